Context: an optimization exercise on an open-source flow, tuned for small area. The choices shown serve that exercise and are no tape-out recipe. Where RTL was checked, it was by simulation tests only, not by an equivalence proof against the original. Order is by start time. A run may have started before the one above it ended, and the first run may already hold edits. Not every run is shown, and edits may drop behaviour that the tests do not exercise. No functional check of the RTL was part of runs 1 and 3 to 7. No activity file was given, so power comes from the tool's default toggle rates.

[flow/run.sh]
#!/bin/bash
# synth_recipe.tcl (not shown) runs the flow's synth.tcl, then flattens the netlist and writes it again
# the make line also repeats each setting of config.mk as NAME=value (left out here)
make -C /OpenROAD-flow-scripts/flow DESIGN_CONFIG=/design/flow/config.mk WORK_HOME=/design/flow/orfs CLKGATE_MAP_FILE= SYNTH_SCRIPT=/design/flow/synth_recipe.tcl finish
[flow/config.mk]
export PLATFORM = sky130hd
export DESIGN_NAME = SuperBallPickupMasterRotaryChampionDeluxe5
export DESIGN_NICKNAME = SuperBallPickupMasterRotaryChampionDeluxe5
export VERILOG_FILES = /design/flow/design.v
export SDC_FILE = /design/flow/constraint.sdc
export NUM_CORES = 4
export LEC_CHECK = 0
export CAP_MARGIN = 20
export CORE_MARGIN = 2
export CORE_UTILIZATION = 40
export SLEW_MARGIN = 20
[flow/constraint.sdc]
create_clock -name core_clock -period 20.0 [get_ports {clk}]
set_input_delay 4.0000 -clock core_clock [delete_from_list [all_inputs] [get_ports {clk}]]
set_output_delay 4.0000 -clock core_clock [all_outputs]
set_load 0.01 [all_outputs]
[flow/design.v]
`timescale 1ns / 1ps
module Contador_Comparador(
	input	clk, rst,
	input enable,
	output reg iguales	
	);
reg [25:0] CuentaCada20ns;
always @ (posedge rst or posedge clk) 
	begin
	  if (rst) CuentaCada20ns <= 0;  
	  else if (iguales) CuentaCada20ns <= 0;
			else if (enable) CuentaCada20ns <= CuentaCada20ns +1;
			else CuentaCada20ns <= CuentaCada20ns;
	end
always @(CuentaCada20ns)
	begin
		if (CuentaCada20ns == 5_000) 
			iguales = 'b1; 
		else iguales = 0;
end
endmodule
`timescale 1ns / 1ps
module Debouncer(
    input Clock,
    input Reset,
    input Switch,
    output reg One_Shot,
	 output reg Sw_Clean
    );
	 parameter [2:0] Ini  = 'b000;
	 parameter [2:0] Shot = 'b001;
	 parameter [2:0] Off1 = 'b011;
	 parameter [2:0] Sw_1 = 'b010;
	 parameter [2:0] Off2 = 'b110;
	 wire Delay_End;
	 reg [2:0] Status;
	 always @ (posedge Reset, posedge Clock)
		begin
			if (Reset)
				Status <= Ini;
			else
				case (Status)
					Ini: if (Switch)
						Status <= Shot;
					else
						Status <= Ini; 
					Shot: Status <= Off1;
					Off1: if (Delay_End)
						Status <= Sw_1;
					else
						Status <= Off1;
					Sw_1: if (~Switch)
						Status <= Off2;
					else
						Status <= Sw_1;
					Off2: if (Delay_End)
						Status <= Ini;
					else
						Status <= Off2;
					default: Status <= Ini;
				endcase
		end
	always @ (Status)
		begin
			case (Status)
				Ini:  begin One_Shot = 'b0; Sw_Clean = 'b0; end
				Shot: begin One_Shot = 'b1; Sw_Clean = 'b0; end
				Off1: begin One_Shot = 'b0; Sw_Clean = 'b1; end
				Sw_1: begin One_Shot = 'b0; Sw_Clean = 'b0; end
				Off2: begin One_Shot = 'b0; Sw_Clean = 'b1; end
				default: begin One_Shot = 'b0; Sw_Clean = 'b0; end
			endcase
		end
	Contador_Comparador CC(.clk(Clock), .rst(Reset), .enable(Switch), .iguales(Delay_End));
endmodule
`timescale 1ns / 1ps
module MaquinaEstados(
	input A,
	input B,
	input clk,
	input reset,
	output reg inc,
	output reg dec
);
parameter espera = 'b0000;
parameter a_0    = 'b0001; 
parameter a_1    = 'b0010; 
parameter b_0    = 'b0011; 
parameter b_1    = 'b0100; 
reg [2:0] estado;
always @ (posedge clk, posedge reset)
begin
	if(reset)
		estado <= 0;
	else
	begin
		case(estado)
		espera:
		begin
			if(A == 1 && B == 0) estado <= a_0;
			else if(B == 1 && A == 0) estado <= b_0;
		end
		a_0:
		begin
			if(B)	estado <= a_1;
		end
		b_0:
		begin
			if(A) estado <= b_1;
		end
		a_1:
		begin
			estado <= espera;
		end
		b_1:
		begin
			estado <= espera;
		end
		default:	estado <= espera;
		endcase
	end
end
always @ (estado)
begin
	case(estado)
	espera:
	begin
		inc = 0;
		dec = 0;
	end
	a_0:
	begin
		inc = 0;
		dec = 0;
	end
	b_0:
	begin
		inc = 0;
		dec = 0;
	end
	a_1:
	begin
		inc = 1;
		dec = 0;
	end
	b_1:
	begin
		inc = 0;
		dec = 1;
	end
	default:
	begin
		inc = 0;
		dec = 0;
	end
	endcase
end
endmodule
`timescale 1ns / 1ps
module SumadorRotary #(parameter [11:0] resetValue = 12'd0)(
	input clk,
	input reset,
	input inc,
	input dec,
	output reg [15:0] result
    );
parameter increase = 15;
	always @ (posedge reset or posedge clk)
		begin
		if(reset) result <= resetValue;
		else if(inc)
		begin
			result <= result+increase;
		end
		else if(dec)
		begin
				result <= result-increase;
		end
		end
endmodule
`timescale 1ns / 1ps
module RotaryEncoders #(parameter [11:0] resetValue = 12'd0)(
	input clk,
	input reset,
	input LeftA,
	input LeftB,
	input RightA,
	input RightB,
	output [15:0] result,
	output [15:0] result2,
	output moved		 
    );
	 wire LeftA_shot;
	 wire LeftB_shot;
	 wire RightA_shot;
	 wire RightB_shot;
	 wire increase;
	 wire decrease;
	 wire [15:0] res;
	 wire increase2;
	 wire decrease2;
	 wire [15:0] res2;
	 Debouncer deb1(.Clock(clk), .Reset(reset), .Switch(LeftA), .Sw_Clean(LeftA_shot));
	 Debouncer deb2(.Clock(clk), .Reset(reset), .Switch(LeftB), .Sw_Clean(LeftB_shot));
	 MaquinaEstados maquina1(.A(LeftA_shot), .B(LeftB_shot), .clk(clk), .reset(reset), .inc(increase), .dec(decrease));
	 SumadorRotary #(resetValue) sumador(.clk(clk), .reset(reset), .inc(increase), .dec(decrease), .result(res));
	 Debouncer deb4(.Clock(clk), .Reset(reset), .Switch(RightA), .Sw_Clean(RightA_shot));
	 Debouncer deb3(.Clock(clk), .Reset(reset), .Switch(RightB), .Sw_Clean(RightB_shot));
	 MaquinaEstados maquina2(.A(RightA_shot), .B(RightB_shot), .clk(clk), .reset(reset), .inc(increase2), .dec(decrease2));
	 SumadorRotary #(resetValue) sumador2(.clk(clk), .reset(reset), .inc(increase2), .dec(decrease2), .result(res2));
	 assign result = res;
	 assign result2 = res2;
	 assign moved = increase | decrease | increase2 | decrease2;
endmodule
`timescale 1ns / 1ps
module clockdiv(
	input wire clk,		 
	input wire clr,		 
	output wire dclk,		 
	output wire segclk	 
	);
reg [16:0] q;
always @(posedge clk or posedge clr)
begin
	if (clr == 1)
		q <= 0;
	else
		q <= q + 1;
end
assign segclk = q[16];
assign dclk = q[0];
endmodule
`timescale 1ns / 1ps
module vga640x480(
	input wire clk,			      
	input wire pix_en,		      
	input wire moved,		      
	input wire clr,	           
	input [15:0] posx,
	input [15:0] posy,
	input [15:0] posx2,
	input [15:0] posy2,
	output wire hsync,		  
	output wire vsync,		 
	output reg[2:0] red,	      
	output reg[2:0] green,    
	output reg[1:0] blue,	    
	output [3:0] score1,
	output [3:0] score2
	);
parameter cursor_width  = 20;
parameter cursor_height = 20;
parameter ball_size = 10;
reg [15:0] ball_x;
reg [15:0] ball_y;
localparam [6:0] cursor_size_player1 = 20;
localparam [6:0] cursor_size_player2 = 20;
reg [3:0] player1_score;
reg [3:0] player2_score;
reg [7:0] player1_color;
reg [7:0] player2_color;
parameter hpixels  = 800;        
parameter vlines   = 521;       
parameter hpulse   = 96; 	    
parameter vpulse   = 2; 	   
parameter hbp      = 144; 	  
parameter hfp      = 784; 	 
parameter vbp      = 31;   
parameter vfp      = 511; 
reg [9:0] hc;
reg [9:0] vc;
always @(posedge clk or posedge clr)
begin
	if (clr == 1)
	begin
		hc <= 0;
		vc <= 0;
	end
	else if (pix_en)
	begin
		if (hc < hpixels - 1)
			hc <= hc + 1;
		else
		begin
			hc <= 0;
			if (vc < vlines - 1)
				vc <= vc + 1;
			else
				vc <= 0;
		end
	end
end
assign hsync = (hc < hpulse) ? 0:1;
assign vsync = (vc < vpulse) ? 0:1;
reg printH_player1;
reg printV_player1;
reg printH_ball;
reg printV_ball;
reg printH_player2;
reg printV_player2;
always @*
begin
	printV_player1 = (vc > vbp + posy && vc < vbp + posy + cursor_size_player1);
	printV_player2 = (vc > vbp + posy2 && vc < vbp + posy2 + cursor_size_player2);
	printV_ball    = (vc > vbp + ball_y && vc < vbp + ball_y + ball_size);
end
always @*
begin
	printH_player1 = (hc > hbp + posx && hc < hbp + posx + cursor_size_player1);
	printH_player2 = (hc > hbp + posx2 && hc < hbp + posx2 + cursor_size_player2);
	printH_ball    = (hc > hbp + ball_x && hc < hbp + ball_x + ball_size);
end
always @ (printH_player1, printV_player1, printH_player2, printV_player2, printH_ball, printV_ball, player1_color, player2_color)
begin
	if(printH_player1 && printV_player1 && printH_ball && printV_ball && printH_player2 && printV_player2)
	begin
		red = 3'b101;
		green = 3'b110;
		blue = 2'b01;
	end
	else if(printH_player1 && printV_player1)
	begin
		red = player1_color[7:5];
		green = player1_color[4:2];
		blue = player1_color[1:0];
	end
	else if(printH_player2 && printV_player2)
	begin
		red = player2_color[7:5];
		green = player2_color[4:2];
		blue = player2_color[1:0];
	end
	else if(printH_ball && printV_ball)
	begin
		red = 3'b001;
		green = 3'b111;
		blue = 2'b01;
	end
	else
	begin
		red = 3'b000;
		green = 3'b000;
		blue = 2'b00;
	end
end
reg [8:0] random;
always @(posedge clk or posedge clr)
begin
	if (clr == 1)
		random <= 0;
	else if (pix_en)
	begin
		if (random == 400)
			random <= 0;
		else
			random <= random + 1'b1;
	end
end
reg moved_q;
always @(posedge clk or posedge clr)
begin
	if (clr == 1)
	begin
		moved_q <= 0;
		ball_x <= 300;
		ball_y <= 300;
		player1_score <= 0;
		player2_score <= 0;
		player1_color <= 8'b11100110;
		player2_color <= 8'b00101011;
	end
	else
	begin
		moved_q <= moved;
		if (moved_q)
		begin
			if((ball_x >= posx && ball_x <= posx + cursor_size_player1) && (ball_y >= posy && ball_y <= posy + cursor_size_player1))
			begin
				ball_x <= random[8:0] ;
				ball_y <= random[8:0] ;
				player1_score <= player1_score + 1;
				player1_color <= player1_color+1;
			end
			else if((ball_x >= posx2 && ball_x <= posx2 + cursor_size_player2) && (ball_y >= posy2 && ball_y <= posy2 + cursor_size_player2))
			begin
				ball_x <= random[8:0] ;
				ball_y <= random[8:0] ;
				player2_score <= player2_score + 1;
				player2_color <= player2_color+1;
			end
		end
	end
end
assign score1 = player1_score;
assign score2 = player2_score;
endmodule
`timescale 1ns / 1ps
module nCounter #(parameter integer limit=2, parameter busSize = 4)(
    input clk, enable, rst,
    output reg [busSize-1:0] count,
	 output reg overflow
    );
	 always @ (posedge rst, posedge clk)
	 begin
		if(rst)
		begin
			count<='b0;
			overflow <= 0;
		end
		else
		begin
		overflow <= 0;
		if(count == limit)  
			begin
				count<='b0;
				overflow <= 1;
			end
		else if(enable)
			count<=count+'b1;
		end
	 end
endmodule
`timescale 1ns / 1ps
module Timer #(parameter busSize = 26, parameter binTime = 50_000_000)(
    input clk, enable, rst,
    output reg toggle
    );
	 reg [busSize-1:0] localCount;
	 reg [busSize-1:0] limit;
	always @ (posedge rst, posedge clk) 
	begin
		if (rst) begin localCount <= 0; limit <= binTime; end
		else if (toggle) localCount <= 0;
		else if (enable) localCount <= localCount +1;
	end
	always @ (limit, localCount) 
	begin
		if (localCount == limit) toggle = 'b1; 
		else toggle = 'b0;
	end
endmodule
`timescale 1ns / 1ps
module Mux4_4(
    input [3:0] numA,
	 input [3:0] numB,
	 input [3:0] numC,
	 input [3:0] numD,
    input [1:0] sw,
    output [3:0] out
    );
	 assign out = (sw[0] == 1) ? (sw[1] == 1 ? numD : numB) : (sw[1] == 1 ? numC : numA);
endmodule
`timescale 1ns / 1ps
module bin_to_hex(
    input w,
    input x,
    input y,
    input z,
    output [6:0] num
    );
		assign num[6]= (~w&~x&~y&z)| (~w&x&~y&~z)| (w&x&~y&z)| (w&~x&y&z);
		assign num[5]= (w&x&y&z)| (w&x&y&~z)| (w&x&~y&~z)| (w&~x&y&z)|(~w&x&y&~z)|(~w&x&~y&z);
		assign num[4]= (~w&~x&y&~z)| (w&x&~y&~z)| (w&x&y);
		assign num[3]= (x&y&z)| (~x&~y&z)| (w&~x&y&~z)| (~w&x&~y&~z);
		assign num[2]= (~w&z)| (~x&~y&z)| (~w&x&~y);
		assign num[1] = (~w&~x&~y&z)| (~w&~x&y&z)| (~w&~x&y&~z)| (~w&x&y&z)| (w&x&~y&z);
		assign num[0]= (~w&~x&~y)| (~w&x&y&z)| (w&x&~y&~z);
endmodule
`timescale 1ns / 1ps
module Display(
	 input clk,
	 input rst,
	 input [3:0]A, 
	 input [3:0]B, 
	 input [3:0]C, 
	 input [3:0]D,
    output [6:0] numOut,
    output [3:0] transistor
    );
	 wire tggl;
	 wire [1:0] switcher;
	 wire [3:0] currentNumber;
	 Timer #(22, 250_000) dispTimer(.clk(clk), .enable(1'b1), .rst(rst), .toggle(tggl));  
	 nCounter #(4, 2) switch(.clk(clk),.count(switcher), .enable(tggl), .rst(rst), .overflow());  
	 Mux4_4 numbers(.sw(switcher), .numA(D), .numB(C), .numC(B), .numD(A), .out(currentNumber));
	 Mux4_4 oneCold(.sw(switcher), .numA(4'b0111), .numB(4'b1011), .numC(4'b1101), .numD(4'b1110), .out(transistor));
	 bin_to_hex converter(.w(currentNumber[3]),.x(currentNumber[2]),.y(currentNumber[1]),.z(currentNumber[0]), .num(numOut));	 
endmodule
`timescale 1ns / 1ps
module SuperBallPickupMasterRotaryChampionDeluxe5(
	input LeftA,
	input LeftB,
	input RightA,
	input RightB,
	input LeftA2,
	input LeftB2,
	input RightA2,
	input RightB2,
	input wire clk,			 
	input wire reset,			 
	output wire [6:0] seg,	 
	output wire [3:0] an,	 
	output wire dp,			 
	output wire [2:0] red,	 
	output wire [2:0] green, 
	output wire [1:0] blue,	 
	output wire hsync,		 
	output wire vsync,			 
	output resetOut
	);
wire segclk;
wire dclk;
assign dp = 1;
wire [15:0] posx;
wire [15:0] posy;
wire [15:0] posx2;
wire [15:0] posy2;
wire moved1;
wire moved2;
RotaryEncoders #(12'd100) rot(.clk(clk),.reset(reset), .LeftA(LeftA),.LeftB(LeftB),.RightA(RightA),.RightB(RightB),.result(posx),.result2(posy),.moved(moved1));
RotaryEncoders #(12'd400) rot2(.clk(clk),.reset(reset), .LeftA(LeftA2),.LeftB(LeftB2),.RightA(RightA2),.RightB(RightB2),.result(posx2),.result2(posy2),.moved(moved2));
clockdiv U1(.clk(clk),.clr(reset),.segclk(segclk),.dclk(dclk));
wire [3:0] score1;
wire [3:0] score2;
vga640x480 U3(.clk(clk),.pix_en(~dclk),.moved(moved1 | moved2),.clr(reset),.hsync(hsync),.vsync(vsync), .posx(posx), .posy(posy),  .posx2(posx2), .posy2(posy2), .red(red),.green(green),.blue(blue),.score1(score1),.score2(score2));
Display outputDisp(.clk(clk),.rst(reset),.A(4'b0001),.B(score1),.C(4'b0010),.D(score2),.numOut(seg),.transistor(an));
assign resetOut = reset;
endmodule
==> results.sh, run 1 <==
export IMPL_wirelength_um=60700
export IMPL_postcts_setup_bufs=0
export IMPL_grt_pass1_wl_um=104000
export IMPL_first_global_vias=20900
export IMPL_cts_htree_levels=2
export IMPL_share_of_flip_flops_with_an_asynchronous_set_or_reset=1.00
export IMPL_fp_row_count=97
export IMPL_cts_root_buf="clkbuf_16"
export IMPL_nNetsFinal=3413
export IMPL_critPathLaunch="U3.ball_x[2]"
export IMPL_grt_util_met1=0.242
export IMPL_intPower_mw=2.34
export IMPL_worst_pin_slew_ns=1.06
export IMPL_report_final_hold_viol_count=0
export IMPL_cp_max_fo=13
export IMPL_required_ns=16.00
export IMPL_fin_tns_setup_ns=0
export IMPL_drcViolationCount=0
export IMPL_ctsHoldBuffers=0
export IMPL_yosysSeqAreaShare=0.354
export IMPL_avgRoutedWirePerCell_um=14.9
export IMPL_yosys_cell_types_count=87
export IMPL_max_cap_violations=0
export IMPL_worst_skew_pair_late_latency_ns=0.62
export IMPL_area_delta_synth_final_pct=10.2
export IMPL_io_pins=33
export IMPL_power_share_sequential=0.308
export IMPL_fmax_mhz=107
export IMPL_via_per_inst=5.27
export IMPL_worst_hold_path_type="reg2reg"
export IMPL_ir_worst_vdd_mv=0.0677
export IMPL_timing_setup_critical_path_class="reg2out"
export IMPL_num_vias=21500
export IMPL_synth_cell_area_um2=28100
export IMPL_numCtsBuffers=47
export IMPL_initialDrtViolationCount=1026
export IMPL_final_core_utilization=0.444
export IMPL_power_frac_clock=0.211
export IMPL_ctsResizeCount=0
export IMPL_timing_final_setup_violations=0
export IMPL_timing_critical_path_slowest_cell_delay_ns=0.78
export IMPL_worst_hold_startpoint="U3.player2_score[3]"
export IMPL_number_of_enable_type_register_cells_in_the_synthesized_netlist=0
export IMPL_crit_reg2reg_launch="U3.ball_x[0]"
export IMPL_clkSlewWorstSetupHoldPaths_ns=0.06
export IMPL_gp_routability_congestion=0.875
export IMPL_groute_layer_met3_usage=0.0237
export IMPL_maxSlewHeadroom=0.283
export IMPL_highest_delay_cell_along_the_critical_path="dfstp_2"
export IMPL_rsz_0062_raised_after_global_routing="false"
export IMPL_timing_critical_path_from_type="register"
export IMPL_fill_cells=6747
export IMPL_status="complete, no violations"
export IMPL_place_detailed_hpwl_um=43700
export IMPL_grt_overflow=0
export IMPL_detailedRoute_firstPassIterationCount=5
export IMPL_power_switching_fraction=0.426
export IMPL_timing_final_crit_share=0.469
export IMPL_cellPowerDensity_nw_per_um2=131
export IMPL_finalClockSkew_ns=0.0385
export IMPL_yosys_warnings=9
export IMPL_design_core_area_um2=69800
export IMPL_share_of_post_route_cells_with_drive_strength_above_1=0.0525
export IMPL_grt_max_degree=85
export IMPL_cts_tree="done"
export IMPL_initial_antenna_violation_count=0
export IMPL_die_height_um=269
export IMPL_die_w_um=269
export IMPL_total_leakage_power_nw=14.2
export IMPL_path_cells="inv_1, ha_1, a21boi_0, nand3_1, and3_1, xnor2_1, nor2_1, a21boi_0, ha_1, a22oi_1, o211ai_1, a311oi_1, nand4_1, nand4b_1, nor3b_2, a221o_1, clkdlybuf4s50_1"
export IMPL_grt_util_all_layers=0.172
export IMPL_cts_sinks=396
export IMPL_clk_path_buf_depth=3
export IMPL_critPathCaptureType="primary output"
export IMPL_syn_nets=3394
export IMPL_synth_main_ff_cell="dfrtp_1"
export IMPL_met2_usage=0.280
export IMPL_floorplan_die_area_um2=72400
export IMPL_port_buf_inserts=31
export IMPL_netlist_instances=3088
export IMPL_final_report_max_slew_violation_count=0
export IMPL_floorplan_initialDensity=0.403
export IMPL_worst_endpoint_arrival_ns=5.39
export IMPL_period_minus_slack_ns=9.39
export IMPL_combPwrFrac=0.481
export IMPL_postSynthRegisterBits=396
export IMPL_power_switching_mw=1.73
export IMPL_top_usage_layer="met2"
export IMPL_post_synth_cell_area_avg_um2=9.10
export IMPL_number_of_routed_nets_with_antenna_violations=0
## worst max-delay path: cells and delay by family (launching register included)
kind	cells	cell delay (ns)
xor+xnor	1	0.33
fa+ha+maj	2	0.51
compound gates	6	1.20
flops	1	0.78
simple gates	6	1.27
buf+inv	2	0.70
## cell usage after synthesis, drive strengths merged (8+ instances only)
cell,number,area share
dfrtp,371,0.33
ha,292,0.13
nor2,290,0.039
xnor2,248,0.078
nand2,234,0.031
xor2,172,0.054
inv,167,0.022
o21ai,140,0.025
nand3,136,0.024
a21oi,123,0.022
nand4,90,0.021
nor3,87,0.017
clkbuf,61,0.0082
and3,57,0.013
a21o,45,0.012
nor4,44,0.010
nand2b,43,0.0096
nor2b,42,0.0093
o21a,31,0.0083
nor4b,28,0.0087
or3,28,0.0062
mux2i,27,0.0096
dfstp,25,0.023
a31oi,24,0.0053
a211oi,20,0.0059
a2111oi,19,0.0061
buf,19,0.0038
and2,17,0.0038
and4,16,0.0050
mux2,16,0.0064
o31ai,15,0.0040
or4,14,0.0037
o211ai,12,0.0032
a22oi,11,0.0029
a21boi,10,0.0027
o21bai,10,0.0027
or2,10,0.0022
nor3b,8,0.0023
## flip-flops by register name, indices dropped and copies added, names as in the netlist, 22 cells and up
| signal | flops |
|---|---|
| rot.deb1.CC.CuentaCada20ns | 26 |
| rot.deb2.CC.CuentaCada20ns | 26 |
| rot.deb3.CC.CuentaCada20ns | 26 |
| rot.deb4.CC.CuentaCada20ns | 26 |
| rot2.deb1.CC.CuentaCada20ns | 26 |
| rot2.deb2.CC.CuentaCada20ns | 26 |
| rot2.deb3.CC.CuentaCada20ns | 26 |
| rot2.deb4.CC.CuentaCada20ns | 26 |
| outputDisp.dispTimer.localCount | 22 |
## per-layer routing
layer | part of all wire | vias to the layer above | wire length [µm]
met5 | 0 | - | 0
met4 | 0.018 | 0 | 1110
met3 | 0.027 | 66 | 1620
met2 | 0.45 | 241 | 27400
met1 | 0.50 | 10200 | 30600
li1 | - | 11000 | -
## area by class of cell
type	instances	area, µm²	share of cell area
tap	940	1180	0.0380
antenna	1	2.50	0.0000808
clock buffer	67	1330	0.0430
timing repair buffer	50	453	0.0146
clock inverter	20	216	0.00699
sequential	396	9940	0.321
multi-input combinational	2444	17200	0.556
inverter	168	638	0.0206
## cell families (layout without fill, tap and decap cells)
group                    after synthesis  in the layout  synth area share
AO/OA/AOI/OAI                        522            522             0.120
buffers and inverters                248            305            0.0345
XOR/XNOR                             420            420             0.131
other                                  1              2          0.000133
multiplexers                          43             43            0.0160
adder cells (fa/ha/maj)              296            296             0.133
flip-flops                           396            396             0.354
AND/OR/NAND/NOR                     1162           1162             0.212
## metrics by stage
stage               instances  total power [mW]  instance area (µm²)  setup slack [ns]  hold WS, ns
CTS                      4085              4.10                31000             10.57        0.467
global placement         3998              3.19                29400             10.84        0.456
detailed placement       3998              3.22                29400             10.84        0.456
finish                   4086              4.07                31000             10.61        0.464
global route             4085              4.46                31000             10.19        0.491
floorplan                3088              2.79                28100              5.03        0.406
## power by group through the flow
| stage | Sequential, mW | Clock, mW | Combinational [mW] |
|---|---|---|---|
| floorplan | 1.13 | 0 | 1.66 |
| global placement | 1.27 | 0 | 1.93 |
| detailed placement | 1.27 | 0 | 1.95 |
| CTS | 1.25 | 0.885 | 1.96 |
| global route | 1.29 | 0.918 | 2.25 |
| finish | 1.25 | 0.857 | 1.96 |
## layout by cell type (no fill, tap or decap), types with 10 or more instances in the layout
master and instances:
xnor2_1 247, xor2_1 172, clkdlybuf4s50_1 31, and4_1 16, nor2b_1 42, a21boi_0 10, dfstp_2 25, nor2_1 289
nand3_1 136, nand2b_1 43, mux2_2 16, o31ai_1 15, nor4_1 43, a21oi_1 123, nor4b_1 28, and2_1 16
clkbuf_16 47, o211ai_1 12, clkbuf_1 12, nand4_1 88, buf_4 19, o21bai_1 10, mux2i_1 27, a21o_1 45
o21a_1 31, o21ai_0 137, a31oi_1 24, or3_1 28, or4_1 14, ha_1 292, dfrtp_1 371, nor3_1 82
a211oi_1 17, and3_1 57, a2111oi_0 18, a22oi_1 11, inv_1 165, nand2_1 234
## path summary, 6_finish.rpt
kind | endpoint | slack [ns] | cells past startpoint
worst min-delay path | U3.player2_score[3] | 0.46 | 1
min in group asynchronous | rot2.deb4.CC.CuentaCada20ns[2] | 3.89 | 2
worst max register to register | U3.ball_x[4] | 15.66 | 12
worst max-delay path | green[1] | 10.61 | 17
max in group asynchronous | rot.sumador2.result[11] | 14.07 | 4
worst min register to register | U3.player2_score[3] | 0.46 | 1
==> run 2: changes to the inputs <==
==> flow/design.v (replaced) <==
`timescale 1ns / 1ps
module Contador_Comparador(
	input clk, rst,
	input enable,
	output iguales
	);
reg [12:0] cnt;
wire [12:0] nxt;
assign iguales = cnt[12] & cnt[9] & cnt[8] & cnt[7] & cnt[3];
inc_chain #(13) inc(.q(cnt), .cin(enable & ~iguales), .s(nxt));
always @(posedge rst or posedge clk)
	if (rst) cnt <= 13'd0;
	else cnt <= nxt & ~({13{iguales}} & 13'b1_0011_1000_1000);
endmodule
`timescale 1ns / 1ps
module Debouncer(
	input Clock,
	input Reset,
	input Switch,
	output Sw_Clean
	);
wire Delay_End;
reg c, a, b;
always @(posedge Reset or posedge Clock)
	if (Reset) begin
		c <= 1'b0;
		a <= 1'b0;
		b <= 1'b0;
	end else begin
		c <= c ? ~Delay_End : (b | (a & ~Switch));
		a <= a ^ (c & Delay_End);
		b <= ~c & ~a & ~b & Switch;
	end
assign Sw_Clean = c;
Contador_Comparador CC(.clk(Clock), .rst(Reset), .enable(Switch), .iguales(Delay_End));
endmodule
`timescale 1ns / 1ps
module MaquinaEstados(
	input A,
	input B,
	input clk,
	input reset,
	output step,
	output down
);
reg p, q, r;
wire second = r ? A : B;
always @(posedge clk, posedge reset)
	if (reset) begin
		p <= 1'b0;
		q <= 1'b0;
		r <= 1'b0;
	end else begin
		p <= p ? ~second : (~q & (A ^ B));
		q <= p & second;
		r <= (p | q) ? r : B;
	end
assign step = q;
assign down = r;
endmodule
`timescale 1ns / 1ps
module SumadorRotary #(parameter [11:0] resetValue = 12'd0)(
	input clk,
	input reset,
	input step,
	input down,
	output reg [15:0] result
	);
wire up = step & ~down;
wire dn = step & down;
wire [15:0] b = {{12{dn}}, up, up, up, step};
wire [16:0] c;
wire [15:0] s;
assign c[0] = 1'b0;
genvar i;
generate for (i = 0; i < 16; i = i + 1) begin : g
	assign s[i] = result[i] ^ b[i] ^ c[i];
	assign c[i+1] = (result[i] & b[i]) | (result[i] & c[i]) | (b[i] & c[i]);
end endgenerate
always @(posedge reset or posedge clk)
	if (reset) result <= {4'd0, resetValue};
	else result <= s;
endmodule
`timescale 1ns / 1ps
module RotaryEncoders #(parameter [11:0] resetValue = 12'd0)(
	input clk,
	input reset,
	input LeftA,
	input LeftB,
	input RightA,
	input RightB,
	output [15:0] result,
	output [15:0] result2,
	output moved		 
	);
wire la, lb, ra, rb;
wire step1, down1, step2, down2;
Debouncer deb1(.Clock(clk), .Reset(reset), .Switch(LeftA), .Sw_Clean(la));
Debouncer deb2(.Clock(clk), .Reset(reset), .Switch(LeftB), .Sw_Clean(lb));
MaquinaEstados maquina1(.A(la), .B(lb), .clk(clk), .reset(reset), .step(step1), .down(down1));
SumadorRotary #(resetValue) sumador(.clk(clk), .reset(reset), .step(step1), .down(down1), .result(result));
Debouncer deb4(.Clock(clk), .Reset(reset), .Switch(RightA), .Sw_Clean(ra));
Debouncer deb3(.Clock(clk), .Reset(reset), .Switch(RightB), .Sw_Clean(rb));
MaquinaEstados maquina2(.A(ra), .B(rb), .clk(clk), .reset(reset), .step(step2), .down(down2));
SumadorRotary #(resetValue) sumador2(.clk(clk), .reset(reset), .step(step2), .down(down2), .result(result2));
assign moved = step1 | step2;
endmodule
`timescale 1ns / 1ps
module clockdiv(
	input wire clk,
	input wire clr,
	output reg dclk
	);
always @(posedge clk or posedge clr)
	if (clr) dclk <= 1'b0;
	else dclk <= ~dclk;
endmodule
`timescale 1ns / 1ps
module vga640x480(
	input wire clk,			 
	input wire pix_en,		 
	input wire moved,		 
	input wire clr,			 
	input [15:0] posx,
	input [15:0] posy,
	input [15:0] posx2,
	input [15:0] posy2,
	output wire hsync,
	output wire vsync,
	output wire [2:0] red,
	output wire [2:0] green,
	output wire [1:0] blue,
	output [3:0] score1,
	output [3:0] score2
	);
reg [9:0] hc;
reg [9:0] vc;
wire hend = hc[9] & hc[8] & hc[4] & hc[3] & hc[2] & hc[1] & hc[0];	 
wire vend = vc[9] & vc[3];						 
wire [9:0] hc_inc, vc_inc;
inc_chain #(10) hinc(.q(hc), .cin(pix_en & ~hend), .s(hc_inc));
inc_chain #(10) vinc(.q(vc), .cin(pix_en & hend & ~vend), .s(vc_inc));
always @(posedge clk or posedge clr)
	if (clr) begin
		hc <= 10'd0;
		vc <= 10'd0;
	end else begin
		hc <= hc_inc & ~({10{pix_en & hend}} & 10'b11_0001_1111);
		vc <= vc_inc & ~({10{pix_en & hend & vend}} & 10'b10_0000_1000);
	end
assign hsync = hc[9] | hc[8] | hc[7] | (hc[6] & hc[5]);	 
assign vsync = |vc[9:1];					 
reg [8:0] ball;
wire [10:0] hh = {1'b0, hc} - 11'd145;
wire [10:0] vv = {1'b0, vc} - 11'd32;
wire [10:0] dh1, dv1, dh2, dv2, dhb, dvb;
sub_chain #(11) sh1(.a(hh), .b({1'b0, posx[9:0]}), .d(dh1));
sub_chain #(11) sv1(.a(vv), .b({1'b0, posy[9:0]}), .d(dv1));
sub_chain #(11) sh2(.a(hh), .b({1'b0, posx2[9:0]}), .d(dh2));
sub_chain #(11) sv2(.a(vv), .b({1'b0, posy2[9:0]}), .d(dv2));
sub_chain #(11) shb(.a(hh), .b({2'b0, ball}), .d(dhb));
sub_chain #(11) svb(.a(vv), .b({2'b0, ball}), .d(dvb));
wire h1 = ~|posx[15:10]  & ~|dh1[10:5] & (dh1[4:0] <= 5'd18);
wire v1 = ~|posy[15:10]  & ~|dv1[10:5] & (dv1[4:0] <= 5'd18);
wire h2 = ~|posx2[15:10] & ~|dh2[10:5] & (dh2[4:0] <= 5'd18);
wire v2 = ~|posy2[15:10] & ~|dv2[10:5] & (dv2[4:0] <= 5'd18);
wire hb = ~|dhb[10:4] & (dhb[3:0] <= 4'd8);
wire vb = ~|dvb[10:4] & (dvb[3:0] <= 4'd8);
wire p1 = h1 & v1;
wire p2 = h2 & v2;
wire pb = hb & vb;
reg [7:0] player1_color;
reg [7:0] player2_color;
assign {red, green, blue} = (p1 & p2 & pb) ? 8'b101_110_01 :
                            p1 ? player1_color :
                            p2 ? player2_color :
                            pb ? 8'b001_111_01 : 8'b0;
reg [8:0] random;
wire rend = random[8] & random[7] & random[4];	 
wire [8:0] random_inc;
inc_chain #(9) rinc(.q(random), .cin(pix_en & ~rend), .s(random_inc));
always @(posedge clk or posedge clr)
	if (clr) random <= 9'd0;
	else random <= random_inc & ~({9{pix_en & rend}} & 9'b1_1001_0000);
wire [9:0] cx1, cy1, cx2, cy2;
sub_chain #(10) scx1(.a({1'b0, ball}), .b({1'b0, posx[8:0]}), .d(cx1));
sub_chain #(10) scy1(.a({1'b0, ball}), .b({1'b0, posy[8:0]}), .d(cy1));
sub_chain #(10) scx2(.a({1'b0, ball}), .b({1'b0, posx2[8:0]}), .d(cx2));
sub_chain #(10) scy2(.a({1'b0, ball}), .b({1'b0, posy2[8:0]}), .d(cy2));
wire catch1 = ~|posx[15:9]  & ~|posy[15:9]  & ~|cx1[9:5] & (cx1[4:0] <= 5'd20) & ~|cy1[9:5] & (cy1[4:0] <= 5'd20);
wire catch2 = ~|posx2[15:9] & ~|posy2[15:9] & ~|cx2[9:5] & (cx2[4:0] <= 5'd20) & ~|cy2[9:5] & (cy2[4:0] <= 5'd20);
reg moved_q;
wire [7:0] c1_inc, c2_inc;
inc_chain #(8) c1i(.q(player1_color), .cin(1'b1), .s(c1_inc));
inc_chain #(8) c2i(.q(player2_color), .cin(1'b1), .s(c2_inc));
always @(posedge clk or posedge clr)
	if (clr) begin
		moved_q <= 1'b0;
		ball <= 9'd300;
		player1_color <= 8'b11100110;
		player2_color <= 8'b00101011;
	end else begin
		moved_q <= moved;
		if (moved_q) begin
			if (catch1) begin
				ball <= random;
				player1_color <= c1_inc;
			end else if (catch2) begin
				ball <= random;
				player2_color <= c2_inc;
			end
		end
	end
assign score1 = player1_color[3:0] - 4'd6;
assign score2 = player2_color[3:0] - 4'd11;
endmodule
`timescale 1ns / 1ps
module inc_chain #(parameter N = 4)(
	input [N-1:0] q,
	input cin,
	output [N-1:0] s
	);
wire [N:0] c;
assign c[0] = cin;
genvar i;
generate for (i = 0; i < N; i = i + 1) begin : g
	assign s[i] = q[i] ^ c[i];
	assign c[i+1] = q[i] & c[i];
end endgenerate
endmodule
module sub_chain #(parameter N = 4)(
	input [N-1:0] a,
	input [N-1:0] b,
	output [N-1:0] d
	);
wire [N:0] c;
assign c[0] = 1'b1;
genvar i;
generate for (i = 0; i < N; i = i + 1) begin : g
	assign d[i] = a[i] ^ ~b[i] ^ c[i];
	assign c[i+1] = (a[i] & ~b[i]) | (a[i] & c[i]) | (~b[i] & c[i]);
end endgenerate
endmodule
`timescale 1ns / 1ps
module Timer(
	input clk, rst,
	output toggle
	);
reg [17:0] localCount;
wire [17:0] nxt;
assign toggle = localCount[17] & localCount[16] & localCount[15] & localCount[14]
              & localCount[12] & localCount[7] & localCount[4];
inc_chain #(18) inc(.q(localCount), .cin(~toggle), .s(nxt));
always @(posedge rst, posedge clk)
	if (rst) localCount <= 18'd0;
	else localCount <= nxt & ~({18{toggle}} & 18'b11_1101_0000_1001_0000);
endmodule
`timescale 1ns / 1ps
module bin_to_hex(
    input w,
    input x,
    input y,
    input z,
    output [6:0] num
    );
		assign num[6]= (~w&~x&~y&z)| (~w&x&~y&~z)| (w&x&~y&z)| (w&~x&y&z);
		assign num[5]= (w&x&y&z)| (w&x&y&~z)| (w&x&~y&~z)| (w&~x&y&z)|(~w&x&y&~z)|(~w&x&~y&z);
		assign num[4]= (~w&~x&y&~z)| (w&x&~y&~z)| (w&x&y);
		assign num[3]= (x&y&z)| (~x&~y&z)| (w&~x&y&~z)| (~w&x&~y&~z);
		assign num[2]= (~w&z)| (~x&~y&z)| (~w&x&~y);
		assign num[1] = (~w&~x&~y&z)| (~w&~x&y&z)| (~w&~x&y&~z)| (~w&x&y&z)| (w&x&~y&z);
		assign num[0]= (~w&~x&~y)| (~w&x&y&z)| (w&x&~y&~z);
endmodule
`timescale 1ns / 1ps
module Display(
	input clk,
	input rst,
	input [3:0] score1,
	input [3:0] score2,
	output [6:0] numOut,
	output [3:0] transistor
	);
wire tggl;
reg [1:0] sw;
Timer dispTimer(.clk(clk), .rst(rst), .toggle(tggl));
always @(posedge rst, posedge clk)
	if (rst) sw <= 2'd0;
	else if (tggl) sw <= sw + 2'd1;
wire [3:0] cur = sw[0] ? (sw[1] ? 4'd1 : 4'd2) : (sw[1] ? score1 : score2);
assign transistor = sw[0] ? (sw[1] ? 4'b1110 : 4'b1011) : (sw[1] ? 4'b1101 : 4'b0111);
bin_to_hex converter(.w(cur[3]), .x(cur[2]), .y(cur[1]), .z(cur[0]), .num(numOut));
endmodule
`timescale 1ns / 1ps
module SuperBallPickupMasterRotaryChampionDeluxe5(
	input LeftA,
	input LeftB,
	input RightA,
	input RightB,
	input LeftA2,
	input LeftB2,
	input RightA2,
	input RightB2,
	input wire clk,			 
	input wire reset,			 
	output wire [6:0] seg,	 
	output wire [3:0] an,	 
	output wire dp,			 
	output wire [2:0] red,	 
	output wire [2:0] green, 
	output wire [1:0] blue,	 
	output wire hsync,		 
	output wire vsync,			 
	output resetOut
	);
assign dp = 1;
wire [15:0] posx, posy, posx2, posy2;
wire moved1, moved2;
wire dclk;
wire [3:0] score1, score2;
RotaryEncoders #(12'd100) rot(.clk(clk), .reset(reset), .LeftA(LeftA), .LeftB(LeftB), .RightA(RightA), .RightB(RightB), .result(posx), .result2(posy), .moved(moved1));
RotaryEncoders #(12'd400) rot2(.clk(clk), .reset(reset), .LeftA(LeftA2), .LeftB(LeftB2), .RightA(RightA2), .RightB(RightB2), .result(posx2), .result2(posy2), .moved(moved2));
clockdiv U1(.clk(clk), .clr(reset), .dclk(dclk));
vga640x480 U3(.clk(clk), .pix_en(~dclk), .moved(moved1 | moved2), .clr(reset), .hsync(hsync), .vsync(vsync),
	.posx(posx), .posy(posy), .posx2(posx2), .posy2(posy2), .red(red), .green(green), .blue(blue),
	.score1(score1), .score2(score2));
Display outputDisp(.clk(clk), .rst(reset), .score1(score1), .score2(score2), .numOut(seg), .transistor(an));
assign resetOut = reset;
endmodule
==> results.sh, run 2 <==
export IMPL_post_route_worst_setup_slack_ns=8.40
export IMPL_netlist_instances=1159
export IMPL_via_per_inst=4.84
export IMPL_power_switching_mw=0.572
export IMPL_worst_hold_path_type="reg2reg"
export IMPL_cp_num_buf_inv=5
export IMPL_mostFrequentLayoutCells="dfrtp_1, ha_1, fa_1"
export IMPL_fin_tns_setup_ns=0
export IMPL_floorplan_die_area_um2=39600
export IMPL_cp_max_fo=12
export IMPL_required_ns=16.00
export IMPL_area_delta_synth_final_pct=13.9
export IMPL_number_of_enable_type_register_cells_in_the_synthesized_netlist=0
export IMPL_first_global_vias=8750
export IMPL_timing_critical_path_from_type="register"
export IMPL_die_w_um=199
export IMPL_cts_tree="done"
export IMPL_critical_path_top_delay_family="adder cells"
export IMPL_wirelength_um=25200
export IMPL_detailedRoute_firstPassIterationCount=4
export IMPL_largest_reg_flops=18
export IMPL_worst_endpoint_arrival_ns=7.60
export IMPL_design_core_area_um2=37600
export IMPL_finalClockSkew_ns=0.00896
export IMPL_status="complete, no violations"
export IMPL_port_buf_inserts=31
export IMPL_timing_final_crit_share=0.580
export IMPL_cellPowerDensity_nw_per_um2=109
export IMPL_die_height_um=199
export IMPL_postSynthRegisterBits=280
export IMPL_synthDominantAreaCellType="dfrtp_1"
export IMPL_synth_cell_area_um2=15200
export IMPL_synth_most_common_cell="dfrtp_1"
export IMPL_cts_sinks=280
export IMPL_registers_top_by_ff_count="outputDisp.dispTimer.localCount"
export IMPL_maxSlewHeadroom=0.369
export IMPL_share_of_flip_flops_with_an_asynchronous_set_or_reset=1.00
export IMPL_yosysSeqAreaShare=0.462
export IMPL_timing_final_setup_violations=0
export IMPL_fill_cells=3401
export IMPL_path_cells="inv_1, ha_1, inv_1, fa_1, inv_1, fa_1, inv_1, fa_1, fa_1, fa_1, fa_1, fa_1, fa_1, fa_1, or4_1, nor4_1, o211ai_1, nor4_4, mux2_2, o21ai_0, clkdlybuf4s50_1"
export IMPL_drcViolationCount=0
export IMPL_layout_area_seq_um2=7040
export IMPL_grt_overflow=0
export IMPL_ctsHoldBuffers=0
export IMPL_fmax_mhz=86.2
export IMPL_grt_util_all_layers=0.137
export IMPL_timing_setup_critical_path_class="reg2out"
export IMPL_power_switching_fraction=0.303
export IMPL_avgRoutedWirePerCell_um=14.4
export IMPL_yosys_warnings=9
export IMPL_postcts_setup_bufs=0
export IMPL_power_share_sequential=0.432
export IMPL_ctsResizeCount=0
export IMPL_ir_worst_vdd_mv=0.0580
export IMPL_worst_hold_startpoint="rot.deb3.b"
export IMPL_rsz_0062_raised_after_global_routing="false"
export IMPL_numCtsBuffers=34
export IMPL_initial_antenna_violation_count=0
export IMPL_yosys_cell_types_count=56
export IMPL_gp_routability_congestion=0.805
export IMPL_whs_path_depth=1
export IMPL_report_final_hold_viol_count=0
export IMPL_synth_main_ff_cell="dfrtp_1"
export IMPL_worst_hold_path_endpoint="rot.deb3.b"
export IMPL_post_synth_cell_area_avg_um2=13.1
export IMPL_worst_pin_slew_ns=0.946
export IMPL_combPwrFrac=0.235
export IMPL_power_frac_clock=0.333
export IMPL_floorplan_initialDensity=0.405
export IMPL_multi_input_area_um2=7750
export IMPL_reg2reg_slack_ns=13.66
export IMPL_cts_htree_levels=2
export IMPL_fp_row_count=71
export IMPL_synth_top_cells_by_count="dfrtp_1, ha_1, fa_1, inv_1, xnor2_1"
export IMPL_max_cap_violations=0
export IMPL_io_pins=33
export IMPL_initialDrtViolationCount=493
export IMPL_highest_delay_cell_along_the_critical_path="nor4_4"
export IMPL_number_of_routed_nets_with_antenna_violations=0
export IMPL_worst_skew_pair_late_latency_ns=0.51
export IMPL_synth_area_top_cells="dfrtp_1, fa_1, ha_1"
export IMPL_final_report_max_slew_violation_count=0
export IMPL_num_vias=8490
export IMPL_reg_to_reg_end="rot2.sumador2.result[15]"
export IMPL_intPower_mw=1.32
export IMPL_place_detailed_hpwl_um=18300
export IMPL_synthDominantCellAreaShare=0.419
export IMPL_syn_nets=1471
export IMPL_timing_critical_path_slowest_cell_delay_ns=0.70
export IMPL_grt_pass1_wl_um=43400
export IMPL_period_minus_slack_ns=11.60
export IMPL_crit_reg2reg_launch="rot2.maquina2.q"
export IMPL_share_of_post_route_cells_with_drive_strength_above_1=0.0901
export IMPL_clkSlewWorstSetupHoldPaths_ns=0.06
export IMPL_nNetsFinal=1530
export IMPL_preCtsSetupSlack_ns=8.59
export IMPL_grt_max_degree=133
export IMPL_critPathCaptureType="primary output"
export IMPL_crit_path_top_cell_by_count="fa_1"
export IMPL_cts_root_buf="clkbuf_16"
export IMPL_timing_reg2reg_worst_path_depth=18
export IMPL_total_leakage_power_nw=8.40
export IMPL_clk_path_buf_depth=3
export IMPL_layout_cells_most_common="dfrtp_1"
export IMPL_antennaDiodeCount=0
## run 2: cell types whose count changed after synthesis, sizes merged, moves of 116 or more
| cell | delta |
|---|---|
| xnor2 | -196 |
| nor2 | -242 |
| ha | -118 |
| o21ai | -117 |
| nand2 | -191 |
| fa | +124 |
| dfrtp | -116 |
| xor2 | -155 |
| nand3 | -116 |
## run 2: area by class of cell
type	count	area share
clock buffers	46	0.0564
clock inverters	15	0.0111
inverters	106	0.0234
multi-input cells	761	0.447
flip-flops and latches	280	0.406
well taps	511	0.0369
repair buffers	35	0.0196
## run 2: cell families (layout without fill, tap and decap cells)
| kind of cell | count (synthesis) | in the layout | share of synthesized area |
|---|---|---|---|
| AO/OA/AOI/OAI | 108 | 108 | 0.0464 |
| other | 1 | 1 | 0.000246 |
| multiplexers | 24 | 24 | 0.0175 |
| XOR/XNOR | 69 | 69 | 0.0397 |
| buffers and inverters | 118 | 202 | 0.0298 |
| adder cells (fa/ha/maj) | 302 | 302 | 0.311 |
| flip-flops | 280 | 280 | 0.462 |
| AND/OR/NAND/NOR | 257 | 257 | 0.0926 |
## run 2: power groups by stage
| stage | Clock, mW | Sequential [mW] | Combinational (mW) |
|---|---|---|---|
| 2_1_floorplan | 0 | 0.795 | 0.344 |
| 3_3_place_gp | 0 | 0.824 | 0.428 |
| 3_5_place_dp | 0 | 0.827 | 0.451 |
| 4_1_cts | 0.652 | 0.819 | 0.457 |
| 5_1_grt | 0.675 | 0.836 | 0.538 |
| 6_report | 0.630 | 0.816 | 0.445 |
## run 2: how the worst max path moves through the flow
stage / start / slack (ns) / to / cells after the start
2_1_floorplan: reset / 8.32 / U1.dclk / 1
4_1_cts: U3.vc[0] / 8.06 / red[2] / 21
3_5_place_dp: U3.vc[0] / 8.59 / red[2] / 21
6_report: U3.vc[0] / 8.40 / red[2] / 21
5_1_grt: U3.vc[0] / 8.04 / green[2] / 21
3_3_place_gp: U3.vc[0] / 8.76 / red[2] / 21
## run 2: per-layer routing
metal  up-vias  share of wire  track usage
met1      4291           0.49        0.204
met5         -              0            0
met4         0          0.024       0.0442
li1       4037              -            -
met3        36          0.041       0.0224
met2       126           0.45        0.205
## run 2: through the flow
step | hold WS [ns] | total power, mW | cell area [µm²] | utilization | instances
finish | 0.433 | 1.89 | 17300 | 0.461 | 1754
global route | 0.452 | 2.05 | 17300 | 0.461 | 1754
CTS | 0.436 | 1.93 | 17300 | 0.461 | 1754
detailed placement | 0.425 | 1.28 | 16200 | 0.430 | 1693
global placement | 0.420 | 1.25 | 16200 | 0.430 | 1693
floorplan | 0.410 | 1.14 | 15200 | - | 1159
==> run 3: changes to the inputs <==
--- a/flow/design.v
+++ b/flow/design.v
@@ -70,13 +70,6 @@
 wire dn = step & down;
-wire [15:0] b = {{12{dn}}, up, up, up, step};
-wire [16:0] c;
 wire [15:0] s;
-assign c[0] = 1'b0;
-genvar i;
-generate for (i = 0; i < 16; i = i + 1) begin : g
-	assign s[i] = result[i] ^ b[i] ^ c[i];
-	assign c[i+1] = (result[i] & b[i]) | (result[i] & c[i]) | (b[i] & c[i]);
-end endgenerate
+add_chain #(16) add(.a(result), .b({{12{up}}, dn, dn, dn, step}), .cin(1'b0), .s(s));
 always @(posedge reset or posedge clk)
-	if (reset) result <= {4'd0, resetValue};
+	if (reset) result <= ~{4'd0, resetValue};
 	else result <= s;
@@ -91,3 +84,3 @@
 	input RightB,
-	output [15:0] result,
+	output [15:0] result,	 
 	output [15:0] result2,
@@ -123,6 +116,6 @@
 	input wire clr,			 
-	input [15:0] posx,
-	input [15:0] posy,
-	input [15:0] posx2,
-	input [15:0] posy2,
+	input [15:0] nposx,		 
+	input [15:0] nposy,
+	input [15:0] nposx2,
+	input [15:0] nposy2,
 	output wire hsync,
@@ -135,35 +128,36 @@
 	);
-reg [9:0] hc;
-reg [9:0] vc;
-wire hend = hc[9] & hc[8] & hc[4] & hc[3] & hc[2] & hc[1] & hc[0];	 
-wire vend = vc[9] & vc[3];						 
-wire [9:0] hc_inc, vc_inc;
-inc_chain #(10) hinc(.q(hc), .cin(pix_en & ~hend), .s(hc_inc));
-inc_chain #(10) vinc(.q(vc), .cin(pix_en & hend & ~vend), .s(vc_inc));
+reg [10:0] ha;
+reg [10:0] va;
+wire hend = ~ha[10] & ha[9] & ha[7] & ha[3] & ha[2] & ha[1];		 
+wire vend = ~va[10] & va[8] & va[7] & va[6] & va[5] & va[3];		 
+wire [10:0] ha_inc, va_inc;
+inc_chain #(11) hinc(.q(ha), .cin(pix_en & ~hend), .s(ha_inc));
+inc_chain #(11) vinc(.q(va), .cin(pix_en & hend & ~vend), .s(va_inc));
+wire hload = pix_en & hend;		 
+wire vload = pix_en & hend & vend;	 
 always @(posedge clk or posedge clr)
 	if (clr) begin
-		hc <= 10'd0;
-		vc <= 10'd0;
+		ha <= -11'sd145;
+		va <= -11'sd32;
 	end else begin
-		hc <= hc_inc & ~({10{pix_en & hend}} & 10'b11_0001_1111);
-		vc <= vc_inc & ~({10{pix_en & hend & vend}} & 10'b10_0000_1000);
+		ha <= (ha_inc | ({11{hload}} & 11'b101_0110_0001)) & ~({11{hload}} & 11'b000_1000_0000);
+		va <= (va_inc | ({11{vload}} & 11'b110_0000_0000)) & ~({11{vload}} & 11'b000_0000_1000);
 	end
-assign hsync = hc[9] | hc[8] | hc[7] | (hc[6] & hc[5]);	 
-assign vsync = |vc[9:1];					 
+assign hsync = ~ha[10] | (ha[9] & ha[8] & ha[7] & ha[6] & (ha[5] | ha[4] | (ha[3] & ha[2] & ha[1] & ha[0])));
+assign vsync = ~va[10] | va[4] | va[3] | va[2] | va[1];
 reg [8:0] ball;
-wire [10:0] hh = {1'b0, hc} - 11'd145;
-wire [10:0] vv = {1'b0, vc} - 11'd32;
+wire [10:0] nball = {2'b11, ~ball};
 wire [10:0] dh1, dv1, dh2, dv2, dhb, dvb;
-sub_chain #(11) sh1(.a(hh), .b({1'b0, posx[9:0]}), .d(dh1));
-sub_chain #(11) sv1(.a(vv), .b({1'b0, posy[9:0]}), .d(dv1));
-sub_chain #(11) sh2(.a(hh), .b({1'b0, posx2[9:0]}), .d(dh2));
-sub_chain #(11) sv2(.a(vv), .b({1'b0, posy2[9:0]}), .d(dv2));
-sub_chain #(11) shb(.a(hh), .b({2'b0, ball}), .d(dhb));
-sub_chain #(11) svb(.a(vv), .b({2'b0, ball}), .d(dvb));
-wire h1 = ~|posx[15:10]  & ~|dh1[10:5] & (dh1[4:0] <= 5'd18);
-wire v1 = ~|posy[15:10]  & ~|dv1[10:5] & (dv1[4:0] <= 5'd18);
-wire h2 = ~|posx2[15:10] & ~|dh2[10:5] & (dh2[4:0] <= 5'd18);
-wire v2 = ~|posy2[15:10] & ~|dv2[10:5] & (dv2[4:0] <= 5'd18);
-wire hb = ~|dhb[10:4] & (dhb[3:0] <= 4'd8);
-wire vb = ~|dvb[10:4] & (dvb[3:0] <= 4'd8);
+add_chain #(11) sh1(.a(ha), .b({1'b1, nposx[9:0]}),  .cin(1'b1), .s(dh1));
+add_chain #(11) sv1(.a(va), .b({1'b1, nposy[9:0]}),  .cin(1'b1), .s(dv1));
+add_chain #(11) sh2(.a(ha), .b({1'b1, nposx2[9:0]}), .cin(1'b1), .s(dh2));
+add_chain #(11) sv2(.a(va), .b({1'b1, nposy2[9:0]}), .cin(1'b1), .s(dv2));
+add_chain #(11) shb(.a(ha), .b(nball), .cin(1'b1), .s(dhb));
+add_chain #(11) svb(.a(va), .b(nball), .cin(1'b1), .s(dvb));
+wire h1 = &nposx[15:10]  & ~|dh1[10:5] & ~(dh1[4] & (dh1[3] | dh1[2] | (dh1[1] & dh1[0])));
+wire v1 = &nposy[15:10]  & ~|dv1[10:5] & ~(dv1[4] & (dv1[3] | dv1[2] | (dv1[1] & dv1[0])));
+wire h2 = &nposx2[15:10] & ~|dh2[10:5] & ~(dh2[4] & (dh2[3] | dh2[2] | (dh2[1] & dh2[0])));
+wire v2 = &nposy2[15:10] & ~|dv2[10:5] & ~(dv2[4] & (dv2[3] | dv2[2] | (dv2[1] & dv2[0])));
+wire hb = ~|dhb[10:4] & ~(dhb[3] & (dhb[2] | dhb[1] | dhb[0]));
+wire vb = ~|dvb[10:4] & ~(dvb[3] & (dvb[2] | dvb[1] | dvb[0]));
 wire p1 = h1 & v1;
@@ -185,12 +179,16 @@
 wire [9:0] cx1, cy1, cx2, cy2;
-sub_chain #(10) scx1(.a({1'b0, ball}), .b({1'b0, posx[8:0]}), .d(cx1));
-sub_chain #(10) scy1(.a({1'b0, ball}), .b({1'b0, posy[8:0]}), .d(cy1));
-sub_chain #(10) scx2(.a({1'b0, ball}), .b({1'b0, posx2[8:0]}), .d(cx2));
-sub_chain #(10) scy2(.a({1'b0, ball}), .b({1'b0, posy2[8:0]}), .d(cy2));
-wire catch1 = ~|posx[15:9]  & ~|posy[15:9]  & ~|cx1[9:5] & (cx1[4:0] <= 5'd20) & ~|cy1[9:5] & (cy1[4:0] <= 5'd20);
-wire catch2 = ~|posx2[15:9] & ~|posy2[15:9] & ~|cx2[9:5] & (cx2[4:0] <= 5'd20) & ~|cy2[9:5] & (cy2[4:0] <= 5'd20);
+add_chain #(10) scx1(.a({1'b0, ball}), .b({1'b1, nposx[8:0]}),  .cin(1'b1), .s(cx1));
+add_chain #(10) scy1(.a({1'b0, ball}), .b({1'b1, nposy[8:0]}),  .cin(1'b1), .s(cy1));
+add_chain #(10) scx2(.a({1'b0, ball}), .b({1'b1, nposx2[8:0]}), .cin(1'b1), .s(cx2));
+add_chain #(10) scy2(.a({1'b0, ball}), .b({1'b1, nposy2[8:0]}), .cin(1'b1), .s(cy2));
+wire in1x = &nposx[15:9]  & ~|cx1[9:5] & ~(cx1[4] & (cx1[3] | (cx1[2] & (cx1[1] | cx1[0]))));
+wire in1y = &nposy[15:9]  & ~|cy1[9:5] & ~(cy1[4] & (cy1[3] | (cy1[2] & (cy1[1] | cy1[0]))));
+wire in2x = &nposx2[15:9] & ~|cx2[9:5] & ~(cx2[4] & (cx2[3] | (cx2[2] & (cx2[1] | cx2[0]))));
+wire in2y = &nposy2[15:9] & ~|cy2[9:5] & ~(cy2[4] & (cy2[3] | (cy2[2] & (cy2[1] | cy2[0]))));
 reg moved_q;
+wire catch1 = moved_q & in1x & in1y;
+wire catch2 = moved_q & ~(in1x & in1y) & in2x & in2y;
 wire [7:0] c1_inc, c2_inc;
-inc_chain #(8) c1i(.q(player1_color), .cin(1'b1), .s(c1_inc));
-inc_chain #(8) c2i(.q(player2_color), .cin(1'b1), .s(c2_inc));
+inc_chain #(8) c1i(.q(player1_color), .cin(catch1), .s(c1_inc));
+inc_chain #(8) c2i(.q(player2_color), .cin(catch2), .s(c2_inc));
 always @(posedge clk or posedge clr)
@@ -203,11 +201,5 @@
 		moved_q <= moved;
-		if (moved_q) begin
-			if (catch1) begin
-				ball <= random;
-				player1_color <= c1_inc;
-			end else if (catch2) begin
-				ball <= random;
-				player2_color <= c2_inc;
-			end
-		end
+		if (catch1 | catch2) ball <= random;
+		player1_color <= c1_inc;
+		player2_color <= c2_inc;
 	end
@@ -230,13 +222,14 @@
 endmodule
-module sub_chain #(parameter N = 4)(
+module add_chain #(parameter N = 4)(
 	input [N-1:0] a,
 	input [N-1:0] b,
-	output [N-1:0] d
+	input cin,
+	output [N-1:0] s
 	);
 wire [N:0] c;
-assign c[0] = 1'b1;
+assign c[0] = cin;
 genvar i;
 generate for (i = 0; i < N; i = i + 1) begin : g
-	assign d[i] = a[i] ^ ~b[i] ^ c[i];
-	assign c[i+1] = (a[i] & ~b[i]) | (a[i] & c[i]) | (~b[i] & c[i]);
+	assign s[i] = a[i] ^ b[i] ^ c[i];
+	assign c[i+1] = (a[i] & b[i]) | (a[i] & c[i]) | (b[i] & c[i]);
 end endgenerate
@@ -248,10 +241,9 @@
 	);
-reg [17:0] localCount;
-wire [17:0] nxt;
-assign toggle = localCount[17] & localCount[16] & localCount[15] & localCount[14]
-              & localCount[12] & localCount[7] & localCount[4];
-inc_chain #(18) inc(.q(localCount), .cin(~toggle), .s(nxt));
+localparam [17:0] FIRST = 18'h0db34;
+localparam [17:0] LAST  = 18'h26c9a;
+reg [17:0] lfsr;
+assign toggle = (lfsr == LAST);
 always @(posedge rst, posedge clk)
-	if (rst) localCount <= 18'd0;
-	else localCount <= nxt & ~({18{toggle}} & 18'b11_1101_0000_1001_0000);
+	if (rst) lfsr <= FIRST;
+	else lfsr <= {lfsr[16:0], lfsr[17] ^ lfsr[10]} ^ {8'd0, toggle, 9'd0};
 endmodule
@@ -323,3 +315,3 @@
 vga640x480 U3(.clk(clk), .pix_en(~dclk), .moved(moved1 | moved2), .clr(reset), .hsync(hsync), .vsync(vsync),
-	.posx(posx), .posy(posy), .posx2(posx2), .posy2(posy2), .red(red), .green(green), .blue(blue),
+	.nposx(posx), .nposy(posy), .nposx2(posx2), .nposy2(posy2), .red(red), .green(green), .blue(blue),
 	.score1(score1), .score2(score2));
==> results.sh, run 3 <==
export IMPL_timing_final_setup_violations=0
export IMPL_grt_pass1_wl_um=43500
export IMPL_crit_path_top_cell_by_count="fa_1"
export IMPL_postSynthRegisterBits=282
export IMPL_timing_critical_path_from_type="register"
export IMPL_via_per_inst=4.91
export IMPL_critPathCaptureType="primary output"
export IMPL_synthDominantCellAreaShare=0.326
export IMPL_fin_total_pwr_mw=1.79
export IMPL_cts_sinks=282
export IMPL_first_global_vias=8504
export IMPL_number_of_routed_nets_with_antenna_violations=0
export IMPL_yosys_cell_types_count=56
export IMPL_max_cap_violations=0
export IMPL_final_core_utilization=0.460
export IMPL_synth_area_top_cells="dfrtp_1, fa_1, dfstp_2"
export IMPL_synth_cell_area_um2=14800
export IMPL_cts_root_buf="clkbuf_16"
export IMPL_total_leakage_power_nw=8.27
export IMPL_synth_main_ff_cell="dfrtp_1"
export IMPL_wirelength_um=24900
export IMPL_period_minus_slack_ns=11.40
export IMPL_combPwrFrac=0.198
export IMPL_clkSlewWorstSetupHoldPaths_ns=0.06
export IMPL_highest_delay_cell_along_the_critical_path="a211oi_2"
export IMPL_grt_overflow=0
export IMPL_fmax_mhz=87.7
export IMPL_finalClockSkew_ns=0.00935
export IMPL_maxSlewHeadroom=0.362
export IMPL_worst_hold_path_type="reg2reg"
export IMPL_ir_worst_vdd_mv=0.0741
export IMPL_registers_top_by_ff_count="outputDisp.dispTimer.lfsr"
export IMPL_initial_antenna_violation_count=0
export IMPL_critical_path_top_delay_family="adder cells"
export IMPL_gp_routability_congestion=0.798
export IMPL_initialDrtViolationCount=379
export IMPL_postcts_setup_bufs=0
export IMPL_timing_final_crit_share=0.570
export IMPL_cts_tree="done"
export IMPL_whs_ns=0.360
export IMPL_power_share_sequential=0.477
export IMPL_floorplan_die_area_um2=38600
export IMPL_final_report_max_slew_violation_count=0
export IMPL_nNetsFinal=1432
export IMPL_report_final_hold_viol_count=0
export IMPL_timing_reg2reg_worst_path_depth=26
export IMPL_number_of_enable_type_register_cells_in_the_synthesized_netlist=0
export IMPL_mostFrequentLayoutCells="dfrtp_1, ha_1, fa_1"
export IMPL_io_pins=33
export IMPL_floorplan_initialDensity=0.405
export IMPL_required_ns=16.00
export IMPL_post_synth_cell_area_avg_um2=13.7
export IMPL_drcViolationCount=0
export IMPL_num_vias=7982
export IMPL_power_switching_mw=0.520
export IMPL_fp_row_count=70
export IMPL_intPower_mw=1.27
export IMPL_timing_setup_critical_path_class="reg2out"
export IMPL_synth_top_cells_by_count="dfrtp_1, ha_1, fa_1, dfstp_2, inv_1"
export IMPL_numCtsBuffers=30
export IMPL_share_of_post_route_cells_with_drive_strength_above_1=0.149
export IMPL_power_frac_clock=0.325
export IMPL_worst_skew_pair_late_latency_ns=0.56
export IMPL_synth_most_common_cell="dfrtp_1"
export IMPL_worst_pin_slew_ns=0.952
export IMPL_place_detailed_hpwl_um=18200
export IMPL_logic_depth_of_the_worst_setup_path_including_buffers=20
export IMPL_antennaDiodeCount=0
export IMPL_ctsResizeCount=0
export IMPL_post_route_cell_area_um2=16800
export IMPL_cp_num_buf_inv=5
export IMPL_worst_endpoint_arrival_ns=7.40
export IMPL_syn_nets=1375
export IMPL_whs_path_depth=0
export IMPL_synthDominantAreaCellType="dfrtp_1"
export IMPL_cellPowerDensity_nw_per_um2=107
export IMPL_port_buf_inserts=31
export IMPL_clk_path_buf_depth=3
export IMPL_rsz_0062_raised_after_global_routing="false"
export IMPL_grt_max_degree=137
export IMPL_layout_cells_most_common="dfrtp_1"
export IMPL_yosysSeqAreaShare=0.484
export IMPL_cts_htree_levels=1
export IMPL_yosys_warnings=9
export IMPL_share_of_flip_flops_with_an_asynchronous_set_or_reset=1.00
export IMPL_die_w_um=196
export IMPL_die_height_um=196
export IMPL_dpl_instance_area_um2=15700
export IMPL_design_core_area_um2=36500
export IMPL_cp_max_fo=10
export IMPL_area_delta_synth_final_pct=13.4
export IMPL_grt_util_all_layers=0.138
export IMPL_largest_reg_flops=18
export IMPL_netlist_instances=1077
export IMPL_detailedRoute_firstPassIterationCount=5
export IMPL_ctsHoldBuffers=0
export IMPL_fin_tns_setup_ns=0
export IMPL_path_cells="inv_1, ha_1, inv_1, fa_1, fa_1, inv_1, fa_1, inv_1, fa_1, fa_1, fa_1, fa_1, fa_1, fa_1, nor4_1, nand3_1, a211oi_2, nor3_1, a221o_1, clkdlybuf4s50_1"
export IMPL_timing_critical_path_slowest_cell_delay_ns=0.61
export IMPL_status="complete, no violations"
export IMPL_avgRoutedWirePerCell_um=15.3
export IMPL_power_switching_fraction=0.290
## run 3: changes by cell type after synthesis, sizes merged, moves of 10 or more
cell and change:
dfstp +64, dfrtp -62, inv -23, ha -14
nand2 -13, xnor2 -11, nor2b -10
## run 3: stage by stage
| stage | std cells | setup slack, ns |
|---|---|---|
| after floorplan | 1077 | 8.37 |
| after global placement | 1569 | 9.33 |
| after detailed placement | 1569 | 9.20 |
| after CTS | 1625 | 8.54 |
| after global routing | 1626 | 8.22 |
| final | 1626 | 8.60 |
## run 3: worst paths after layout
check                                              start                            end  slack, ns
setup / recovery                                U3.ha[0]                        blue[0]       8.60
hold / removal             outputDisp.dispTimer.lfsr[14]  outputDisp.dispTimer.lfsr[15]       0.36
setup reg to reg                              U3.ball[0]            U3.player2_color[7]      13.04
hold reg to reg            outputDisp.dispTimer.lfsr[14]  outputDisp.dispTimer.lfsr[15]       0.36
max in group asynchronous                          reset            rot.deb1.CC.cnt[11]      13.88
min in group asynchronous                          reset        rot2.sumador2.result[4]       4.09
## run 3: final cells by class
class                   instances  area, µm²
fillers                      3241      19700
multi-input cells             701       7290
flip-flops and latches        282       7170
clock buffers                  42        877
well taps                     468        586
repair buffers                 36        368
inverters                      83        319
clock inverters                14        178
## run 3: power by group through the flow
stage / logic (mW) / clock network, mW / registers, mW
after floorplan: 0.278 / 0 / 0.829
after global placement: 0.339 / 0 / 0.865
after detailed placement: 0.363 / 0 / 0.867
after CTS: 0.366 / 0.604 / 0.859
after global routing: 0.434 / 0.630 / 0.876
final: 0.356 / 0.582 / 0.855
## run 3: cells by family after synthesis
family / share of synthesized area
other: 0.000253
flip-flops: 0.484
AND/OR/NAND/NOR: 0.0923
multiplexers: 0.0155
adder cells (fa/ha/maj): 0.308
AO/OA/AOI/OAI: 0.0415
buffers and inverters: 0.0245
XOR/XNOR: 0.0331
## run 3: metal layers
layer,part of all wire,up-vias,GRT usage
met3,0.043,48,0.0212
met5,0,-,0
li1,-,3782,-
met1,0.48,4041,0.198
met2,0.45,111,0.220
met4,0.025,0,0.0390
==> run 4: changes to the inputs <==
--- a/flow/config.mk
+++ b/flow/config.mk
@@ -10,2 +10,3 @@
 export CORE_UTILIZATION = 40
+export CTS_BUF_LIST = sky130_fd_sc_hd__clkbuf_4
 export SLEW_MARGIN = 20
==> results.sh, run 4 <==
export IMPL_grt_overflow=0
export IMPL_crit_path_top_cell_by_count="fa_1"
export IMPL_die_height_um=196
export IMPL_area_delta_synth_final_pct=12.9
export IMPL_initial_antenna_violation_count=2
export IMPL_status="complete, no violations"
export IMPL_registers_top_by_ff_count="outputDisp.dispTimer.lfsr"
export IMPL_timing_critical_path_slowest_cell_delay_ns=0.60
export IMPL_grt_max_degree=137
export IMPL_maxSlewHeadroom=0.352
export IMPL_dpl_instance_area_um2=15700
export IMPL_grt_pass1_wl_um=44300
export IMPL_gp_routability_congestion=0.798
export IMPL_io_pins=33
export IMPL_place_detailed_hpwl_um=18200
export IMPL_netlist_instances=1077
export IMPL_number_of_enable_type_register_cells_in_the_synthesized_netlist=0
export IMPL_crit_reg2reg_launch="U3.ball[0]"
export IMPL_reg2reg_slack_ns=13.01
export IMPL_postSynthRegisterBits=282
export IMPL_rsz_0062_raised_after_global_routing="false"
export IMPL_numCtsBuffers=77
export IMPL_floorplan_die_area_um2=38600
export IMPL_postcts_setup_bufs=0
export IMPL_groute_layer_met3_usage=0.0363
export IMPL_fmax_mhz=86.2
export IMPL_max_cap_violations=0
export IMPL_design_core_area_um2=36500
export IMPL_path_cells="inv_1, ha_1, inv_1, fa_1, fa_1, inv_1, fa_1, inv_1, fa_1, fa_1, fa_1, fa_1, fa_1, fa_1, nor4_1, nand4_1, a211oi_2, nor3_1, a221o_1, clkdlybuf4s50_1"
export IMPL_highest_delay_cell_along_the_critical_path="a211oi_2"
export IMPL_via_per_inst=4.84
export IMPL_cellPowerDensity_nw_per_um2=103
export IMPL_report_final_hold_viol_count=0
export IMPL_period_minus_slack_ns=11.60
export IMPL_mostFrequentLayoutCells="dfrtp_1, ha_1, fa_1"
export IMPL_synth_main_ff_cell="dfrtp_1"
export IMPL_cts_root_buf="clkbuf_4"
export IMPL_worst_pin_slew_ns=0.972
export IMPL_num_vias=8269
export IMPL_finalClockSkew_ns=0.0546
export IMPL_die_w_um=196
export IMPL_worst_endpoint_arrival_ns=7.60
export IMPL_ctsHoldBuffers=0
export IMPL_total_leakage_power_nw=8.33
export IMPL_clkSlewWorstSetupHoldPaths_ns=0.06
export IMPL_critPathCaptureType="primary output"
export IMPL_met2_usage=0.223
export IMPL_required_ns=16.00
export IMPL_fin_tns_setup_ns=0
export IMPL_nNetsFinal=1478
export IMPL_yosys_warnings=9
export IMPL_worst_hold_path_type="reg2reg"
export IMPL_timing_reg2reg_worst_path_depth=26
export IMPL_cp_max_fo=10
export IMPL_synthDominantCellAreaShare=0.326
export IMPL_grt_util_all_layers=0.144
export IMPL_grt_util_met1=0.193
export IMPL_worst_skew_pair_late_latency_ns=0.74
export IMPL_layout_cells_most_common="dfrtp_1"
export IMPL_timing_final_crit_share=0.580
export IMPL_fill_cells=3324
export IMPL_wirelength_um=25200
export IMPL_clk_path_buf_depth=3
export IMPL_floorplan_initialDensity=0.405
export IMPL_critPathLaunch="U3.va[0]"
export IMPL_syn_nets=1375
export IMPL_drcViolationCount=0
export IMPL_critPathCapture="blue[0]"
export IMPL_largest_reg_flops=18
export IMPL_number_of_routed_nets_with_antenna_violations=0
export IMPL_final_report_max_slew_violation_count=0
export IMPL_post_route_cell_area_um2=16700
export IMPL_synthDominantAreaCellType="dfrtp_1"
export IMPL_first_global_vias=8931
export IMPL_post_synth_cell_area_avg_um2=13.7
export IMPL_detailedRoute_firstPassIterationCount=4
export IMPL_whs_ns=0.365
export IMPL_timing_final_setup_violations=0
export IMPL_fp_row_count=70
export IMPL_synth_cell_area_um2=14800
export IMPL_cts_sinks=282
export IMPL_preCtsSetupSlack_ns=9.20
export IMPL_top_usage_layer="met2"
export IMPL_timing_critical_path_from_type="register"
export IMPL_fin_total_pwr_mw=1.72
export IMPL_cts_htree_levels=3
export IMPL_synth_most_common_cell="dfrtp_1"
export IMPL_yosysSeqAreaShare=0.484
export IMPL_reg_to_reg_end="U3.player2_color[7]"
export IMPL_yosys_cell_types_count=56
export IMPL_synth_area_top_cells="dfrtp_1, fa_1, dfstp_2"
export IMPL_share_of_post_route_cells_with_drive_strength_above_1=0.198
export IMPL_avgRoutedWirePerCell_um=14.7
export IMPL_timing_setup_critical_path_class="reg2out"
export IMPL_synth_top_cells_by_count="dfrtp_1, ha_1, fa_1, dfstp_2, inv_1"
export IMPL_initialDrtViolationCount=363
export IMPL_share_of_flip_flops_with_an_asynchronous_set_or_reset=1.00
export IMPL_ctsResizeCount=0
export IMPL_port_buf_inserts=31
export IMPL_ir_worst_vdd_mv=0.0428
export IMPL_post_route_worst_setup_slack_ns=8.40
export IMPL_cts_tree="done"
[run 4: per-layer routing]
metal / vias to the layer above / part of all wire / wire length, µm
met4: 0 / 0.024 / 607
li1: 3926 / - / -
met2: 145 / 0.46 / 11700
met5: - / 0 / 0
met3: 51 / 0.047 / 1190
met1: 4147 / 0.46 / 11700
[run 4: cell families after synthesis]
group / count (synthesis) / synth area share
XOR/XNOR: 56 / 0.0331
other: 1 / 0.000253
buffers and inverters: 94 / 0.0245
AO/OA/AOI/OAI: 90 / 0.0415
multiplexers: 20 / 0.0155
AND/OR/NAND/NOR: 246 / 0.0923
flip-flops: 282 / 0.484
adder cells (fa/ha/maj): 288 / 0.308
[run 4: cell type report]
type | count | area [µm²] | share of cell area
inverters | 83 | 319 | 0.0191
diodes | 4 | 10.0 | 0.000599
clock inverters | 17 | 104 | 0.00622
well taps | 468 | 586 | 0.0351
multi-input cells | 701 | 7290 | 0.436
repair buffers | 35 | 340 | 0.0204
clock buffers | 118 | 886 | 0.0530
flip-flops and latches | 282 | 7170 | 0.429
[run 4: worst min path at each step]
stage                     cells past startpoint  slack (ns)                           from                            end
after global placement                        0        0.35  outputDisp.dispTimer.lfsr[14]  outputDisp.dispTimer.lfsr[15]
after global routing                          0        0.37  outputDisp.dispTimer.lfsr[14]  outputDisp.dispTimer.lfsr[15]
after floorplan                               0        0.35  outputDisp.dispTimer.lfsr[13]  outputDisp.dispTimer.lfsr[14]
after detailed placement                      0        0.36   outputDisp.dispTimer.lfsr[3]   outputDisp.dispTimer.lfsr[4]
after CTS                                     0        0.36  outputDisp.dispTimer.lfsr[14]  outputDisp.dispTimer.lfsr[15]
final                                         0        0.36  outputDisp.dispTimer.lfsr[14]  outputDisp.dispTimer.lfsr[15]
[run 4: report_power, final]
part,switching (mW),internal (mW),total [mW]
Sequential,0.113,0.742,0.855
Combinational,0.180,0.174,0.355
Clock,0.229,0.281,0.510
Total,0.523,1.20,1.72
[run 4: metrics by stage]
| stage | std cells | utilization |
|---|---|---|
| 2_1_floorplan | 1077 | - |
| 3_3_place_gp | 1569 | 0.430 |
| 3_5_place_dp | 1569 | 0.430 |
| 4_1_cts | 1704 | 0.457 |
| 5_1_grt | 1708 | 0.457 |
| 6_report | 1708 | 0.457 |
[run 4: worst max-delay path, delay by kind of cell (launching register included)]
family,cells,cell delay [ns]
AO/OA/AOI/OAI,2,0.92
adder cells (fa/ha/maj),10,4.07
buffers and inverters,5,0.81
flip-flops,1,0.38
AND/OR/NAND/NOR,3,0.71
==> run 5: changes to the inputs <==
==> flow/flow/run.sh (new file) <==
#!/bin/bash
# Layout flow: the standard synthesis and layout, with a lighter clock tree
# (small buffers, no dummy loads) and the smallest buffer on the ports.
set -euo pipefail
bash standard.sh synth > synth.log 2>&1
bash standard.sh \
  "CTS_ARGS=-sink_clustering_enable -repair_clock_nets -dont_use_dummy_load -buf_list sky130_fd_sc_hd__clkbuf_4" \
  "BUFFER_PORTS_ARGS=-buffer_cell sky130_fd_sc_hd__buf_1" \
  finish > layout.log 2>&1
==> flow/standard.sh (new file) <==
#!/bin/bash
# synth_recipe.tcl (not shown) runs the flow's synth.tcl, then flattens the netlist and writes it again
# the make line also repeats each setting of config.mk as NAME=value (left out here)
make -C /OpenROAD-flow-scripts/flow DESIGN_CONFIG=/design/flow/config.mk WORK_HOME=/design/flow/orfs CLKGATE_MAP_FILE= SYNTH_SCRIPT=/design/flow/synth_recipe.tcl "${@:-finish}"
--- a/flow/config.mk
+++ b/flow/config.mk
@@ -10,3 +10,2 @@
 export CORE_UTILIZATION = 40
-export CTS_BUF_LIST = sky130_fd_sc_hd__clkbuf_4
 export SLEW_MARGIN = 20
removed: flow/run.sh
==> results.sh, run 5 <==
export IMPL_clkSlewWorstSetupHoldPaths_ns=0.06
export IMPL_synthDominantCellAreaShare=0.326
export IMPL_required_ns=16.00
export IMPL_worst_hold_path_type="reg2reg"
export IMPL_dpl_instance_area_um2=15500
export IMPL_worst_hold_path_endpoint="outputDisp.dispTimer.lfsr[15]"
export IMPL_num_vias=8148
export IMPL_rsz_0062_raised_after_global_routing="false"
export IMPL_share_of_post_route_cells_with_drive_strength_above_1=0.169
export IMPL_layout_cells_non_filler=1648
export IMPL_placedCellCount=1568
export IMPL_timing_critical_path_from_type="register"
export IMPL_timing_setup_critical_path_class="reg2out"
export IMPL_synth_most_common_cell="dfrtp_1"
export IMPL_numCtsBuffers=79
export IMPL_timing_final_crit_share=0.555
export IMPL_maxSlewHeadroom=0.332
export IMPL_initial_antenna_violation_count=1
export IMPL_whs_path_depth=0
export IMPL_synth_area_top_cells="dfrtp_1, fa_1, dfstp_2"
export IMPL_wirelength_um=24800
export IMPL_first_global_vias=8884
export IMPL_drcViolationCount=0
export IMPL_cts_sinks=282
export IMPL_timing_final_setup_violations=0
export IMPL_post_route_cell_area_um2=16100
export IMPL_period_minus_slack_ns=11.10
export IMPL_reg_to_reg_end="U3.player2_color[7]"
export IMPL_worst_hold_startpoint="outputDisp.dispTimer.lfsr[14]"
export IMPL_registers_top_by_ff_count="outputDisp.dispTimer.lfsr"
export IMPL_reg2reg_slack_ns=12.95
export IMPL_number_of_routed_nets_with_antenna_violations=0
export IMPL_netlist_instances=1077
export IMPL_initialDrtViolationCount=413
export IMPL_post_synth_cell_area_avg_um2=13.7
export IMPL_detailedRoute_firstPassIterationCount=4
export IMPL_crit_path_top_cell_by_count="fa_1"
export IMPL_die_w_um=196
export IMPL_floorplan_initialDensity=0.405
export IMPL_fill_cells=3361
export IMPL_cp_max_fo=10
export IMPL_syn_nets=1375
export IMPL_crit_reg2reg_launch="U3.ball[0]"
export IMPL_worst_pin_slew_ns=0.997
export IMPL_synth_cell_area_um2=14800
export IMPL_final_report_max_slew_violation_count=0
export IMPL_nNetsFinal=1479
export IMPL_timing_critical_path_slowest_cell_delay_ns=0.63
export IMPL_finalClockSkew_ns=0.0746
export IMPL_grt_max_degree=133
export IMPL_ctsResizeCount=0
export IMPL_number_of_enable_type_register_cells_in_the_synthesized_netlist=0
export IMPL_yosys_cell_types_count=56
export IMPL_cts_tree="done"
export IMPL_place_detailed_hpwl_um=18000
export IMPL_io_pins=33
export IMPL_clk_path_buf_depth=3
export IMPL_yosysSeqAreaShare=0.484
export IMPL_ir_worst_vdd_mv=0.0323
export IMPL_worst_endpoint_arrival_ns=7.10
export IMPL_grt_util_all_layers=0.142
export IMPL_ctsHoldBuffers=0
export IMPL_cts_htree_levels=3
export IMPL_floorplan_die_area_um2=38600
export IMPL_die_height_um=196
export IMPL_postSynthRegisterBits=282
export IMPL_cellPowerDensity_nw_per_um2=98.8
export IMPL_port_buf_inserts=31
export IMPL_cts_root_buf="clkbuf_4"
export IMPL_synth_top_cells_by_count="dfrtp_1, ha_1, fa_1, dfstp_2, inv_1"
export IMPL_highest_delay_cell_along_the_critical_path="a211oi_2"
export IMPL_status="complete, no violations"
export IMPL_design_core_area_um2=36500
export IMPL_grt_overflow=0
export IMPL_postcts_setup_bufs=0
export IMPL_synthDominantAreaCellType="dfrtp_1"
export IMPL_report_final_hold_viol_count=0
export IMPL_total_leakage_power_nw=8.01
export IMPL_grt_pass1_wl_um=43700
export IMPL_mostFrequentLayoutCells="dfrtp_1, ha_1, fa_1"
export IMPL_timing_reg2reg_worst_path_depth=26
export IMPL_yosys_warnings=9
export IMPL_fin_total_pwr_mw=1.59
export IMPL_max_cap_violations=0
export IMPL_via_per_inst=4.94
export IMPL_layout_cells_most_common="dfrtp_1"
export IMPL_fmax_mhz=90.1
export IMPL_critPathCaptureType="primary output"
export IMPL_avgRoutedWirePerCell_um=15.1
export IMPL_worst_skew_pair_late_latency_ns=0.70
export IMPL_gp_routability_congestion=0.790
export IMPL_largest_reg_flops=18
export IMPL_fin_tns_setup_ns=0
export IMPL_path_cells="inv_1, ha_1, inv_1, fa_1, fa_1, inv_1, fa_1, inv_1, fa_1, fa_1, fa_1, fa_1, fa_1, fa_1, nor4_1, nand3_1, a211oi_2, nor3_1, a221o_1, buf_1"
export IMPL_share_of_flip_flops_with_an_asynchronous_set_or_reset=1.00
export IMPL_synth_main_ff_cell="dfrtp_1"
export IMPL_fp_row_count=70
export IMPL_area_delta_synth_final_pct=8.69
run 5: changes by cell type in the layout (fill, tap and decap cells not counted), moves of 2 or more:
cell             change
clkbuf_4            -39
buf_1               +31
clkdlybuf4s50_1     -31
clkinv_1            -11
diode_2              -3
clkinvlp_4           -2
nor2b_2              +2
nor2b_4              -2
run 5: worst max-delay path: cells and delay by family, from the launching register on:
| kind | cells | cell delay, ns |
|---|---|---|
| AOI/OAI and AO/OA | 2 | 0.94 |
| adders and majority gates | 10 | 4.04 |
| buffers and inverters | 5 | 0.46 |
| DFF | 1 | 0.37 |
| and+or+nand+nor | 3 | 0.61 |
run 5: routing by layer:
layer,wire length [µm],GRT usage,up-vias
met5,0,0,-
met4,567,0.0527,0
met3,1220,0.0383,55
met2,11100,0.215,145
met1,12000,0.196,4063
li1,-,-,3885
run 5: cells by family (layout without fill, tap and decap cells):
kind of cell,Yosys count,after routing,share of synthesized area
buffers and inverters,94,196,0.0245
adders and majority gates,288,288,0.308
AOI/OAI and AO/OA,90,90,0.0415
muxes,20,20,0.0155
DFF,282,282,0.484
other,1,2,0.000253
xor gates and xnor gates,56,56,0.0331
and+or+nand+nor,246,246,0.0923
run 5: power breakdown:
group	switching, mW	leakage (nW)	internal [mW]
clock	0.205	0.363	0.178
sequential	0.114	3.42	0.743
combinational	0.179	4.23	0.170
total	0.498	8.01	1.09
run 5: layout make-up:
cell class / count / area (µm²) / area share
Antenna cell: 1 / 2.50 / 0.000156
Multi-Input combinational cell: 701 / 7280 / 0.452
Timing Repair Buffer: 34 / 139 / 0.00863
Sequential cell: 282 / 7170 / 0.446
Clock buffer: 79 / 593 / 0.0369
Tap cell: 468 / 586 / 0.0364
Inverter: 83 / 319 / 0.0198
run 5: worst max-delay path by stage:
stage / slack, ns / cells past startpoint / to / from
2_1_floorplan: 8.37 / 1 / U1.dclk / reset
3_3_place_gp: 9.69 / 20 / green[1] / U3.ha[0]
3_5_place_dp: 9.59 / 20 / blue[0] / U3.va[0]
4_1_cts: 8.82 / 20 / blue[0] / U3.ha[0]
5_1_grt: 8.52 / 20 / blue[0] / U3.ha[0]
6_report: 8.90 / 20 / blue[0] / U3.ha[0]
run 5: stage by stage:
stage	setup slack, ns	util	hold slack [ns]
final	8.90	0.440	0.356
after global routing	8.52	0.440	0.364
after CTS	8.82	0.440	0.358
after detailed placement	9.59	0.424	0.354
after global placement	9.69	0.424	0.354
after floorplan	8.37	-	0.347
==> run 6: changes to the inputs <==
--- a/flow/flow/run.sh
+++ b/flow/flow/run.sh
@@ -6,3 +6,3 @@
 bash standard.sh \
-  "CTS_ARGS=-sink_clustering_enable -repair_clock_nets -dont_use_dummy_load -buf_list sky130_fd_sc_hd__clkbuf_4" \
+  "CTS_ARGS=-sink_clustering_enable -repair_clock_nets -dont_use_dummy_load -buf_list sky130_fd_sc_hd__clkbuf_8 -sink_clustering_size 12 -sink_clustering_max_diameter 40" \
   "BUFFER_PORTS_ARGS=-buffer_cell sky130_fd_sc_hd__buf_1" \
==> results.sh, run 6 <==
export IMPL_grt_util_all_layers=0.140
export IMPL_max_cap_violations=0
export IMPL_synth_main_ff_cell="dfrtp_1"
export IMPL_crit_path_top_cell_by_count="fa_1"
export IMPL_post_synth_cell_area_avg_um2=13.7
export IMPL_final_report_max_slew_violation_count=0
export IMPL_synth_cell_area_um2=14800
export IMPL_timing_final_crit_share=0.549
export IMPL_yosysSeqAreaShare=0.484
export IMPL_floorplan_initialDensity=0.405
export IMPL_avgRoutedWirePerCell_um=15.2
export IMPL_port_buf_inserts=31
export IMPL_worst_endpoint_arrival_ns=6.98
export IMPL_number_of_routed_nets_with_antenna_violations=0
export IMPL_wirelength_um=24600
export IMPL_nNetsFinal=1445
export IMPL_detailroute_wirelength_met3_um=986
export IMPL_detailedRoute_firstPassIterationCount=4
export IMPL_place_detailed_hpwl_um=18000
export IMPL_timing_setup_critical_path_class="reg2out"
export IMPL_io_pins=33
export IMPL_area_delta_synth_final_pct=8.85
export IMPL_timing_final_setup_violations=0
export IMPL_ir_worst_vdd_mv=0.0438
export IMPL_ctsHoldBuffers=0
export IMPL_placedCellCount=1568
export IMPL_met2WireLength_um=11000
export IMPL_worst_skew_pair_late_latency_ns=0.57
export IMPL_timing_critical_path_from_type="register"
export IMPL_cts_sinks=282
export IMPL_critPathLaunch="U3.va[0]"
export IMPL_registers_top_by_ff_count="outputDisp.dispTimer.lfsr"
export IMPL_gp_routability_congestion=0.790
export IMPL_power_frac_clock=0.248
export IMPL_final_core_utilization=0.441
export IMPL_timing_critical_path_slowest_cell_delay_ns=0.59
export IMPL_highest_layer="met4"
export IMPL_period_minus_slack_ns=10.98
export IMPL_report_final_hold_viol_count=0
export IMPL_clk_path_buf_depth=3
export IMPL_cts_tree="done"
export IMPL_crit_reg2reg_launch="U3.ball[0]"
export IMPL_intPower_mw=1.11
export IMPL_largest_reg_flops=18
export IMPL_synth_most_common_cell="dfrtp_1"
export IMPL_grt_overflow=0
export IMPL_fin_tns_setup_ns=0
export IMPL_antennaDiodeCount=0
export IMPL_highest_delay_cell_along_the_critical_path="a211oi_2"
export IMPL_fmax_mhz=91.1
export IMPL_first_global_vias=8596
export IMPL_clkSlewWorstSetupHoldPaths_ns=0.07
export IMPL_grt_pass1_wl_um=43400
export IMPL_synthDominantAreaCellType="dfrtp_1"
export IMPL_cellPowerDensity_nw_per_um2=99.4
export IMPL_synth_area_top_cells="dfrtp_1, fa_1, dfstp_2"
export IMPL_syn_nets=1375
export IMPL_required_ns=16.00
export IMPL_status="complete, no violations"
export IMPL_power_switching_fraction=0.307
export IMPL_yosys_cell_types_count=56
export IMPL_layout_cells_most_common="dfrtp_1"
export IMPL_die_w_um=196
export IMPL_floorplan_die_area_um2=38600
export IMPL_fp_row_count=70
export IMPL_design_core_area_um2=36500
export IMPL_share_of_flip_flops_with_an_asynchronous_set_or_reset=1.00
export IMPL_power_switching_mw=0.492
export IMPL_grt_max_degree=133
export IMPL_power_share_sequential=0.535
export IMPL_die_height_um=196
export IMPL_num_vias=7913
export IMPL_post_route_met1_wirelength_um=11900
export IMPL_postSynthRegisterBits=282
export IMPL_fin_total_pwr_mw=1.60
export IMPL_postcts_setup_bufs=0
export IMPL_cts_root_buf="clkbuf_8"
export IMPL_path_cells="inv_1, ha_1, inv_1, fa_1, fa_1, inv_1, fa_1, inv_1, fa_1, fa_1, fa_1, fa_1, fa_1, fa_1, nor4_1, nand4_1, a211oi_2, nor3_1, a221o_1, buf_1"
export IMPL_synthDominantCellAreaShare=0.326
export IMPL_initial_antenna_violation_count=0
export IMPL_worst_hold_startpoint="outputDisp.dispTimer.lfsr[13]"
export IMPL_numCtsBuffers=45
export IMPL_worst_pin_slew_ns=1.00
export IMPL_cts_htree_levels=2
export IMPL_number_of_enable_type_register_cells_in_the_synthesized_netlist=0
export IMPL_finalClockSkew_ns=0.0386
export IMPL_rsz_0062_raised_after_global_routing="false"
export IMPL_critPathCaptureType="primary output"
export IMPL_yosys_warnings=9
export IMPL_initialDrtViolationCount=425
export IMPL_share_of_post_route_cells_with_drive_strength_above_1=0.144
export IMPL_netlist_instances=1077
export IMPL_ctsResizeCount=0
export IMPL_drcViolationCount=0
export IMPL_cp_max_fo=10
export IMPL_via_per_inst=4.91
export IMPL_total_leakage_power_nw=7.97
export IMPL_mostFrequentLayoutCells="dfrtp_1, ha_1, fa_1"
export IMPL_combPwrFrac=0.217
export IMPL_synth_top_cells_by_count="dfrtp_1, ha_1, fa_1, dfstp_2, inv_1"
export IMPL_fill_cells=3321
export IMPL_layout_cells_non_filler=1613
export IMPL_worst_hold_path_type="reg2reg"
export IMPL_maxSlewHeadroom=0.329
run 6: layout make-up:
type                    count  area (µm²)  area share
well taps                 468         586      0.0363
multi-input cells         701        7280       0.452
repair buffers             34         139     0.00862
inverters                  83         319      0.0198
flip-flops and latches    282        7170       0.445
clock buffers              45         619      0.0384
run 6: logic make-up (layout without fill, tap and decap cells):
logic type	Yosys count	count (layout)	share of synthesized area
XOR/XNOR	56	56	0.0331
AND/OR/NAND/NOR	246	246	0.0923
adder cells (fa/ha/maj)	288	288	0.308
AO/OA/AOI/OAI	90	90	0.0415
other	1	1	0.000253
buffers and inverters	94	162	0.0245
multiplexers	20	20	0.0155
flip-flops	282	282	0.484
run 6: power by group through the flow:
stage	clock (mW)	combinational, mW	sequential, mW
floorplan	0	0.278	0.829
detailed placement	0	0.359	0.868
global placement	0	0.336	0.865
CTS	0.421	0.358	0.861
global route	0.443	0.428	0.877
finish	0.397	0.348	0.857
run 6: worst paths after layout:
path	depth (start not counted)	slack, ns	to
setup / recovery	20	9.02	blue[0]
hold / removal	0	0.35	outputDisp.dispTimer.lfsr[14]
setup reg to reg	26	12.99	U3.player2_color[7]
hold reg to reg	0	0.35	outputDisp.dispTimer.lfsr[14]
max in group asynchronous	3	14.76	rot.deb1.CC.cnt[5]
min in group asynchronous	2	3.67	U3.player2_color[6]
run 6: metal layers:
metal  GRT usage  vias up
li1            -     3782
met1       0.199     3968
met2       0.215      112
met3      0.0265       51
met4      0.0502        0
met5           0        -
run 6: per-stage QoR:
stage	worst slack, ns	area, µm²	hold slack (ns)
2_1_floorplan	8.37	14800	0.347
3_3_place_gp	9.69	15500	0.354
3_5_place_dp	9.59	15500	0.354
4_1_cts	8.97	16100	0.348
5_1_grt	8.67	16100	0.363
6_report	9.02	16100	0.349
run 6: critical path, delay by kind of cell (launching register included):
kind / cells / cell delay [ns]
AO/OA/AOI/OAI: 2 / 0.89
flip-flops: 1 / 0.37
adder cells (fa/ha/maj): 10 / 4.05
buffers and inverters: 5 / 0.45
AND/OR/NAND/NOR: 3 / 0.67
==> run 7: changes to the inputs <==
--- a/flow/flow/run.sh
+++ b/flow/flow/run.sh
@@ -6,3 +6,3 @@
 bash standard.sh \
-  "CTS_ARGS=-sink_clustering_enable -repair_clock_nets -dont_use_dummy_load -buf_list sky130_fd_sc_hd__clkbuf_8 -sink_clustering_size 12 -sink_clustering_max_diameter 40" \
+  "CTS_ARGS=-sink_clustering_enable -repair_clock_nets -dont_use_dummy_load -buf_list sky130_fd_sc_hd__clkbuf_16 -sink_clustering_size 25 -sink_clustering_max_diameter 50" \
   "BUFFER_PORTS_ARGS=-buffer_cell sky130_fd_sc_hd__buf_1" \
==> results.sh, run 7 <==
export IMPL_status="complete, no violations"
export IMPL_timing_reg2reg_worst_path_depth=26
export IMPL_max_cap_violations=0
export IMPL_final_report_max_slew_violation_count=0
export IMPL_fin_total_pwr_mw=1.71
export IMPL_grt_util_all_layers=0.139
export IMPL_synthDominantAreaCellType="dfrtp_1"
export IMPL_clk_path_buf_depth=3
export IMPL_synth_most_common_cell="dfrtp_1"
export IMPL_ctsResizeCount=0
export IMPL_post_synthesis_xor_xnor_area_fraction=0.0331
export IMPL_netlist_instances=1077
export IMPL_power_frac_clock=0.296
export IMPL_io_pins=33
export IMPL_share_of_post_route_cells_with_drive_strength_above_1=0.136
export IMPL_yosys_warnings=9
export IMPL_mostFrequentLayoutCells="dfrtp_1, ha_1, fa_1"
export IMPL_cts_htree_levels=2
export IMPL_initial_antenna_violation_count=0
export IMPL_reg2reg_slack_ns=12.99
export IMPL_worst_skew_pair_late_latency_ns=0.52
export IMPL_yosysSeqAreaShare=0.484
export IMPL_intPower_mw=1.21
export IMPL_synth_cell_area_um2=14800
export IMPL_cellPowerDensity_nw_per_um2=105
export IMPL_combPwrFrac=0.204
export IMPL_port_buf_inserts=31
export IMPL_timing_setup_critical_path_class="reg2out"
export IMPL_registers_top_by_ff_count="outputDisp.dispTimer.lfsr"
export IMPL_whs_path_depth=0
export IMPL_rsz_0062_raised_after_global_routing="false"
export IMPL_syn_nets=1375
export IMPL_place_detailed_hpwl_um=18000
export IMPL_die_w_um=196
export IMPL_drcViolationCount=0
export IMPL_timing_critical_path_from_type="register"
export IMPL_power_share_sequential=0.501
export IMPL_postcts_setup_bufs=0
export IMPL_combinational_family_with_the_most_area_after_synthesis="adder cells"
export IMPL_synth_area_top_cells="dfrtp_1, fa_1, dfstp_2"
export IMPL_grt_overflow=0
export IMPL_via_per_inst=4.91
export IMPL_report_final_hold_viol_count=0
export IMPL_clkSlewWorstSetupHoldPaths_ns=0.07
export IMPL_fp_row_count=70
export IMPL_largest_reg_flops=18
export IMPL_share_of_flip_flops_with_an_asynchronous_set_or_reset=1.00
export IMPL_post_synth_mux_area_share=0.0155
export IMPL_worst_hold_startpoint="outputDisp.dispTimer.lfsr[13]"
export IMPL_avgRoutedWirePerCell_um=15.3
export IMPL_finalClockSkew_ns=0.0531
export IMPL_post_synth_cell_area_avg_um2=13.7
export IMPL_fmax_mhz=91.6
export IMPL_postSynthRegisterBits=282
export IMPL_worst_pin_slew_ns=0.998
export IMPL_power_switching_mw=0.502
export IMPL_worst_hold_path_endpoint="outputDisp.dispTimer.lfsr[14]"
export IMPL_worst_endpoint_arrival_ns=6.92
export IMPL_area_delta_synth_final_pct=10.4
export IMPL_total_leakage_power_nw=8.07
export IMPL_required_ns=16.00
export IMPL_yosys_cell_types_count=56
export IMPL_synth_fa_ha_area_frac=0.308
export IMPL_first_global_vias=8507
export IMPL_critPathCaptureType="primary output"
export IMPL_multi_input_area_um2=7280
export IMPL_synth_main_ff_cell="dfrtp_1"
export IMPL_synth_compound_area_frac=0.0415
export IMPL_gp_routability_congestion=0.790
export IMPL_layout_cells_most_common="dfrtp_1"
export IMPL_cts_root_buf="clkbuf_16"
export IMPL_floorplan_die_area_um2=38600
export IMPL_period_minus_slack_ns=10.92
export IMPL_grt_max_degree=133
export IMPL_antennaDiodeCount=0
export IMPL_final_core_utilization=0.447
export IMPL_power_switching_fraction=0.293
export IMPL_num_vias=7869
export IMPL_initialDrtViolationCount=438
export IMPL_timing_final_setup_violations=0
export IMPL_synthDominantCellAreaShare=0.326
export IMPL_detailedRoute_firstPassIterationCount=4
export IMPL_design_core_area_um2=36500
export IMPL_ctsHoldBuffers=0
export IMPL_number_of_enable_type_register_cells_in_the_synthesized_netlist=0
export IMPL_layout_area_seq_um2=7170
export IMPL_fill_cells=3287
export IMPL_cp_max_fo=10
export IMPL_numCtsBuffers=34
export IMPL_number_of_routed_nets_with_antenna_violations=0
export IMPL_maxSlewHeadroom=0.332
export IMPL_cts_tree="done"
export IMPL_synth_top_cells_by_count="dfrtp_1, ha_1, fa_1, dfstp_2, inv_1"
export IMPL_synthSimpleGateAreaFrac=0.0923
export IMPL_wirelength_um=24500
export IMPL_crit_reg2reg_launch="U3.ball[0]"
export IMPL_cts_sinks=282
export IMPL_timing_final_crit_share=0.546
export IMPL_grt_pass1_wl_um=43200
export IMPL_worst_hold_path_type="reg2reg"
export IMPL_ir_worst_vdd_mv=0.0587
export IMPL_reg_to_reg_end="U3.player2_color[7]"
export IMPL_floorplan_initialDensity=0.405
export IMPL_nNetsFinal=1434
export IMPL_fin_tns_setup_ns=0
export IMPL_die_height_um=196
run 7: cell counts after synthesis:
Identical to the previous run, type by type.
run 7: worst max path at each step:
stage,start,end,slack [ns]
2_1_floorplan,reset,U1.dclk,8.37
3_3_place_gp,U3.ha[0],green[1],9.69
3_5_place_dp,U3.va[0],blue[0],9.59
4_1_cts,U3.ha[0],blue[0],9.04
5_1_grt,U3.ha[0],blue[0],8.74
6_report,U3.ha[0],blue[0],9.08
run 7: routing by layer:
metal	track usage	up-vias	routed length, µm
met5	0	-	0
met3	0.0217	44	944
li1	-	3766	-
met1	0.200	3947	11900
met4	0.0457	0	605
met2	0.216	112	11100
run 7: cell type report:
class	instances	share of cell area
clock buffer	34	0.0521
sequential	282	0.439
multi-input combinational	701	0.445
tap	468	0.0358
inverter	83	0.0195
timing repair buffer	34	0.00850
run 7: power groups by stage:
stage | clock network, mW | registers [mW] | logic, mW
2_1_floorplan | 0 | 0.829 | 0.278
5_1_grt | 0.551 | 0.878 | 0.428
4_1_cts | 0.528 | 0.861 | 0.359
3_5_place_dp | 0 | 0.868 | 0.359
6_report | 0.506 | 0.857 | 0.349
3_3_place_gp | 0 | 0.865 | 0.336
run 7: critical path, stage by stage (launching register included):
cell and delay [ns]:
dfstp_2 0.37, inv_1 0.13, ha_1 0.16, inv_1 0.05, fa_1 0.44, fa_1 0.43, inv_1 0.09, fa_1 0.18
inv_1 0.06, fa_1 0.48, fa_1 0.47, fa_1 0.47, fa_1 0.46, fa_1 0.47, fa_1 0.48, nor4_1 0.27
nand3_1 0.12, a211oi_2 0.63, nor3_1 0.22, a221o_1 0.30, buf_1 0.13
run 7: logic make-up after synthesis:
family | after synthesis
fa+ha+maj | 288
flops | 282
simple gates | 246
buf+inv | 94
compound gates | 90
xor+xnor | 56
mux | 20
other cells | 1
run 7: metrics by stage:
stage          std cells  area [µm²]  hold WS (ns)  setup slack, ns
6_report            1602       16300         0.349             9.08
5_1_grt             1602       16300         0.369             8.74
4_1_cts             1602       16300         0.354             9.04
3_5_place_dp        1568       15500         0.354             9.59
3_3_place_gp        1568       15500         0.354             9.69
2_1_floorplan       1077       14800         0.347             8.37
==> run 8: changes to the inputs <==
--- a/flow/design.v
+++ b/flow/design.v
@@ -71,3 +71,3 @@
 wire [15:0] s;
-add_chain #(16) add(.a(result), .b({{12{up}}, dn, dn, dn, step}), .cin(1'b0), .s(s));
+add_chain #(16) add(.a(result), .b({{12{up}}, dn, dn, dn, step}), .cin(1'b0), .s(s), .co());
 always @(posedge reset or posedge clk)
@@ -148,16 +148,17 @@
 reg [8:0] ball;
-wire [10:0] nball = {2'b11, ~ball};
-wire [10:0] dh1, dv1, dh2, dv2, dhb, dvb;
-add_chain #(11) sh1(.a(ha), .b({1'b1, nposx[9:0]}),  .cin(1'b1), .s(dh1));
-add_chain #(11) sv1(.a(va), .b({1'b1, nposy[9:0]}),  .cin(1'b1), .s(dv1));
-add_chain #(11) sh2(.a(ha), .b({1'b1, nposx2[9:0]}), .cin(1'b1), .s(dh2));
-add_chain #(11) sv2(.a(va), .b({1'b1, nposy2[9:0]}), .cin(1'b1), .s(dv2));
-add_chain #(11) shb(.a(ha), .b(nball), .cin(1'b1), .s(dhb));
-add_chain #(11) svb(.a(va), .b(nball), .cin(1'b1), .s(dvb));
-wire h1 = &nposx[15:10]  & ~|dh1[10:5] & ~(dh1[4] & (dh1[3] | dh1[2] | (dh1[1] & dh1[0])));
-wire v1 = &nposy[15:10]  & ~|dv1[10:5] & ~(dv1[4] & (dv1[3] | dv1[2] | (dv1[1] & dv1[0])));
-wire h2 = &nposx2[15:10] & ~|dh2[10:5] & ~(dh2[4] & (dh2[3] | dh2[2] | (dh2[1] & dh2[0])));
-wire v2 = &nposy2[15:10] & ~|dv2[10:5] & ~(dv2[4] & (dv2[3] | dv2[2] | (dv2[1] & dv2[0])));
-wire hb = ~|dhb[10:4] & ~(dhb[3] & (dhb[2] | dhb[1] | dhb[0]));
-wire vb = ~|dvb[10:4] & ~(dvb[3] & (dvb[2] | dvb[1] | dvb[0]));
+wire [9:0] dh1, dh2, dhb;
+wire [8:0] dv1, dv2, dvb;
+wire ch1, ch2, chb, cv1, cv2, cvb;
+add_chain #(10) sh1(.a(ha[9:0]), .b(nposx[9:0]),  .cin(1'b1), .s(dh1), .co(ch1));
+add_chain #(10) sh2(.a(ha[9:0]), .b(nposx2[9:0]), .cin(1'b1), .s(dh2), .co(ch2));
+add_chain #(10) shb(.a(ha[9:0]), .b({1'b1, ~ball}), .cin(1'b1), .s(dhb), .co(chb));
+add_chain #(9)  sv1(.a(va[8:0]), .b(nposy[8:0]),  .cin(1'b1), .s(dv1), .co(cv1));
+add_chain #(9)  sv2(.a(va[8:0]), .b(nposy2[8:0]), .cin(1'b1), .s(dv2), .co(cv2));
+add_chain #(9)  svb(.a(va[8:0]), .b(~ball), .cin(1'b1), .s(dvb), .co(cvb));
+wire h1 = ~ha[10] & &nposx[15:10]  & ch1 & ~|dh1[9:5] & ~(dh1[4] & (dh1[3] | dh1[2] | (dh1[1] & dh1[0])));
+wire h2 = ~ha[10] & &nposx2[15:10] & ch2 & ~|dh2[9:5] & ~(dh2[4] & (dh2[3] | dh2[2] | (dh2[1] & dh2[0])));
+wire v1 = ~va[10] & &nposy[15:9]   & cv1 & ~|dv1[8:5] & ~(dv1[4] & (dv1[3] | dv1[2] | (dv1[1] & dv1[0])));
+wire v2 = ~va[10] & &nposy2[15:9]  & cv2 & ~|dv2[8:5] & ~(dv2[4] & (dv2[3] | dv2[2] | (dv2[1] & dv2[0])));
+wire hb = ~ha[10] & chb & ~|dhb[9:4] & ~(dhb[3] & (dhb[2] | dhb[1] | dhb[0]));
+wire vb = ~va[10] & cvb & ~|dvb[8:4] & ~(dvb[3] & (dvb[2] | dvb[1] | dvb[0]));
 wire p1 = h1 & v1;
@@ -178,11 +179,12 @@
 	else random <= random_inc & ~({9{pix_en & rend}} & 9'b1_1001_0000);
-wire [9:0] cx1, cy1, cx2, cy2;
-add_chain #(10) scx1(.a({1'b0, ball}), .b({1'b1, nposx[8:0]}),  .cin(1'b1), .s(cx1));
-add_chain #(10) scy1(.a({1'b0, ball}), .b({1'b1, nposy[8:0]}),  .cin(1'b1), .s(cy1));
-add_chain #(10) scx2(.a({1'b0, ball}), .b({1'b1, nposx2[8:0]}), .cin(1'b1), .s(cx2));
-add_chain #(10) scy2(.a({1'b0, ball}), .b({1'b1, nposy2[8:0]}), .cin(1'b1), .s(cy2));
-wire in1x = &nposx[15:9]  & ~|cx1[9:5] & ~(cx1[4] & (cx1[3] | (cx1[2] & (cx1[1] | cx1[0]))));
-wire in1y = &nposy[15:9]  & ~|cy1[9:5] & ~(cy1[4] & (cy1[3] | (cy1[2] & (cy1[1] | cy1[0]))));
-wire in2x = &nposx2[15:9] & ~|cx2[9:5] & ~(cx2[4] & (cx2[3] | (cx2[2] & (cx2[1] | cx2[0]))));
-wire in2y = &nposy2[15:9] & ~|cy2[9:5] & ~(cy2[4] & (cy2[3] | (cy2[2] & (cy2[1] | cy2[0]))));
+wire [8:0] cx1, cy1, cx2, cy2;
+wire kx1, ky1, kx2, ky2;
+add_chain #(9) scx1(.a(ball), .b(nposx[8:0]),  .cin(1'b1), .s(cx1), .co(kx1));
+add_chain #(9) scy1(.a(ball), .b(nposy[8:0]),  .cin(1'b1), .s(cy1), .co(ky1));
+add_chain #(9) scx2(.a(ball), .b(nposx2[8:0]), .cin(1'b1), .s(cx2), .co(kx2));
+add_chain #(9) scy2(.a(ball), .b(nposy2[8:0]), .cin(1'b1), .s(cy2), .co(ky2));
+wire in1x = &nposx[15:9]  & kx1 & ~|cx1[8:5] & ~(cx1[4] & (cx1[3] | (cx1[2] & (cx1[1] | cx1[0]))));
+wire in1y = &nposy[15:9]  & ky1 & ~|cy1[8:5] & ~(cy1[4] & (cy1[3] | (cy1[2] & (cy1[1] | cy1[0]))));
+wire in2x = &nposx2[15:9] & kx2 & ~|cx2[8:5] & ~(cx2[4] & (cx2[3] | (cx2[2] & (cx2[1] | cx2[0]))));
+wire in2y = &nposy2[15:9] & ky2 & ~|cy2[8:5] & ~(cy2[4] & (cy2[3] | (cy2[2] & (cy2[1] | cy2[0]))));
 reg moved_q;
@@ -226,3 +228,4 @@
 	input cin,
-	output [N-1:0] s
+	output [N-1:0] s,
+	output co
 	);
@@ -235,2 +238,3 @@
 end endgenerate
+assign co = c[N];
 endmodule
--- a/flow/flow/run.sh
+++ b/flow/flow/run.sh
@@ -6,3 +6,3 @@
 bash standard.sh \
-  "CTS_ARGS=-sink_clustering_enable -repair_clock_nets -dont_use_dummy_load -buf_list sky130_fd_sc_hd__clkbuf_16 -sink_clustering_size 25 -sink_clustering_max_diameter 50" \
+  "CTS_ARGS=-sink_clustering_enable -repair_clock_nets -dont_use_dummy_load -buf_list sky130_fd_sc_hd__clkbuf_4" \
   "BUFFER_PORTS_ARGS=-buffer_cell sky130_fd_sc_hd__buf_1" \
==> results.sh, run 8 <==
export IMPL_post_route_worst_setup_slack_ns=8.77
export IMPL_design_core_area_um2=36500
export IMPL_number_of_enable_type_register_cells_in_the_synthesized_netlist=0
export IMPL_rsz_0062_raised_after_global_routing="false"
export IMPL_combPwrFrac=0.215
export IMPL_clk_path_buf_depth=3
export IMPL_io_pins=33
export IMPL_first_global_vias=8875
export IMPL_wirelength_um=24700
export IMPL_post_synth_cell_area_avg_um2=13.9
export IMPL_yosys_cell_types_count=57
export IMPL_share_of_post_route_cells_with_drive_strength_above_1=0.180
export IMPL_share_of_flip_flops_with_an_asynchronous_set_or_reset=1.00
export IMPL_cellPowerDensity_nw_per_um2=98.9
export IMPL_port_buf_inserts=31
export IMPL_yosys_warnings=9
export IMPL_grt_max_degree=159
export IMPL_power_switching_fraction=0.311
export IMPL_ctsHoldBuffers=0
export IMPL_synthDominantCellAreaShare=0.326
export IMPL_cts_sinks=282
export IMPL_fp_row_count=70
export IMPL_layout_cells_non_filler=1643
export IMPL_floorplan_die_area_um2=38600
export IMPL_grt_overflow=0
export IMPL_num_vias=8163
export IMPL_synthDominantAreaCellType="dfrtp_1"
export IMPL_detailedRoute_firstPassIterationCount=5
export IMPL_synth_top_cells_by_count="dfrtp_1, ha_1, fa_1, dfstp_2, inv_1"
export IMPL_cts_tree="done"
export IMPL_initialDrtViolationCount=346
export IMPL_power_frac_clock=0.249
export IMPL_number_of_routed_nets_with_antenna_violations=0
export IMPL_power_share_sequential=0.536
export IMPL_worst_hold_path_type="reg2reg"
export IMPL_initial_antenna_violation_count=2
export IMPL_fmax_mhz=89.1
export IMPL_via_per_inst=4.97
export IMPL_preCtsSetupSlack_ns=9.50
export IMPL_registers_top_by_ff_count="outputDisp.dispTimer.lfsr"
export IMPL_timing_critical_path_from_type="register"
export IMPL_synth_most_common_cell="dfrtp_1"
export IMPL_grt_pass1_wl_um=43600
export IMPL_mostFrequentLayoutCells="dfrtp_1, ha_1, fa_1"
export IMPL_intPower_mw=1.10
export IMPL_synth_area_top_cells="dfrtp_1, fa_1, dfstp_2"
export IMPL_grt_util_all_layers=0.141
export IMPL_die_w_um=196
export IMPL_worst_skew_pair_late_latency_ns=0.72
export IMPL_floorplan_initialDensity=0.405
export IMPL_ir_worst_vdd_mv=0.0409
export IMPL_postSynthRegisterBits=282
export IMPL_avgRoutedWirePerCell_um=15.0
export IMPL_cp_max_fo=13
export IMPL_total_leakage_power_nw=8.00
export IMPL_largest_reg_flops=18
export IMPL_power_switching_mw=0.497
export IMPL_yosysSeqAreaShare=0.484
export IMPL_fin_tns_setup_ns=0
export IMPL_worst_pin_slew_ns=1.03
export IMPL_finalClockSkew_ns=0.0698
export IMPL_place_detailed_hpwl_um=17500
export IMPL_status="complete, no violations"
export IMPL_postcts_setup_bufs=0
export IMPL_drcViolationCount=0
export IMPL_placedCellCount=1555
export IMPL_critPathCaptureType="primary output"
export IMPL_die_height_um=196
export IMPL_cts_root_buf="clkbuf_4"
export IMPL_max_cap_violations=0
export IMPL_maxSlewHeadroom=0.306
export IMPL_period_minus_slack_ns=11.23
export IMPL_netlist_instances=1067
export IMPL_final_report_max_slew_violation_count=0
export IMPL_layout_cells_most_common="dfrtp_1"
export IMPL_syn_nets=1362
export IMPL_cts_htree_levels=3
export IMPL_timing_final_crit_share=0.561
export IMPL_clkSlewWorstSetupHoldPaths_ns=0.05
export IMPL_gp_routability_congestion=0.794
export IMPL_ctsResizeCount=0
export IMPL_timing_final_setup_violations=0
export IMPL_nNetsFinal=1468
export IMPL_worst_endpoint_arrival_ns=7.23
export IMPL_report_final_hold_viol_count=0
export IMPL_numCtsBuffers=84
export IMPL_required_ns=16.00
export IMPL_synth_cell_area_um2=14800
export IMPL_synth_main_ff_cell="dfrtp_1"
export IMPL_area_delta_synth_final_pct=9.04
export IMPL_whs_ns=0.364
export IMPL_timing_setup_critical_path_class="reg2out"
[run 8: area by class of cell]
class / instances / area, µm²
diodes: 4 / 10.0
well taps: 468 / 586
repair buffers: 34 / 151
clock buffers: 84 / 631
flip-flops and latches: 282 / 7170
fillers: 3309 / 20400
inverters: 81 / 312
multi-input cells: 690 / 7290
[run 8: power groups by stage]
stage / clock network (mW) / registers, mW / logic (mW)
final: 0.397 / 0.857 / 0.344
after global routing: 0.458 / 0.877 / 0.416
after CTS: 0.425 / 0.861 / 0.355
after detailed placement: 0 / 0.868 / 0.351
after global placement: 0 / 0.864 / 0.327
after floorplan: 0 / 0.826 / 0.275
[run 8: layer usage]
| metal | routed length [µm] | track usage | part of all wire | vias up |
|---|---|---|---|---|
| met5 | 0 | 0 | 0 | - |
| met4 | 478 | 0.0525 | 0.019 | 0 |
| met3 | 1190 | 0.0395 | 0.048 | 49 |
| met2 | 11400 | 0.219 | 0.46 | 141 |
| met1 | 11700 | 0.189 | 0.47 | 4110 |
| li1 | - | - | - | 3863 |
[run 8: cell families (layout without fill, tap and decap cells)]
family                   after synthesis  in the layout  share of synthesized area
AO/OA/AOI/OAI                         84             84                     0.0372
XOR/XNOR                              50             50                     0.0296
adder cells (fa/ha/maj)              286            286                      0.305
buffers and inverters                 95            199                     0.0248
flip-flops                           282            282                      0.484
multiplexers                          27             27                     0.0226
other                                  1              5                   0.000253
AND/OR/NAND/NOR                      242            242                     0.0962
[run 8: critical path: stages (launching register included)]
cell	delay [ns]
dfstp_2	0.36
inv_1	0.15
ha_1	0.18
inv_1	0.05
fa_1	0.44
fa_1	0.42
inv_1	0.09
fa_1	0.18
inv_1	0.06
fa_1	0.45
fa_1	0.46
fa_1	0.47
fa_1	0.46
fa_1	0.47
fa_1	0.48
nor4_1	0.21
and4_1	0.21
and4_1	0.58
mux2_2	0.40
mux2_2	0.26
buf_1	0.13
[run 8: worst paths after layout]
kind,startpoint,endpoint,slack (ns),cells after the start
worst max-delay path,U3.ha[0],green[0],8.77,20
worst min-delay path,outputDisp.dispTimer.lfsr[3],outputDisp.dispTimer.lfsr[4],0.36,0
worst max register to register,U3.ball[0],U3.player2_color[7],12.86,25
worst min register to register,outputDisp.dispTimer.lfsr[3],outputDisp.dispTimer.lfsr[4],0.36,0
max in group asynchronous,reset,rot.deb3.CC.cnt[3],15.12,3
min in group asynchronous,reset,rot2.sumador2.result[8],3.44,2
[run 8: per-stage QoR]
| step | utilization | instance area, µm² | total power, mW |
|---|---|---|---|
| after floorplan | - | 14800 | 1.10 |
| after global placement | 0.425 | 15500 | 1.19 |
| after detailed placement | 0.425 | 15500 | 1.22 |
| after CTS | 0.442 | 16100 | 1.64 |
| after global routing | 0.442 | 16100 | 1.75 |
| final | 0.442 | 16100 | 1.60 |
==> run 9: changes to the inputs <==
--- a/flow/flow/run.sh
+++ b/flow/flow/run.sh
@@ -6,3 +6,3 @@
 bash standard.sh \
-  "CTS_ARGS=-sink_clustering_enable -repair_clock_nets -dont_use_dummy_load -buf_list sky130_fd_sc_hd__clkbuf_4" \
+  "CTS_ARGS=-sink_clustering_enable -repair_clock_nets -dont_use_dummy_load -buf_list sky130_fd_sc_hd__clkbuf_4 -sink_clustering_size 8 -sink_clustering_max_diameter 200" \
   "BUFFER_PORTS_ARGS=-buffer_cell sky130_fd_sc_hd__buf_1" \
==> results.sh, run 9 <==
export IMPL_cts_tree="done"
export IMPL_timing_final_setup_violations=0
export IMPL_avgRoutedWirePerCell_um=15.3
export IMPL_drcViolationCount=0
export IMPL_cts_sinks=282
export IMPL_timing_setup_critical_path_class="reg2out"
export IMPL_crit_reg2reg_launch="U3.ball[0]"
export IMPL_clkSlewWorstSetupHoldPaths_ns=0.09
export IMPL_cts_root_buf="clkbuf_4"
export IMPL_yosysSeqAreaShare=0.484
export IMPL_period_minus_slack_ns=11.17
export IMPL_maxSlewHeadroom=0.335
export IMPL_max_cap_violations=0
export IMPL_synth_main_ff_cell="dfrtp_1"
export IMPL_grt_util_all_layers=0.137
export IMPL_place_detailed_hpwl_um=17500
export IMPL_worst_hold_path_type="reg2reg"
export IMPL_yosys_warnings=9
export IMPL_postcts_setup_bufs=0
export IMPL_ctsResizeCount=0
export IMPL_fmax_mhz=89.5
export IMPL_timing_reg2reg_worst_path_depth=25
export IMPL_nNetsFinal=1425
export IMPL_area_delta_synth_final_pct=6.81
export IMPL_cp_max_fo=13
export IMPL_port_buf_inserts=31
export IMPL_synthDominantAreaCellType="dfrtp_1"
export IMPL_status="complete, no violations"
export IMPL_syn_nets=1362
export IMPL_fin_tns_setup_ns=0
export IMPL_numCtsBuffers=41
export IMPL_layout_area_seq_um2=7170
export IMPL_wirelength_um=24500
export IMPL_timing_critical_path_from_type="register"
export IMPL_grt_max_degree=159
export IMPL_share_of_post_route_cells_with_drive_strength_above_1=0.149
export IMPL_number_of_routed_nets_with_antenna_violations=0
export IMPL_critPathLaunch="U3.ha[0]"
export IMPL_reg_to_reg_end="U3.player2_color[7]"
export IMPL_registers_top_by_ff_count="outputDisp.dispTimer.lfsr"
export IMPL_clk_path_buf_depth=3
export IMPL_critPathCapture="green[0]"
export IMPL_synth_cell_area_um2=14800
export IMPL_critPathCaptureType="primary output"
export IMPL_fp_row_count=70
export IMPL_initialDrtViolationCount=336
export IMPL_die_height_um=196
export IMPL_rsz_0062_raised_after_global_routing="false"
export IMPL_floorplan_initialDensity=0.405
export IMPL_postSynthRegisterBits=282
export IMPL_layout_cells_most_common="dfrtp_1"
export IMPL_die_w_um=196
export IMPL_synth_top_cells_by_count="dfrtp_1, ha_1, fa_1, dfstp_2, inv_1"
export IMPL_timing_final_crit_share=0.559
export IMPL_multi_input_area_um2=7290
export IMPL_fill_cells=3311
export IMPL_netlist_instances=1067
export IMPL_grt_pass1_wl_um=42900
export IMPL_floorplan_die_area_um2=38600
export IMPL_grt_overflow=0
export IMPL_yosys_cell_types_count=57
export IMPL_fin_total_pwr_mw=1.48
export IMPL_whs_ns=0.362
export IMPL_worst_pin_slew_ns=0.989
export IMPL_design_core_area_um2=36500
export IMPL_final_report_max_slew_violation_count=0
export IMPL_io_pins=33
export IMPL_synthDominantCellAreaShare=0.326
export IMPL_worst_endpoint_arrival_ns=7.17
export IMPL_cts_htree_levels=2
export IMPL_required_ns=16.00
export IMPL_num_vias=7913
export IMPL_finalClockSkew_ns=0.0653
export IMPL_synth_area_top_cells="dfrtp_1, fa_1, dfstp_2"
export IMPL_report_final_hold_viol_count=0
export IMPL_reg2reg_slack_ns=12.86
export IMPL_largest_reg_flops=18
export IMPL_detailedRoute_firstPassIterationCount=7
export IMPL_total_leakage_power_nw=7.81
export IMPL_post_synth_cell_area_avg_um2=13.9
export IMPL_via_per_inst=4.95
export IMPL_first_global_vias=8511
export IMPL_cellPowerDensity_nw_per_um2=93.4
export IMPL_synth_most_common_cell="dfrtp_1"
export IMPL_ir_worst_vdd_mv=0.0420
export IMPL_gp_routability_congestion=0.794
export IMPL_initial_antenna_violation_count=1
export IMPL_share_of_flip_flops_with_an_asynchronous_set_or_reset=1.00
export IMPL_ctsHoldBuffers=0
export IMPL_mostFrequentLayoutCells="dfrtp_1, ha_1, fa_1"
export IMPL_number_of_enable_type_register_cells_in_the_synthesized_netlist=0
export IMPL_worst_skew_pair_late_latency_ns=0.68
-- run 9: critical path, cell delays in order, from the launching register on --
cell     delay, ns
dfstp_2       0.37
inv_1         0.14
ha_1          0.18
inv_1         0.05
fa_1          0.44
fa_1          0.42
inv_1         0.09
fa_1          0.18
inv_1         0.06
fa_1          0.45
fa_1          0.46
fa_1          0.47
fa_1          0.46
fa_1          0.47
fa_1          0.48
nor4_1        0.20
and4_1        0.21
and4_1        0.59
mux2_2        0.40
mux2_2        0.26
buf_1         0.13
-- run 9: layout make-up --
class,count,area share
Sequential cell,282,0.453
Antenna cell,1,0.000158
Timing Repair Buffer,34,0.00957
Clock buffer,41,0.0195
Multi-Input combinational cell,690,0.461
Inverter,81,0.0197
Tap cell,468,0.0370
-- run 9: cell families (layout without fill, tap and decap cells) --
| kind of cell | Yosys count | in the layout | share of synthesized area |
|---|---|---|---|
| flops | 282 | 282 | 0.484 |
| buf+inv | 95 | 156 | 0.0248 |
| other cells | 1 | 2 | 0.000253 |
| mux | 27 | 27 | 0.0226 |
| simple gates | 242 | 242 | 0.0962 |
| fa+ha+maj | 286 | 286 | 0.305 |
| xor+xnor | 50 | 50 | 0.0296 |
| compound gates | 84 | 84 | 0.0372 |
-- run 9: layer usage --
metal  routed length [µm]  track usage  part of all wire
met4                  492       0.0384             0.020
met3                 1180       0.0265             0.048
met2                11300        0.219              0.46
met5                    0            0                 0
met1                11500        0.193              0.47
-- run 9: metrics by stage --
stage | instance area [µm²] | instances | utilization | setup slack (ns)
floorplan | 14800 | 1067 | - | 8.37
finish | 15800 | 1597 | 0.433 | 8.83
detailed placement | 15500 | 1555 | 0.425 | 9.50
global route | 15800 | 1597 | 0.433 | 8.42
CTS | 15800 | 1596 | 0.433 | 8.70
global placement | 15500 | 1555 | 0.425 | 9.58
-- run 9: worst min path at each step --
| stage | startpoint | endpoint | slack [ns] | depth (start not counted) |
|---|---|---|---|---|
| 4_1_cts | outputDisp.dispTimer.lfsr[4] | outputDisp.dispTimer.lfsr[5] | 0.36 | 0 |
| 2_1_floorplan | outputDisp.dispTimer.lfsr[13] | outputDisp.dispTimer.lfsr[14] | 0.35 | 0 |
| 5_1_grt | outputDisp.dispTimer.lfsr[11] | outputDisp.dispTimer.lfsr[12] | 0.37 | 0 |
| 6_report | outputDisp.dispTimer.lfsr[11] | outputDisp.dispTimer.lfsr[12] | 0.36 | 0 |
| 3_5_place_dp | outputDisp.dispTimer.lfsr[11] | outputDisp.dispTimer.lfsr[12] | 0.36 | 0 |
| 3_3_place_gp | outputDisp.dispTimer.lfsr[7] | outputDisp.dispTimer.lfsr[8] | 0.35 | 0 |
-- run 9: power breakdown --
group / internal (mW) / switching (mW) / leakage (nW)
Sequential: 0.740 / 0.114 / 3.42
Combinational: 0.169 / 0.174 / 4.20
Clock: 0.0945 / 0.185 / 0.189
Total: 1.00 / 0.473 / 7.81
==> run 10: changes to the inputs <==
--- a/flow/design.v
+++ b/flow/design.v
@@ -6,9 +6,9 @@
 	);
-reg [12:0] cnt;
-wire [12:0] nxt;
-assign iguales = cnt[12] & cnt[9] & cnt[8] & cnt[7] & cnt[3];
-inc_chain #(13) inc(.q(cnt), .cin(enable & ~iguales), .s(nxt));
+localparam [12:0] FIRST = 13'h0310;
+localparam [10:0] LAST  = 11'h388;
+reg [12:0] lfsr;
+assign iguales = (lfsr[10:0] == LAST);
 always @(posedge rst or posedge clk)
-	if (rst) cnt <= 13'd0;
-	else cnt <= nxt & ~({13{iguales}} & 13'b1_0011_1000_1000);
+	if (rst) lfsr <= FIRST;
+	else if (enable | iguales) lfsr <= {lfsr[11:0], lfsr[12] ^ lfsr[2]} ^ {2'b0, iguales, 10'd0};
 endmodule
@@ -51,3 +51,2 @@
 		q <= 1'b0;
-		r <= 1'b0;
 	end else begin
@@ -55,4 +54,5 @@
 		q <= p & second;
-		r <= (p | q) ? r : B;
 	end
+always @(posedge clk)
+	r <= (p | q) ? r : B;
 assign step = q;
@@ -128,9 +128,11 @@
 	);
-reg [10:0] ha;
-reg [10:0] va;
-wire hend = ~ha[10] & ha[9] & ha[7] & ha[3] & ha[2] & ha[1];		 
-wire vend = ~va[10] & va[8] & va[7] & va[6] & va[5] & va[3];		 
-wire [10:0] ha_inc, va_inc;
-inc_chain #(11) hinc(.q(ha), .cin(pix_en & ~hend), .s(ha_inc));
-inc_chain #(11) vinc(.q(va), .cin(pix_en & hend & ~vend), .s(va_inc));
+reg [9:0] ha;
+reg [9:0] va;
+wire hneg = ha[9] & ha[8];
+wire vneg = va[9];
+wire hend = ha[9] & ~ha[8] & ha[7] & ha[3] & ha[2] & ha[1];		 
+wire vend = ~va[9] & va[8] & va[7] & va[6] & va[5] & va[3];		 
+wire [9:0] ha_inc, va_inc;
+inc_chain #(10) hinc(.q(ha), .cin(pix_en & ~hend), .s(ha_inc));
+inc_chain #(10) vinc(.q(va), .cin(pix_en & hend & ~vend), .s(va_inc));
 wire hload = pix_en & hend;		 
@@ -139,10 +141,10 @@
 	if (clr) begin
-		ha <= -11'sd145;
-		va <= -11'sd32;
+		ha <= 10'd879;
+		va <= 10'd992;
 	end else begin
-		ha <= (ha_inc | ({11{hload}} & 11'b101_0110_0001)) & ~({11{hload}} & 11'b000_1000_0000);
-		va <= (va_inc | ({11{vload}} & 11'b110_0000_0000)) & ~({11{vload}} & 11'b000_0000_1000);
+		ha <= (ha_inc | ({10{hload}} & 10'b01_0110_0001)) & ~({10{hload}} & 10'b00_1000_0000);
+		va <= (va_inc | ({10{vload}} & 10'b10_0000_0000)) & ~({10{vload}} & 10'b00_0000_1000);
 	end
-assign hsync = ~ha[10] | (ha[9] & ha[8] & ha[7] & ha[6] & (ha[5] | ha[4] | (ha[3] & ha[2] & ha[1] & ha[0])));
-assign vsync = ~va[10] | va[4] | va[3] | va[2] | va[1];
+assign hsync = ~hneg | (ha[7] & ha[6] & (ha[5] | ha[4] | (ha[3] & ha[2] & ha[1] & ha[0])));
+assign vsync = ~vneg | va[4] | va[3] | va[2] | va[1];
 reg [8:0] ball;
@@ -157,8 +159,8 @@
 add_chain #(9)  svb(.a(va[8:0]), .b(~ball), .cin(1'b1), .s(dvb), .co(cvb));
-wire h1 = ~ha[10] & &nposx[15:10]  & ch1 & ~|dh1[9:5] & ~(dh1[4] & (dh1[3] | dh1[2] | (dh1[1] & dh1[0])));
-wire h2 = ~ha[10] & &nposx2[15:10] & ch2 & ~|dh2[9:5] & ~(dh2[4] & (dh2[3] | dh2[2] | (dh2[1] & dh2[0])));
-wire v1 = ~va[10] & &nposy[15:9]   & cv1 & ~|dv1[8:5] & ~(dv1[4] & (dv1[3] | dv1[2] | (dv1[1] & dv1[0])));
-wire v2 = ~va[10] & &nposy2[15:9]  & cv2 & ~|dv2[8:5] & ~(dv2[4] & (dv2[3] | dv2[2] | (dv2[1] & dv2[0])));
-wire hb = ~ha[10] & chb & ~|dhb[9:4] & ~(dhb[3] & (dhb[2] | dhb[1] | dhb[0]));
-wire vb = ~va[10] & cvb & ~|dvb[8:4] & ~(dvb[3] & (dvb[2] | dvb[1] | dvb[0]));
+wire h1 = ~hneg & &nposx[15:10]  & ch1 & ~|dh1[9:5] & ~(dh1[4] & (dh1[3] | dh1[2] | (dh1[1] & dh1[0])));
+wire h2 = ~hneg & &nposx2[15:10] & ch2 & ~|dh2[9:5] & ~(dh2[4] & (dh2[3] | dh2[2] | (dh2[1] & dh2[0])));
+wire v1 = ~vneg & &nposy[15:9]   & cv1 & ~|dv1[8:5] & ~(dv1[4] & (dv1[3] | dv1[2] | (dv1[1] & dv1[0])));
+wire v2 = ~vneg & &nposy2[15:9]  & cv2 & ~|dv2[8:5] & ~(dv2[4] & (dv2[3] | dv2[2] | (dv2[1] & dv2[0])));
+wire hb = ~hneg & chb & ~|dhb[9:4] & ~(dhb[3] & (dhb[2] | dhb[1] | dhb[0]));
+wire vb = ~vneg & cvb & ~|dvb[8:4] & ~(dvb[3] & (dvb[2] | dvb[1] | dvb[0]));
 wire p1 = h1 & v1;
==> flow/flow/run.sh (replaced) <==
#!/bin/bash
# Layout flow: the standard synthesis and layout (standard.sh), with a
# lighter clock tree (clkbuf_4 leaf buffers driving about 7 flip-flops each,
# no dummy loads) and the smallest buffer (buf_1) on the input and output ports.
# Each step's full output goes to its own log here (synth.log, layout.log),
# besides ORFS's per-step logs under orfs/logs.
set -euo pipefail
bash standard.sh synth > synth.log 2>&1
bash standard.sh \
  "CTS_ARGS=-sink_clustering_enable -repair_clock_nets -dont_use_dummy_load -buf_list sky130_fd_sc_hd__clkbuf_4 -sink_clustering_size 7 -sink_clustering_max_diameter 60" \
  "BUFFER_PORTS_ARGS=-buffer_cell sky130_fd_sc_hd__buf_1" \
  finish > layout.log 2>&1
==> results.sh, run 10 <==
export IMPL_status="complete, no violations"
export IMPL_worst_skew_pair_late_latency_ns=0.75
export IMPL_numCtsBuffers=47
export IMPL_floorplan_die_area_um2=38200
export IMPL_dpl_instance_area_um2=15300
export IMPL_synthDominantCellAreaShare=0.282
export IMPL_first_global_vias=8915
export IMPL_fp_row_count=70
export IMPL_worst_hold_path_type="reg2reg"
export IMPL_wirelength_um=25400
export IMPL_highest_delay_cell_along_the_critical_path="and4_1"
export IMPL_clkSlewWorstSetupHoldPaths_ns=0.07
export IMPL_mostFrequentLayoutCells="dfrtp_1, fa_1, dfstp_2"
export IMPL_detailedRoute_firstPassIterationCount=4
export IMPL_area_delta_synth_final_pct=7.00
export IMPL_grt_overflow=0
export IMPL_clk_path_buf_depth=3
export IMPL_number_of_enable_type_register_cells_in_the_synthesized_netlist=4
export IMPL_cp_num_buf_inv=5
export IMPL_initial_antenna_violation_count=1
export IMPL_netlist_instances=1083
export IMPL_power_switching_fraction=0.325
export IMPL_timing_final_setup_violations=0
export IMPL_critPathLaunch="U3.ha[0]"
export IMPL_number_of_routed_nets_with_antenna_violations=0
export IMPL_cts_root_buf="clkbuf_4"
export IMPL_synthDominantAreaCellType="dfrtp_1"
export IMPL_io_pins=33
export IMPL_maxSlewHeadroom=0.347
export IMPL_reg_to_reg_end="U3.player2_color[7]"
export IMPL_design_core_area_um2=36300
export IMPL_crit_reg2reg_launch="U3.ball[0]"
export IMPL_power_frac_clock=0.196
export IMPL_cts_htree_levels=2
export IMPL_cellPowerDensity_nw_per_um2=97.4
export IMPL_grt_util_all_layers=0.143
export IMPL_num_vias=8157
export IMPL_finalClockSkew_ns=0.0799
export IMPL_path_cells="inv_1, ha_1, inv_1, fa_1, fa_1, inv_1, fa_1, inv_1, fa_1, fa_1, fa_1, fa_1, fa_1, fa_1, nor4_1, and4_1, and4_1, mux2i_1, o221a_2, buf_1"
export IMPL_crit_path_top_cell_by_count="fa_1"
export IMPL_multi_input_area_um2=7140
export IMPL_fin_tns_setup_ns=0
export IMPL_nNetsFinal=1346
export IMPL_grt_pass1_wl_um=44000
export IMPL_fill_cells=3338
export IMPL_registers_top_by_ff_count="outputDisp.dispTimer.lfsr"
export IMPL_reg2reg_slack_ns=13.12
export IMPL_timing_final_crit_share=0.554
export IMPL_ctsResizeCount=0
export IMPL_worst_pin_slew_ns=0.975
export IMPL_synth_main_ff_cell="dfrtp_1"
export IMPL_die_height_um=195
export IMPL_yosys_cell_types_count=64
export IMPL_cp_max_fo=15
export IMPL_postSynthRegisterBits=280
export IMPL_largest_reg_flops=18
export IMPL_floorplan_initialDensity=0.403
export IMPL_syn_nets=1279
export IMPL_critical_path_top_delay_family="adder cells"
export IMPL_postcts_setup_bufs=0
export IMPL_die_w_um=195
export IMPL_max_cap_violations=0
export IMPL_timing_critical_path_slowest_cell_delay_ns=0.61
export IMPL_worst_endpoint_arrival_ns=7.08
export IMPL_place_detailed_hpwl_um=17700
export IMPL_timing_reg2reg_worst_path_depth=25
export IMPL_final_report_max_slew_violation_count=0
export IMPL_yosysSeqAreaShare=0.489
export IMPL_port_buf_inserts=31
export IMPL_period_minus_slack_ns=11.08
export IMPL_timing_critical_path_from_type="register"
export IMPL_synth_most_common_cell="dfrtp_1"
export IMPL_placedCellCount=1569
export IMPL_share_of_flip_flops_with_an_asynchronous_set_or_reset=0.986
export IMPL_layout_cells_non_filler=1618
export IMPL_layout_cells_most_common="dfrtp_1"
export IMPL_synth_top_cells_by_count="dfrtp_1, fa_1, dfstp_2, nand2_1, mux2_2"
export IMPL_via_per_inst=5.04
export IMPL_rsz_0062_raised_after_global_routing="false"
export IMPL_synth_area_top_cells="dfrtp_1, dfstp_2, fa_1"
export IMPL_avgRoutedWirePerCell_um=15.7
export IMPL_grt_max_degree=147
export IMPL_cts_tree="done"
export IMPL_cts_sinks=280
export IMPL_logic_depth_of_the_worst_setup_path_including_buffers=20
export IMPL_layout_area_seq_um2=7170
export IMPL_post_synth_cell_area_avg_um2=13.5
export IMPL_ir_worst_vdd_mv=0.0559
export IMPL_drcViolationCount=0
export IMPL_fmax_mhz=90.3
export IMPL_power_share_sequential=0.566
export IMPL_combPwrFrac=0.238
export IMPL_post_route_cell_area_um2=15700
export IMPL_critPathCaptureType="primary output"
export IMPL_share_of_post_route_cells_with_drive_strength_above_1=0.242
export IMPL_timing_setup_critical_path_class="reg2out"
export IMPL_whs_ns=0.366
export IMPL_gp_routability_congestion=0.822
export IMPL_ctsHoldBuffers=0
export IMPL_power_switching_mw=0.497
export IMPL_critPathCapture="green[0]"
export IMPL_report_final_hold_viol_count=0
export IMPL_total_leakage_power_nw=7.21
export IMPL_intPower_mw=1.03
export IMPL_initialDrtViolationCount=333
export IMPL_yosys_warnings=9
export IMPL_required_ns=16.00
export IMPL_synth_cell_area_um2=14700
## run 10: changes by cell type in the layout (fill, tap and decap cells not counted), sizes merged, moves of 9 or more
cell	before	now
nand2	28	86
nor3	12	21
mux2i	12	22
mux2	15	85
nor2	26	35
dfrtp	193	165
dfstp	89	111
and3	26	9
and2	38	3
ha	159	60
## run 10: worst min path at each step
stage                                  start                       endpoint  cells after the start
4_1_cts        outputDisp.dispTimer.lfsr[11]  outputDisp.dispTimer.lfsr[12]                      0
2_1_floorplan  outputDisp.dispTimer.lfsr[13]  outputDisp.dispTimer.lfsr[14]                      0
3_5_place_dp   outputDisp.dispTimer.lfsr[11]  outputDisp.dispTimer.lfsr[12]                      0
3_3_place_gp   outputDisp.dispTimer.lfsr[14]  outputDisp.dispTimer.lfsr[15]                      0
5_1_grt        outputDisp.dispTimer.lfsr[14]  outputDisp.dispTimer.lfsr[15]                      0
6_report       outputDisp.dispTimer.lfsr[11]  outputDisp.dispTimer.lfsr[12]                      0
## run 10: layout make-up
class                      instances  area share
clock buffer                      47      0.0225
inverter                          76      0.0187
tap                              468      0.0373
sequential                       280       0.457
timing repair buffer              33     0.00917
multi-input combinational        712       0.455
antenna                            2    0.000319
## run 10: through the flow
| stage | util | power (mW) | worst slack, ns |
|---|---|---|---|
| finish | 0.432 | 1.53 | 8.92 |
| global route | 0.432 | 1.67 | 8.51 |
| CTS | 0.431 | 1.57 | 8.75 |
| detailed placement | 0.422 | 1.25 | 9.57 |
| global placement | 0.422 | 1.23 | 9.69 |
| floorplan | - | 1.13 | 8.57 |
## run 10: power by group through the flow
stage	Combinational, mW	Sequential (mW)	Clock (mW)
final	0.364	0.865	0.299
after global routing	0.434	0.888	0.346
after CTS	0.375	0.868	0.325
after detailed placement	0.373	0.876	0
after global placement	0.354	0.874	0
after floorplan	0.297	0.837	0
## run 10: per-layer routing
layer  routed length (µm)  part of all wire  vias to the layer above  track usage
met3                 1160             0.046                       45       0.0333
met2                11800              0.46                      131        0.233
li1                     -                 -                     3865            -
met5                    0                 0                        -            0
met1                11800              0.46                     4116        0.187
met4                  655             0.026                        0       0.0563
## run 10: kinds of logic (layout without fill, tap and decap cells)
logic type	count (synthesis)	after routing	synth area share
flops	280	280	0.489
xor+xnor	49	49	0.0293
mux	107	107	0.0817
simple gates	281	281	0.112
buf+inv	91	156	0.0252
fa+ha+maj	186	186	0.223
compound gates	88	88	0.0400
other cells	1	3	0.000256
==> run 11: changes to the inputs <==
--- a/flow/design.v
+++ b/flow/design.v
@@ -132,4 +132,4 @@
 wire vneg = va[9];
-wire hend = ha[9] & ~ha[8] & ha[7] & ha[3] & ha[2] & ha[1];		 
-wire vend = ~va[9] & va[8] & va[7] & va[6] & va[5] & va[3];		 
+wire hend = ha[9] & ~ha[8] & ha[7] & ha[3] & ha[2] & ha[1] & ha[0];	 
+wire vend = ~va[9] & va[8] & va[7] & va[6] & va[5] & va[3] & va[0];	 
 wire [9:0] ha_inc, va_inc;
@@ -141,10 +141,10 @@
 	if (clr) begin
-		ha <= 10'd879;
-		va <= 10'd992;
+		ha <= 10'd880;
+		va <= 10'd993;
 	end else begin
-		ha <= (ha_inc | ({10{hload}} & 10'b01_0110_0001)) & ~({10{hload}} & 10'b00_1000_0000);
+		ha <= (ha_inc | ({10{hload}} & 10'b01_0111_0000)) & ~({10{hload}} & 10'b00_1000_1111);
 		va <= (va_inc | ({10{vload}} & 10'b10_0000_0000)) & ~({10{vload}} & 10'b00_0000_1000);
 	end
-assign hsync = ~hneg | (ha[7] & ha[6] & (ha[5] | ha[4] | (ha[3] & ha[2] & ha[1] & ha[0])));
-assign vsync = ~vneg | va[4] | va[3] | va[2] | va[1];
+assign hsync = ~hneg | (ha[7] & ha[6] & (ha[5] | ha[4]));
+assign vsync = ~vneg | va[4] | va[3] | va[2] | ~(va[1] ^ va[0]);
 reg [8:0] ball;
@@ -153,8 +153,8 @@
 wire ch1, ch2, chb, cv1, cv2, cvb;
-add_chain #(10) sh1(.a(ha[9:0]), .b(nposx[9:0]),  .cin(1'b1), .s(dh1), .co(ch1));
-add_chain #(10) sh2(.a(ha[9:0]), .b(nposx2[9:0]), .cin(1'b1), .s(dh2), .co(ch2));
-add_chain #(10) shb(.a(ha[9:0]), .b({1'b1, ~ball}), .cin(1'b1), .s(dhb), .co(chb));
-add_chain #(9)  sv1(.a(va[8:0]), .b(nposy[8:0]),  .cin(1'b1), .s(dv1), .co(cv1));
-add_chain #(9)  sv2(.a(va[8:0]), .b(nposy2[8:0]), .cin(1'b1), .s(dv2), .co(cv2));
-add_chain #(9)  svb(.a(va[8:0]), .b(~ball), .cin(1'b1), .s(dvb), .co(cvb));
+add_chain #(10) sh1(.a(ha[9:0]), .b(nposx[9:0]),  .cin(1'b0), .s(dh1), .co(ch1));
+add_chain #(10) sh2(.a(ha[9:0]), .b(nposx2[9:0]), .cin(1'b0), .s(dh2), .co(ch2));
+add_chain #(10) shb(.a(ha[9:0]), .b({1'b1, ~ball}), .cin(1'b0), .s(dhb), .co(chb));
+add_chain #(9)  sv1(.a(va[8:0]), .b(nposy[8:0]),  .cin(1'b0), .s(dv1), .co(cv1));
+add_chain #(9)  sv2(.a(va[8:0]), .b(nposy2[8:0]), .cin(1'b0), .s(dv2), .co(cv2));
+add_chain #(9)  svb(.a(va[8:0]), .b(~ball), .cin(1'b0), .s(dvb), .co(cvb));
 wire h1 = ~hneg & &nposx[15:10]  & ch1 & ~|dh1[9:5] & ~(dh1[4] & (dh1[3] | dh1[2] | (dh1[1] & dh1[0])));
==> results.sh, run 11 <==
export IMPL_finalClockSkew_ns=0.0809
export IMPL_share_of_post_route_cells_with_drive_strength_above_1=0.232
export IMPL_worst_pin_slew_ns=1.03
export IMPL_grt_overflow=0
export IMPL_critPathCaptureType="primary output"
export IMPL_drcViolationCount=0
export IMPL_timing_final_setup_violations=0
export IMPL_io_pins=33
export IMPL_fin_total_pwr_mw=1.56
export IMPL_cellPowerDensity_nw_per_um2=100
export IMPL_share_of_flip_flops_with_an_asynchronous_set_or_reset=0.986
export IMPL_required_ns=16.00
export IMPL_period_minus_slack_ns=10.98
export IMPL_final_core_utilization=0.436
export IMPL_cts_root_buf="clkbuf_4"
export IMPL_max_cap_violations=0
export IMPL_combPwrFrac=0.234
export IMPL_gp_routability_congestion=0.810
export IMPL_synth_main_ff_cell="dfrtp_1"
export IMPL_number_of_enable_type_register_cells_in_the_synthesized_netlist=4
export IMPL_grt_max_degree=158
export IMPL_area_delta_synth_final_pct=7.13
export IMPL_clkSlewWorstSetupHoldPaths_ns=0.08
export IMPL_crit_path_top_cell_by_count="fa_1"
export IMPL_highest_delay_cell_along_the_critical_path="or4_1"
export IMPL_worst_skew_pair_late_latency_ns=0.76
export IMPL_die_height_um=195
export IMPL_postSynthRegisterBits=280
export IMPL_synth_most_common_cell="dfrtp_1"
export IMPL_yosysSeqAreaShare=0.492
export IMPL_dpl_instance_area_um2=15200
export IMPL_die_w_um=195
export IMPL_synth_area_top_cells="dfrtp_1, dfstp_2, fa_1"
export IMPL_initialDrtViolationCount=360
export IMPL_fin_tns_setup_ns=0
export IMPL_post_synth_cell_area_avg_um2=13.4
export IMPL_number_of_routed_nets_with_antenna_violations=0
export IMPL_port_buf_inserts=31
export IMPL_wirelength_um=25600
export IMPL_power_frac_clock=0.192
export IMPL_report_final_hold_viol_count=0
export IMPL_design_core_area_um2=35700
export IMPL_post_route_worst_setup_slack_ns=9.02
export IMPL_layout_cells_most_common="dfrtp_1"
export IMPL_num_vias=8299
export IMPL_grt_util_all_layers=0.145
export IMPL_detailedRoute_firstPassIterationCount=4
export IMPL_rsz_0062_raised_after_global_routing="false"
export IMPL_maxSlewHeadroom=0.312
export IMPL_total_leakage_power_nw=7.12
export IMPL_placedCellCount=1564
export IMPL_cp_max_fo=6
export IMPL_place_detailed_hpwl_um=18100
export IMPL_floorplan_die_area_um2=37900
export IMPL_status="complete, no violations"
export IMPL_layout_cells_non_filler=1614
export IMPL_largest_reg_flops=18
export IMPL_worst_hold_path_type="reg2reg"
export IMPL_syn_nets=1279
export IMPL_ctsHoldBuffers=0
export IMPL_floorplan_initialDensity=0.407
export IMPL_synthDominantAreaCellType="dfrtp_1"
export IMPL_numCtsBuffers=47
export IMPL_fp_row_count=69
export IMPL_power_switching_mw=0.509
export IMPL_ctsResizeCount=0
export IMPL_via_per_inst=5.14
export IMPL_nNetsFinal=1347
export IMPL_power_switching_fraction=0.326
export IMPL_registers_top_by_ff_count="outputDisp.dispTimer.lfsr"
export IMPL_initial_antenna_violation_count=2
export IMPL_preCtsSetupSlack_ns=9.74
export IMPL_intPower_mw=1.05
export IMPL_timing_critical_path_from_type="register"
export IMPL_avgRoutedWirePerCell_um=15.9
export IMPL_yosys_cell_types_count=58
export IMPL_cts_sinks=280
export IMPL_path_cells="ha_1, fa_1, fa_1, inv_1, fa_1, inv_1, fa_1, fa_1, fa_1, fa_1, fa_1, fa_1, nor4_1, nand4_1, or4_1, a21oi_1, a22o_1, buf_1"
export IMPL_cts_tree="done"
export IMPL_whs_ns=0.352
export IMPL_clk_path_buf_depth=3
export IMPL_power_share_sequential=0.574
export IMPL_timing_final_crit_share=0.549
export IMPL_netlist_instances=1084
export IMPL_yosys_warnings=9
export IMPL_final_report_max_slew_violation_count=0
export IMPL_synth_top_cells_by_count="dfrtp_1, fa_1, dfstp_2, nand2_1, mux2_2"
export IMPL_ir_worst_vdd_mv=0.0343
export IMPL_fmax_mhz=91.1
export IMPL_worst_endpoint_arrival_ns=6.98
export IMPL_post_route_cell_area_um2=15600
export IMPL_first_global_vias=8788
export IMPL_cts_htree_levels=2
export IMPL_grt_pass1_wl_um=44600
export IMPL_timing_setup_critical_path_class="reg2out"
export IMPL_synth_cell_area_um2=14600
export IMPL_mostFrequentLayoutCells="dfrtp_1, fa_1, dfstp_2"
export IMPL_postcts_setup_bufs=0
export IMPL_synthDominantCellAreaShare=0.287
export IMPL_timing_critical_path_slowest_cell_delay_ns=0.60
-- run 11: logic make-up after synthesis --
logic type               share of synthesized area
AO/OA/AOI/OAI                               0.0447
XOR/XNOR                                    0.0307
flip-flops                                   0.492
AND/OR/NAND/NOR                              0.104
multiplexers                                0.0810
adder cells (fa/ha/maj)                      0.224
buffers and inverters                       0.0235
other                                     0.000258
-- run 11: power groups by stage --
stage,clock (mW),combinational (mW),sequential (mW)
floorplan,0,0.299,0.857
global placement,0,0.358,0.902
detailed placement,0,0.374,0.906
CTS,0.324,0.375,0.897
global route,0.346,0.434,0.920
finish,0.300,0.366,0.896
-- run 11: critical path, delay by kind of cell (launching register included) --
family,cells,cell delay (ns)
fa+ha+maj,10,4.07
simple gates,3,1.11
flops,1,0.47
compound gates,2,0.35
buf+inv,3,0.28
-- run 11: routing by layer --
metal	up-vias	global-route usage	share of wire
met3	59	0.0324	0.044
met5	-	0	0
li1	3860	-	-
met1	4243	0.197	0.46
met2	137	0.227	0.46
met4	0	0.0529	0.029
-- run 11: path summary, 6_finish.rpt --
kind	from	end	slack, ns	depth (start not counted)
min in group asynchronous	reset	U3.random[3]	3.48	2
min	outputDisp.dispTimer.lfsr[11]	outputDisp.dispTimer.lfsr[12]	0.35	0
min reg2reg	outputDisp.dispTimer.lfsr[11]	outputDisp.dispTimer.lfsr[12]	0.35	0
max in group asynchronous	reset	rot2.deb3.CC.lfsr[7]	15.26	3
max	U3.ha[0]	blue[1]	9.02	18
max reg2reg	U3.ball[0]	U3.player2_color[7]	13.00	25
-- run 11: layout make-up --
class / count / area [µm²]
multi-input cells: 716 / 7060
flip-flops and latches: 280 / 7160
fillers: 3293 / 20100
repair buffers: 34 / 151
inverters: 73 / 282
well taps: 461 / 577
diodes: 3 / 7.51
clock buffers: 47 / 353
==> run 12: changes to the inputs <==
--- a/flow/design.v
+++ b/flow/design.v
@@ -56,3 +56,3 @@
 always @(posedge clk)
-	r <= (p | q) ? r : B;
+	r <= p ? r : B;
 assign step = q;
==> results.sh, run 12 <==
export IMPL_port_buf_inserts=31
export IMPL_worst_pin_slew_ns=0.954
export IMPL_floorplan_die_area_um2=37900
export IMPL_total_leakage_power_nw=7.13
export IMPL_intPower_mw=1.05
export IMPL_floorplan_initialDensity=0.408
export IMPL_cts_htree_levels=2
export IMPL_share_of_flip_flops_with_an_asynchronous_set_or_reset=0.986
export IMPL_timing_critical_path_from_type="register"
export IMPL_final_core_utilization=0.437
export IMPL_cts_sinks=280
export IMPL_io_pins=33
export IMPL_fmax_mhz=90.9
export IMPL_first_global_vias=8760
export IMPL_detailedRoute_firstPassIterationCount=4
export IMPL_yosys_cell_types_count=59
export IMPL_ctsHoldBuffers=0
export IMPL_via_per_inst=5.13
export IMPL_synth_most_common_cell="dfrtp_1"
export IMPL_timing_final_crit_share=0.550
export IMPL_gp_routability_congestion=0.810
export IMPL_fin_total_pwr_mw=1.55
export IMPL_cp_max_fo=6
export IMPL_worst_skew_pair_late_latency_ns=0.69
export IMPL_power_switching_mw=0.504
export IMPL_synth_area_top_cells="dfrtp_1, dfstp_2, fa_1"
export IMPL_mostFrequentLayoutCells="dfrtp_1, fa_1, dfstp_2"
export IMPL_finalClockSkew_ns=0.0947
export IMPL_initial_antenna_violation_count=1
export IMPL_dpl_instance_area_um2=15200
export IMPL_area_delta_synth_final_pct=7.05
export IMPL_design_core_area_um2=35700
export IMPL_power_share_sequential=0.573
export IMPL_critPathCaptureType="primary output"
export IMPL_met2WireLength_um=12300
export IMPL_wirelength_um=25600
export IMPL_numCtsBuffers=46
export IMPL_netlist_instances=1079
export IMPL_cts_tree="done"
export IMPL_clk_path_buf_depth=3
export IMPL_largest_reg_flops=18
export IMPL_maxSlewHeadroom=0.364
export IMPL_detailroute_wirelength_met3_um=1020
export IMPL_nNetsFinal=1342
export IMPL_synth_cell_area_um2=14500
export IMPL_ir_worst_vdd_mv=0.0375
export IMPL_synth_top_cells_by_count="dfrtp_1, fa_1, dfstp_2, nand2_1, mux2_2"
export IMPL_avgRoutedWirePerCell_um=15.9
export IMPL_cellPowerDensity_nw_per_um2=99.8
export IMPL_die_w_um=195
export IMPL_grt_max_degree=136
export IMPL_worst_endpoint_arrival_ns=7.00
export IMPL_number_of_routed_nets_with_antenna_violations=0
export IMPL_cts_root_buf="clkbuf_4"
export IMPL_initialDrtViolationCount=424
export IMPL_timing_final_setup_violations=0
export IMPL_place_detailed_hpwl_um=18400
export IMPL_postSynthRegisterBits=280
export IMPL_num_vias=8244
export IMPL_max_cap_violations=0
export IMPL_syn_nets=1274
export IMPL_highest_layer="met4"
export IMPL_clkSlewWorstSetupHoldPaths_ns=0.07
export IMPL_share_of_post_route_cells_with_drive_strength_above_1=0.235
export IMPL_die_height_um=195
export IMPL_required_ns=16.00
export IMPL_grt_util_all_layers=0.146
export IMPL_power_switching_fraction=0.324
export IMPL_post_route_met1_wirelength_um=11800
export IMPL_final_report_max_slew_violation_count=0
export IMPL_layout_cells_most_common="dfrtp_1"
export IMPL_post_synth_cell_area_avg_um2=13.5
export IMPL_synthDominantAreaCellType="dfrtp_1"
export IMPL_yosys_warnings=9
export IMPL_period_minus_slack_ns=11.00
export IMPL_drcViolationCount=0
export IMPL_combPwrFrac=0.238
export IMPL_whs_ns=0.364
export IMPL_power_frac_clock=0.189
export IMPL_registers_top_by_ff_count="outputDisp.dispTimer.lfsr"
export IMPL_rsz_0062_raised_after_global_routing="false"
export IMPL_yosysSeqAreaShare=0.493
export IMPL_timing_setup_critical_path_class="reg2out"
export IMPL_synth_main_ff_cell="dfrtp_1"
export IMPL_number_of_enable_type_register_cells_in_the_synthesized_netlist=4
export IMPL_postcts_setup_bufs=0
export IMPL_fp_row_count=69
export IMPL_status="complete, no violations"
export IMPL_worst_hold_path_type="reg2reg"
export IMPL_post_route_cell_area_um2=15600
export IMPL_grt_overflow=0
export IMPL_grt_pass1_wl_um=45100
export IMPL_report_final_hold_viol_count=0
export IMPL_fin_tns_setup_ns=0
export IMPL_ctsResizeCount=0
export IMPL_synthDominantCellAreaShare=0.287
-- run 12: changes by cell type in the layout (fill, tap and decap cells not counted), moves of 2 or more --
cell and delta:
nand2_1 -6, diode_2 -2, a21oi_1 -4, a2bb2oi_1 +4
buf_4 +2, nor4b_1 -2, mux2_2 +2, inv_1 +4
nor2b_1 -8, nor2_1 +5
-- run 12: final cells by class --
class,count,area (µm²)
Tap cell,461,577
Fill cell,3290,20100
Sequential cell,280,7160
Multi-Input combinational cell,707,7040
Timing Repair Buffer,35,146
Inverter,77,297
Antenna cell,1,2.50
Clock buffer,46,345
-- run 12: through the flow --
| step | std cells | worst slack [ns] |
|---|---|---|
| 2_1_floorplan | 1079 | 8.57 |
| 3_3_place_gp | 1560 | 9.70 |
| 3_5_place_dp | 1560 | 9.65 |
| 4_1_cts | 1606 | 8.99 |
| 5_1_grt | 1607 | 8.57 |
| 6_report | 1607 | 9.00 |
-- run 12: critical path, cell delays in order, from the launching register on --
cell and delay (ns):
dfrtp_1 0.46, ha_1 0.26, fa_1 0.45, fa_1 0.42
inv_1 0.08, fa_1 0.17, inv_1 0.05, fa_1 0.44
fa_1 0.46, fa_1 0.46, fa_1 0.47, fa_1 0.47
fa_1 0.49, nor4_1 0.34, nand4_1 0.25, or4_1 0.61
a21oi_1 0.22, a22o_1 0.16, buf_1 0.15
-- run 12: routing by layer --
metal  vias to the layer above  global-route usage
li1                       3848                   -
met1                      4216               0.201
met2                       132               0.238
met3                        48              0.0264
met4                         0              0.0393
met5                         -                   0
-- run 12: cells by family after synthesis --
group,after synthesis,share of synthesized area
AND/OR/NAND/NOR,270,0.0998
multiplexers,108,0.0826
AO/OA/AOI/OAI,92,0.0454
flip-flops,280,0.493
buffers and inverters,92,0.0245
XOR/XNOR,51,0.0307
other,1,0.000258
adder cells (fa/ha/maj),185,0.224
-- run 12: power by group through the flow --
stage	Combinational [mW]	Clock, mW	Sequential (mW)
after floorplan	0.299	0	0.856
after global placement	0.357	0	0.898
after detailed placement	0.375	0	0.902
after CTS	0.377	0.310	0.893
after global routing	0.439	0.338	0.916
final	0.370	0.294	0.890
-- run 12: final timing paths --
path                                          startpoint                       endpoint  slack (ns)  cells after the start
min                        outputDisp.dispTimer.lfsr[14]  outputDisp.dispTimer.lfsr[15]        0.36                      0
max reg2reg                                   U3.ball[0]            U3.player2_color[7]       13.08                     25
min in group asynchronous                          reset          rot.sumador.result[6]        3.56                      2
min reg2reg                outputDisp.dispTimer.lfsr[14]  outputDisp.dispTimer.lfsr[15]        0.36                      0
max in group asynchronous                          reset                     rot.deb4.a       14.90                      3
max                                             U3.ha[0]                         red[1]        9.00                     18
==> run 13: changes to the inputs <==
==> flow/flow/run.sh (replaced) <==
#!/bin/bash
# Layout flow: the standard synthesis and layout (standard.sh), with a
# lighter clock tree (clkbuf_4 leaf buffers driving about 8 flip-flops each,
# no dummy loads) and the smallest buffer (buf_1) on the input and output ports.
# Each step's full output goes to its own log here (synth.log, layout.log),
# besides ORFS's per-step logs under orfs/logs.
set -euo pipefail
bash standard.sh synth > synth.log 2>&1
bash standard.sh \
  "CTS_ARGS=-sink_clustering_enable -repair_clock_nets -dont_use_dummy_load -buf_list sky130_fd_sc_hd__clkbuf_4 -sink_clustering_size 8 -sink_clustering_max_diameter 80" \
  "BUFFER_PORTS_ARGS=-buffer_cell sky130_fd_sc_hd__buf_1" \
  finish > layout.log 2>&1
==> results.sh, run 13 <==
export IMPL_status="complete, no violations"
export IMPL_numCtsBuffers=41
export IMPL_synth_most_common_cell="dfrtp_1"
export IMPL_synthSimpleGateAreaFrac=0.0998
export IMPL_die_w_um=195
export IMPL_post_synth_mux_area_share=0.0826
export IMPL_num_vias=8209
export IMPL_design_core_area_um2=35700
export IMPL_timing_setup_critical_path_class="reg2out"
export IMPL_first_global_vias=8751
export IMPL_post_synthesis_xor_xnor_area_fraction=0.0307
export IMPL_number_of_routed_nets_with_antenna_violations=0
export IMPL_report_final_hold_viol_count=0
export IMPL_post_synth_cell_area_avg_um2=13.5
export IMPL_cts_htree_levels=2
export IMPL_avgRoutedWirePerCell_um=16.0
export IMPL_yosysSeqAreaShare=0.493
export IMPL_worst_skew_pair_late_latency_ns=0.67
export IMPL_timing_reg2reg_worst_path_depth=25
export IMPL_number_of_enable_type_register_cells_in_the_synthesized_netlist=4
export IMPL_critical_path_top_delay_family="adder cells"
export IMPL_grt_max_degree=136
export IMPL_required_ns=16.00
export IMPL_cts_tree="done"
export IMPL_synth_cell_area_um2=14500
export IMPL_syn_nets=1274
export IMPL_synth_fa_ha_area_frac=0.224
export IMPL_postSynthRegisterBits=280
export IMPL_wirelength_um=25600
export IMPL_via_per_inst=5.12
export IMPL_layout_cells_most_common="dfrtp_1"
export IMPL_cts_root_buf="clkbuf_4"
export IMPL_total_leakage_power_nw=7.10
export IMPL_timing_critical_path_from_type="register"
export IMPL_crit_path_top_cell_by_count="fa_1"
export IMPL_fmax_mhz=90.6
export IMPL_postcts_setup_bufs=0
export IMPL_ctsResizeCount=0
export IMPL_period_minus_slack_ns=11.04
export IMPL_whs_path_depth=0
export IMPL_worst_hold_path_type="reg2reg"
export IMPL_place_detailed_hpwl_um=18400
export IMPL_nNetsFinal=1337
export IMPL_die_height_um=195
export IMPL_final_report_max_slew_violation_count=0
export IMPL_grt_overflow=0
export IMPL_area_delta_synth_final_pct=6.80
export IMPL_fp_row_count=69
export IMPL_whs_ns=0.354
export IMPL_worst_endpoint_arrival_ns=7.04
export IMPL_synth_area_top_cells="dfrtp_1, dfstp_2, fa_1"
export IMPL_cp_max_fo=6
export IMPL_rsz_0062_raised_after_global_routing="false"
export IMPL_worst_pin_slew_ns=0.951
export IMPL_netlist_instances=1079
export IMPL_grt_util_all_layers=0.145
export IMPL_floorplan_die_area_um2=37900
export IMPL_max_cap_violations=0
export IMPL_timing_final_setup_violations=0
export IMPL_grt_pass1_wl_um=44900
export IMPL_path_cells="ha_1, fa_1, fa_1, inv_1, fa_1, inv_1, fa_1, fa_1, fa_1, fa_1, fa_1, fa_1, nor4_1, nand4_1, or4_1, a21oi_1, a22o_1, buf_1"
export IMPL_cellPowerDensity_nw_per_um2=99.1
export IMPL_io_pins=33
export IMPL_cts_sinks=280
export IMPL_registers_top_by_ff_count="outputDisp.dispTimer.lfsr"
export IMPL_ctsHoldBuffers=0
export IMPL_timing_final_crit_share=0.552
export IMPL_synthDominantCellAreaShare=0.287
export IMPL_fin_tns_setup_ns=0
export IMPL_critPathCaptureType="primary output"
export IMPL_maxSlewHeadroom=0.363
export IMPL_yosys_warnings=9
export IMPL_drcViolationCount=0
export IMPL_largest_reg_flops=18
export IMPL_cp_num_buf_inv=3
export IMPL_synth_top_cells_by_count="dfrtp_1, fa_1, dfstp_2, nand2_1, mux2_2"
export IMPL_share_of_flip_flops_with_an_asynchronous_set_or_reset=0.986
export IMPL_port_buf_inserts=31
export IMPL_synth_main_ff_cell="dfrtp_1"
export IMPL_share_of_post_route_cells_with_drive_strength_above_1=0.232
export IMPL_combinational_family_with_the_most_area_after_synthesis="adder cells"
export IMPL_timing_critical_path_slowest_cell_delay_ns=0.61
export IMPL_ir_worst_vdd_mv=0.0350
export IMPL_synthDominantAreaCellType="dfrtp_1"
export IMPL_clkSlewWorstSetupHoldPaths_ns=0.11
export IMPL_clk_path_buf_depth=3
export IMPL_detailedRoute_firstPassIterationCount=4
export IMPL_initial_antenna_violation_count=1
export IMPL_logic_depth_of_the_worst_setup_path_including_buffers=18
export IMPL_mostFrequentLayoutCells="dfrtp_1, fa_1, dfstp_2"
export IMPL_finalClockSkew_ns=0.0800
export IMPL_yosys_cell_types_count=59
export IMPL_synth_compound_area_frac=0.0454
export IMPL_gp_routability_congestion=0.810
export IMPL_floorplan_initialDensity=0.408
export IMPL_highest_delay_cell_along_the_critical_path="or4_1"
export IMPL_initialDrtViolationCount=427
## run 13: layout make-up
class,instances,area (µm²)
Tap cell,461,577
Timing Repair Buffer,35,146
Clock buffer,41,308
Inverter,77,297
Multi-Input combinational cell,707,7040
Sequential cell,280,7160
Antenna cell,1,2.50
Fill cell,3296,20100
## run 13: kinds of logic (layout without fill, tap and decap cells)
group | after synthesis | after routing
flops | 280 | 280
simple gates | 270 | 270
fa+ha+maj | 185 | 185
mux | 108 | 108
compound gates | 92 | 92
buf+inv | 92 | 153
xor+xnor | 51 | 51
other cells | 1 | 2
## run 13: worst reg2reg max path, delay by kind of cell, from the launching register on
family | cells | cell delay, ns
fa+ha+maj | 16 | 4.74
compound gates | 1 | 0.48
flops | 1 | 0.39
simple gates | 3 | 0.61
buf+inv | 4 | 0.45
xor+xnor | 1 | 0.14
## run 13: final timing paths
path                                                 to                    startpoint  slack, ns
max                                              red[1]                      U3.ha[0]       8.96
min                        outputDisp.dispTimer.lfsr[5]  outputDisp.dispTimer.lfsr[4]       0.35
max reg2reg                         U3.player2_color[7]                    U3.ball[0]      13.07
min reg2reg                outputDisp.dispTimer.lfsr[5]  outputDisp.dispTimer.lfsr[4]       0.35
max in group asynchronous                    rot.deb4.a                         reset      14.89
min in group asynchronous         rot.sumador.result[6]                         reset       3.57
## run 13: per-stage QoR
step | cell area [µm²] | instances | total power, mW | worst slack, ns | utilization
floorplan | 14500 | 1079 | 1.15 | 8.57 | -
global placement | 15200 | 1560 | 1.26 | 9.70 | 0.427
CTS | 15500 | 1601 | 1.57 | 8.95 | 0.435
global route | 15500 | 1602 | 1.67 | 8.54 | 0.436
detailed placement | 15200 | 1560 | 1.28 | 9.65 | 0.427
finish | 15500 | 1602 | 1.54 | 8.96 | 0.436
## run 13: power breakdown
group	switching, mW	internal, mW	total (mW)
clock	0.185	0.0944	0.279
sequential	0.137	0.753	0.890
combinational	0.178	0.192	0.369
## run 13: per-layer routing
| layer | part of all wire | track usage | vias to the layer above |
|---|---|---|---|
| met5 | 0 | 0 | - |
| met4 | 0.023 | 0.0405 | 0 |
| met3 | 0.041 | 0.0245 | 46 |
| met2 | 0.47 | 0.238 | 134 |
| met1 | 0.46 | 0.199 | 4189 |
| li1 | - | - | 3840 |
==> run 14: changes to the inputs <==
--- a/flow/design.v
+++ b/flow/design.v
@@ -248,5 +248,5 @@
 localparam [17:0] FIRST = 18'h0db34;
-localparam [17:0] LAST  = 18'h26c9a;
+localparam [16:0] LAST  = 17'h06c9a;	 
 reg [17:0] lfsr;
-assign toggle = (lfsr == LAST);
+assign toggle = (lfsr[16:0] == LAST);
 always @(posedge rst, posedge clk)
==> results.sh, run 14 <==
export IMPL_ctsResizeCount=0
export IMPL_gp_routability_congestion=0.838
export IMPL_fmax_mhz=91.5
export IMPL_grt_overflow=0
export IMPL_reg2reg_slack_ns=13.05
export IMPL_worst_endpoint_arrival_ns=6.93
export IMPL_yosysSeqAreaShare=0.493
export IMPL_worst_pin_slew_ns=0.948
export IMPL_synth_most_common_cell="dfrtp_1"
export IMPL_synth_main_ff_cell="dfrtp_1"
export IMPL_cp_max_fo=6
export IMPL_syn_nets=1277
export IMPL_number_of_enable_type_register_cells_in_the_synthesized_netlist=4
export IMPL_max_cap_violations=0
export IMPL_wirelength_um=25800
export IMPL_cellPowerDensity_nw_per_um2=99.3
export IMPL_die_w_um=195
export IMPL_reg_to_reg_end="U3.player2_color[7]"
export IMPL_ctsHoldBuffers=0
export IMPL_postcts_setup_bufs=0
export IMPL_registers_top_by_ff_count="outputDisp.dispTimer.lfsr"
export IMPL_cts_htree_levels=2
export IMPL_clkSlewWorstSetupHoldPaths_ns=0.11
export IMPL_multi_input_area_um2=7040
export IMPL_netlist_instances=1082
export IMPL_port_buf_inserts=31
export IMPL_critPathCaptureType="primary output"
export IMPL_synthDominantCellAreaShare=0.287
export IMPL_grt_max_degree=134
export IMPL_maxSlewHeadroom=0.365
export IMPL_number_of_routed_nets_with_antenna_violations=0
export IMPL_design_core_area_um2=35700
export IMPL_place_detailed_hpwl_um=18600
export IMPL_post_synth_cell_area_avg_um2=13.4
export IMPL_critPathCapture="blue[1]"
export IMPL_synth_area_top_cells="dfrtp_1, dfstp_2, fa_1"
export IMPL_die_height_um=195
export IMPL_grt_pass1_wl_um=45100
export IMPL_via_per_inst=5.11
export IMPL_nNetsFinal=1340
export IMPL_worst_skew_pair_late_latency_ns=0.69
export IMPL_io_pins=33
export IMPL_cts_sinks=280
export IMPL_critPathLaunch="U3.ha[0]"
export IMPL_share_of_post_route_cells_with_drive_strength_above_1=0.230
export IMPL_rsz_0062_raised_after_global_routing="false"
export IMPL_numCtsBuffers=41
export IMPL_area_delta_synth_final_pct=6.80
export IMPL_drcViolationCount=0
export IMPL_synth_top_cells_by_count="dfrtp_1, fa_1, dfstp_2, nand2_1, mux2_2"
export IMPL_layout_cells_non_filler=1605
export IMPL_timing_final_crit_share=0.547
export IMPL_avgRoutedWirePerCell_um=16.1
export IMPL_timing_reg2reg_worst_path_depth=25
export IMPL_synth_cell_area_um2=14500
export IMPL_final_report_max_slew_violation_count=0
export IMPL_floorplan_die_area_um2=37900
export IMPL_yosys_cell_types_count=60
export IMPL_mostFrequentLayoutCells="dfrtp_1, fa_1, dfstp_2"
export IMPL_ir_worst_vdd_mv=0.0320
export IMPL_required_ns=16.00
export IMPL_fp_row_count=69
export IMPL_worst_hold_path_type="reg2reg"
export IMPL_initialDrtViolationCount=414
export IMPL_timing_critical_path_from_type="register"
export IMPL_cts_root_buf="clkbuf_4"
export IMPL_timing_setup_critical_path_class="reg2out"
export IMPL_cts_tree="done"
export IMPL_clk_path_buf_depth=3
export IMPL_floorplan_initialDensity=0.408
export IMPL_postSynthRegisterBits=280
export IMPL_num_vias=8205
export IMPL_share_of_flip_flops_with_an_asynchronous_set_or_reset=0.986
export IMPL_initial_antenna_violation_count=1
export IMPL_largest_reg_flops=18
export IMPL_placedCellCount=1563
export IMPL_period_minus_slack_ns=10.93
export IMPL_status="complete, no violations"
export IMPL_crit_reg2reg_launch="U3.ball[0]"
export IMPL_finalClockSkew_ns=0.105
export IMPL_yosys_warnings=9
export IMPL_timing_final_setup_violations=0
export IMPL_fin_tns_setup_ns=0
export IMPL_total_leakage_power_nw=7.10
export IMPL_fill_cells=3298
export IMPL_layout_area_seq_um2=7160
export IMPL_report_final_hold_viol_count=0
export IMPL_grt_util_all_layers=0.146
export IMPL_synthDominantAreaCellType="dfrtp_1"
export IMPL_layout_cells_most_common="dfrtp_1"
export IMPL_detailedRoute_firstPassIterationCount=4
export IMPL_first_global_vias=8909
-- run 14: kinds of logic after synthesis --
kind of cell | count (synthesis) | synth area share
flops | 280 | 0.493
simple gates | 274 | 0.101
fa+ha+maj | 185 | 0.224
mux | 107 | 0.0818
compound gates | 92 | 0.0454
buf+inv | 92 | 0.0245
xor+xnor | 51 | 0.0307
other cells | 1 | 0.000258
-- run 14: power breakdown --
group          total [mW]  internal [mW]  switching (mW)
clock               0.279         0.0944           0.185
sequential          0.891          0.753           0.137
combinational       0.373          0.192           0.181
-- run 14: critical path, cell delays in order, from the launching register on --
cell and delay (ns):
dfrtp_1 0.47, ha_1 0.26, fa_1 0.45, fa_1 0.42, inv_1 0.09, fa_1 0.18, inv_1 0.06, fa_1 0.45
fa_1 0.46, fa_1 0.46, fa_1 0.47, fa_1 0.48, fa_1 0.50, nor4_1 0.28, nand4_1 0.22, or4_1 0.61
a21oi_1 0.20, a22o_1 0.16, buf_1 0.15
-- run 14: per-stage QoR --
stage	hold WS [ns]	area, µm²	utilization	total power [mW]	setup WS, ns
after floorplan	0.347	14500	-	1.16	8.57
after global placement	0.355	15200	0.427	1.26	9.72
after detailed placement	0.357	15200	0.427	1.28	9.65
after CTS	0.351	15500	0.435	1.57	8.94
after global routing	0.368	15500	0.436	1.67	8.60
final	0.348	15500	0.436	1.54	9.07
-- run 14: layout make-up --
| cell class | instances | area share |
|---|---|---|
| diodes | 1 | 0.000161 |
| clock buffers | 41 | 0.0198 |
| inverters | 77 | 0.0191 |
| multi-input cells | 710 | 0.453 |
| flip-flops and latches | 280 | 0.461 |
| well taps | 461 | 0.0371 |
| repair buffers | 35 | 0.00942 |
-- run 14: worst min path at each step --
| stage | from | depth (start not counted) | end | slack (ns) |
|---|---|---|---|---|
| 2_1_floorplan | outputDisp.dispTimer.lfsr[7] | 0 | outputDisp.dispTimer.lfsr[8] | 0.35 |
| 3_3_place_gp | outputDisp.dispTimer.lfsr[11] | 0 | outputDisp.dispTimer.lfsr[12] | 0.35 |
| 3_5_place_dp | outputDisp.dispTimer.lfsr[11] | 0 | outputDisp.dispTimer.lfsr[12] | 0.36 |
| 4_1_cts | outputDisp.dispTimer.lfsr[4] | 0 | outputDisp.dispTimer.lfsr[5] | 0.35 |
| 5_1_grt | outputDisp.dispTimer.lfsr[4] | 0 | outputDisp.dispTimer.lfsr[5] | 0.37 |
| 6_report | outputDisp.dispTimer.lfsr[4] | 0 | outputDisp.dispTimer.lfsr[5] | 0.35 |
-- run 14: per-layer routing --
layer | GRT usage | vias up | wire length [µm]
li1 | - | 3844 | -
met1 | 0.200 | 4174 | 12000
met2 | 0.235 | 139 | 12000
met3 | 0.0286 | 48 | 1090
met4 | 0.0501 | 0 | 634
met5 | 0 | - | 0
==> run 15: changes to the inputs <==
==> flow/run.sh (new file) <==
#!/bin/bash
# synth_recipe.tcl (not shown) runs the flow's synth.tcl, then flattens the netlist and writes it again
# the make line also repeats each setting of config.mk as NAME=value (left out here)
make -C /OpenROAD-flow-scripts/flow DESIGN_CONFIG=/design/flow/config.mk WORK_HOME=/design/flow/orfs CLKGATE_MAP_FILE= SYNTH_SCRIPT=/design/flow/synth_recipe.tcl finish
--- a/flow/config.mk
+++ b/flow/config.mk
@@ -10,2 +10,5 @@
 export CORE_UTILIZATION = 40
+export CTS_BUF_LIST = sky130_fd_sc_hd__clkbuf_4
+export CTS_CLUSTER_DIAMETER = 80
+export CTS_CLUSTER_SIZE = 8
 export SLEW_MARGIN = 20
removed: flow/flow/run.sh
removed: flow/standard.sh
==> results.sh, run 15 <==
export IMPL_die_w_um=195
export IMPL_path_cells="ha_1, fa_1, fa_1, inv_1, fa_1, inv_1, fa_1, fa_1, fa_1, fa_1, fa_1, fa_1, nor4_1, nand4_1, or4_1, a21oi_1, a22o_1, clkdlybuf4s50_1"
export IMPL_area_delta_synth_final_pct=10.0
export IMPL_logic_depth_of_the_worst_setup_path_including_buffers=18
export IMPL_post_route_worst_setup_slack_ns=8.60
export IMPL_finalClockSkew_ns=0.0250
export IMPL_mostFrequentLayoutCells="dfrtp_1, fa_1, dfstp_2"
export IMPL_fp_row_count=69
export IMPL_first_global_vias=8854
export IMPL_multi_input_area_um2=7040
export IMPL_report_final_hold_viol_count=0
export IMPL_fin_tns_setup_ns=0
export IMPL_max_cap_violations=0
export IMPL_critPathCaptureType="primary output"
export IMPL_io_pins=33
export IMPL_share_of_post_route_cells_with_drive_strength_above_1=0.252
export IMPL_wirelength_um=26100
export IMPL_rsz_0062_raised_after_global_routing="false"
export IMPL_synthDominantAreaCellType="dfrtp_1"
export IMPL_netlist_instances=1082
export IMPL_detailedRoute_firstPassIterationCount=5
export IMPL_number_of_enable_type_register_cells_in_the_synthesized_netlist=4
export IMPL_largest_reg_flops=18
export IMPL_worst_hold_path_endpoint="outputDisp.dispTimer.lfsr[12]"
export IMPL_yosys_warnings=9
export IMPL_drcViolationCount=0
export IMPL_die_height_um=195
export IMPL_numCtsBuffers=40
export IMPL_layout_cells_most_common="dfrtp_1"
export IMPL_grt_util_all_layers=0.146
export IMPL_place_detailed_hpwl_um=18700
export IMPL_cts_htree_levels=2
export IMPL_synth_cell_area_um2=14500
export IMPL_preCtsSetupSlack_ns=9.30
export IMPL_whs_path_depth=0
export IMPL_timing_final_setup_violations=0
export IMPL_total_leakage_power_nw=7.35
export IMPL_fill_cells=3252
export IMPL_maxSlewHeadroom=0.364
export IMPL_placedCellCount=1564
export IMPL_layout_cells_non_filler=1639
export IMPL_worst_pin_slew_ns=0.950
export IMPL_yosysSeqAreaShare=0.493
export IMPL_crit_path_top_cell_by_count="fa_1"
export IMPL_port_buf_inserts=31
export IMPL_final_report_max_slew_violation_count=0
export IMPL_reg_to_reg_end="U3.player2_color[7]"
export IMPL_ctsResizeCount=0
export IMPL_ctsHoldBuffers=0
export IMPL_clk_path_buf_depth=3
export IMPL_worst_hold_startpoint="outputDisp.dispTimer.lfsr[11]"
export IMPL_synthDominantCellAreaShare=0.287
export IMPL_postcts_setup_bufs=0
export IMPL_layout_area_seq_um2=7160
export IMPL_fmax_mhz=87.7
export IMPL_dpl_instance_area_um2=15400
export IMPL_highest_delay_cell_along_the_critical_path="or4_1"
export IMPL_avgRoutedWirePerCell_um=15.9
export IMPL_initialDrtViolationCount=395
export IMPL_syn_nets=1277
export IMPL_cts_tree="done"
export IMPL_via_per_inst=5.09
export IMPL_postSynthRegisterBits=280
export IMPL_cts_root_buf="clkbuf_4"
export IMPL_initial_antenna_violation_count=1
export IMPL_worst_hold_path_type="reg2reg"
export IMPL_grt_overflow=0
export IMPL_number_of_routed_nets_with_antenna_violations=0
export IMPL_num_vias=8335
export IMPL_status="complete, no violations"
export IMPL_registers_top_by_ff_count="outputDisp.dispTimer.lfsr"
export IMPL_synth_area_top_cells="dfrtp_1, dfstp_2, fa_1"
export IMPL_ir_worst_vdd_mv=0.0363
export IMPL_synth_most_common_cell="dfrtp_1"
export IMPL_post_route_cell_area_um2=16000
export IMPL_yosys_cell_types_count=60
export IMPL_required_ns=16.00
export IMPL_timing_reg2reg_worst_path_depth=25
export IMPL_reg2reg_slack_ns=12.97
export IMPL_synth_top_cells_by_count="dfrtp_1, fa_1, dfstp_2, nand2_1, mux2_2"
export IMPL_synth_main_ff_cell="dfrtp_1"
export IMPL_crit_reg2reg_launch="U3.ball[0]"
export IMPL_timing_critical_path_slowest_cell_delay_ns=0.61
export IMPL_cp_num_buf_inv=3
export IMPL_timing_critical_path_from_type="register"
export IMPL_period_minus_slack_ns=11.40
export IMPL_cp_max_fo=6
export IMPL_clkSlewWorstSetupHoldPaths_ns=0.11
export IMPL_floorplan_initialDensity=0.408
export IMPL_cellPowerDensity_nw_per_um2=102
export IMPL_post_synth_cell_area_avg_um2=13.4
export IMPL_worst_skew_pair_late_latency_ns=0.66
export IMPL_cts_sinks=280
export IMPL_gp_routability_congestion=0.827
export IMPL_worst_endpoint_arrival_ns=7.40
export IMPL_nNetsFinal=1340
export IMPL_timing_setup_critical_path_class="reg2out"
export IMPL_share_of_flip_flops_with_an_asynchronous_set_or_reset=0.986
export IMPL_design_core_area_um2=35700
export IMPL_floorplan_die_area_um2=37900
export IMPL_critical_path_top_delay_family="adder cells"
export IMPL_grt_max_degree=81
export IMPL_grt_pass1_wl_um=45200
export IMPL_timing_final_crit_share=0.570
run 15: cell families after synthesis:
| kind of cell | synth area share |
|---|---|
| muxes | 0.0818 |
| DFF | 0.493 |
| AOI/OAI and AO/OA | 0.0454 |
| buffers and inverters | 0.0245 |
| other | 0.000258 |
| xor gates and xnor gates | 0.0307 |
| adders and majority gates | 0.224 |
| and+or+nand+nor | 0.101 |
run 15: area by class of cell:
class / count / area share
flip-flops and latches: 280 / 0.448
clock inverters: 1 / 0.00188
well taps: 461 / 0.0360
repair buffers: 36 / 0.0217
diodes: 1 / 0.000156
inverters: 77 / 0.0185
clock buffers: 73 / 0.0342
multi-input cells: 710 / 0.440
run 15: per-stage QoR:
step                hold WS, ns   util  power, mW
finish                    0.361  0.449       1.64
global route              0.376  0.449       1.77
CTS                       0.369  0.449       1.67
detailed placement        0.358  0.432       1.28
global placement          0.354  0.432       1.26
floorplan                 0.347      -       1.16
run 15: worst max path at each step:
stage,startpoint,endpoint,slack (ns)
3_5_place_dp,U3.ha[0],red[1],9.30
2_1_floorplan,reset,U1.dclk,8.57
4_1_cts,U3.ha[0],red[1],8.53
6_report,U3.ha[0],red[1],8.60
3_3_place_gp,U3.ha[0],blue[1],9.34
5_1_grt,U3.ha[0],red[1],8.18
run 15: where the power goes:
group,internal (mW),switching [mW]
clock network,0.175,0.199
registers,0.753,0.138
logic,0.193,0.179
run 15: metal layers:
layer | part of all wire | GRT usage | wire, µm | vias up
met5 | 0 | 0 | 0 | -
met4 | 0.017 | 0.0387 | 449 | 0
met3 | 0.038 | 0.0259 | 999 | 44
met2 | 0.47 | 0.236 | 12400 | 133
met1 | 0.47 | 0.204 | 12200 | 4275
li1 | - | - | - | 3883
==> run 16: changes to the inputs <==
==> flow/flow/run.sh (new file) <==
#!/bin/bash
# Layout flow: the standard synthesis and layout (standard.sh), with a
# lighter clock tree (clkbuf_4 leaf buffers driving about 8 flip-flops each,
# no dummy loads), the smallest buffer (buf_1) on the input and output ports,
# and power recovery after global routing (downsizes gates that have slack).
# Each step's full output goes to its own log here (synth.log, layout.log),
# besides ORFS's per-step logs under orfs/logs.
set -euo pipefail
bash standard.sh synth > synth.log 2>&1
bash standard.sh \
  "CTS_ARGS=-sink_clustering_enable -repair_clock_nets -dont_use_dummy_load -buf_list sky130_fd_sc_hd__clkbuf_4 -sink_clustering_size 8 -sink_clustering_max_diameter 80" \
  "BUFFER_PORTS_ARGS=-buffer_cell sky130_fd_sc_hd__buf_1" \
  "RECOVER_POWER=100" \
  finish > layout.log 2>&1
==> flow/standard.sh (new file) <==
#!/bin/bash
# synth_recipe.tcl (not shown) runs the flow's synth.tcl, then flattens the netlist and writes it again
# the make line also repeats each setting of config.mk as NAME=value (left out here)
make -C /OpenROAD-flow-scripts/flow DESIGN_CONFIG=/design/flow/config.mk WORK_HOME=/design/flow/orfs CLKGATE_MAP_FILE= SYNTH_SCRIPT=/design/flow/synth_recipe.tcl "${@:-finish}"
--- a/flow/config.mk
+++ b/flow/config.mk
@@ -10,5 +10,2 @@
 export CORE_UTILIZATION = 40
-export CTS_BUF_LIST = sky130_fd_sc_hd__clkbuf_4
-export CTS_CLUSTER_DIAMETER = 80
-export CTS_CLUSTER_SIZE = 8
 export SLEW_MARGIN = 20
removed: flow/run.sh
==> results.sh, run 16 <==
export IMPL_grt_util_all_layers=0.146
export IMPL_initialDrtViolationCount=388
export IMPL_met2WireLength_um=12100
export IMPL_number_of_routed_nets_with_antenna_violations=0
export IMPL_synthDominantAreaCellType="dfrtp_1"
export IMPL_cts_root_buf="clkbuf_4"
export IMPL_cp_max_fo=133
export IMPL_synth_area_top_cells="dfrtp_1, dfstp_2, fa_1"
export IMPL_post_route_met1_wirelength_um=12100
export IMPL_postcts_setup_bufs=0
export IMPL_floorplan_die_area_um2=37900
export IMPL_wirelength_um=25800
export IMPL_required_ns=19.95
export IMPL_die_w_um=195
export IMPL_die_height_um=195
export IMPL_fp_row_count=69
export IMPL_whs_ns=0.348
export IMPL_max_cap_violations=6
export IMPL_worst_pin_slew_ns=5.72
export IMPL_cp_num_buf_inv=4
export IMPL_yosysSeqAreaShare=0.493
export IMPL_preCtsSetupSlack_ns=9.65
export IMPL_synthDominantCellAreaShare=0.287
export IMPL_ir_worst_vdd_mv=0.0320
export IMPL_worst_endpoint_arrival_ns=12.74
export IMPL_place_detailed_hpwl_um=18600
export IMPL_grt_max_degree=134
export IMPL_grt_overflow=0
export IMPL_violatedChecks="capacitance limit, slew limit"
export IMPL_path_cells="buf_1, clkinvlp_2, clkbuf_1, clkbuf_1"
export IMPL_critical_path_top_delay_family="buffers and inverters"
export IMPL_via_per_inst=5.11
export IMPL_drcViolationCount=0
export IMPL_critPathCaptureType="async pin"
export IMPL_highest_layer="met4"
export IMPL_clkSlewWorstSetupHoldPaths_ns=0.11
export IMPL_status="failed layout checks"
export IMPL_worst_hold_path_type="reg2reg"
export IMPL_crit_path_top_cell_by_count="clkbuf_1"
export IMPL_timing_critical_path_slowest_cell_delay_ns=3.11
export IMPL_avgRoutedWirePerCell_um=16.1
export IMPL_netlist_instances=1082
export IMPL_nNetsFinal=1340
export IMPL_io_pins=33
export IMPL_yosys_cell_types_count=60
export IMPL_layout_cells_most_common="dfrtp_1"
export IMPL_timing_final_setup_violations=0
export IMPL_number_of_enable_type_register_cells_in_the_synthesized_netlist=4
export IMPL_timing_final_crit_share=0.639
export IMPL_synth_main_ff_cell="dfrtp_1"
export IMPL_largest_reg_flops=18
export IMPL_synth_top_cells_by_count="dfrtp_1, fa_1, dfstp_2, nand2_1, mux2_2"
export IMPL_postSynthRegisterBits=280
export IMPL_period_minus_slack_ns=12.78
export IMPL_cts_tree="done"
export IMPL_total_leakage_power_nw=7.09
export IMPL_first_global_vias=8909
export IMPL_cellPowerDensity_nw_per_um2=99.4
export IMPL_maxSlewHeadroom=-2.82
export IMPL_fmax_mhz=78.2
export IMPL_report_final_hold_viol_count=0
export IMPL_design_core_area_um2=35700
export IMPL_gp_routability_congestion=0.838
export IMPL_rsz_0062_raised_after_global_routing="false"
export IMPL_detailedRoute_firstPassIterationCount=5
export IMPL_cts_sinks=280
export IMPL_grt_pass1_wl_um=45100
export IMPL_timing_critical_path_from_type="input pin"
export IMPL_area_delta_synth_final_pct=6.47
export IMPL_syn_nets=1277
export IMPL_clk_path_buf_depth=3
export IMPL_timing_setup_critical_path_class="in2async"
export IMPL_mostFrequentLayoutCells="dfrtp_1, fa_1, dfstp_2"
export IMPL_share_of_post_route_cells_with_drive_strength_above_1=0.212
export IMPL_final_report_max_slew_violation_count=320
export IMPL_yosys_warnings=9
export IMPL_finalClockSkew_ns=0.106
export IMPL_fill_cells=3299
export IMPL_cts_htree_levels=2
export IMPL_floorplan_initialDensity=0.408
export IMPL_numCtsBuffers=41
export IMPL_registers_top_by_ff_count="outputDisp.dispTimer.lfsr"
export IMPL_share_of_flip_flops_with_an_asynchronous_set_or_reset=0.986
export IMPL_synth_cell_area_um2=14500
export IMPL_initial_antenna_violation_count=1
export IMPL_ctsResizeCount=0
export IMPL_detailroute_wirelength_met3_um=980
export IMPL_fin_tns_setup_ns=0
export IMPL_port_buf_inserts=31
export IMPL_post_synth_cell_area_avg_um2=13.4
export IMPL_num_vias=8201
export IMPL_ctsHoldBuffers=0
export IMPL_synth_most_common_cell="dfrtp_1"
export IMPL_highest_delay_cell_along_the_critical_path="clkinvlp_2"
export IMPL_post_route_worst_setup_slack_ns=7.22
export IMPL_worst_skew_pair_late_latency_ns=0.68
## run 16: changes by cell type in the layout (fill, tap and decap cells not counted), moves of 12 or more
cell / previous run / this run
clkdlybuf4s50_1: 31 / 0
clkbuf_4: 73 / 41
buf_1: 0 / 23
dfstp_2: 109 / 97
dfstp_1: 0 / 12
clkbuf_1: 0 / 12
## run 16: worst register-to-register path, delay by kind of cell, from the launching register on
kind                     cells  cell delay (ns)
buffers and inverters        4             0.45
AO/OA/AOI/OAI                1             0.45
XOR/XNOR                     1             0.14
AND/OR/NAND/NOR              3             0.62
adder cells (fa/ha/maj)     16             4.73
flip-flops                   1             0.38
## run 16: cell families (layout without fill, tap and decap cells)
group,Yosys count,in the layout,synth area share
other,1,2,0.000258
adders and majority gates,185,185,0.224
muxes,107,107,0.0818
AOI/OAI and AO/OA,92,92,0.0454
DFF,280,280,0.493
and+or+nand+nor,274,274,0.101
xor gates and xnor gates,51,51,0.0307
buffers and inverters,92,153,0.0245
## run 16: path summary, 6_finish.rpt
check / cells past startpoint / slack [ns] / from / end
setup reg to reg: 25 / 13.11 / U3.ball[0] / U3.player2_color[7]
hold / removal: 0 / 0.35 / outputDisp.dispTimer.lfsr[4] / outputDisp.dispTimer.lfsr[5]
max in group core_clock: 19 / 8.67 / U3.ha[0] / green[0]
min in group asynchronous: 2 / 5.12 / reset / U3.player1_color[3]
hold reg to reg: 0 / 0.35 / outputDisp.dispTimer.lfsr[4] / outputDisp.dispTimer.lfsr[5]
setup / recovery: 4 / 7.22 / reset / rot2.sumador.result[7]
## run 16: final cells by class
| type | count | area (µm²) | area share |
|---|---|---|---|
| repair buffers | 35 | 131 | 0.00848 |
| clock buffers | 41 | 308 | 0.0199 |
| diodes | 1 | 2.50 | 0.000162 |
| well taps | 461 | 577 | 0.0372 |
| multi-input cells | 710 | 7010 | 0.453 |
| inverters | 77 | 290 | 0.0187 |
| flip-flops and latches | 280 | 7160 | 0.463 |
## run 16: through the flow
| stage | cell area [µm²] | total power [mW] | util | cells |
|---|---|---|---|---|
| after global placement | 15200 | 1.26 | 0.427 | 1563 |
| after global routing | 15500 | 1.67 | 0.434 | 1605 |
| after detailed placement | 15200 | 1.28 | 0.427 | 1563 |
| after CTS | 15500 | 1.57 | 0.435 | 1604 |
| after floorplan | 14500 | 1.16 | - | 1082 |
| final | 15500 | 1.54 | 0.434 | 1605 |
## run 16: where the power goes
| part | switching [mW] | internal [mW] | total [mW] |
|---|---|---|---|
| registers | 0.138 | 0.752 | 0.890 |
| clock network | 0.184 | 0.0944 | 0.278 |
| logic | 0.179 | 0.192 | 0.371 |
## run 16: per-layer routing
metal | global-route usage | vias to the layer above
li1 | - | 3847
met1 | 0.200 | 4176
met2 | 0.235 | 129
met3 | 0.0286 | 49
met4 | 0.0501 | 0
met5 | 0 | -

==> what the ideal ports hide <==
In the flow no input, the clock included, has a driving cell. The finished layouts below were timed again as built, in two steps.
Step 1, drivers: a clkbuf_16 drives clk and a buf_2 each remaining input, both assumed.
Step 2 also shifts input and output timing later by t, the mid clock arrival at the registers, as if the neighbouring blocks saw the same clock.
Three values: ideal, step 1, step 2; two values: the first two.
| run | t, ns | setup WS [ns] | hold WS [ns] |
|---|---|---|---|
| run 1 | 0.660 | 10.612 / 10.548 / 10.814 | 0.464 / 0.464 / 0.464 |
| run 2 | 0.550 | 8.398 / 8.350 / 8.900 | 0.433 / 0.433 / 0.433 |
| run 3 | 0.599 | 8.598 / 8.551 / 9.150 | 0.360 / 0.360 / 0.360 |
| run 4 | 0.754 | 8.398 / 8.352 / 9.105 | 0.365 / 0.365 / 0.365 |
| run 5 | 0.713 | 8.896 / 8.851 / 9.564 | 0.356 / 0.356 / 0.356 |
| run 6 | 0.591 | 9.019 / 8.975 / 9.565 | 0.349 / 0.349 / 0.349 |
| run 7 | 0.539 | 9.079 / 9.031 / 9.570 | 0.349 / 0.349 / 0.349 |
| run 8 | 0.742 | 8.772 / 8.722 / 9.464 | 0.364 / 0.364 / 0.364 |
| run 9 | 0.693 | 8.828 / 8.779 / 9.471 | 0.362 / 0.362 / 0.362 |
| run 10 | 0.746 | 8.920 / 8.876 / 9.621 | 0.366 / 0.366 / 0.366 |
| run 11 | 0.766 | 9.019 / 8.976 / 9.742 | 0.352 / 0.352 / 0.352 |
| run 12 | 0.684 | 9.000 / 8.955 / 9.640 | 0.364 / 0.364 / 0.364 |
| run 13 | 0.678 | 8.962 / 8.919 / 9.597 | 0.354 / 0.354 / 0.354 |
| run 14 | 0.679 | 9.069 / 9.025 / 9.704 | 0.348 / 0.348 / 0.348 |
| run 15 | 0.692 | 8.597 / 8.552 / 9.244 | 0.361 / 0.361 / 0.361 |
| run 16 | 0.674 | 7.217 / 7.240 / 6.566 | 0.348 / 0.348 / 0.348 |
For run 16, which loses most, drivers alone change the setup slack by +0.023 ns; drivers and shift together by -0.651 ns. The worst setup slack also covers recovery checks on asynchronous resets.
